Source: an optimization exercise on an open RTL-to-GDS flow (aim: small area and a short achievable clock period). Production flows keep margins and buffers that such runs may drop. RTL that was checked went through simulation tests only; none was proved equivalent to the original. Runs are listed by start time; runs that overlapped did not see each other's results, and the first one shown may already differ from the original design. The series may have gaps, and a smaller design here may also do less where the tests do not look. The RTL of runs 1, 5 to 7, 13, 15, 16, 20, 26, 27 and 29 was laid out without a check of its function. No activity file was given, so power comes from the tool's default toggle rates.

==> flow/design.v <==
module divmodder
  #( parameter WIDTH = 32,
     parameter LATENCY = 4 
   )
   (
     input clock,
     input reset,
     input [WIDTH-1:0] in1,
     input [WIDTH-1:0] in2,
     output reg [WIDTH-1:0] div,
     output reg [WIDTH-1:0] mod
   );
  integer i;
  reg [WIDTH-1:0] sr1[LATENCY];
  reg [WIDTH-1:0] sr2[LATENCY];
  always @(posedge clock) begin
    begin
      sr1[0] <= in1 % in2;
      sr2[0] <= in1 / in2;
      for(i=1; i<LATENCY; i=i+1) begin
        sr1[i] <= sr1[i-1];
        sr2[i] <= sr2[i-1];
      end
    end
  end
  always @(*) begin
    mod = sr1[LATENCY-1];
    div = sr2[LATENCY-1];
  end
endmodule 
==> flow/run.sh <==
#!/bin/bash
# synth_recipe.tcl (not shown) runs the flow's synth.tcl, then flattens the netlist and writes it again
# the make line also repeats each setting of config.mk as NAME=value (left out here)
make -C /OpenROAD-flow-scripts/flow DESIGN_CONFIG=/design/flow/config.mk WORK_HOME=/design/flow/orfs CLKGATE_MAP_FILE= SYNTH_SCRIPT=/design/flow/synth_recipe.tcl finish
==> flow/config.mk <==
export PLATFORM = sky130hd
export DESIGN_NAME = divmodder
export DESIGN_NICKNAME = divmodder
export VERILOG_FILES = /design/flow/design.v
export SDC_FILE = /design/flow/constraint.sdc
export NUM_CORES = 4
export LEC_CHECK = 0
export CAP_MARGIN = 20
export CORE_MARGIN = 2
export CORE_UTILIZATION = 40
export SLEW_MARGIN = 20
==> flow/constraint.sdc <==
create_clock -name core_clock -period 85.0 [get_ports {clock}]
set_input_delay 17.0000 -clock core_clock [delete_from_list [all_inputs] [get_ports {clock}]]
set_output_delay 17.0000 -clock core_clock [all_outputs]
set_load 0.01 [all_outputs]
==> results of run 1 <==
registers in the layout, summed over array words and instances, names as in the netlist:
register,cells
sr1,128
sr2,128
critical path, delay by kind of cell:
kind            cells  cell delay [ns]
compound gates    138            26.18
simple gates       91            20.26
buf+inv            67             9.90
fa+ha+maj          31             8.36
mux                 2             0.67
xor+xnor            3             0.37
final cells by class:
class / count / area, µm²
Sequential cell: 256 / 5120
Multi-Input combinational cell: 4277 / 31000
Clock buffer: 32 / 692
Timing Repair Buffer: 2348 / 18200
Fill cell: 8100 / 32700
Inverter: 209 / 793
Tap cell: 1176 / 1470
Antenna cell: 2 / 5.00
Clock inverter: 13 / 119
stage by stage:
stage	utilization [%]	cell area, µm²	hold slack, ns
4_1_cts	62.1	55900	0.317
5_1_grt	63.7	57300	0.323
2_1_floorplan	-	36400	0.310
3_5_place_dp	61.1	55000	0.312
6_report	63.7	57300	0.317
3_3_place_gp	61.1	55000	0.310
cell families after synthesis:
kind of cell	share of synthesized area, %
xor+xnor	8.45
buf+inv	4.16
flops	14.1
simple gates	21.8
fa+ha+maj	18.3
mux	2.76
compound gates	30.5
cell usage in the layout, fill, tap and decap left out, drive strengths merged, types with 37 or more instances in the layout:
| cell type | netlist | layout |
|---|---|---|
| inv | 204 | 205 |
| nor2 | 421 | 421 |
| o21ai | 307 | 307 |
| a211oi | 58 | 58 |
| nor4 | 37 | 37 |
| dfxtp | 256 | 256 |
| o211ai | 63 | 63 |
| a21oi | 387 | 387 |
| ha | 529 | 529 |
| xnor2 | 201 | 201 |
| xor2 | 150 | 150 |
| o21bai | 44 | 44 |
| nand3 | 129 | 129 |
| nand2b | 47 | 47 |
| nor3 | 182 | 182 |
| buf | 32 | 2219 |
| and2 | 45 | 45 |
| a31oi | 88 | 88 |
| o31ai | 40 | 40 |
| o21a | 135 | 135 |
| or3 | 63 | 63 |
| and3 | 41 | 41 |
| a21o | 176 | 176 |
| nand4 | 37 | 37 |
| mux2 | 65 | 65 |
| clkdlybuf4s50 | 0 | 126 |
| nor2b | 40 | 40 |
| or2 | 37 | 37 |
| nand2 | 506 | 506 |
Yosys cell counts (15+ instances only):
cell type | n | area share [%]
dfxtp_1 | 256 | 14
a221o_1 | 19 | 0.52
or3_1 | 61 | 1.0
o211ai_1 | 62 | 1.3
clkbuf_1 | 100 | 1.0
nand3_1 | 127 | 1.7
nor4_1 | 33 | 0.57
nand2b_1 | 47 | 0.81
nand3b_1 | 15 | 0.31
o22ai_1 | 26 | 0.45
xor2_1 | 150 | 3.6
mux2_2 | 65 | 2.0
ha_1 | 529 | 18
xnor2_1 | 201 | 4.8
a21oi_1 | 384 | 5.3
o21a_1 | 135 | 2.8
o31ai_1 | 37 | 0.76
o211a_1 | 17 | 0.47
nor2_1 | 418 | 4.3
o31a_1 | 17 | 0.41
nand4_1 | 37 | 0.64
a21boi_0 | 33 | 0.68
o21ai_0 | 292 | 4.0
nor3_1 | 179 | 2.5
o21bai_1 | 44 | 0.91
nor2b_1 | 40 | 0.69
a21o_1 | 176 | 3.6
nand2_1 | 504 | 5.2
and3_1 | 41 | 0.71
o2111ai_1 | 17 | 0.41
a31o_2 | 21 | 0.51
a211oi_1 | 55 | 1.1
or2_2 | 37 | 0.64
and2_1 | 43 | 0.74
inv_1 | 195 | 2.0
mux2i_1 | 27 | 0.74
a31oi_1 | 87 | 1.5
final timing paths:
kind              startpoint         end  slack [ns]  cells after the start
setup / recovery     in2[19]  sr1[0][26]        2.41                    332
hold / removal    sr2[1][21]  sr2[2][21]        0.32                      0
setup reg to reg  sr2[2][10]  sr2[3][10]       84.44                      0
hold reg to reg   sr2[1][21]  sr2[2][21]        0.32                      0
power by group through the flow:
stage | sequential, mW | clock (mW) | combinational [mW]
6_report | 0.160 | 0.107 | 0.457
5_1_grt | 0.163 | 0.114 | 0.497
4_1_cts | 0.161 | 0.110 | 0.443
3_5_place_dp | 0.163 | 0 | 0.438
3_3_place_gp | 0.161 | 0 | 0.430
2_1_floorplan | 0.165 | 0 | 0.221
repair_timing:
| item | 4_1_cts | 5_1_grt |
|---|---|---|
| setup endpoints to repair | 33 | 34 |
| gates cloned | 0 | 2 |
| hold buffers | 0 | 0 |
| gates resized for setup | 35 | 282 |
| setup buffers | 1 | 40 |
| pin swaps | 2 | 87 |
metal layers:
metal	track usage, %	up-vias
met2	53.2	1429
met3	2.84	333
met1	40.4	21170
met5	0	-
met4	12.8	2
li1	-	22686
==> key figures, run 1 <==
Floorplan
  • I/O pin count: 130
  • Die Area: 93300 µm²
  • Placeable Area: 90000 µm²
  • Initial core utilization: 40.4%
  • Die X: 306 µm
  • Die Y: 306 µm
  • # rows: 110

STA
  • Endpoints failing setup: 0
  • Tmin final: slightly above 80 ns
  • Final Hold Fails: 0
  • Max Freq: between 10 and 15 MHz
  • Max Slew Vio Count: 0
  • Slew at the pin with the worst max-slew slack: about 1.2 ns
  • Slew headroom: 22.5%
  • Clk_skew: 0.0129 ns
  • Setup TNS Final: 0 ns
  • Fin crit share: 97.2%
  • Setup WS post-layout: 2.41 ns

Synthesis
  • Post-synth EDFFs: 0
  • Syn avg cell area: 7.44 µm²
  • Yosys cell types: between 100 and 150
  • Mapped Nets: 5484
  • #FFs+latches synth: ~260
  • Syn Inst Count: 4888
  • Async set-reset flop share out of synthesis: 0%
  • Synthesized area: 36400 µm²
  • Syn. warnings: 3
  • Ys flop type: dfxtp_1
  • Register area share after synthesis: 14.1%

Outcome
  • Status: complete, no violations

Clocking
  • # H-tree levels: 1
  • Num CTS Buffers: 25
  • Clock sink count: around 260
  • Latest clock arrival within the worst-skew pair: ~0.55 ns
  • CTS max path bufs: 3
  • CTS tree: yes
  • Clock slew at reported path FFs: approximately 0.07 ns
  • Root buffer cell: clkbuf_16

Route
  • First DRT Iteration DRCs: 2979
  • Vias/cell: 5.49
  • Routed met2 length: 69200 µm
  • WL met3: between 8000 and 9000 µm
  • Pre-Repair DR Iteration Count: 6
  • Post-route DRC: 0
  • Antenna viol nets, final: 0
  • DRT met1 WL: between 60000 and 70000 µm
  • Top sig layer: met5
  • Aggregate routed wire length: ~150000 µm
  • Post-DR wirelength/cell: 18.4 µm
  • Vias: ~46000

Worst setup path
  • Critical path type: primary input to flop
  • Crit-path slowest cell: or4_2
  • Crit path largest cell delay: around 0.71 ns
  • Most used cell, CP: buf_4
  • Worst-path maximum fanout: 16
  • Nature of the critical path endpoint: flop
  • Startpoint Class: primary input
  • Crit path DAT: slightly above 80 ns
  • CP required: approximately 85 ns

Power and ir drop
  • Gate power share: 63.1%
  • Pwr/cell area: 12.6 nW/µm²
  • Psw: 0.267 mW
  • Sequential Power Share: 22.1%
  • Clock Power Share: ~15%
  • Switch share: 36.9%
  • Lkg Pwr: 28.6 nW
  • Max rail drop VDD: between 0.01 and 0.015 mV
  • Pint: around 0.46 mW
  • Tot Pwr: between 0.7 and 0.8 mW

Global route
  • Initial antenna violation count: 2
  • First-pass GRT wire length: 234000 µm
  • Vias in the first global route: 43836
  • Congestion Overflow GR: 0
  • Total track usage: 31.2%
  • Largest net degree at the start of global routing: 31

Cells and area
  • Layout area overhead: 57.7%
  • Final-stage net count: 7713
  • Non-Filler Instances: 8313
  • Fraction of layout instances using a drive strength above 1: 37.7%

Placed design
  • GP Congestion: 1.03
  • Post-placement worst setup slack: -1.58 ns
  • HPWL Detailed: 127000 µm
  • Dpl cells: a little over 8000
  • Port bufs: 128

Job
  • Max_cap viols: 0

Hold path
  • Hold WC Path Type: flop to flop
==> run 2, diff against run 1 <==
==> flow/design.v (replaced) <==
module divmodder #(parameter WIDTH = 32, parameter LATENCY = 4) (
  input clock, input reset,
  input [WIDTH-1:0] in1, input [WIDTH-1:0] in2,
  output [WIDTH-1:0] div, output [WIDTH-1:0] mod);
  wire [0:0] t0 = in1[31];
  wire hi0 = |in2[31:1];
  wire [1:0] df0 = {1'b0, t0} - {1'b0, in2[0:0]};
  wire ge0 = ~df0[1] & ~hi0;
  wire [0:0] r1 = ge0 ? df0[0:0] : t0;
  wire [0:0] q1 = ge0;
  wire [1:0] t1 = {r1, in1[30]};
  wire hi1 = |in2[31:2];
  wire [2:0] df1 = {1'b0, t1} - {1'b0, in2[1:0]};
  wire ge1 = ~df1[2] & ~hi1;
  wire [1:0] r2 = ge1 ? df1[1:0] : t1;
  wire [1:0] q2 = {q1, ge1};
  wire [2:0] t2 = {r2, in1[29]};
  wire hi2 = |in2[31:3];
  wire [3:0] df2 = {1'b0, t2} - {1'b0, in2[2:0]};
  wire ge2 = ~df2[3] & ~hi2;
  wire [2:0] r3 = ge2 ? df2[2:0] : t2;
  wire [2:0] q3 = {q2, ge2};
  reg [31:0] s1_d;
  always @(posedge clock) s1_d <= in2;
  reg [28:0] s1_a;
  always @(posedge clock) s1_a <= in1[28:0];
  reg [2:0] s1_r;
  always @(posedge clock) s1_r <= r3;
  reg [2:0] s1_q;
  always @(posedge clock) s1_q <= q3;
  wire [3:0] t3 = {s1_r, s1_a[28]};
  wire hi3 = |s1_d[31:4];
  wire [4:0] df3 = {1'b0, t3} - {1'b0, s1_d[3:0]};
  wire ge3 = ~df3[4] & ~hi3;
  wire [3:0] r4 = ge3 ? df3[3:0] : t3;
  wire [3:0] q4 = {s1_q, ge3};
  wire [4:0] t4 = {r4, s1_a[27]};
  wire hi4 = |s1_d[31:5];
  wire [5:0] df4 = {1'b0, t4} - {1'b0, s1_d[4:0]};
  wire ge4 = ~df4[5] & ~hi4;
  wire [4:0] r5 = ge4 ? df4[4:0] : t4;
  wire [4:0] q5 = {q4, ge4};
  wire [5:0] t5 = {r5, s1_a[26]};
  wire hi5 = |s1_d[31:6];
  wire [6:0] df5 = {1'b0, t5} - {1'b0, s1_d[5:0]};
  wire ge5 = ~df5[6] & ~hi5;
  wire [5:0] r6 = ge5 ? df5[5:0] : t5;
  wire [5:0] q6 = {q5, ge5};
  wire [6:0] t6 = {r6, s1_a[25]};
  wire hi6 = |s1_d[31:7];
  wire [7:0] df6 = {1'b0, t6} - {1'b0, s1_d[6:0]};
  wire ge6 = ~df6[7] & ~hi6;
  wire [6:0] r7 = ge6 ? df6[6:0] : t6;
  wire [6:0] q7 = {q6, ge6};
  wire [7:0] t7 = {r7, s1_a[24]};
  wire hi7 = |s1_d[31:8];
  wire [8:0] df7 = {1'b0, t7} - {1'b0, s1_d[7:0]};
  wire ge7 = ~df7[8] & ~hi7;
  wire [7:0] r8 = ge7 ? df7[7:0] : t7;
  wire [7:0] q8 = {q7, ge7};
  wire [8:0] t8 = {r8, s1_a[23]};
  wire hi8 = |s1_d[31:9];
  wire [9:0] df8 = {1'b0, t8} - {1'b0, s1_d[8:0]};
  wire ge8 = ~df8[9] & ~hi8;
  wire [8:0] r9 = ge8 ? df8[8:0] : t8;
  wire [8:0] q9 = {q8, ge8};
  wire [9:0] t9 = {r9, s1_a[22]};
  wire hi9 = |s1_d[31:10];
  wire [10:0] df9 = {1'b0, t9} - {1'b0, s1_d[9:0]};
  wire ge9 = ~df9[10] & ~hi9;
  wire [9:0] r10 = ge9 ? df9[9:0] : t9;
  wire [9:0] q10 = {q9, ge9};
  wire [10:0] t10 = {r10, s1_a[21]};
  wire hi10 = |s1_d[31:11];
  wire [11:0] df10 = {1'b0, t10} - {1'b0, s1_d[10:0]};
  wire ge10 = ~df10[11] & ~hi10;
  wire [10:0] r11 = ge10 ? df10[10:0] : t10;
  wire [10:0] q11 = {q10, ge10};
  wire [11:0] t11 = {r11, s1_a[20]};
  wire hi11 = |s1_d[31:12];
  wire [12:0] df11 = {1'b0, t11} - {1'b0, s1_d[11:0]};
  wire ge11 = ~df11[12] & ~hi11;
  wire [11:0] r12 = ge11 ? df11[11:0] : t11;
  wire [11:0] q12 = {q11, ge11};
  wire [12:0] t12 = {r12, s1_a[19]};
  wire hi12 = |s1_d[31:13];
  wire [13:0] df12 = {1'b0, t12} - {1'b0, s1_d[12:0]};
  wire ge12 = ~df12[13] & ~hi12;
  wire [12:0] r13 = ge12 ? df12[12:0] : t12;
  wire [12:0] q13 = {q12, ge12};
  wire [13:0] t13 = {r13, s1_a[18]};
  wire hi13 = |s1_d[31:14];
  wire [14:0] df13 = {1'b0, t13} - {1'b0, s1_d[13:0]};
  wire ge13 = ~df13[14] & ~hi13;
  wire [13:0] r14 = ge13 ? df13[13:0] : t13;
  wire [13:0] q14 = {q13, ge13};
  reg [31:0] s2_d;
  always @(posedge clock) s2_d <= s1_d;
  reg [17:0] s2_a;
  always @(posedge clock) s2_a <= s1_a[17:0];
  reg [13:0] s2_r;
  always @(posedge clock) s2_r <= r14;
  reg [13:0] s2_q;
  always @(posedge clock) s2_q <= q14;
  wire [14:0] t14 = {s2_r, s2_a[17]};
  wire hi14 = |s2_d[31:15];
  wire [15:0] df14 = {1'b0, t14} - {1'b0, s2_d[14:0]};
  wire ge14 = ~df14[15] & ~hi14;
  wire [14:0] r15 = ge14 ? df14[14:0] : t14;
  wire [14:0] q15 = {s2_q, ge14};
  wire [15:0] t15 = {r15, s2_a[16]};
  wire hi15 = |s2_d[31:16];
  wire [16:0] df15 = {1'b0, t15} - {1'b0, s2_d[15:0]};
  wire ge15 = ~df15[16] & ~hi15;
  wire [15:0] r16 = ge15 ? df15[15:0] : t15;
  wire [15:0] q16 = {q15, ge15};
  wire [16:0] t16 = {r16, s2_a[15]};
  wire hi16 = |s2_d[31:17];
  wire [17:0] df16 = {1'b0, t16} - {1'b0, s2_d[16:0]};
  wire ge16 = ~df16[17] & ~hi16;
  wire [16:0] r17 = ge16 ? df16[16:0] : t16;
  wire [16:0] q17 = {q16, ge16};
  wire [17:0] t17 = {r17, s2_a[14]};
  wire hi17 = |s2_d[31:18];
  wire [18:0] df17 = {1'b0, t17} - {1'b0, s2_d[17:0]};
  wire ge17 = ~df17[18] & ~hi17;
  wire [17:0] r18 = ge17 ? df17[17:0] : t17;
  wire [17:0] q18 = {q17, ge17};
  wire [18:0] t18 = {r18, s2_a[13]};
  wire hi18 = |s2_d[31:19];
  wire [19:0] df18 = {1'b0, t18} - {1'b0, s2_d[18:0]};
  wire ge18 = ~df18[19] & ~hi18;
  wire [18:0] r19 = ge18 ? df18[18:0] : t18;
  wire [18:0] q19 = {q18, ge18};
  wire [19:0] t19 = {r19, s2_a[12]};
  wire hi19 = |s2_d[31:20];
  wire [20:0] df19 = {1'b0, t19} - {1'b0, s2_d[19:0]};
  wire ge19 = ~df19[20] & ~hi19;
  wire [19:0] r20 = ge19 ? df19[19:0] : t19;
  wire [19:0] q20 = {q19, ge19};
  wire [20:0] t20 = {r20, s2_a[11]};
  wire hi20 = |s2_d[31:21];
  wire [21:0] df20 = {1'b0, t20} - {1'b0, s2_d[20:0]};
  wire ge20 = ~df20[21] & ~hi20;
  wire [20:0] r21 = ge20 ? df20[20:0] : t20;
  wire [20:0] q21 = {q20, ge20};
  wire [21:0] t21 = {r21, s2_a[10]};
  wire hi21 = |s2_d[31:22];
  wire [22:0] df21 = {1'b0, t21} - {1'b0, s2_d[21:0]};
  wire ge21 = ~df21[22] & ~hi21;
  wire [21:0] r22 = ge21 ? df21[21:0] : t21;
  wire [21:0] q22 = {q21, ge21};
  wire [22:0] t22 = {r22, s2_a[9]};
  wire hi22 = |s2_d[31:23];
  wire [23:0] df22 = {1'b0, t22} - {1'b0, s2_d[22:0]};
  wire ge22 = ~df22[23] & ~hi22;
  wire [22:0] r23 = ge22 ? df22[22:0] : t22;
  wire [22:0] q23 = {q22, ge22};
  reg [31:0] s3_d;
  always @(posedge clock) s3_d <= s2_d;
  reg [8:0] s3_a;
  always @(posedge clock) s3_a <= s2_a[8:0];
  reg [22:0] s3_r;
  always @(posedge clock) s3_r <= r23;
  reg [22:0] s3_q;
  always @(posedge clock) s3_q <= q23;
  wire [23:0] t23 = {s3_r, s3_a[8]};
  wire hi23 = |s3_d[31:24];
  wire [24:0] df23 = {1'b0, t23} - {1'b0, s3_d[23:0]};
  wire ge23 = ~df23[24] & ~hi23;
  wire [23:0] r24 = ge23 ? df23[23:0] : t23;
  wire [23:0] q24 = {s3_q, ge23};
  wire [24:0] t24 = {r24, s3_a[7]};
  wire hi24 = |s3_d[31:25];
  wire [25:0] df24 = {1'b0, t24} - {1'b0, s3_d[24:0]};
  wire ge24 = ~df24[25] & ~hi24;
  wire [24:0] r25 = ge24 ? df24[24:0] : t24;
  wire [24:0] q25 = {q24, ge24};
  wire [25:0] t25 = {r25, s3_a[6]};
  wire hi25 = |s3_d[31:26];
  wire [26:0] df25 = {1'b0, t25} - {1'b0, s3_d[25:0]};
  wire ge25 = ~df25[26] & ~hi25;
  wire [25:0] r26 = ge25 ? df25[25:0] : t25;
  wire [25:0] q26 = {q25, ge25};
  wire [26:0] t26 = {r26, s3_a[5]};
  wire hi26 = |s3_d[31:27];
  wire [27:0] df26 = {1'b0, t26} - {1'b0, s3_d[26:0]};
  wire ge26 = ~df26[27] & ~hi26;
  wire [26:0] r27 = ge26 ? df26[26:0] : t26;
  wire [26:0] q27 = {q26, ge26};
  wire [27:0] t27 = {r27, s3_a[4]};
  wire hi27 = |s3_d[31:28];
  wire [28:0] df27 = {1'b0, t27} - {1'b0, s3_d[27:0]};
  wire ge27 = ~df27[28] & ~hi27;
  wire [27:0] r28 = ge27 ? df27[27:0] : t27;
  wire [27:0] q28 = {q27, ge27};
  wire [28:0] t28 = {r28, s3_a[3]};
  wire hi28 = |s3_d[31:29];
  wire [29:0] df28 = {1'b0, t28} - {1'b0, s3_d[28:0]};
  wire ge28 = ~df28[29] & ~hi28;
  wire [28:0] r29 = ge28 ? df28[28:0] : t28;
  wire [28:0] q29 = {q28, ge28};
  wire [29:0] t29 = {r29, s3_a[2]};
  wire hi29 = |s3_d[31:30];
  wire [30:0] df29 = {1'b0, t29} - {1'b0, s3_d[29:0]};
  wire ge29 = ~df29[30] & ~hi29;
  wire [29:0] r30 = ge29 ? df29[29:0] : t29;
  wire [29:0] q30 = {q29, ge29};
  wire [30:0] t30 = {r30, s3_a[1]};
  wire hi30 = |s3_d[31:31];
  wire [31:0] df30 = {1'b0, t30} - {1'b0, s3_d[30:0]};
  wire ge30 = ~df30[31] & ~hi30;
  wire [30:0] r31 = ge30 ? df30[30:0] : t30;
  wire [30:0] q31 = {q30, ge30};
  reg [31:0] s4_d;
  always @(posedge clock) s4_d <= s3_d;
  reg [0:0] s4_a;
  always @(posedge clock) s4_a <= s3_a[0:0];
  reg [30:0] s4_r;
  always @(posedge clock) s4_r <= r31;
  reg [30:0] s4_q;
  always @(posedge clock) s4_q <= q31;
  wire [31:0] t31 = {s4_r, s4_a[0]};
  wire hi31 = 1'b0;
  wire [32:0] df31 = {1'b0, t31} - {1'b0, s4_d[31:0]};
  wire ge31 = ~df31[32] & ~hi31;
  wire [31:0] r32 = ge31 ? df31[31:0] : t31;
  wire [31:0] q32 = {s4_q, ge31};
  assign div = q32;
  assign mod = r32;
endmodule
==> key figures, run 2 <==
Cells and area
  • Most common cell after layout, fill and taps aside: ha_1
  • Final-stage net count: 5926 (-23%)
  • Final Cell Area: 43500 µm² (-24%)
  • Layout area overhead: 10.7%
  • Fraction of layout instances using a drive strength above 1: 5.74% (-32 points)
  • Most frequent cells in the layout: ha_1 (527), nor2_1 (459), nand2_1 (435)

Worst setup path
  • Worst-path maximum fanout: 42 (+26)
  • Worst Setup EP: s4_r[16]
  • Worst flop-to-flop path endpoint: s4_r[16]
  • Most used cell, CP: buf_4
  • R2R Path Start: s3_d[1]
  • Startpoint Class: flop
  • Critical path type: flop to flop
  • Start point of the critical path: s3_d[1]
  • Nature of the critical path endpoint: flop
  • Worst R2R Path Depth: 94 (+94)
  • Crit path largest cell delay: 0.90 ns (+0.19 ns)
  • Reg2Reg Setup Slack: 56.95 ns (-27.49 ns)
  • Crit path DAT: 28.53 ns (-54.48 ns)
  • CP required: 85.47 ns (+0.05 ns)
  • Crit-path slowest cell: o41ai_1

Hold path
  • Worst Hold Depth: 0 (unchanged)
  • Hold WC Path Type: flop to flop

Clocking
  • Root buffer cell: clkbuf_16
  • CTS max path bufs: 3 (unchanged)
  • Post-CTS setup buffer count: 0 (-1)
  • Clock sink count: 327 (+28%)
  • Clock slew at reported path FFs: 0.06 ns (about the same)
  • # H-tree levels: 2 (+1)
  • Cts repair resizes: 0 (-100%)
  • CTS tree: yes
  • Num CTS Buffers: 40 (+60%)
  • Post-CTS Hold Buffers: 0 (unchanged)
  • Latest clock arrival within the worst-skew pair: 0.64 ns (+0.09 ns)

Job
  • Max_cap viols: 0 (unchanged)

Floorplan
  • Placeable Area: 97000 µm² (+7.8%)
  • Initial core utilization: 40.5% (+0.12 points)
  • Die Y: 317 µm (+3.9%)
  • Die Area: 101000 µm² (+8.0%)
  • # rows: 114 (+3.6%)
  • I/O pin count: 130 (unchanged)
  • Die X: 317 µm (+3.9%)

Synthesis
  • Synth top area cells: ha_1 (17%), dfxtp_1 (17%), a21oi_1 (5.4%)
  • Synthesized area: 39300 µm² (+8.1%)
  • Async set-reset flop share out of synthesis: 0% (unchanged)
  • Post-synth top area share: 16.8% (-1.4 points)
  • Syn Inst Count: 5203 (+6.4%)
  • Syn avg cell area: 7.55 µm² (+1.5%)
  • Register area share after synthesis: 16.7% (+2.6 points)
  • #FFs+latches synth: 327 (+28%)
  • Post-synth EDFFs: 0 (unchanged)
  • Top-count cell post-synth: ha_1
  • Mapped Nets: 5827 (+6.3%)
  • Most common library cells after synthesis: ha_1 (527), nor2_1 (460), nand2_1 (435), a21oi_1 (424), inv_1 (365)
  • Synth area leader: ha_1
  • Ys flop type: dfxtp_1
  • Yosys cell types: 96 (-15%)
  • Syn. warnings: 1 (-2)

Power and ir drop
  • Lkg Pwr: 19.3 nW (-32%)
  • Pwr/cell area: 15.6 nW/µm² (+24%)
  • Pint: 0.411 mW (-10%)
  • Switch share: 39.4% (+2.5 points)
  • Gate power share: 47.9% (-15 points)
  • Clock Power Share: 26.7% (+12 points)
  • Tot Pwr: 0.678 mW (-6.2%)
  • Max rail drop VDD: 0.0205 mV (+68%)
  • Sequential Power Share: 25.4% (+3.3 points)
  • Psw: 0.267 mW (+0.24%)

Route
  • First DRT Iteration DRCs: 2700 (-9.4%)
  • Post-route DRC: 0 (unchanged)
  • Vias/cell: 5.80 (+5.7%)
  • Post-DR wirelength/cell: 19.1 µm (+3.8%)
  • Vias: 38331 (-16%)
  • Aggregate routed wire length: 126000 µm (-17%)
  • Pre-Repair DR Iteration Count: 6 (unchanged)
  • Antenna viol nets, final: 0 (unchanged)

Placed design
  • Port bufs: 128 (unchanged)
  • DP Area: 42100 µm² (-23%)
  • GP Congestion: 0.924 (-10%)
  • HPWL Detailed: 101000 µm (-20%)

STA
  • RSZ-0062 raised after global routing: no
  • Fin crit share: 33.0% (-64 points)
  • Setup TNS Final: 0 ns (unchanged)
  • Tmin final: 28.05 ns (-54.53 ns)
  • Endpoints failing setup: 0 (unchanged)
  • Max Freq: 35.6 MHz (+190%)
  • Final Hold Fails: 0 (unchanged)
  • Fin Hold WS: 0.318 ns (+0.00129 ns)
  • Slew headroom: 26.3% (+3.8 points)
  • Slew at the pin with the worst max-slew slack: 1.10 ns (-0.0651 ns)
  • Clk_skew: 0.0532 ns (+0.0403 ns)
  • Max Slew Vio Count: 0 (unchanged)

Global route
  • Congestion Overflow GR: 0 (unchanged)
  • First-pass GRT wire length: 195000 µm (-16%)
  • Total track usage: 24.0% (-7.3 points)
  • Largest net degree at the start of global routing: 56 (+81%)
  • Vias in the first global route: 35364 (-19%)
  • Initial antenna violation count: 2 (unchanged)

Outcome
  • Status: complete, no violations
run 2: changes by cell type after synthesis, moves of 30 or more:
| cell | before | now |
|---|---|---|
| nor2_1 | 418 | 460 |
| nor3_1 | 179 | 122 |
| a21oi_1 | 384 | 424 |
| inv_1 | 195 | 365 |
| o21ai_0 | 292 | 361 |
| a211oi_1 | 55 | 106 |
| xor2_1 | 150 | 120 |
| dfxtp_1 | 256 | 327 |
| nand2_1 | 504 | 435 |
| nor2b_1 | 40 | 78 |
| fa_1 | 1 | 31 |
run 2: layout make-up:
cell class / instances / area (µm²)
antenna: 1 / 2.50
clock buffer: 49 / 1070
clock inverter: 23 / 314
fill: 9779 / 53500
inverter: 370 / 1390
multi-input combinational: 4383 / 30900
sequential: 327 / 6550
tap: 1276 / 1600
timing repair buffer: 180 / 1670
run 2: stage by stage:
step | instances | worst slack, ns | utilization (%)
floorplan | 5203 | 61.91 | -
global placement | 6536 | 57.60 | 43.4
detailed placement | 6536 | 57.54 | 43.4
CTS | 6608 | 57.38 | 44.8
global route | 6608 | 54.87 | 44.8
finish | 6609 | 56.95 | 44.8
run 2: worst min path at each step:
| stage | slack [ns] | start | to |
|---|---|---|---|
| 2_1_floorplan | 0.31 | s1_a[0] | s2_a[0] |
| 3_3_place_gp | 0.31 | s3_q[13] | s4_q[21] |
| 3_5_place_dp | 0.31 | s3_q[9] | s4_q[17] |
| 4_1_cts | 0.32 | s3_q[14] | s4_q[22] |
| 5_1_grt | 0.32 | s3_q[8] | s4_q[16] |
| 6_report | 0.32 | s3_q[8] | s4_q[16] |
run 2: critical path: cells and delay by family (launching register included):
family	cells	cell delay [ns]
multiplexers	1	0.61
buffers and inverters	19	5.26
AO/OA/AOI/OAI	47	13.43
AND/OR/NAND/NOR	19	5.23
flip-flops	1	0.46
adder cells (fa/ha/maj)	8	2.74
run 2: logic make-up (layout without fill, tap and decap cells):
logic type               count (synthesis)  after routing  synth area share, %
adder cells (fa/ha/maj)                558            558                 18.4
buffers and inverters                  493            622                 4.79
AO/OA/AOI/OAI                         1779           1779                 30.1
flip-flops                             327            327                 16.7
multiplexers                           132            132                 3.63
AND/OR/NAND/NOR                       1590           1590                 19.2
other                                    0              1                    0
XOR/XNOR                               324            324                 7.22
run 2: per-layer routing:
layer / track usage [%] / part of all wire [%] / vias to the layer above
met4: 7.43 / 3.1 / 0
met3: 2.79 / 4.9 / 174
li1: - / - / 19346
met2: 39.8 / 46 / 953
met5: 0 / 0 / -
met1: 32.4 / 47 / 17858
run 2: power by group through the flow:
| stage | Combinational, mW | Sequential (mW) | Clock, mW |
|---|---|---|---|
| floorplan | 0.238 | 0.171 | 0 |
| global placement | 0.318 | 0.176 | 0 |
| detailed placement | 0.320 | 0.176 | 0 |
| CTS | 0.323 | 0.172 | 0.187 |
| global route | 0.361 | 0.173 | 0.194 |
| finish | 0.325 | 0.172 | 0.181 |
==> run 3, diff against run 2 <==
--- a/flow/config.mk
+++ b/flow/config.mk
@@ -7,5 +7,6 @@
 export LEC_CHECK = 0
 export CAP_MARGIN = 20
 export CORE_MARGIN = 2
-export CORE_UTILIZATION = 40
+export CORE_UTILIZATION = 65
+export PLACE_DENSITY = 0.75
 export SLEW_MARGIN = 20
==> key figures, run 3 <==
Synthesis
  • Synth top area cells: ha_1 (17%), dfxtp_1 (17%), a21oi_1 (5.4%)
  • Top-count cell post-synth: ha_1
  • Async set-reset flop share out of synthesis: 0% (unchanged)
  • Mapped Nets: 5827 (unchanged)
  • Register area share after synthesis: 16.7% (unchanged)
  • Synth area leader: ha_1
  • #FFs+latches synth: 327 (unchanged)
  • Post-synth EDFFs: 0 (unchanged)
  • Syn Inst Count: 5203 (unchanged)
  • Syn avg cell area: 7.55 µm² (unchanged)
  • Post-synth top area share: 16.8% (unchanged)
  • Synthesized area: 39300 µm² (unchanged)
  • Most common library cells after synthesis: ha_1 (527), nor2_1 (460), nand2_1 (435), a21oi_1 (424), inv_1 (365)
  • Ys flop type: dfxtp_1
  • Syn. warnings: 1 (unchanged)
  • Yosys cell types: 96 (unchanged)

Floorplan
  • Die X: 250 µm (-21%)
  • I/O pin count: 130 (unchanged)
  • Die Area: 62400 µm² (-38%)
  • # rows: 90 (-21%)
  • Die Y: 250 µm (-21%)
  • Placeable Area: 60000 µm² (-38%)
  • Initial core utilization: 65.5% (+25 points)

Route
  • Routed met2 length: 54400 µm (-5.1%)
  • Vias/cell: 6.42 (+11%)
  • Antenna viol nets, final: 0 (unchanged)
  • Aggregate routed wire length: 118000 µm (-6.0%)
  • Post-route DRC: 0 (unchanged)
  • Vias: 39184 (+2.2%)
  • First DRT Iteration DRCs: 3240 (+20%)
  • Post-DR wirelength/cell: 19.4 µm (+1.8%)
  • Top sig layer: met4
  • Pre-Repair DR Iteration Count: 6 (unchanged)
  • DRT met1 WL: 50500 µm (-14%)
  • WL met3: 8000 µm (+29%)

Placed design
  • Post-placement worst setup slack: 56.93 ns (-0.611 ns)
  • GP Congestion: 0.988 (+7.0%)
  • HPWL Detailed: 94200 µm (-7.2%)
  • DP Area: 41400 µm² (-1.6%)
  • Port bufs: 128 (unchanged)

Cells and area
  • Layout area overhead: 8.52%
  • Most frequent cells in the layout: ha_1 (527), nor2_1 (459), nand2_1 (435)
  • Final Cell Area: 42600 µm² (-1.9%)
  • Most common cell after layout, fill and taps aside: ha_1
  • Final-stage net count: 5914 (-0.20%)
  • # diodes: 0 (-1)
  • Fillers: 5135 (-47%)
  • Fraction of layout instances using a drive strength above 1: 5.47% (-0.27 points)

Global route
  • Congestion Overflow GR: 0 (unchanged)
  • First-pass GRT wire length: 187000 µm (-4.4%)
  • Initial antenna violation count: 5 (+3)
  • Vias in the first global route: 36036 (+1.9%)
  • Largest net degree at the start of global routing: 63 (+13%)
  • Total track usage: 36.6% (+13 points)

Worst setup path
  • Nature of the critical path endpoint: flop
  • CP Buf/Inv Count: 17 (-2)
  • CP top delay family: compound AO/OA/AOI/OAI gates
  • Critical path type: flop to flop
  • Worst R2R Path Depth: 99 (+5.3%)
  • Worst-path maximum fanout: 31 (-26%)
  • Crit path DAT: 29.44 ns (+0.91 ns)
  • Crit path depth: 99 (+5.3%)
  • CP required: 85.44 ns (-0.03 ns)
  • Crit-path slowest cell: inv_1
  • Startpoint Class: flop
  • Crit path largest cell delay: 0.72 ns (-0.18 ns)
  • Reg2Reg Setup Slack: 56.00 ns (-0.95 ns)
  • Most used cell, CP: inv_1

STA
  • Setup TNS Final: 0 ns (unchanged)
  • Endpoints failing setup: 0 (unchanged)
  • Clk_skew: 0.0379 ns (-0.0152 ns)
  • Slew headroom: 25.0% (-1.2 points)
  • Max Freq: 34.5 MHz (-3.3%)
  • Fin crit share: 34.1% (+1.1 points)
  • Max Slew Vio Count: 0 (unchanged)
  • Final Hold Fails: 0 (unchanged)
  • RSZ-0062 raised after global routing: no
  • Slew at the pin with the worst max-slew slack: 1.12 ns (+0.0186 ns)
  • Tmin final: 29.00 ns (+0.951 ns)
  • Setup WS post-layout: 56.00 ns (-0.951 ns)

Clocking
  • Num CTS Buffers: 36 (-10%)
  • CTS tree: yes
  • Post-CTS Hold Buffers: 0 (unchanged)
  • Post-CTS setup buffer count: 0 (unchanged)
  • Root buffer cell: clkbuf_16
  • Latest clock arrival within the worst-skew pair: 0.59 ns (-0.05 ns)
  • CTS max path bufs: 3 (unchanged)
  • Cts repair resizes: 0 (unchanged)
  • # H-tree levels: 2 (unchanged)
  • Clock sink count: 327 (unchanged)
  • Clock slew at reported path FFs: 0.06 ns (about the same)

Power and ir drop
  • Pwr/cell area: 15.5 nW/µm² (-0.87%)
  • Lkg Pwr: 19.2 nW (-0.64%)
  • Max rail drop VDD: 0.0165 mV (-19%)

Hold path
  • Hold WC Path Type: flop to flop
  • Worst Hold Depth: 0 (unchanged)

Outcome
  • Status: complete, no violations

Job
  • Max_cap viols: 0 (unchanged)
## run 3: cell counts after synthesis
Identical to the previous run, type by type.
## run 3: area by class of cell
class	count	area, µm²	area share (%)
flip-flops and latches	327	6550	15.4
clock inverters	19	229	0.537
multi-input cells	4383	30900	72.4
inverters	370	1390	3.26
well taps	782	978	2.29
clock buffers	46	1000	2.34
repair buffers	172	1610	3.78
## run 3: final timing paths
| kind | from | endpoint |
|---|---|---|
| worst max-delay path | s2_d[1] | s3_r[10] |
| worst min-delay path | s3_q[18] | s4_q[26] |
| worst max register to register | s2_d[1] | s3_r[10] |
| worst min register to register | s3_q[18] | s4_q[26] |
## run 3: routing by layer
| layer | up-vias | GRT usage, % |
|---|---|---|
| li1 | 19352 | - |
| met1 | 18169 | 47.3 |
| met2 | 1350 | 61.6 |
| met3 | 313 | 4.22 |
| met4 | 0 | 15.5 |
| met5 | - | 0 |
## run 3: where the power goes
group | switching, mW | internal [mW]
clock network | 0.0690 | 0.0936
registers | 0.00872 | 0.164
logic | 0.182 | 0.142
total | 0.260 | 0.400
## run 3: through the flow
step	power (mW)	std cells	hold WS (ns)	util (%)
global route	0.703	6099	0.330	71.0
global placement	0.487	6034	0.310	69.0
detailed placement	0.492	6034	0.312	69.0
finish	0.660	6099	0.323	71.0
CTS	0.658	6099	0.325	71.0
floorplan	0.410	5203	0.310	-
## run 3: kinds of logic after synthesis
group / count (synthesis) / synth area share [%]
simple gates: 1590 / 19.2
mux: 132 / 3.63
buf+inv: 493 / 4.79
compound gates: 1779 / 30.1
xor+xnor: 324 / 7.22
fa+ha+maj: 558 / 18.4
flops: 327 / 16.7
==> run 4, diff against run 3 <==
--- a/flow/config.mk
+++ b/flow/config.mk
@@ -8,5 +8,6 @@
 export CAP_MARGIN = 20
 export CORE_MARGIN = 2
 export CORE_UTILIZATION = 65
+export GPL_TIMING_DRIVEN = 1
 export PLACE_DENSITY = 0.75
 export SLEW_MARGIN = 20
==> key figures, run 4 <==
Synthesis
  • Synth top area cells: ha_1 (17%), dfxtp_1 (17%), a21oi_1 (5.4%)
  • #FFs+latches synth: 327 (unchanged)
  • Mapped Nets: 5827 (unchanged)
  • Syn. warnings: 1 (unchanged)
  • Ys flop type: dfxtp_1
  • Register area share after synthesis: 16.7% (unchanged)
  • Async set-reset flop share out of synthesis: 0% (unchanged)
  • Syn Inst Count: 5203 (unchanged)
  • Synthesized area: 39300 µm² (unchanged)
  • Most common library cells after synthesis: ha_1 (527), nor2_1 (460), nand2_1 (435), a21oi_1 (424), inv_1 (365)
  • Syn avg cell area: 7.55 µm² (unchanged)
  • Post-synth EDFFs: 0 (unchanged)
  • Synth area leader: ha_1
  • Yosys cell types: 96 (unchanged)
  • Top-count cell post-synth: ha_1
  • Post-synth top area share: 16.8% (unchanged)

Global route
  • Vias in the first global route: 36036 (unchanged)
  • Total track usage: 36.6% (unchanged)
  • First-pass GRT wire length: 187000 µm (unchanged)
  • Initial antenna violation count: 5 (unchanged)
  • Largest net degree at the start of global routing: 63 (unchanged)
  • Congestion Overflow GR: 0 (unchanged)

STA
  • Slew at the pin with the worst max-slew slack: 1.12 ns (unchanged)
  • Fin Hold WS: 0.323 ns (unchanged)
  • Max Freq: 34.5 MHz (unchanged)
  • Max Slew Vio Count: 0 (unchanged)
  • Setup TNS Final: 0 ns (unchanged)
  • Final Hold Fails: 0 (unchanged)
  • Endpoints failing setup: 0 (unchanged)
  • Tmin final: 29.00 ns (unchanged)
  • Slew headroom: 25.0% (unchanged)
  • RSZ-0062 raised after global routing: no
  • Setup WS post-layout: 56.00 ns (unchanged)
  • Fin crit share: 34.1% (unchanged)
  • Clk_skew: 0.0379 ns (unchanged)

Clocking
  • Cts repair resizes: 0 (unchanged)
  • # H-tree levels: 2 (unchanged)
  • Clock slew at reported path FFs: 0.06 ns (about the same)
  • Latest clock arrival within the worst-skew pair: 0.59 ns (about the same)
  • Num CTS Buffers: 36 (unchanged)
  • Clock sink count: 327 (unchanged)
  • Root buffer cell: clkbuf_16
  • Post-CTS setup buffer count: 0 (unchanged)
  • CTS tree: yes
  • CTS max path bufs: 3 (unchanged)
  • Post-CTS Hold Buffers: 0 (unchanged)

Worst setup path
  • Worst-path maximum fanout: 31 (unchanged)
  • Crit path DAT: 29.44 ns (about the same)
  • Crit-path slowest cell: inv_1
  • Crit path largest cell delay: 0.72 ns (about the same)
  • Worst R2R Path Depth: 99 (unchanged)
  • Worst flop-to-flop path endpoint: s3_r[10]
  • R2R Path Start: s2_d[1]
  • Startpoint Class: flop
  • CP required: 85.44 ns (about the same)
  • Critical path type: flop to flop
  • Nature of the critical path endpoint: flop
  • Reg2Reg Setup Slack: 56.00 ns (about the same)
  • Most used cell, CP: inv_1

Outcome
  • Status: complete, no violations

Power and ir drop
  • Sequential Power Share: 26.2% (about the same)
  • Pint: 0.400 mW (unchanged)
  • Psw: 0.260 mW (unchanged)
  • Clock Power Share: 24.7% (about the same)
  • Tot Pwr: 0.660 mW (unchanged)
  • Gate power share: 49.2% (about the same)
  • Lkg Pwr: 19.2 nW (unchanged)
  • Switch share: 39.4% (unchanged)
  • Max rail drop VDD: 0.0165 mV (unchanged)
  • Pwr/cell area: 15.5 nW/µm² (unchanged)

Cells and area
  • Fillers: 5135 (unchanged)
  • Storage cell area: 6550 µm² (unchanged)
  • Most common cell after layout, fill and taps aside: ha_1
  • Fraction of layout instances using a drive strength above 1: 5.47% (unchanged)
  • Fin util: 71.0% (unchanged)
  • Multi-input gate area: 30900 µm² (unchanged)
  • Final-stage net count: 5914 (unchanged)
  • Layout area overhead: 8.52% (unchanged)
  • Most frequent cells in the layout: ha_1 (527), nor2_1 (459), nand2_1 (435)
  • # diodes: 0 (unchanged)

Route
  • Aggregate routed wire length: 118000 µm (unchanged)
  • Routed met2 length: 54400 µm (unchanged)
  • Pre-Repair DR Iteration Count: 6 (unchanged)
  • Post-route DRC: 0 (unchanged)
  • Top sig layer: met4
  • Vias: 39184 (unchanged)
  • WL met3: 8000 µm (unchanged)
  • First DRT Iteration DRCs: 3240 (unchanged)
  • Vias/cell: 6.42 (unchanged)
  • Antenna viol nets, final: 0 (unchanged)
  • DRT met1 WL: 50500 µm (unchanged)
  • Post-DR wirelength/cell: 19.4 µm (unchanged)

Hold path
  • WHS Endpoint: s4_q[26]
  • HP Start: s3_q[18]
  • Hold WC Path Type: flop to flop
  • Worst Hold Depth: 0 (unchanged)

Placed design
  • HPWL Detailed: 94200 µm (unchanged)
  • Port bufs: 128 (unchanged)
  • GP Congestion: 0.988 (unchanged)
  • Post-placement worst setup slack: 56.93 ns (unchanged)

Floorplan
  • Die Y: 250 µm (unchanged)
  • Initial core utilization: 65.5% (unchanged)
  • Placeable Area: 60000 µm² (unchanged)
  • I/O pin count: 130 (unchanged)
  • Die X: 250 µm (unchanged)
  • # rows: 90 (unchanged)
  • Die Area: 62400 µm² (unchanged)

Job
  • Max_cap viols: 0 (unchanged)
## run 4: cell families (layout without fill, tap and decap cells)
logic type | count (synthesis) | in the layout | synth area share (%)
AO/OA/AOI/OAI | 1779 | 1779 | 30.1
buffers and inverters | 493 | 607 | 4.79
adder cells (fa/ha/maj) | 558 | 558 | 18.4
XOR/XNOR | 324 | 324 | 7.22
multiplexers | 132 | 132 | 3.63
flip-flops | 327 | 327 | 16.7
AND/OR/NAND/NOR | 1590 | 1590 | 19.2
## run 4: power groups by stage
stage | logic, mW | clock network (mW) | registers (mW)
CTS | 0.320 | 0.165 | 0.172
global placement | 0.312 | 0 | 0.176
finish | 0.324 | 0.163 | 0.173
global route | 0.358 | 0.171 | 0.173
detailed placement | 0.317 | 0 | 0.176
floorplan | 0.238 | 0 | 0.171
## run 4: metal layers
metal	up-vias	GRT usage, %
met5	-	0
met4	0	15.5
met3	313	4.22
met2	1350	61.6
met1	18169	47.3
li1	19352	-
## run 4: through the flow
step                      std cells  instance area (µm²)
after floorplan                5203                39300
after global placement         6034                41400
after detailed placement       6034                41400
after CTS                      6099                42600
after global routing           6099                42600
final                          6099                42600
## run 4: critical path: cells and delay by family (launching register included)
kind / cells / cell delay (ns)
AO/OA/AOI/OAI: 51 / 14.13
adder cells (fa/ha/maj): 9 / 2.89
buffers and inverters: 17 / 5.66
flip-flops: 1 / 0.30
multiplexers: 2 / 0.85
AND/OR/NAND/NOR: 20 / 4.91
## run 4: cell type report
type | instances | area share [%]
Timing Repair Buffer | 172 | 3.78
Sequential cell | 327 | 15.4
Clock inverter | 19 | 0.537
Multi-Input combinational cell | 4383 | 72.4
Inverter | 370 | 3.26
Clock buffer | 46 | 2.34
Tap cell | 782 | 2.29
## run 4: how the worst max path moves through the flow
stage                       start        to  slack, ns  cells after the start
after floorplan           s2_d[1]  s3_r[14]      61.91                    103
after CTS                 s2_d[1]  s3_r[10]      56.76                     98
final                     s2_d[1]  s3_r[10]      56.00                     99
after global placement    s2_d[1]  s3_r[10]      57.11                     99
after detailed placement  s2_d[1]  s3_r[10]      56.93                     98
after global routing      s2_d[1]  s3_r[10]      54.63                     99
--- run 5: outline of the changes from run 4 ---
flow/design.v: 231 -> 2503 lines; modules unchanged: 0
  divmodder: edited, 231 -> 2503 lines, shown in part
==> module divmodder, changes in run 5, first 52 of 2626 lines <==
@@ -4,157 +4,1233 @@
   output [WIDTH-1:0] div, output [WIDTH-1:0] mod);
   wire [0:0] t0 = in1[31];
   wire hi0 = |in2[31:1];
-  wire [1:0] df0 = {1'b0, t0} - {1'b0, in2[0:0]};
-  wire ge0 = ~df0[1] & ~hi0;
-  wire [0:0] r1 = ge0 ? df0[0:0] : t0;
+  wire [0:0] dd0 = in2[0:0];
+  wire [0:0] pg0 = ~(t0 ^ dd0);
+  wire [0:0] gg0 = ~t0 & dd0;
+  wire [1:0] bw0 = {gg0[0], 1'b0};
+  wire [0:0] df0 = ~pg0 ^ bw0[0:0];
+  wire ge0 = ~bw0[1] & ~hi0;
+  wire [0:0] r1 = ge0 ? df0 : t0;
   wire [0:0] q1 = ge0;
   wire [1:0] t1 = {r1, in1[30]};
   wire hi1 = |in2[31:2];
-  wire [2:0] df1 = {1'b0, t1} - {1'b0, in2[1:0]};
-  wire ge1 = ~df1[2] & ~hi1;
-  wire [1:0] r2 = ge1 ? df1[1:0] : t1;
+  wire [1:0] dd1 = in2[1:0];
+  wire [1:0] pg1 = ~(t1 ^ dd1);
+  wire [1:0] gg1 = ~t1 & dd1;
+  wire G1_1 = gg1[1] | (pg1[1] & gg1[0]);
+  wire P1_1 = pg1[1] & pg1[0];
+  wire [2:0] bw1 = {G1_1, gg1[0], 1'b0};
+  wire [1:0] df1 = ~pg1 ^ bw1[1:0];
+  wire ge1 = ~bw1[2] & ~hi1;
+  wire [1:0] r2 = ge1 ? df1 : t1;
   wire [1:0] q2 = {q1, ge1};
   wire [2:0] t2 = {r2, in1[29]};
   wire hi2 = |in2[31:3];
-  wire [3:0] df2 = {1'b0, t2} - {1'b0, in2[2:0]};
-  wire ge2 = ~df2[3] & ~hi2;
-  wire [2:0] r3 = ge2 ? df2[2:0] : t2;
+  wire [2:0] dd2 = in2[2:0];
+  wire [2:0] pg2 = ~(t2 ^ dd2);
+  wire [2:0] gg2 = ~t2 & dd2;
+  wire G2_1 = gg2[1] | (pg2[1] & gg2[0]);
+  wire P2_1 = pg2[1] & pg2[0];
+  wire G2_2 = gg2[2] | (pg2[2] & G2_1);
+  wire P2_2 = pg2[2] & P2_1;
+  wire [3:0] bw2 = {G2_2, G2_1, gg2[0], 1'b0};
+  wire [2:0] df2 = ~pg2 ^ bw2[2:0];
+  wire ge2 = ~bw2[3] & ~hi2;
+  wire [2:0] r3 = ge2 ? df2 : t2;
   wire [2:0] q3 = {q2, ge2};
+  wire [3:0] t3 = {r3, in1[28]};
+  wire hi3 = |in2[31:4];
+  wire [3:0] dd3 = in2[3:0];
+  wire [3:0] pg3 = ~(t3 ^ dd3);
+  wire [3:0] gg3 = ~t3 & dd3;
--- a/flow/config.mk
+++ b/flow/config.mk
@@ -7,7 +7,5 @@
 export LEC_CHECK = 0
 export CAP_MARGIN = 20
 export CORE_MARGIN = 2
-export CORE_UTILIZATION = 65
-export GPL_TIMING_DRIVEN = 1
-export PLACE_DENSITY = 0.75
+export CORE_UTILIZATION = 40
 export SLEW_MARGIN = 20
==> key figures, run 5 <==
STA
  • Final Hold Fails: 0 (unchanged)
  • Max Slew Vio Count: 0 (unchanged)
  • Slew headroom: 28.7% (+3.7 points)
  • Endpoints failing setup: 0 (unchanged)
  • Max Freq: 36.3 MHz (+5.4%)
  • Clk_skew: 0.0345 ns (-0.00342 ns)
  • Setup TNS Final: 0 ns (unchanged)
  • Slew at the pin with the worst max-slew slack: 1.07 ns (-0.0463 ns)
  • Fin crit share: 32.4% (-1.7 points)
  • Setup WS post-layout: 57.48 ns (+1.49 ns)
  • RSZ-0062 raised after global routing: no
  • Tmin final: 27.52 ns (-1.49 ns)

Clocking
  • Num CTS Buffers: 39 (+8.3%)
  • Post-CTS setup buffer count: 0 (unchanged)
  • Post-CTS Hold Buffers: 0 (unchanged)
  • Latest clock arrival within the worst-skew pair: 0.59 ns (about the same)
  • CTS max path bufs: 3 (unchanged)
  • # H-tree levels: 2 (unchanged)
  • Clock sink count: 328 (+0.31%)
  • Clock slew at reported path FFs: 0.06 ns (about the same)
  • Cts repair resizes: 0 (unchanged)
  • CTS tree: yes
  • Root buffer cell: clkbuf_16

Floorplan
  • Die Y: 297 µm (+19%)
  • # rows: 107 (+19%)
  • Die X: 297 µm (+19%)
  • Placeable Area: 85000 µm² (+42%)
  • I/O pin count: 130 (unchanged)
  • Die Area: 88100 µm² (+41%)
  • Initial core utilization: 40.3% (-25 points)

Synthesis
  • Mapped Nets: 4715 (-19%)
  • Ys flop type: dfxtp_1
  • Compound-gate portion of the synthesized area: 23.3% (-6.9 points)
  • Synthesized area: 34300 µm² (-13%)
  • #FFs+latches synth: 328 (+0.31%)
  • Largest family of logic cells by synthesized area: adder cells
  • Most common library cells after synthesis: ha_1 (493), dfxtp_1 (328), inv_1 (314), nor2_1 (273)
  • Register area share after synthesis: 19.2% (+2.5 points)
  • Adder-Cell Fraction of Synth Area: 25.5% (+7.1 points)
  • Synth top area cells: dfxtp_1 (19%), ha_1 (18%), fa_1 (7.5%)
  • Simple-Gate Fraction of Synth Area: 15.0% (-4.2 points)
  • Post-synth EDFFs: 0 (unchanged)
  • Top-count cell post-synth: ha_1
  • Mux cell area share after synthesis: 5.26% (+1.6 points)
  • Xor and xnor area share after synthesis: 6.95% (-0.27 points)
  • Post-synth top area share: 19.2% (+2.4 points)
  • Synth area leader: dfxtp_1
  • Syn avg cell area: 8.51 µm² (+13%)
  • Yosys cell types: 104 (+8.3%)
  • Syn. warnings: 1 (unchanged)
  • Syn Inst Count: 4028 (-23%)
  • Async set-reset flop share out of synthesis: 0% (unchanged)

Route
  • Post-route DRC: 0 (unchanged)
  • First DRT Iteration DRCs: 1622 (-50%)
  • Vias/cell: 5.49 (-15%)
  • Post-DR wirelength/cell: 17.0 µm (-13%)
  • Aggregate routed wire length: 90100 µm (-24%)
  • Vias: 29120 (-26%)
  • Pre-Repair DR Iteration Count: 5 (-1)
  • Antenna viol nets, final: 0 (unchanged)

Placed design
  • Post-placement worst setup slack: 57.66 ns (+0.732 ns)
  • Dpl cells: 5237 (-13%)
  • GP Congestion: 0.898 (-9.2%)
  • Port bufs: 128 (unchanged)
  • HPWL Detailed: 73500 µm (-22%)

Worst setup path
  • Crit path DAT: 27.98 ns (-1.46 ns)
  • CP required: 85.46 ns (+0.02 ns)
  • Startpoint Class: flop
  • Crit path largest cell delay: 0.87 ns (+0.15 ns)
  • Critical path type: flop to flop
  • Nature of the critical path endpoint: flop
  • Crit-path slowest cell: a31oi_4
  • Worst-path maximum fanout: 37 (+19%)

Global route
  • Met2 usage: 34.3% (-27 points)
  • Congestion Overflow GR: 0 (unchanged)
  • Largest net degree at the start of global routing: 57 (-9.5%)
  • Met1 GRT Util: 27.5% (-20 points)
  • Total track usage: 20.3% (-16 points)
  • Met3 Use GR: 2.29% (-1.9 points)
  • Initial antenna violation count: 5 (unchanged)
  • First-pass GRT wire length: 148000 µm (-21%)
  • Vias in the first global route: 28382 (-21%)
  • GRT busiest layer: met2

Cells and area
  • Most common cell after layout, fill and taps aside: ha_1
  • Fraction of layout instances using a drive strength above 1: 6.77% (+1.3 points)
  • Most frequent cells in the layout: ha_1 (493), dfxtp_1 (328), inv_1 (314)
  • Fillers: 8377 (+63%)
  • Layout area overhead: 11.5%
  • Final-stage net count: 4821 (-18%)
  • Multi-input gate area: 26100 µm² (-16%)
  • Storage cell area: 6570 µm² (+0.31%)
  • Non-Filler Instances: 5309 (-13%)

Power and ir drop
  • Lkg Pwr: 17.3 nW (-9.7%)
  • Pwr/cell area: 17.6 nW/µm² (+14%)
  • Max rail drop VDD: 0.0165 mV (-0.16%)

Job
  • Max_cap viols: 0 (unchanged)

Hold path
  • Hold WC Path Type: flop to flop

Outcome
  • Status: complete, no violations
[run 5: stage by stage]
| step | total power [mW] | util (%) | area [µm²] | hold WS [ns] |
|---|---|---|---|---|
| final | 0.674 | 45.0 | 38200 | 0.322 |
| after global placement | 0.496 | 43.3 | 36800 | 0.311 |
| after detailed placement | 0.500 | 43.3 | 36800 | 0.312 |
| after global routing | 0.730 | 44.9 | 38200 | 0.327 |
| after CTS | 0.682 | 44.9 | 38200 | 0.323 |
| after floorplan | 0.411 | - | 34300 | 0.310 |
[run 5: worst paths after layout]
check | cells after the start | startpoint | slack, ns | end
max | 84 | s2_d[26] | 57.48 | s3_r[8]
min | 0 | s1_a[11] | 0.32 | s2_a[11]
max reg2reg | 84 | s2_d[26] | 57.48 | s3_r[8]
min reg2reg | 0 | s1_a[11] | 0.32 | s2_a[11]
[run 5: final cells by class]
type	instances	area share, %
clock inverters	20	0.779
repair buffers	160	3.98
diodes	2	0.0131
inverters	331	3.27
flip-flops and latches	328	17.2
well taps	1144	3.75
clock buffers	50	2.79
multi-input cells	3274	68.2
[run 5: logic make-up after synthesis]
group / after synthesis
and+or+nand+nor: 1045
buffers and inverters: 426
xor gates and xnor gates: 272
muxes: 171
adders and majority gates: 622
DFF: 328
AOI/OAI and AO/OA: 1164
[run 5: critical path: cells and delay by family (launching register included)]
family | cells | cell delay [ns]
multiplexers | 3 | 1.07
buffers and inverters | 7 | 3.18
AO/OA/AOI/OAI | 50 | 14.56
adder cells (fa/ha/maj) | 8 | 2.79
AND/OR/NAND/NOR | 16 | 5.39
flip-flops | 1 | 0.32
[run 5: report_power, final]
part / internal (mW) / switching, mW
combinational: 0.155 / 0.167
sequential: 0.163 / 0.0108
clock: 0.106 / 0.0721
total: 0.424 / 0.250
[run 5: per-layer routing]
layer	vias to the layer above	wire [µm]
li1	14909	-
met3	110	3220
met1	13644	43800
met2	457	41100
met5	-	0
met4	0	1990
==> run 6, diff against run 5 <==
--- a/flow/config.mk
+++ b/flow/config.mk
@@ -5,6 +5,7 @@
 export SDC_FILE = /design/flow/constraint.sdc
 export NUM_CORES = 4
 export LEC_CHECK = 0
+export ABC_AREA = 1
 export CAP_MARGIN = 20
 export CORE_MARGIN = 2
 export CORE_UTILIZATION = 40
==> key figures, run 6 <==
Outcome
  • Status: complete, no violations

Power and ir drop
  • Sequential Power Share: 27.7% (+1.9 points)
  • Lkg Pwr: 20.5 nW (+19%)
  • Switch share: 38.6% (+1.5 points)
  • Clock Power Share: 29.6% (+3.3 points)
  • Max rail drop VDD: 0.0173 mV (+5.0%)
  • Gate power share: 42.7% (-5.1 points)
  • Psw: 0.239 mW (-4.4%)
  • Pint: 0.380 mW (-11%)
  • Pwr/cell area: 15.7 nW/µm² (-11%)

Cells and area
  • Most frequent cells in the layout: nand2_1 (1346), inv_1 (656), nand3_1 (614)
  • Final-stage net count: 5908 (+23%)
  • Fin util: 44.6% (-0.33 points)
  • Fraction of layout instances using a drive strength above 1: 6.19% (-0.59 points)
  • # diodes: 0 (-2)
  • Most common cell after layout, fill and taps aside: nand2_1
  • Non-Filler Instances: 6418 (+21%)
  • Fillers: 9016 (+7.6%)
  • Layout area overhead: 10.6%

Synthesis
  • Top-count cell post-synth: nand2_1
  • Async set-reset flop share out of synthesis: 0% (unchanged)
  • Syn avg cell area: 6.96 µm² (-18%)
  • Mapped Nets: 5798 (+23%)
  • Synth area leader: dfxtp_1
  • Post-synth top area share: 18.4% (-0.70 points)
  • Post-synth EDFFs: 0 (unchanged)
  • Yosys cell types: 67 (-36%)
  • Synth top area cells: dfxtp_1 (18%), ha_1 (17%), nand2_1 (14%)
  • Syn Inst Count: 5111 (+27%)
  • Register area share after synthesis: 18.4% (-0.70 points)
  • Ys flop type: dfxtp_1
  • #FFs+latches synth: 328 (unchanged)
  • Most common library cells after synthesis: nand2_1 (1346), inv_1 (656), nand3_1 (614), ha_1 (493), dfxtp_1 (328)
  • Synthesized area: 35600 µm² (+3.8%)
  • Syn. warnings: 1 (unchanged)

Global route
  • Vias in the first global route: 30141 (+6.2%)
  • Largest net degree at the start of global routing: 47 (-18%)
  • Total track usage: 20.1% (-0.19 points)
  • Initial antenna violation count: 5 (unchanged)
  • Congestion Overflow GR: 0 (unchanged)
  • First-pass GRT wire length: 151000 µm (+1.8%)

Route
  • Antenna viol nets, final: 0 (unchanged)
  • Aggregate routed wire length: 90300 µm (+0.28%)
  • Post-route DRC: 0 (unchanged)
  • Vias: 31692 (+8.8%)
  • Post-DR wirelength/cell: 14.1 µm (-17%)
  • Pre-Repair DR Iteration Count: 5 (unchanged)
  • Vias/cell: 4.94 (-10%)
  • First DRT Iteration DRCs: 1472 (-9.2%)

STA
  • Setup TNS Final: 0 ns (unchanged)
  • Max Slew Vio Count: 0 (unchanged)
  • Final Hold Fails: 0 (unchanged)
  • Fin crit share: 28.7% (-3.7 points)
  • Max Freq: 41.0 MHz (+13%)
  • Slew at the pin with the worst max-slew slack: 0.837 ns (-0.232 ns)
  • Tmin final: 24.39 ns (-3.13 ns)
  • Endpoints failing setup: 0 (unchanged)
  • Slew headroom: 43.7% (+15 points)
  • Clk_skew: 0.0607 ns (+0.0262 ns)
  • RSZ-0062 raised after global routing: no

Worst setup path
  • Nature of the critical path endpoint: output port
  • Crit path DAT: 7.39 ns (-20.59 ns)
  • Critical path type: flop to output port
  • CP required: 68.00 ns (-17.46 ns)
  • Crit path largest cell delay: 0.63 ns (-0.24 ns)
  • Start point of the critical path: s4_a[1]
  • Crit-path slowest cell: inv_2
  • Worst-path maximum fanout: 46 (+24%)
  • R2R Path Start: s1_d[1]
  • CP top delay family: compound AO/OA/AOI/OAI gates
  • Startpoint Class: flop
  • CP Buf/Inv Count: 6 (-1)
  • Most used cell, CP: nand2_1

Job
  • Max_cap viols: 0 (unchanged)

Clocking
  • Post-CTS setup buffer count: 0 (unchanged)
  • CTS max path bufs: 3 (unchanged)
  • CTS tree: yes
  • Num CTS Buffers: 41 (+5.1%)
  • Post-CTS Hold Buffers: 0 (unchanged)
  • Clock sink count: 328 (unchanged)
  • Root buffer cell: clkbuf_16
  • Clock slew at reported path FFs: 0.06 ns (about the same)
  • Latest clock arrival within the worst-skew pair: 0.61 ns (+0.02 ns)
  • Cts repair resizes: 0 (unchanged)
  • # H-tree levels: 2 (unchanged)

Floorplan
  • I/O pin count: 130 (unchanged)
  • Die Y: 302 µm (+1.9%)
  • Placeable Area: 88200 µm² (+3.8%)
  • Die X: 302 µm (+1.9%)
  • # rows: 109 (+1.9%)
  • Initial core utilization: 40.3% (about the same)
  • Die Area: 91400 µm² (+3.8%)

Hold path
  • Hold WC Path Type: flop to flop
  • HP Start: s1_a[14]

Placed design
  • Dpl cells: 6343 (+21%)
  • HPWL Detailed: 75700 µm (+2.9%)
  • Port bufs: 128 (unchanged)
  • GP Congestion: 0.913 (+1.7%)
-- run 6: final timing paths --
check,to,slack [ns],cells after the start
max,mod[12],60.61,31
min,s2_a[14],0.32,0
max reg2reg,s2_r[3],63.68,127
min reg2reg,s2_a[14],0.32,0
-- run 6: cells by family after synthesis --
group                      count (synthesis)  synth area share, %
buffers and inverters                    769                 8.83
and+or+nand+nor                         2567                 32.3
adders and majority gates                621                 24.5
AOI/OAI and AO/OA                        585                 9.93
DFF                                      328                 18.4
xor gates and xnor gates                 235                 5.78
muxes                                      6                0.172
-- run 6: final cells by class --
type	instances	area (µm²)	share of cell area (%)
Clock buffer	49	1120	2.83
Multi-Input combinational cell	4014	25900	65.7
Tap cell	1165	1460	3.70
Inverter	685	2580	6.56
Sequential cell	328	6570	16.7
Clock inverter	26	317	0.804
Timing Repair Buffer	151	1450	3.69
-- run 6: layer usage --
layer | share of wire (%) | vias up | routed length [µm] | GRT usage [%]
met5 | 0.016 | - | 14 | 0
met4 | 3.0 | 2 | 2680 | 5.67
met3 | 3.3 | 121 | 3020 | 2.23
met2 | 47 | 429 | 42000 | 35.1
met1 | 47 | 14278 | 42600 | 26.0
li1 | - | 16862 | - | -
-- run 6: power by group through the flow --
stage                     clock network, mW  registers, mW  logic [mW]
after global routing                  0.196          0.173       0.305
after floorplan                           0          0.172       0.198
after global placement                    0          0.175       0.260
after CTS                             0.189          0.172       0.266
after detailed placement                  0          0.175       0.264
final                                 0.183          0.172       0.264
-- run 6: through the flow --
stage | area [µm²] | hold WS, ns | setup slack (ns) | power (mW)
2_1_floorplan | 35600 | 0.310 | 63.42 | 0.370
3_3_place_gp | 37900 | 0.311 | 61.30 | 0.435
6_report | 39400 | 0.321 | 60.61 | 0.619
3_5_place_dp | 37900 | 0.312 | 61.28 | 0.440
5_1_grt | 39400 | 0.329 | 59.84 | 0.673
4_1_cts | 39400 | 0.320 | 60.57 | 0.627
==> run 7, diff against run 6 <==
--- a/flow/design.v
+++ b/flow/design.v
@@ -2160,17 +2160,9 @@
   wire ge29 = ~bw29[30] & ~hi29;
   wire [29:0] r30 = ge29 ? df29 : t29;
   wire [29:0] q30 = {q29, ge29};
-  reg [31:0] s4_d;
-  always @(posedge clock) s4_d <= s3_d;
-  reg [1:0] s4_a;
-  always @(posedge clock) s4_a <= s3_a[1:0];
-  reg [29:0] s4_r;
-  always @(posedge clock) s4_r <= r30;
-  reg [29:0] s4_q;
-  always @(posedge clock) s4_q <= q30;
-  wire [30:0] t30 = {s4_r, s4_a[1]};
-  wire hi30 = |s4_d[31:31];
-  wire [30:0] dd30 = s4_d[30:0];
+  wire [30:0] t30 = {r30, s3_a[1]};
+  wire hi30 = |s3_d[31:31];
+  wire [30:0] dd30 = s3_d[30:0];
   wire [30:0] pg30 = ~(t30 ^ dd30);
   wire [30:0] gg30 = ~t30 & dd30;
   wire G30_1 = gg30[1] | (pg30[1] & gg30[0]);
@@ -2327,8 +2319,16 @@
   wire [30:0] df30 = ~pg30 ^ bw30[30:0];
   wire ge30 = ~bw30[31] & ~hi30;
   wire [30:0] r31 = ge30 ? df30 : t30;
-  wire [30:0] q31 = {s4_q, ge30};
-  wire [31:0] t31 = {r31, s4_a[0]};
+  wire [30:0] q31 = {q30, ge30};
+  reg [31:0] s4_d;
+  always @(posedge clock) s4_d <= s3_d;
+  reg [0:0] s4_a;
+  always @(posedge clock) s4_a <= s3_a[0:0];
+  reg [30:0] s4_r;
+  always @(posedge clock) s4_r <= r31;
+  reg [30:0] s4_q;
+  always @(posedge clock) s4_q <= q31;
+  wire [31:0] t31 = {s4_r, s4_a[0]};
   wire hi31 = 1'b0;
   wire [31:0] dd31 = s4_d[31:0];
   wire [31:0] pg31 = ~(t31 ^ dd31);
@@ -2497,7 +2497,7 @@
   wire [31:0] df31 = ~pg31 ^ bw31[31:0];
   wire ge31 = ~bw31[32] & ~hi31;
   wire [31:0] r32 = ge31 ? df31 : t31;
-  wire [31:0] q32 = {q31, ge31};
+  wire [31:0] q32 = {s4_q, ge31};
   assign div = q32;
   assign mod = r32;
 endmodule
==> key figures, run 7 <==
Synthesis
  • Yosys cell types: 63 (-6.0%)
  • Async set-reset flop share out of synthesis: 0% (unchanged)
  • Syn Inst Count: 5260 (+2.9%)
  • Register area share after synthesis: 18.3% (-0.11 points)
  • Post-synth EDFFs: 0 (unchanged)
  • Top-count cell post-synth: nand2_1
  • Post-synth top area share: 18.3% (-0.11 points)
  • Syn. warnings: 1 (unchanged)
  • Synth top area cells: dfxtp_1 (18%), ha_1 (17%), nand2_1 (15%)
  • Synth area leader: dfxtp_1
  • #FFs+latches synth: 329 (+0.30%)
  • Most common library cells after synthesis: nand2_1 (1400), inv_1 (700), nand3_1 (675), ha_1 (493), dfxtp_1 (329)
  • Synthesized area: 35900 µm² (+0.91%)
  • Syn avg cell area: 6.83 µm² (-2.0%)
  • Mapped Nets: 5947 (+2.6%)
  • Ys flop type: dfxtp_1

Clocking
  • Clock slew at reported path FFs: 0.06 ns (about the same)
  • Cts repair resizes: 0 (unchanged)
  • Post-CTS setup buffer count: 0 (unchanged)
  • Root buffer cell: clkbuf_16
  • Latest clock arrival within the worst-skew pair: 0.62 ns (about the same)
  • # H-tree levels: 2 (unchanged)
  • Clock sink count: 329 (+0.30%)
  • Post-CTS Hold Buffers: 0 (unchanged)
  • CTS max path bufs: 3 (unchanged)
  • CTS tree: yes
  • Num CTS Buffers: 43 (+4.9%)

Global route
  • First-pass GRT wire length: 156000 µm (+3.7%)
  • Vias in the first global route: 31514 (+4.6%)
  • Congestion Overflow GR: 0 (unchanged)
  • Largest net degree at the start of global routing: 38 (-19%)
  • Total track usage: 20.3% (+0.24 points)
  • Initial antenna violation count: 2 (-3)

Worst setup path
  • Reg2Reg Setup Slack: 61.96 ns (-1.72 ns)
  • Nature of the critical path endpoint: flop
  • Crit path DAT: 23.50 ns (+16.11 ns)
  • Critical path type: flop to flop
  • Worst R2R Path Depth: 121 (-4.7%)
  • Worst flop-to-flop path endpoint: s2_r[6]
  • Crit path largest cell delay: 0.66 ns (+0.03 ns)
  • CP required: 85.46 ns (+17.46 ns)
  • R2R Path Start: s1_d[3]
  • Most used cell, CP: nand2_1
  • Worst-path maximum fanout: 21 (-54%)
  • Crit-path slowest cell: nand3_1
  • Startpoint Class: flop

Cells and area
  • Most common cell after layout, fill and taps aside: nand2_1
  • Final Cell Area: 39800 µm² (+1.1%)
  • Non-Filler Instances: 6572 (+2.4%)
  • Most frequent cells in the layout: nand2_1 (1400), inv_1 (700), nand3_1 (675)
  • Layout area overhead: 10.8%
  • Fraction of layout instances using a drive strength above 1: 5.49% (-0.69 points)
  • Fin util: 44.9% (+0.28 points)
  • Final-stage net count: 6060 (+2.6%)

Route
  • Post-route DRC: 0 (unchanged)
  • Post-DR wirelength/cell: 14.1 µm (+0.26%)
  • Vias/cell: 4.97 (+0.74%)
  • Vias: 32691 (+3.2%)
  • Aggregate routed wire length: 92700 µm (+2.7%)
  • Pre-Repair DR Iteration Count: 6 (+1)
  • Antenna viol nets, final: 0 (unchanged)
  • First DRT Iteration DRCs: 1500 (+1.9%)

Power and ir drop
  • Tot Pwr: 0.629 mW (+1.7%)
  • Max rail drop VDD: 0.0154 mV (-11%)
  • Lkg Pwr: 21.0 nW (+2.3%)
  • Pwr/cell area: 15.8 nW/µm² (+0.56%)

STA
  • Endpoints failing setup: 0 (unchanged)
  • Tmin final: 23.04 ns (-1.35 ns)
  • Final Hold Fails: 0 (unchanged)
  • RSZ-0062 raised after global routing: no
  • Slew at the pin with the worst max-slew slack: 0.967 ns (+0.130 ns)
  • Slew headroom: 35.4% (-8.3 points)
  • Max Freq: 43.4 MHz (+5.9%)
  • Max Slew Vio Count: 0 (unchanged)
  • Fin crit share: 27.1% (-1.6 points)
  • Clk_skew: 0.0399 ns (-0.0208 ns)
  • Setup TNS Final: 0 ns (unchanged)

Hold path
  • WHS Endpoint: s2_a[16]
  • Hold WC Path Type: flop to flop
  • HP Start: s1_a[16]
  • Worst Hold Depth: 0 (unchanged)

Floorplan
  • Die Area: 92200 µm² (+0.90%)
  • # rows: 109 (unchanged)
  • I/O pin count: 130 (unchanged)
  • Die Y: 304 µm (+0.45%)
  • Die X: 304 µm (+0.45%)
  • Placeable Area: 88600 µm² (+0.46%)
  • Initial core utilization: 40.5% (+0.18 points)

Placed design
  • HPWL Detailed: 77800 µm (+2.8%)
  • Dpl cells: 6493 (+2.4%)
  • GP Congestion: 0.901 (-1.4%)
  • Port bufs: 128 (unchanged)
  • DP Area: 38400 µm² (+1.1%)

Job
  • Max_cap viols: 0 (unchanged)

Outcome
  • Status: complete, no violations
## run 7: cell count changes after synthesis, moves of 13 or more
cell	previous run	this run
nand4_1	20	33
o21ai_1	55	23
nand3_1	614	675
or2_2	71	84
a21oi_1	250	264
inv_1	656	700
nand2_1	1346	1400
o21ai_2	18	3
o21ai_0	96	118
and2_1	98	114
## run 7: worst max-delay path by stage
stage	from	end	slack (ns)	cells after the start
after floorplan	in2[6]	s1_r[1]	63.64	24
after global placement	in2[20]	s1_r[3]	61.92	26
after detailed placement	in2[20]	s1_r[3]	61.92	28
after CTS	s1_d[3]	s2_r[6]	61.93	123
after global routing	s1_d[3]	s2_r[6]	59.30	123
final	s1_d[3]	s2_r[6]	61.96	121
## run 7: layout make-up
| cell class | count | area [µm²] |
|---|---|---|
| fill | 9190 | 48800 |
| multi-input combinational | 4123 | 26100 |
| sequential | 329 | 6590 |
| inverter | 720 | 2700 |
| timing repair buffer | 156 | 1490 |
| tap | 1165 | 1460 |
| clock buffer | 57 | 1210 |
| clock inverter | 21 | 226 |
| antenna | 1 | 2.50 |
## run 7: layer usage
metal | GRT usage (%) | up-vias | share of wire, %
met5 | 0 | - | 0.025
met4 | 5.36 | 4 | 2.5
met1 | 26.4 | 14815 | 48
li1 | - | 17323 | -
met3 | 2.32 | 113 | 3.3
met2 | 35.7 | 436 | 47
## run 7: logic make-up (layout without fill, tap and decap cells)
kind of cell	Yosys count	after routing	synth area share [%]
AO/OA/AOI/OAI	556	556	8.98
XOR/XNOR	228	228	5.56
adder cells (fa/ha/maj)	621	621	24.3
buffers and inverters	808	954	8.93
flip-flops	329	329	18.3
multiplexers	5	5	0.143
other	0	1	0
AND/OR/NAND/NOR	2713	2713	33.7
## run 7: power by group
part | internal [mW] | switching [mW] | leakage, nW
Sequential | 0.165 | 0.0105 | 2.75
Clock | 0.107 | 0.0764 | 0.697
Combinational | 0.115 | 0.154 | 17.5
Total | 0.388 | 0.241 | 21.0
## run 7: critical path: cells and delay by family (launching register included)
family	cells	cell delay (ns)
compound gates	19	3.42
flops	1	0.30
buf+inv	20	4.11
fa+ha+maj	14	4.67
simple gates	68	10.32
## run 7: per-stage QoR
stage / setup slack [ns] / hold slack [ns]
after floorplan: 63.64 / 0.310
after global placement: 61.92 / 0.310
after detailed placement: 61.92 / 0.312
after CTS: 61.93 / 0.320
after global routing: 59.30 / 0.323
final: 61.96 / 0.316
==> run 8, diff against run 7 <==
--- a/flow/design.v
+++ b/flow/design.v
@@ -38,9 +38,17 @@
   wire ge2 = ~bw2[3] & ~hi2;
   wire [2:0] r3 = ge2 ? df2 : t2;
   wire [2:0] q3 = {q2, ge2};
-  wire [3:0] t3 = {r3, in1[28]};
-  wire hi3 = |in2[31:4];
-  wire [3:0] dd3 = in2[3:0];
+  reg [31:0] s1_d;
+  always @(posedge clock) s1_d <= in2;
+  reg [28:0] s1_a;
+  always @(posedge clock) s1_a <= in1[28:0];
+  reg [2:0] s1_r;
+  always @(posedge clock) s1_r <= r3;
+  reg [2:0] s1_q;
+  always @(posedge clock) s1_q <= q3;
+  wire [3:0] t3 = {s1_r, s1_a[28]};
+  wire hi3 = |s1_d[31:4];
+  wire [3:0] dd3 = s1_d[3:0];
   wire [3:0] pg3 = ~(t3 ^ dd3);
   wire [3:0] gg3 = ~t3 & dd3;
   wire G3_1 = gg3[1] | (pg3[1] & gg3[0]);
@@ -55,16 +63,8 @@
   wire [3:0] df3 = ~pg3 ^ bw3[3:0];
   wire ge3 = ~bw3[4] & ~hi3;
   wire [3:0] r4 = ge3 ? df3 : t3;
-  wire [3:0] q4 = {q3, ge3};
-  reg [31:0] s1_d;
-  always @(posedge clock) s1_d <= in2;
-  reg [27:0] s1_a;
-  always @(posedge clock) s1_a <= in1[27:0];
-  reg [3:0] s1_r;
-  always @(posedge clock) s1_r <= r4;
-  reg [3:0] s1_q;
-  always @(posedge clock) s1_q <= q4;
-  wire [4:0] t4 = {s1_r, s1_a[27]};
+  wire [3:0] q4 = {s1_q, ge3};
+  wire [4:0] t4 = {r4, s1_a[27]};
   wire hi4 = |s1_d[31:5];
   wire [4:0] dd4 = s1_d[4:0];
   wire [4:0] pg4 = ~(t4 ^ dd4);
@@ -83,7 +83,7 @@
   wire [4:0] df4 = ~pg4 ^ bw4[4:0];
   wire ge4 = ~bw4[5] & ~hi4;
   wire [4:0] r5 = ge4 ? df4 : t4;
-  wire [4:0] q5 = {s1_q, ge4};
+  wire [4:0] q5 = {q4, ge4};
   wire [5:0] t5 = {r5, s1_a[26]};
   wire hi5 = |s1_d[31:6];
   wire [5:0] dd5 = s1_d[5:0];
@@ -454,9 +454,17 @@
   wire ge13 = ~bw13[14] & ~hi13;
   wire [13:0] r14 = ge13 ? df13 : t13;
   wire [13:0] q14 = {q13, ge13};
-  wire [14:0] t14 = {r14, s1_a[17]};
-  wire hi14 = |s1_d[31:15];
-  wire [14:0] dd14 = s1_d[14:0];
+  reg [31:0] s2_d;
+  always @(posedge clock) s2_d <= s1_d;
+  reg [17:0] s2_a;
+  always @(posedge clock) s2_a <= s1_a[17:0];
+  reg [13:0] s2_r;
+  always @(posedge clock) s2_r <= r14;
+  reg [13:0] s2_q;
+  always @(posedge clock) s2_q <= q14;
+  wire [14:0] t14 = {s2_r, s2_a[17]};
+  wire hi14 = |s2_d[31:15];
+  wire [14:0] dd14 = s2_d[14:0];
   wire [14:0] pg14 = ~(t14 ^ dd14);
   wire [14:0] gg14 = ~t14 & dd14;
   wire G14_1 = gg14[1] | (pg14[1] & gg14[0]);
@@ -519,16 +527,8 @@
   wire [14:0] df14 = ~pg14 ^ bw14[14:0];
   wire ge14 = ~bw14[15] & ~hi14;
   wire [14:0] r15 = ge14 ? df14 : t14;
-  wire [14:0] q15 = {q14, ge14};
-  reg [31:0] s2_d;
-  always @(posedge clock) s2_d <= s1_d;
-  reg [16:0] s2_a;
-  always @(posedge clock) s2_a <= s1_a[16:0];
-  reg [14:0] s2_r;
-  always @(posedge clock) s2_r <= r15;
-  reg [14:0] s2_q;
-  always @(posedge clock) s2_q <= q15;
-  wire [15:0] t15 = {s2_r, s2_a[16]};
+  wire [14:0] q15 = {s2_q, ge14};
+  wire [15:0] t15 = {r15, s2_a[16]};
   wire hi15 = |s2_d[31:16];
   wire [15:0] dd15 = s2_d[15:0];
   wire [15:0] pg15 = ~(t15 ^ dd15);
@@ -601,7 +601,7 @@
   wire [15:0] df15 = ~pg15 ^ bw15[15:0];
   wire ge15 = ~bw15[16] & ~hi15;
   wire [15:0] r16 = ge15 ? df15 : t15;
-  wire [15:0] q16 = {s2_q, ge15};
+  wire [15:0] q16 = {q15, ge15};
   wire [16:0] t16 = {r16, s2_a[15]};
   wire hi16 = |s2_d[31:17];
   wire [16:0] dd16 = s2_d[16:0];
==> key figures, run 8 <==
Cells and area
  • Non-Filler Instances: 6441 (-2.0%)
  • Most common cell after layout, fill and taps aside: nand2_1
  • Fin util: 45.0% (+0.091 points)
  • # diodes: 0 (-1)
  • Final Cell Area: 39200 µm² (-1.5%)
  • Most frequent cells in the layout: nand2_1 (1376), inv_1 (672), nand3_1 (601)
  • Final-stage net count: 5942 (-1.9%)
  • Fraction of layout instances using a drive strength above 1: 4.82% (-0.67 points)
  • Fillers: 8973 (-2.4%)
  • Layout area overhead: 11.0%

Worst setup path
  • Reg2Reg Setup Slack: 61.95 ns (-0.02 ns)
  • Startpoint Class: flop
  • CP Buf/Inv Count: 16 (-20%)
  • Critical path type: flop to flop
  • Worst-path maximum fanout: 21 (unchanged)
  • Crit-path slowest cell: dfxtp_1
  • CP required: 85.45 ns (about the same)
  • Worst R2R Path Depth: 129 (+6.6%)
  • Most used cell, CP: nand2_1
  • Worst flop-to-flop path endpoint: s2_r[2]
  • CP top delay family: simple AND/OR/NAND/NOR gates
  • Crit path DAT: 23.50 ns (about the same)
  • R2R Path Start: s1_d[0]
  • Nature of the critical path endpoint: flop
  • Crit path largest cell delay: 0.57 ns (-0.09 ns)

Synthesis
  • Top-count cell post-synth: nand2_1
  • Synth top area cells: dfxtp_1 (19%), ha_1 (17%), nand2_1 (15%)
  • #FFs+latches synth: 327 (-0.61%)
  • Synthesized area: 35300 µm² (-1.7%)
  • Post-synth top area share: 18.5% (+0.20 points)
  • Synth area leader: dfxtp_1
  • Syn. warnings: 1 (unchanged)
  • Syn avg cell area: 6.86 µm² (+0.49%)
  • Syn Inst Count: 5147 (-2.1%)
  • Async set-reset flop share out of synthesis: 0% (unchanged)
  • Mapped Nets: 5834 (-1.9%)
  • Yosys cell types: 58 (-7.9%)
  • Most common library cells after synthesis: nand2_1 (1376), inv_1 (672), nand3_1 (601), ha_1 (493), dfxtp_1 (327)
  • Register area share after synthesis: 18.5% (+0.20 points)
  • Ys flop type: dfxtp_1
  • Post-synth EDFFs: 0 (unchanged)

Power and ir drop
  • Lkg Pwr: 20.5 nW (-2.2%)
  • Switch share: 38.0% (-0.39 points)
  • Pwr/cell area: 16.0 nW/µm² (+1.6%)
  • Sequential Power Share: 27.9% (about the same)
  • Gate power share: 42.3% (-0.5 points)
  • Pint: 0.390 mW (+0.68%)
  • Clock Power Share: 29.8% (+0.6 points)
  • Max rail drop VDD: 0.0170 mV (+10%)
  • Tot Pwr: 0.629 mW (about the same)
  • Psw: 0.239 mW (-0.96%)

Hold path
  • WHS Endpoint: s2_a[13]
  • Hold WC Path Type: flop to flop
  • Worst Hold Depth: 0 (unchanged)
  • HP Start: s1_a[13]

STA
  • Fin Hold WS: 0.315 ns (-0.00125 ns)
  • Max Slew Vio Count: 0 (unchanged)
  • Setup WS post-layout: 61.95 ns (-0.0184 ns)
  • Tmin final: 23.06 ns (+0.0184 ns)
  • Final Hold Fails: 0 (unchanged)
  • Slew headroom: 35.4% (-0.062 points)
  • Max Freq: 43.4 MHz (about the same)
  • Slew at the pin with the worst max-slew slack: 0.968 ns (+0.000931 ns)
  • RSZ-0062 raised after global routing: no
  • Endpoints failing setup: 0 (unchanged)
  • Setup TNS Final: 0 ns (unchanged)
  • Fin crit share: 27.1% (about the same)
  • Clk_skew: 0.0234 ns (-0.0166 ns)

Global route
  • Vias in the first global route: 30563 (-3.0%)
  • First-pass GRT wire length: 152000 µm (-2.7%)
  • Congestion Overflow GR: 0 (unchanged)
  • Total track usage: 20.3% (-0.051 points)
  • Largest net degree at the start of global routing: 43 (+13%)
  • Initial antenna violation count: 2 (unchanged)

Floorplan
  • Placeable Area: 87200 µm² (-1.7%)
  • Initial core utilization: 40.5% (about the same)
  • # rows: 108 (-0.92%)
  • Die Area: 90700 µm² (-1.6%)
  • I/O pin count: 130 (unchanged)
  • Die Y: 301 µm (-0.83%)
  • Die X: 301 µm (-0.83%)

Clocking
  • Latest clock arrival within the worst-skew pair: 0.59 ns (-0.03 ns)
  • # H-tree levels: 2 (unchanged)
  • Post-CTS Hold Buffers: 0 (unchanged)
  • Clock slew at reported path FFs: 0.07 ns (about the same)
  • Num CTS Buffers: 42 (-2.3%)
  • CTS tree: yes
  • CTS max path bufs: 3 (unchanged)
  • Post-CTS setup buffer count: 0 (unchanged)
  • Clock sink count: 327 (-0.61%)
  • Cts repair resizes: 0 (unchanged)
  • Root buffer cell: clkbuf_16

Route
  • Aggregate routed wire length: 90200 µm (-2.7%)
  • Pre-Repair DR Iteration Count: 5 (-1)
  • Vias/cell: 4.95 (-0.56%)
  • Post-route DRC: 0 (unchanged)
  • Post-DR wirelength/cell: 14.0 µm (-0.69%)
  • First DRT Iteration DRCs: 1605 (+7.0%)
  • Antenna viol nets, final: 0 (unchanged)
  • Vias: 31861 (-2.5%)

Placed design
  • Port bufs: 128 (unchanged)
  • Dpl cells: 6366 (-2.0%)
  • Post-placement worst setup slack: 61.83 ns (-0.0918 ns)
  • DP Area: 37800 µm² (-1.6%)
  • GP Congestion: 0.878 (-2.5%)
  • HPWL Detailed: 75300 µm (-3.3%)

Job
  • Max_cap viols: 0 (unchanged)

Outcome
  • Status: complete, no violations
run 8: per-layer routing:
layer	wire [µm]	share of wire, %	track usage, %
met2	41900	46	35.3
met5	0	0	0
met4	2180	2.4	5.18
met1	43600	48	26.7
met3	2610	2.9	2.06
run 8: worst max path at each step:
stage,slack (ns),depth (start not counted),end,from
final,61.95,129,s2_r[2],s1_d[0]
after global routing,59.04,123,s4_r[5],s3_d[4]
after CTS,61.74,128,s2_r[2],s1_d[0]
after detailed placement,61.83,128,s2_r[2],s1_d[0]
after global placement,62.03,130,s2_r[4],s1_d[0]
after floorplan,64.31,16,s1_r[2],in2[18]
run 8: logic make-up after synthesis:
group / after synthesis / synth area share (%)
and+or+nand+nor: 2573 / 32.2
DFF: 327 / 18.5
adders and majority gates: 621 / 24.7
xor gates and xnor gates: 237 / 5.88
AOI/OAI and AO/OA: 613 / 10.0
buffers and inverters: 775 / 8.59
muxes: 1 / 0.0283
run 8: worst register-to-register path: cells and delay by family (launching register included):
family,cells,cell delay [ns]
adder cells (fa/ha/maj),14,4.67
buffers and inverters,16,2.97
flip-flops,1,0.57
AND/OR/NAND/NOR,67,8.08
AO/OA/AOI/OAI,32,6.66
run 8: area by class of cell:
type	count	area, µm²	area share (%)
clock inverters	21	245	0.625
multi-input cells	4045	25700	65.6
well taps	1155	1450	3.69
flip-flops and latches	327	6550	16.7
repair buffers	149	1440	3.67
clock buffers	54	1210	3.09
inverters	690	2590	6.61
run 8: power by group through the flow:
stage | sequential, mW | combinational, mW | clock (mW)
5_1_grt | 0.177 | 0.307 | 0.200
6_report | 0.176 | 0.266 | 0.188
4_1_cts | 0.176 | 0.267 | 0.194
3_5_place_dp | 0.179 | 0.266 | 0
2_1_floorplan | 0.174 | 0.196 | 0
3_3_place_gp | 0.179 | 0.262 | 0
==> run 9, diff against run 8 <==
==> flow/flow/run.sh (new file) <==
#!/bin/bash
# The standard layout, with plain buf_1 cells as the port buffers
# (instead of the default delay-buffer cells), and timing repair asked
# to leave a setup margin, so that it speeds up the critical paths.
set -euo pipefail
bash standard.sh "BUFFER_PORTS_ARGS=-buffer_cell sky130_fd_sc_hd__buf_1" "SETUP_SLACK_MARGIN=63" finish > standard.log 2>&1
==> flow/standard.sh (new file) <==
#!/bin/bash
# synth_recipe.tcl (not shown) runs the flow's synth.tcl, then flattens the netlist and writes it again
# the make line also repeats each setting of config.mk as NAME=value (left out here)
make -C /OpenROAD-flow-scripts/flow DESIGN_CONFIG=/design/flow/config.mk WORK_HOME=/design/flow/orfs CLKGATE_MAP_FILE= SYNTH_SCRIPT=/design/flow/synth_recipe.tcl "${@:-finish}"
removed: flow/run.sh
==> key figures, run 9 <==
Cells and area
  • Most frequent cells in the layout: nand2_1 (1371), inv_1 (664), nand3_1 (597)
  • Layout area overhead: 10.9% (about the same)
  • Storage cell area: 6570 µm² (+0.38%)
  • Fraction of layout instances using a drive strength above 1: 6.69% (+1.9 points)
  • Most common cell after layout, fill and taps aside: nand2_1
  • # diodes: 0 (unchanged)
  • Final Cell Area: 39200 µm² (about the same)
  • Multi-input gate area: 26000 µm² (+1.1%)
  • Fillers: 9005 (+0.36%)
  • Final-stage net count: 5993 (+0.86%)
  • Fin util: 44.9% (about the same)

STA
  • Slew headroom: 32.2% (-3.2 points)
  • Tmin final: 21.66 ns (-1.39 ns)
  • Slew at the pin with the worst max-slew slack: 1.01 ns (+0.0399 ns)
  • Endpoints failing setup: 0 (unchanged)
  • Setup TNS Final: 0 ns (unchanged)
  • Fin crit share: 25.5% (-1.6 points)
  • RSZ-0062 raised after global routing: no
  • Max Slew Vio Count: 0 (unchanged)
  • Setup WS post-layout: 63.34 ns (+1.39 ns)
  • Final Hold Fails: 0 (unchanged)
  • Clk_skew: 0.0264 ns (+0.00303 ns)
  • Max Freq: 46.2 MHz (+6.4%)
  • Fin Hold WS: 0.324 ns (+0.00935 ns)

Global route
  • Congestion Overflow GR: 0 (unchanged)
  • Largest net degree at the start of global routing: 42 (-2.3%)
  • First-pass GRT wire length: 151000 µm (-0.59%)
  • Vias in the first global route: 30642 (+0.26%)
  • Initial antenna violation count: 0 (-2)
  • Total track usage: 20.2% (-0.070 points)

Clocking
  • Clock sink count: 327 (unchanged)
  • CTS tree: yes
  • Clock slew at reported path FFs: 0.06 ns (about the same)
  • Latest clock arrival within the worst-skew pair: 0.62 ns (+0.03 ns)
  • # H-tree levels: 2 (unchanged)
  • CTS max path bufs: 3 (unchanged)
  • Num CTS Buffers: 42 (unchanged)
  • Root buffer cell: clkbuf_16

Worst setup path
  • Crit path largest cell delay: 0.90 ns (+0.33 ns)
  • Nature of the critical path endpoint: flop
  • CP required: 85.50 ns (+0.05 ns)
  • Critical path type: primary input to flop
  • Most used cell, CP: inv_1
  • Cell Chain, Critical Path: buf_1, nor4_1, nand4_1, inv_1, nand3_1, or4_1, inv_1, o21ai_0, fa_1, nor4_1, nand4_1, inv_1, o21ai_0, fa_1, fa_1, nor3_1, inv_1, o21ai_0
  • Startpoint Class: primary input
  • Crit path DAT: 22.16 ns (-1.34 ns)
  • Crit-path slowest cell: nor4_1
  • Worst-path maximum fanout: 4 (-81%)

Synthesis
  • Synthesized area: 35300 µm² (unchanged)
  • Post-synth top area share: 18.5% (unchanged)
  • Top-count cell post-synth: nand2_1
  • Synth area leader: dfxtp_1
  • Syn Inst Count: 5147 (unchanged)
  • Most common library cells after synthesis: nand2_1 (1376), inv_1 (672), nand3_1 (601), ha_1 (493), dfxtp_1 (327)
  • Syn avg cell area: 6.86 µm² (unchanged)
  • Ys flop type: dfxtp_1
  • Syn. warnings: 1 (unchanged)
  • Yosys cell types: 58 (unchanged)
  • Mapped Nets: 5834 (unchanged)
  • Async set-reset flop share out of synthesis: 0% (unchanged)
  • Synth top area cells: dfxtp_1 (19%), ha_1 (17%), nand2_1 (15%)
  • #FFs+latches synth: 327 (unchanged)
  • Register area share after synthesis: 18.5% (unchanged)
  • Post-synth EDFFs: 0 (unchanged)

Route
  • Pre-Repair DR Iteration Count: 7 (+2)
  • Antenna viol nets, final: 0 (unchanged)
  • Post-DR wirelength/cell: 14.2 µm (+1.4%)
  • Vias/cell: 5.00 (+1.0%)
  • Aggregate routed wire length: 92300 µm (+2.3%)
  • Post-route DRC: 0 (unchanged)
  • Vias: 32456 (+1.9%)
  • First DRT Iteration DRCs: 1811 (+13%)

Floorplan
  • # rows: 108 (unchanged)
  • Die Area: 90700 µm² (unchanged)
  • I/O pin count: 130 (unchanged)
  • Placeable Area: 87200 µm² (unchanged)
  • Initial core utilization: 40.5% (unchanged)
  • Die Y: 301 µm (unchanged)
  • Die X: 301 µm (unchanged)

Outcome
  • Status: complete, no violations

Placed design
  • DP Area: 36900 µm² (-2.1%)
  • GP Congestion: 0.889 (+1.2%)
  • HPWL Detailed: 75100 µm (-0.29%)
  • Post-placement worst setup slack: 61.80 ns (-0.0307 ns)
  • Port bufs: 128 (unchanged)

Power and ir drop
  • Max rail drop VDD: 0.0149 mV (-12%)
  • Pwr/cell area: 15.7 nW/µm² (-1.9%)
  • Lkg Pwr: 20.4 nW (-0.70%)

Hold path
  • Hold WC Path Type: flop to flop

Job
  • Max_cap viols: 0 (unchanged)
==> run 9: cell counts after synthesis <==
Identical to the previous run, type by type.
==> run 9: power breakdown <==
group	switching, mW	internal [mW]
combinational	0.155	0.0969
clock	0.0756	0.113
sequential	0.0113	0.164
total	0.242	0.375
==> run 9: critical path: cells and delay by family <==
kind | cells | cell delay (ns)
AND/OR/NAND/NOR | 7 | 2.59
adder cells (fa/ha/maj) | 3 | 1.27
buffers and inverters | 5 | 0.74
AO/OA/AOI/OAI | 3 | 0.56
==> run 9: per-stage QoR <==
stage,std cells,total power [mW]
floorplan,5147,0.370
global placement,6365,0.424
detailed placement,6365,0.428
CTS,6443,0.622
global route,6495,0.670
finish,6495,0.617
==> run 9: kinds of logic after synthesis <==
kind of cell	Yosys count	synth area share, %
mux	1	0.0283
simple gates	2573	32.2
buf+inv	775	8.59
flops	327	18.5
xor+xnor	237	5.88
compound gates	613	10.0
fa+ha+maj	621	24.7
==> run 9: repair_timing <==
item                                    CTS  global route
hold buffers                              0             0
endpoints found under the setup margin   70            71
pin swaps                                 1             7
resized for setup                        15            83
setup buffers                             0            45
cloned                                    0             7
==> run 9: layout make-up <==
type | instances | area share, %
clock buffers | 53 | 2.86
clock inverters | 25 | 0.853
inverters | 690 | 6.77
multi-input cells | 4052 | 66.4
flip-flops and latches | 327 | 16.8
well taps | 1155 | 3.69
repair buffers | 193 | 2.64
==> run 9: worst paths after layout <==
| check | from | to | slack, ns | cells after the start |
|---|---|---|---|---|
| setup / recovery | in2[20] | s1_r[0] | 63.34 | 18 |
| hold / removal | s1_a[17] | s2_a[17] | 0.32 | 0 |
| hold reg to reg | s1_a[17] | s2_a[17] | 0.32 | 0 |
| setup reg to reg | s1_d[0] | s2_r[8] | 64.91 | 129 |
==> run 9: routing by layer <==
metal	wire length, µm	vias up	track usage [%]	part of all wire (%)
met5	0	-	0	0
met3	3030	136	1.90	3.3
met1	44100	14694	26.3	48
met4	2730	0	6.72	3.0
li1	-	17133	-	-
met2	42400	493	35.0	46
==> run 10, diff against run 9 <==
==> flow/flow/run.sh (replaced) <==
#!/bin/bash
# The standard layout, with plain buf_1 cells as the port buffers
# (instead of the default delay-buffer cells).
set -euo pipefail
bash standard.sh "BUFFER_PORTS_ARGS=-buffer_cell sky130_fd_sc_hd__buf_1" finish > standard.log 2>&1
==> key figures, run 10 <==
Route
  • Vias/cell: 4.97 (-0.53%)
  • First DRT Iteration DRCs: 1808 (-0.17%)
  • Vias: 32025 (-1.3%)
  • Antenna viol nets, final: 0 (unchanged)
  • Pre-Repair DR Iteration Count: 6 (-1)
  • Aggregate routed wire length: 90000 µm (-2.5%)
  • Post-DR wirelength/cell: 14.0 µm (-1.7%)
  • Post-route DRC: 0 (unchanged)

Synthesis
  • Register area share after synthesis: 18.5% (unchanged)
  • Most common library cells after synthesis: nand2_1 (1376), inv_1 (672), nand3_1 (601), ha_1 (493), dfxtp_1 (327)
  • Xor and xnor area share after synthesis: 5.88% (unchanged)
  • Top-count cell post-synth: nand2_1
  • Synth area leader: dfxtp_1
  • Synth top area cells: dfxtp_1 (19%), ha_1 (17%), nand2_1 (15%)
  • Async set-reset flop share out of synthesis: 0% (unchanged)
  • Post-synth top area share: 18.5% (unchanged)
  • Yosys cell types: 58 (unchanged)
  • Largest family of logic cells by synthesized area: simple AND/OR/NAND/NOR gates
  • Compound-gate portion of the synthesized area: 10.0% (unchanged)
  • #FFs+latches synth: 327 (unchanged)
  • Syn. warnings: 1 (unchanged)
  • Ys flop type: dfxtp_1
  • Syn avg cell area: 6.86 µm² (unchanged)
  • Mapped Nets: 5834 (unchanged)
  • Adder-Cell Fraction of Synth Area: 24.7% (unchanged)
  • Simple-Gate Fraction of Synth Area: 32.2% (unchanged)
  • Post-synth EDFFs: 0 (unchanged)
  • Mux cell area share after synthesis: 0.0283% (unchanged)
  • Syn Inst Count: 5147 (unchanged)
  • Synthesized area: 35300 µm² (unchanged)

Global route
  • Vias in the first global route: 30572 (-0.23%)
  • Total track usage: 20.2% (-0.023 points)
  • Initial antenna violation count: 0 (unchanged)
  • Congestion Overflow GR: 0 (unchanged)
  • Largest net degree at the start of global routing: 42 (unchanged)
  • First-pass GRT wire length: 151000 µm (-0.13%)

STA
  • Setup WS post-layout: 61.90 ns (-1.44 ns)
  • Fin crit share: 27.2% (+1.7 points)
  • Fin Hold WS: 0.324 ns (-0.00000400 ns)
  • Setup TNS Final: 0 ns (unchanged)
  • Slew at the pin with the worst max-slew slack: 0.987 ns (-0.0215 ns)
  • Slew headroom: 34.2% (+2.0 points)
  • Max Slew Vio Count: 0 (unchanged)
  • Endpoints failing setup: 0 (unchanged)
  • Tmin final: 23.10 ns (+1.44 ns)
  • Clk_skew: 0.0242 ns (-0.00223 ns)
  • Max Freq: 43.3 MHz (-6.2%)
  • RSZ-0062 raised after global routing: no
  • Final Hold Fails: 0 (unchanged)

Worst setup path
  • Crit-path slowest cell: dfxtp_1
  • Worst-path maximum fanout: 21 (+17)
  • Crit path largest cell delay: 0.56 ns (-0.34 ns)
  • Crit path DAT: 23.59 ns (+1.43 ns)
  • CP required: 85.48 ns (-0.02 ns)
  • Nature of the critical path endpoint: flop
  • Most used cell, CP: nand2_1
  • Critical path type: flop to flop
  • Startpoint Class: flop

Floorplan
  • # rows: 108 (unchanged)
  • Die X: 301 µm (unchanged)
  • Placeable Area: 87200 µm² (unchanged)
  • Initial core utilization: 40.5% (unchanged)
  • Die Area: 90700 µm² (unchanged)
  • I/O pin count: 130 (unchanged)
  • Die Y: 301 µm (unchanged)

Hold path
  • Hold WC Path Type: flop to flop

Power and ir drop
  • Max rail drop VDD: 0.0149 mV (about the same)
  • Tot Pwr: 0.614 mW (-0.55%)
  • Lkg Pwr: 20.2 nW (-0.95%)
  • Pwr/cell area: 16.0 nW/µm² (+1.4%)

Cells and area
  • Most frequent cells in the layout: nand2_1 (1376), inv_1 (672), nand3_1 (601)
  • Fillers: 9084 (+0.88%)
  • Layout area overhead: 8.75%
  • # diodes: 0 (unchanged)
  • Fraction of layout instances using a drive strength above 1: 4.80% (-1.9 points)
  • Most common cell after layout, fill and taps aside: nand2_1
  • Final-stage net count: 5941 (-0.87%)

Clocking
  • CTS tree: yes
  • # H-tree levels: 2 (unchanged)
  • Clock sink count: 327 (unchanged)
  • Cts repair resizes: 0 (-15)
  • Clock slew at reported path FFs: 0.06 ns (about the same)
  • Root buffer cell: clkbuf_16
  • CTS max path bufs: 3 (unchanged)
  • Latest clock arrival within the worst-skew pair: 0.61 ns (about the same)
  • Post-CTS setup buffer count: 0 (unchanged)
  • Post-CTS Hold Buffers: 0 (unchanged)
  • Num CTS Buffers: 42 (unchanged)

Outcome
  • Status: complete, no violations

Placed design
  • HPWL Detailed: 75100 µm (unchanged)
  • Port bufs: 128 (unchanged)
  • GP Congestion: 0.889 (unchanged)
  • Post-placement worst setup slack: 61.80 ns (unchanged)

Job
  • Max_cap viols: 0 (unchanged)
==> run 10: cell counts after synthesis <==
No cell type changed its count.
==> run 10: final timing paths <==
check | startpoint | endpoint | slack, ns | cells after the start
max reg2reg | s1_d[0] | s2_r[8] | 61.90 | 129
min reg2reg | s1_a[17] | s2_a[17] | 0.32 | 0
max | s1_d[0] | s2_r[8] | 61.90 | 129
min | s1_a[17] | s2_a[17] | 0.32 | 0
==> run 10: area by class of cell <==
| class | instances | area (µm²) | area share (%) |
|---|---|---|---|
| Multi-Input combinational cell | 4045 | 25700 | 67.0 |
| Sequential cell | 327 | 6550 | 17.0 |
| Inverter | 690 | 2590 | 6.75 |
| Tap cell | 1155 | 1450 | 3.76 |
| Clock buffer | 53 | 1120 | 2.92 |
| Timing Repair Buffer | 148 | 631 | 1.64 |
| Clock inverter | 25 | 334 | 0.870 |
==> run 10: per-stage QoR <==
step,cell area (µm²),instances,utilization (%)
after global routing,38400,6443,44.1
after detailed placement,36900,6365,42.4
final,38400,6443,44.1
after global placement,36900,6365,42.4
after CTS,38400,6443,44.1
after floorplan,35300,5147,-
==> run 10: cell families (layout without fill, tap and decap cells) <==
logic type / after synthesis / in the layout
AOI/OAI and AO/OA: 613 / 613
xor gates and xnor gates: 237 / 237
adders and majority gates: 621 / 621
buffers and inverters: 775 / 916
DFF: 327 / 327
muxes: 1 / 1
and+or+nand+nor: 2573 / 2573
==> run 10: worst max-delay path, delay by kind of cell (launching register included) <==
kind	cells	cell delay, ns
AOI/OAI and AO/OA	32	6.71
adders and majority gates	14	4.68
buffers and inverters	16	2.86
and+or+nand+nor	67	8.11
DFF	1	0.56
==> run 10: report_power, final <==
group / switching (mW) / total (mW) / internal (mW)
logic: 0.153 / 0.249 / 0.0959
clock network: 0.0753 / 0.189 / 0.113
registers: 0.0113 / 0.176 / 0.164
total: 0.240 / 0.614 / 0.374
==> run 10: metal layers <==
layer,part of all wire (%),vias up,GRT usage [%]
met3,2.8,139,1.90
met5,0,-,0
met2,46,436,34.9
met4,3.1,0,6.63
met1,48,14442,26.3
li1,-,17008,-
==> run 11, diff against run 10 <==
==> flow/flow/run.sh (replaced) <==
#!/bin/bash
# The standard layout, with plain buf_1 cells as the port buffers
# (instead of the default delay-buffer cells), and timing repair asked
# to leave a setup margin, so that it speeds up the critical paths.
set -euo pipefail
bash standard.sh "BUFFER_PORTS_ARGS=-buffer_cell sky130_fd_sc_hd__buf_1" "SETUP_SLACK_MARGIN=67" finish > standard.log 2>&1
==> key figures, run 11 <==
Synthesis
  • Post-synth top area share: 18.5% (unchanged)
  • #FFs+latches synth: 327 (unchanged)
  • Post-synth EDFFs: 0 (unchanged)
  • Top-count cell post-synth: nand2_1
  • Syn avg cell area: 6.86 µm² (unchanged)
  • Yosys cell types: 58 (unchanged)
  • Async set-reset flop share out of synthesis: 0% (unchanged)
  • Ys flop type: dfxtp_1
  • Synthesized area: 35300 µm² (unchanged)
  • Syn Inst Count: 5147 (unchanged)
  • Mapped Nets: 5834 (unchanged)
  • Synth area leader: dfxtp_1
  • Register area share after synthesis: 18.5% (unchanged)
  • Most common library cells after synthesis: nand2_1 (1376), inv_1 (672), nand3_1 (601), ha_1 (493), dfxtp_1 (327)
  • Synth top area cells: dfxtp_1 (19%), ha_1 (17%), nand2_1 (15%)
  • Syn. warnings: 1 (unchanged)

Worst setup path
  • Worst-path maximum fanout: 5 (-76%)
  • Worst R2R Path Depth: 131 (+1.6%)
  • R2R Path Start: s1_d[0]
  • CP required: 68.00 ns (-17.48 ns)
  • Nature of the critical path endpoint: output port
  • Critical path type: flop to output port
  • Crit path DAT: 3.56 ns (-20.03 ns)
  • Startpoint Class: flop
  • Start point of the critical path: s4_r[15]

Cells and area
  • Non-Filler Instances: 6847 (+6.3%)
  • Fillers: 8155 (-10%)
  • Most frequent cells in the layout: nand2_1 (1200), inv_1 (621), nand3_1 (557)
  • Most common cell after layout, fill and taps aside: nand2_1
  • Layout area overhead: 32.0%
  • Final-stage net count: 6346 (+6.8%)
  • Fraction of layout instances using a drive strength above 1: 24.1% (+19 points)

Route
  • Pre-Repair DR Iteration Count: 5 (-1)
  • Vias: 35161 (+9.8%)
  • Post-route DRC: 0 (unchanged)
  • Antenna viol nets, final: 0 (unchanged)
  • First DRT Iteration DRCs: 2007 (+11%)
  • Aggregate routed wire length: 110000 µm (+23%)
  • Vias/cell: 5.14 (+3.3%)
  • Post-DR wirelength/cell: 16.1 µm (+15%)

STA
  • Endpoints failing setup: 0 (unchanged)
  • RSZ-0062 raised after global routing: yes
  • Setup TNS Final: 0 ns (unchanged)
  • Fin crit share: 24.2% (-3.0 points)
  • Clk_skew: 0.0366 ns (+0.0125 ns)
  • Tmin final: 20.56 ns (-2.55 ns)
  • Slew headroom: 39.9% (+5.7 points)
  • Max Freq: 48.6 MHz (+12%)
  • Final Hold Fails: 0 (unchanged)
  • Fin Hold WS: 0.320 ns (-0.00438 ns)
  • Max Slew Vio Count: 0 (unchanged)
  • Slew at the pin with the worst max-slew slack: 0.895 ns (-0.0918 ns)

Power and ir drop
  • Pwr/cell area: 15.8 nW/µm² (-0.81%)
  • Lkg Pwr: 23.4 nW (+16%)
  • Max rail drop VDD: 0.0196 mV (+32%)

Floorplan
  • Die Y: 301 µm (unchanged)
  • Placeable Area: 87200 µm² (unchanged)
  • Die X: 301 µm (unchanged)
  • Die Area: 90700 µm² (unchanged)
  • Initial core utilization: 40.5% (unchanged)
  • I/O pin count: 130 (unchanged)
  • # rows: 108 (unchanged)

Clocking
  • Clock slew at reported path FFs: 0.06 ns (about the same)
  • # H-tree levels: 2 (unchanged)
  • Num CTS Buffers: 41 (-2.4%)
  • Latest clock arrival within the worst-skew pair: 0.61 ns (about the same)
  • Post-CTS Hold Buffers: 0 (unchanged)
  • Root buffer cell: clkbuf_16
  • Clock sink count: 327 (unchanged)
  • CTS tree: yes
  • CTS max path bufs: 3 (unchanged)

Global route
  • Vias in the first global route: 32922 (+7.7%)
  • Congestion Overflow GR: 0 (unchanged)
  • Total track usage: 22.7% (+2.5 points)
  • Initial antenna violation count: 0 (unchanged)
  • First-pass GRT wire length: 167000 µm (+11%)
  • Largest net degree at the start of global routing: 43 (+2.4%)

Placed design
  • Dpl cells: 6364 (-0.016%)
  • HPWL Detailed: 75400 µm (+0.47%)
  • Port bufs: 128 (unchanged)
  • GP Congestion: 0.880 (-1.0%)

Outcome
  • Status: complete, no violations

Job
  • Max_cap viols: 0 (unchanged)

Hold path
  • Hold WC Path Type: flop to flop
  • HP Start: s3_q[10]
  • Worst Hold Depth: 0 (unchanged)
==> run 11: worst max-delay path, stage by stage, from the launching register on <==
cell and delay, ns:
dfxtp_2 0.35, inv_1 0.10, ha_1 0.25, a21oi_2 0.19, nor2_1 0.07, nor2_2 0.14, nor2_1 0.07, nor2_2 0.13
inv_1 0.10, a221o_2 0.40, a211oi_4 0.28, buf_6 0.17, nand2_8 0.07, buf_4 0.14, buf_6 0.12, inv_8 0.10
nand3_4 0.08, o21ai_4 0.06, buf_6 0.13
==> run 11: kinds of logic (layout without fill, tap and decap cells) <==
family,count (synthesis),after routing,synth area share (%)
and+or+nand+nor,2573,2588,32.2
buffers and inverters,775,1303,8.59
adders and majority gates,621,621,24.7
AOI/OAI and AO/OA,613,614,10.0
DFF,327,327,18.5
xor gates and xnor gates,237,237,5.88
muxes,1,1,0.0283
other,0,1,0
==> run 11: path summary, 6_finish.rpt <==
kind | to | slack, ns
worst min-delay path | s4_q[18] | 0.32
worst min register to register | s4_q[18] | 0.32
worst max register to register | s2_r[5] | 67.33
worst max-delay path | mod[30] | 64.44
==> run 11: per-stage QoR <==
step                worst slack, ns  instance area, µm²  power [mW]  util (%)
floorplan                     64.75               35900       0.397         -
global placement              61.89               37400       0.448      42.9
global route                  64.28               46600       0.791      53.5
detailed placement            61.71               37400       0.452      42.9
finish                        64.44               46600       0.739      53.5
CTS                           64.48               42800       0.706      49.1
==> run 11: cell type report <==
type | instances | area [µm²] | share of cell area [%]
diodes | 1 | 2.50 | 0.00537
clock buffers | 47 | 1080 | 2.31
clock inverters | 28 | 343 | 0.736
inverters | 690 | 2730 | 5.85
multi-input cells | 4061 | 29400 | 63.0
flip-flops and latches | 327 | 6690 | 14.3
well taps | 1155 | 1450 | 3.10
repair buffers | 525 | 4790 | 10.3
repair inverters | 13 | 171 | 0.368
==> run 11: what timing repair did <==
| item | 4_1_cts | 5_1_grt |
|---|---|---|
| gates cloned | 28 | 22 |
| setup endpoints to repair | 144 | 141 |
| resized for setup | 543 | 524 |
| setup buffers | 195 | 162 |
| pin swaps | 97 | 241 |
==> run 11: layer usage <==
metal / wire length (µm) / GRT usage, %
met1: 50700 / 29.8
met2: 52800 / 39.3
met3: 3910 / 2.42
met4: 3010 / 6.10
met5: 0 / 0
==> run 11: report_power, final <==
group	switching, mW	leakage (nW)	internal [mW]
Clock	0.0789	0.677	0.106
Sequential	0.0121	2.75	0.164
Combinational	0.212	19.9	0.165
Total	0.303	23.4	0.436
==> run 12, diff against run 11 <==
==> flow/flow/run.sh (replaced) <==
#!/bin/bash
# The standard layout, with plain buf_1 cells as the port buffers
# (instead of the default delay-buffer cells), and timing repair asked
# to leave a setup margin, so that it speeds up the critical paths.
set -euo pipefail
bash standard.sh "BUFFER_PORTS_ARGS=-buffer_cell sky130_fd_sc_hd__buf_1" "SETUP_SLACK_MARGIN=65" finish > standard.log 2>&1
==> key figures, run 12 <==
Global route
  • Initial antenna violation count: 1 (+1)
  • Congestion Overflow GR: 0 (unchanged)
  • Total track usage: 21.2% (-1.5 points)
  • Vias in the first global route: 31421 (-4.6%)
  • Largest net degree at the start of global routing: 43 (unchanged)
  • First-pass GRT wire length: 158000 µm (-5.9%)

Synthesis
  • Syn Inst Count: 5147 (unchanged)
  • Top-count cell post-synth: nand2_1
  • #FFs+latches synth: 327 (unchanged)
  • Async set-reset flop share out of synthesis: 0% (unchanged)
  • Post-synth EDFFs: 0 (unchanged)
  • Yosys cell types: 58 (unchanged)
  • Syn. warnings: 1 (unchanged)
  • Register area share after synthesis: 18.5% (unchanged)
  • Most common library cells after synthesis: nand2_1 (1376), inv_1 (672), nand3_1 (601), ha_1 (493), dfxtp_1 (327)
  • Synthesized area: 35300 µm² (unchanged)
  • Synth area leader: dfxtp_1
  • Synth top area cells: dfxtp_1 (19%), ha_1 (17%), nand2_1 (15%)
  • Ys flop type: dfxtp_1
  • Mapped Nets: 5834 (unchanged)
  • Post-synth top area share: 18.5% (unchanged)
  • Syn avg cell area: 6.86 µm² (unchanged)

Cells and area
  • Final Cell Area: 41100 µm² (-12%)
  • Layout area overhead: 16.4%
  • Fillers: 8835 (+8.3%)
  • Most frequent cells in the layout: nand2_1 (1339), inv_1 (650), nand3_1 (590)
  • Multi-input gate area: 27000 µm² (-8.2%)
  • Final-stage net count: 6088 (-4.1%)
  • # diodes: 0 (-1)
  • Most common cell after layout, fill and taps aside: nand2_1
  • Storage cell area: 6600 µm² (-1.2%)
  • Fraction of layout instances using a drive strength above 1: 12.1% (-12 points)

Placed design
  • Port bufs: 128 (unchanged)
  • GP Congestion: 0.859 (-2.4%)
  • HPWL Detailed: 75300 µm (-0.11%)
  • DP Area: 37000 µm² (-1.0%)

Outcome
  • Status: complete, no violations

Route
  • Post-DR wirelength/cell: 14.9 µm (-7.8%)
  • Aggregate routed wire length: 97900 µm (-11%)
  • Pre-Repair DR Iteration Count: 7 (+2)
  • Vias: 33203 (-5.6%)
  • First DRT Iteration DRCs: 1762 (-12%)
  • Vias/cell: 5.04 (-1.9%)
  • Antenna viol nets, final: 0 (unchanged)
  • Post-route DRC: 0 (unchanged)

Hold path
  • Worst Hold Depth: 0 (unchanged)
  • WHS Endpoint: s4_q[25]
  • Hold WC Path Type: flop to flop
  • HP Start: s3_q[17]

STA
  • Slew headroom: 47.8% (+7.9 points)
  • Endpoints failing setup: 0 (unchanged)
  • Fin crit share: 24.1% (-0.052 points)
  • Slew at the pin with the worst max-slew slack: 0.782 ns (-0.113 ns)
  • Fin Hold WS: 0.326 ns (+0.00571 ns)
  • Tmin final: 20.51 ns (-0.0441 ns)
  • Final Hold Fails: 0 (unchanged)
  • RSZ-0062 raised after global routing: yes
  • Setup TNS Final: 0 ns (unchanged)
  • Max Freq: 48.7 MHz (+0.22%)
  • Clk_skew: 0.0253 ns (-0.0114 ns)
  • Max Slew Vio Count: 0 (unchanged)

Worst setup path
  • Crit-path slowest cell: fa_2
  • R2R Path Start: s1_d[0]
  • Crit path DAT: 3.51 ns (-0.05 ns)
  • CP Buf/Inv Count: 4 (-3)
  • CP top delay family: adder cells
  • Crit path largest cell delay: 0.48 ns (+0.08 ns)
  • Cell Chain, Critical Path: inv_2, ha_4, inv_2, fa_2, nor2_2, a211oi_2, o21ai_1, nand2_1, nand2_1, nand2_1, nand2_2, a21oi_4, nor2_4, buf_4, o22ai_4, fa_2, nand2_1, o21ai_1, buf_2
  • Startpoint Class: flop
  • Worst-path maximum fanout: 4 (-1)
  • Nature of the critical path endpoint: output port
  • Most used cell, CP: nand2_1
  • Reg2Reg Setup Slack: 66.16 ns (-1.17 ns)
  • CP required: 68.00 ns (about the same)
  • Worst R2R Path Depth: 124 (-5.3%)
  • Critical path type: flop to output port
  • Worst flop-to-flop path endpoint: s2_r[8]

Clocking
  • Latest clock arrival within the worst-skew pair: 0.59 ns (-0.02 ns)
  • CTS max path bufs: 3 (unchanged)
  • Num CTS Buffers: 41 (unchanged)
  • Clock sink count: 327 (unchanged)
  • Root buffer cell: clkbuf_16
  • CTS tree: yes
  • # H-tree levels: 2 (unchanged)
  • Clock slew at reported path FFs: 0.06 ns (about the same)

Floorplan
  • Die Y: 301 µm (unchanged)
  • Die X: 301 µm (unchanged)
  • I/O pin count: 130 (unchanged)
  • Placeable Area: 87200 µm² (unchanged)
  • Die Area: 90700 µm² (unchanged)
  • # rows: 108 (unchanged)
  • Initial core utilization: 40.5% (unchanged)

Power and ir drop
  • Pwr/cell area: 15.9 nW/µm² (+0.56%)
  • Tot Pwr: 0.655 mW (-11%)
  • Lkg Pwr: 21.2 nW (-9.3%)
  • Max rail drop VDD: 0.0177 mV (-10%)

Job
  • Max_cap viols: 0 (unchanged)
[run 12: final cells by class]
cell class                 count  area share (%)
clock inverter                22           0.715
sequential                   327            16.1
inverter                     690            6.53
clock buffer                  53            2.81
timing repair inverter         3          0.0426
multi-input combinational   4060            65.6
timing repair buffer         278            4.77
tap                         1155            3.51
[run 12: per-layer routing]
metal	GRT usage (%)	routed length, µm	vias up	share of wire, %
met3	1.75	3110	119	3.2
met2	37.4	45700	496	47
met4	5.70	2570	0	2.6
li1	-	-	17367	-
met5	0	0	-	0
met1	27.7	46500	15221	47
[run 12: repair_timing]
| item | in CTS | in global routing |
|---|---|---|
| gates resized for setup | 221 | 224 |
| cloned | 7 | 14 |
| buffers inserted | 54 | 69 |
| setup endpoints to repair | 109 | 108 |
| endpoints found under the hold margin | 0 | 0 |
| hold buffers | 0 | 0 |
| pin swaps | 35 | 57 |
[run 12: logic make-up after synthesis]
| family | Yosys count | share of synthesized area, % |
|---|---|---|
| AO/OA/AOI/OAI | 613 | 10.0 |
| AND/OR/NAND/NOR | 2573 | 32.2 |
| buffers and inverters | 775 | 8.59 |
| adder cells (fa/ha/maj) | 621 | 24.7 |
| multiplexers | 1 | 0.0283 |
| XOR/XNOR | 237 | 5.88 |
| flip-flops | 327 | 18.5 |
[run 12: how the worst max path moves through the flow]
stage / from / endpoint / slack [ns] / depth (start not counted)
global route: s4_a / mod[16] / 64.25 / 19
CTS: s4_a / mod[16] / 64.39 / 19
finish: s4_a / mod[16] / 64.49 / 19
detailed placement: s1_d[8] / s2_r[2] / 61.64 / 125
global placement: s1_d[8] / s2_r[4] / 61.73 / 124
floorplan: in2[8] / s1_r[2] / 64.75 / 18
[run 12: power by group]
part | internal [mW] | switching (mW) | leakage (nW)
Clock | 0.115 | 0.0739 | 0.711
Sequential | 0.164 | 0.0113 | 2.74
Combinational | 0.119 | 0.172 | 17.7
[run 12: per-stage QoR]
step           instances  setup WS (ns)  util (%)
3_3_place_gp        6369          61.73      42.5
2_1_floorplan       5147          64.75         -
5_1_grt             6588          64.25      47.2
4_1_cts             6505          64.39      45.5
6_report            6588          64.49      47.2
3_5_place_dp        6369          61.64      42.5
==> run 13, diff against run 12 <==
--- a/flow/design.v
+++ b/flow/design.v
@@ -24,9 +24,17 @@
   wire ge1 = ~bw1[2] & ~hi1;
   wire [1:0] r2 = ge1 ? df1 : t1;
   wire [1:0] q2 = {q1, ge1};
-  wire [2:0] t2 = {r2, in1[29]};
-  wire hi2 = |in2[31:3];
-  wire [2:0] dd2 = in2[2:0];
+  reg [31:0] s1_d;
+  always @(posedge clock) s1_d <= in2;
+  reg [29:0] s1_a;
+  always @(posedge clock) s1_a <= in1[29:0];
+  reg [1:0] s1_r;
+  always @(posedge clock) s1_r <= r2;
+  reg [1:0] s1_q;
+  always @(posedge clock) s1_q <= q2;
+  wire [2:0] t2 = {s1_r, s1_a[29]};
+  wire hi2 = |s1_d[31:3];
+  wire [2:0] dd2 = s1_d[2:0];
   wire [2:0] pg2 = ~(t2 ^ dd2);
   wire [2:0] gg2 = ~t2 & dd2;
   wire G2_1 = gg2[1] | (pg2[1] & gg2[0]);
@@ -37,16 +45,8 @@
   wire [2:0] df2 = ~pg2 ^ bw2[2:0];
   wire ge2 = ~bw2[3] & ~hi2;
   wire [2:0] r3 = ge2 ? df2 : t2;
-  wire [2:0] q3 = {q2, ge2};
-  reg [31:0] s1_d;
-  always @(posedge clock) s1_d <= in2;
-  reg [28:0] s1_a;
-  always @(posedge clock) s1_a <= in1[28:0];
-  reg [2:0] s1_r;
-  always @(posedge clock) s1_r <= r3;
-  reg [2:0] s1_q;
-  always @(posedge clock) s1_q <= q3;
-  wire [3:0] t3 = {s1_r, s1_a[28]};
+  wire [2:0] q3 = {s1_q, ge2};
+  wire [3:0] t3 = {r3, s1_a[28]};
   wire hi3 = |s1_d[31:4];
   wire [3:0] dd3 = s1_d[3:0];
   wire [3:0] pg3 = ~(t3 ^ dd3);
@@ -63,7 +63,7 @@
   wire [3:0] df3 = ~pg3 ^ bw3[3:0];
   wire ge3 = ~bw3[4] & ~hi3;
   wire [3:0] r4 = ge3 ? df3 : t3;
-  wire [3:0] q4 = {s1_q, ge3};
+  wire [3:0] q4 = {q3, ge3};
   wire [4:0] t4 = {r4, s1_a[27]};
   wire hi4 = |s1_d[31:5];
   wire [4:0] dd4 = s1_d[4:0];
==> key figures, run 13 <==
Outcome
  • Status: complete, no violations

Worst setup path
  • R2R Path Start: s1_d[0]
  • Start point of the critical path: s4_a
  • Crit path largest cell delay: 0.35 ns (-0.13 ns)
  • Most used cell, CP: nand2_2
  • CP required: 68.00 ns (about the same)
  • Critical path type: flop to output port
  • Nature of the critical path endpoint: output port
  • Worst-path maximum fanout: 7 (+3)
  • Cell Chain, Critical Path: inv_2, ha_4, inv_2, fa_2, inv_2, nand3_2, nand2_2, nand3_2, nand2_2, a21o_1, nand2_1, nand2_2, a21oi_4, o21ai_2, nand2_2, nand2_8, inv_4, fa_2, xor2_1, nand2_1, o21ai_1, buf_2
  • Crit path DAT: 3.54 ns (+0.03 ns)
  • Startpoint Class: flop
  • Crit-path slowest cell: fa_2

Cells and area
  • Layout area overhead: 18.5%
  • Most common cell after layout, fill and taps aside: nand2_1
  • Final-stage net count: 6090 (+0.033%)
  • Fraction of layout instances using a drive strength above 1: 15.4% (+3.3 points)
  • Most frequent cells in the layout: nand2_1 (1231), inv_1 (626), nand3_1 (560)
  • Fin util: 47.8% (+0.60 points)

Global route
  • Total track usage: 20.7% (-0.48 points)
  • Congestion Overflow GR: 0 (unchanged)
  • Largest net degree at the start of global routing: 45 (+4.7%)
  • Initial antenna violation count: 4 (+3)
  • First-pass GRT wire length: 154000 µm (-2.1%)
  • Vias in the first global route: 31020 (-1.3%)

STA
  • Setup TNS Final: 0 ns (unchanged)
  • Max Slew Vio Count: 0 (unchanged)
  • Final Hold Fails: 0 (unchanged)
  • Tmin final: 20.54 ns (+0.0245 ns)
  • RSZ-0062 raised after global routing: yes
  • Max Freq: 48.7 MHz (-0.12%)
  • Endpoints failing setup: 0 (unchanged)
  • Fin crit share: 24.2% (+0.029 points)
  • Slew at the pin with the worst max-slew slack: 0.819 ns (+0.0375 ns)
  • Setup WS post-layout: 64.46 ns (-0.0245 ns)
  • Slew headroom: 44.9% (-2.9 points)
  • Clk_skew: 0.0575 ns (+0.0322 ns)

Clocking
  • CTS max path bufs: 3 (unchanged)
  • Clock slew at reported path FFs: 0.08 ns (+0.02 ns)
  • CTS tree: yes
  • Num CTS Buffers: 40 (-2.4%)
  • Root buffer cell: clkbuf_16
  • Latest clock arrival within the worst-skew pair: 0.64 ns (+0.05 ns)
  • # H-tree levels: 2 (unchanged)
  • Clock sink count: 326 (-0.31%)

Job
  • Max_cap viols: 0 (unchanged)

Floorplan
  • Die Y: 302 µm (+0.44%)
  • Die X: 302 µm (+0.44%)
  • Placeable Area: 88400 µm² (+1.4%)
  • # rows: 109 (+0.93%)
  • Die Area: 91500 µm² (+0.88%)
  • I/O pin count: 130 (unchanged)
  • Initial core utilization: 40.3% (-0.20 points)

Hold path
  • Hold WC Path Type: flop to flop
  • HP Start: s1_a[10]

Route
  • Vias: 33004 (-0.60%)
  • Pre-Repair DR Iteration Count: 5 (-2)
  • Vias/cell: 5.00 (-0.73%)
  • Antenna viol nets, final: 0 (unchanged)
  • Post-route DRC: 0 (unchanged)
  • Aggregate routed wire length: 98400 µm (+0.55%)
  • First DRT Iteration DRCs: 1602 (-9.1%)
  • Post-DR wirelength/cell: 14.9 µm (+0.42%)

Synthesis
  • Syn avg cell area: 6.99 µm² (+1.9%)
  • Mapped Nets: 5781 (-0.91%)
  • Post-synth EDFFs: 0 (unchanged)
  • Synthesized area: 35600 µm² (+0.89%)
  • #FFs+latches synth: 326 (-0.31%)
  • Register area share after synthesis: 18.3% (-0.22 points)
  • Top-count cell post-synth: nand2_1
  • Ys flop type: dfxtp_1
  • Yosys cell types: 69 (+19%)
  • Async set-reset flop share out of synthesis: 0% (unchanged)
  • Syn Inst Count: 5094 (-1.0%)
  • Synth area leader: dfxtp_1
  • Post-synth top area share: 18.3% (-0.22 points)
  • Synth top area cells: dfxtp_1 (18%), ha_1 (17%), nand2_1 (14%)
  • Syn. warnings: 1 (unchanged)
  • Most common library cells after synthesis: nand2_1 (1301), inv_1 (647), nand3_1 (576), ha_1 (493), dfxtp_1 (326)

Power and ir drop
  • Pwr/cell area: 15.7 nW/µm² (-1.6%)
  • Lkg Pwr: 21.6 nW (+1.7%)
  • Max rail drop VDD: 0.0185 mV (+4.7%)

Placed design
  • Port bufs: 128 (unchanged)
  • HPWL Detailed: 74200 µm (-1.5%)
  • GP Congestion: 0.882 (+2.7%)
  • Post-placement worst setup slack: 61.82 ns (+0.184 ns)
-- run 13: area by class of cell --
type	instances	area (µm²)
Antenna cell	1	2.50
Clock inverter	23	308
Sequential cell	326	6560
Fill cell	8867	46200
Inverter	686	2750
Tap cell	1165	1460
Multi-Input combinational cell	4009	27500
Clock buffer	47	1050
Timing Repair inverter	5	45.0
Timing Repair Buffer	335	2500
-- run 13: metal layers --
metal	vias to the layer above	routed length (µm)	global-route usage [%]
met4	0	3490	6.97
li1	17293	-	-
met2	488	47000	36.5
met5	-	0	0
met1	15061	44300	26.4
met3	162	3620	2.12
-- run 13: worst paths after layout --
check / endpoint / slack [ns] / cells past startpoint
min reg2reg: s2_a[10] / 0.31 / 0
max reg2reg: s2_r[0] / 65.87 / 121
max: mod[17] / 64.46 / 22
min: s2_a[10] / 0.31 / 0
-- run 13: where the power goes --
part           switching [mW]  internal [mW]
Sequential             0.0113          0.164
Clock                  0.0745          0.102
Combinational           0.177          0.133
-- run 13: logic make-up after synthesis --
logic type      after synthesis  synth area share, %
compound gates              603                 10.0
xor+xnor                    242                 5.95
fa+ha+maj                   621                 24.5
buf+inv                     770                 8.86
flops                       326                 18.3
mux                           2               0.0562
simple gates               2530                 32.3
-- run 13: critical path: cells and delay by family (launching register included) --
family | cells | cell delay [ns]
buffers and inverters | 5 | 0.34
DFF | 1 | 0.32
AOI/OAI and AO/OA | 4 | 0.48
xor gates and xnor gates | 1 | 0.20
adders and majority gates | 3 | 0.79
and+or+nand+nor | 9 | 0.78
-- run 13: repair_timing --
item / CTS / global route
hold buffers: 0 / 0
gates cloned: 11 / 18
resized for setup: 199 / 333
pin swaps: 34 / 103
endpoints found under the setup margin: 102 / 104
buffers inserted: 74 / 94
-- run 13: through the flow --
| step | total power, mW | instance area, µm² | instances | hold WS (ns) |
|---|---|---|---|---|
| 6_report | 0.662 | 42200 | 6597 | 0.306 |
| 5_1_grt | 0.717 | 42200 | 6597 | 0.320 |
| 4_1_cts | 0.639 | 39900 | 6484 | 0.307 |
| 3_5_place_dp | 0.425 | 37200 | 6329 | 0.312 |
| 3_3_place_gp | 0.420 | 37200 | 6329 | 0.310 |
| 2_1_floorplan | 0.370 | 35600 | 5094 | 0.310 |
==> run 14, diff against run 13 <==
--- a/flow/design.v
+++ b/flow/design.v
@@ -2320,17 +2320,9 @@
   wire ge30 = ~bw30[31] & ~hi30;
   wire [30:0] r31 = ge30 ? df30 : t30;
   wire [30:0] q31 = {q30, ge30};
-  reg [31:0] s4_d;
-  always @(posedge clock) s4_d <= s3_d;
-  reg [0:0] s4_a;
-  always @(posedge clock) s4_a <= s3_a[0:0];
-  reg [30:0] s4_r;
-  always @(posedge clock) s4_r <= r31;
-  reg [30:0] s4_q;
-  always @(posedge clock) s4_q <= q31;
-  wire [31:0] t31 = {s4_r, s4_a[0]};
+  wire [31:0] t31 = {r31, s3_a[0]};
   wire hi31 = 1'b0;
-  wire [31:0] dd31 = s4_d[31:0];
+  wire [31:0] dd31 = s3_d[31:0];
   wire [31:0] pg31 = ~(t31 ^ dd31);
   wire [31:0] gg31 = ~t31 & dd31;
   wire G31_1 = gg31[1] | (pg31[1] & gg31[0]);
@@ -2496,8 +2488,13 @@
   wire [32:0] bw31 = {G31_80, G31_79, G31_78, G31_77, G31_76, G31_75, G31_74, G31_73, G31_72, G31_71, G31_70, G31_69, G31_68, G31_67, G31_66, G31_65, G31_56, G31_55, G31_54, G31_53, G31_52, G31_51, G31_50, G31_49, G31_36, G31_35, G31_34, G31_33, G31_18, G31_17, G31_1, gg31[0], 1'b0};
   wire [31:0] df31 = ~pg31 ^ bw31[31:0];
   wire ge31 = ~bw31[32] & ~hi31;
-  wire [31:0] r32 = ge31 ? df31 : t31;
-  wire [31:0] q32 = {s4_q, ge31};
-  assign div = q32;
-  assign mod = r32;
+  wire [31:0] q32 = {q31, ge31};
+  reg [31:0] s4_t;
+  always @(posedge clock) s4_t <= t31;
+  reg [31:0] s4_df;
+  always @(posedge clock) s4_df <= df31;
+  reg [31:0] s4_q;
+  always @(posedge clock) s4_q <= q32;
+  assign div = s4_q;
+  assign mod = (s4_q[0] ? s4_df : s4_t);
 endmodule
==> key figures, run 14 <==
Floorplan
  • Placeable Area: 88600 µm² (+0.31%)
  • Die X: 304 µm (+0.38%)
  • Die Area: 92200 µm² (+0.77%)
  • Die Y: 304 µm (+0.38%)
  • Initial core utilization: 40.5% (+0.19 points)
  • # rows: 109 (unchanged)
  • I/O pin count: 130 (unchanged)

Cells and area
  • # diodes: 0 (-1)
  • Final-stage net count: 6078 (-0.20%)
  • Most frequent cells in the layout: nand2_1 (1228), inv_1 (614), nand3_1 (494)
  • Most common cell after layout, fill and taps aside: nand2_1
  • Layout area overhead: 18.5% (about the same)
  • Fraction of layout instances using a drive strength above 1: 17.2% (+1.8 points)
  • Non-Filler Instances: 6584 (-0.20%)
  • Fillers: 8773 (-1.1%)

Clocking
  • CTS tree: yes
  • Root buffer cell: clkbuf_16
  • Post-CTS Hold Buffers: 0 (unchanged)
  • # H-tree levels: 2 (unchanged)
  • CTS max path bufs: 3 (unchanged)
  • Clock sink count: 327 (+0.31%)
  • Num CTS Buffers: 41 (+2.5%)
  • Latest clock arrival within the worst-skew pair: 0.62 ns (-0.02 ns)
  • Clock slew at reported path FFs: 0.06 ns (-0.02 ns)

Route
  • Vias: 33070 (+0.20%)
  • Post-route DRC: 0 (unchanged)
  • Antenna viol nets, final: 0 (unchanged)
  • Aggregate routed wire length: 99400 µm (+1.0%)
  • Vias/cell: 5.02 (+0.40%)
  • Pre-Repair DR Iteration Count: 6 (+1)
  • Post-DR wirelength/cell: 15.1 µm (+1.2%)
  • First DRT Iteration DRCs: 1651 (+3.1%)

STA
  • Setup WS post-layout: 65.87 ns (+1.41 ns)
  • Clk_skew: 0.0325 ns (-0.0249 ns)
  • Final Hold Fails: 0 (unchanged)
  • Endpoints failing setup: 0 (unchanged)
  • Max Slew Vio Count: 0 (unchanged)
  • Max Freq: 52.3 MHz (+7.3%)
  • Slew headroom: 50.1% (+5.2 points)
  • Setup TNS Final: 0 ns (unchanged)
  • Fin crit share: 22.5% (-1.7 points)
  • RSZ-0062 raised after global routing: no
  • Slew at the pin with the worst max-slew slack: 0.742 ns (-0.0775 ns)
  • Tmin final: 19.13 ns (-1.41 ns)

Job
  • Max_cap viols: 0 (unchanged)

Worst setup path
  • Most used cell, CP: inv_1
  • Startpoint Class: flop
  • Critical path type: flop to flop
  • Crit-path slowest cell: fa_1
  • Crit path DAT: 19.64 ns (+16.10 ns)
  • Nature of the critical path endpoint: flop
  • CP required: 85.51 ns (+17.51 ns)
  • Worst-path maximum fanout: 8 (+1)
  • Crit path largest cell delay: 0.44 ns (+0.09 ns)

Power and ir drop
  • Gate power share: 42.7% (-4.1 points)
  • Sequential Power Share: 28.3% (+1.8 points)
  • Lkg Pwr: 21.6 nW (about the same)
  • Max rail drop VDD: 0.0153 mV (-17%)
  • Pint: 0.400 mW (+0.17%)
  • Switch share: 38.4% (-1.3 points)
  • Psw: 0.249 mW (-5.0%)
  • Pwr/cell area: 15.3 nW/µm² (-2.7%)
  • Clock Power Share: 29.0% (+2.3 points)

Synthesis
  • Ys flop type: dfxtp_1
  • Post-synth EDFFs: 0 (unchanged)
  • Post-synth top area share: 18.2% (-0.085 points)
  • Syn Inst Count: 5083 (-0.22%)
  • Async set-reset flop share out of synthesis: 0% (unchanged)
  • Top-count cell post-synth: nand2_1
  • Synthesized area: 35900 µm² (+0.78%)
  • Most common library cells after synthesis: nand2_1 (1286), inv_1 (640), nand3_1 (511), ha_1 (493), dfxtp_1 (327)
  • Synth area leader: dfxtp_1
  • Register area share after synthesis: 18.2% (-0.085 points)
  • #FFs+latches synth: 327 (+0.31%)
  • Synth top area cells: dfxtp_1 (18%), ha_1 (17%), nand2_1 (13%)
  • Syn. warnings: 1 (unchanged)
  • Mapped Nets: 5770 (-0.19%)
  • Yosys cell types: 70 (+1.4%)
  • Syn avg cell area: 7.06 µm² (+0.99%)

Global route
  • Largest net degree at the start of global routing: 42 (-6.7%)
  • First-pass GRT wire length: 157000 µm (+1.9%)
  • Congestion Overflow GR: 0 (unchanged)
  • Vias in the first global route: 31486 (+1.5%)
  • Initial antenna violation count: 4 (unchanged)
  • Total track usage: 20.6% (-0.13 points)

Hold path
  • Hold WC Path Type: flop to flop

Placed design
  • HPWL Detailed: 74600 µm (+0.58%)
  • Port bufs: 128 (unchanged)
  • Dpl cells: 6311 (-0.28%)
  • GP Congestion: 0.895 (+1.5%)
  • Post-placement worst setup slack: 61.93 ns (+0.111 ns)

Outcome
  • Status: complete, no violations
==> run 14: cell types whose count changed after synthesis, sizes merged, moves of 12 or more <==
cell   previous run  this run
nand3           614       561
and2            101        69
mux2              0        32
or2              92       115
xnor2            84        97
inv             680       668
==> run 14: cell type report <==
type | instances | area (µm²) | area share (%)
multi-input combinational | 4002 | 27800 | 65.3
sequential | 327 | 6610 | 15.5
inverter | 671 | 2640 | 6.20
timing repair buffer | 344 | 2590 | 6.08
tap | 1165 | 1460 | 3.42
clock buffer | 47 | 1100 | 2.58
clock inverter | 24 | 368 | 0.864
timing repair inverter | 4 | 27.5 | 0.0647
==> run 14: path summary, 6_finish.rpt <==
kind | start | to | slack (ns) | depth (start not counted)
setup reg to reg | s1_a[29] | s2_q[0] | 65.87 | 126
setup / recovery | s1_a[29] | s2_q[0] | 65.87 | 126
hold / removal | s3_q[14] | s4_q[23] | 0.32 | 0
hold reg to reg | s3_q[14] | s4_q[23] | 0.32 | 0
==> run 14: stage by stage <==
stage / hold slack (ns) / util [%] / total power, mW / cell area, µm²
after floorplan: 0.310 / - / 0.383 / 35900
final: 0.324 / 48.0 / 0.650 / 42600
after global routing: 0.330 / 48.0 / 0.704 / 42600
after CTS: 0.326 / 45.1 / 0.639 / 40000
after detailed placement: 0.312 / 42.3 / 0.440 / 37500
after global placement: 0.309 / 42.3 / 0.434 / 37500
==> run 14: worst max-delay path, delay by kind of cell (launching register included) <==
| kind | cells | cell delay [ns] |
|---|---|---|
| simple gates | 55 | 7.46 |
| buf+inv | 31 | 3.16 |
| compound gates | 23 | 3.38 |
| fa+ha+maj | 17 | 4.65 |
| flops | 1 | 0.33 |
==> run 14: power by group through the flow <==
stage | Clock, mW | Combinational [mW] | Sequential, mW
floorplan | 0 | 0.201 | 0.183
global placement | 0 | 0.248 | 0.186
global route | 0.201 | 0.317 | 0.185
finish | 0.189 | 0.278 | 0.184
CTS | 0.196 | 0.260 | 0.184
detailed placement | 0 | 0.253 | 0.187
==> run 14: timing repair <==
item                       CTS  global route
setup endpoints to repair  104            71
buffers inserted            58           116
cloned                      12            16
pin swaps                   20           104
gates resized for setup    125           358
==> run 14: cell families (layout without fill, tap and decap cells) <==
group	Yosys count	in the layout	synth area share [%]
AO/OA/AOI/OAI	595	595	9.94
XOR/XNOR	265	265	6.46
adder cells (fa/ha/maj)	621	621	24.3
buffers and inverters	764	1090	8.61
flip-flops	327	327	18.2
multiplexers	33	33	1.03
AND/OR/NAND/NOR	2478	2488	31.4
==> run 14: routing by layer <==
metal / global-route usage, % / wire length, µm / vias up
li1: - / - / 17223
met1: 26.5 / 45800 / 15162
met2: 36.3 / 47000 / 552
met3: 2.42 / 4020 / 133
met4: 5.43 / 2580 / 0
met5: 0 / 0 / -
==> run 15, diff against run 14 <==
--- a/flow/design.v
+++ b/flow/design.v
@@ -394,9 +394,17 @@
   wire ge12 = ~bw12[13] & ~hi12;
   wire [12:0] r13 = ge12 ? df12 : t12;
   wire [12:0] q13 = {q12, ge12};
-  wire [13:0] t13 = {r13, s1_a[18]};
-  wire hi13 = |s1_d[31:14];
-  wire [13:0] dd13 = s1_d[13:0];
+  reg [31:0] s2_d;
+  always @(posedge clock) s2_d <= s1_d;
+  reg [18:0] s2_a;
+  always @(posedge clock) s2_a <= s1_a[18:0];
+  reg [12:0] s2_r;
+  always @(posedge clock) s2_r <= r13;
+  reg [12:0] s2_q;
+  always @(posedge clock) s2_q <= q13;
+  wire [13:0] t13 = {s2_r, s2_a[18]};
+  wire hi13 = |s2_d[31:14];
+  wire [13:0] dd13 = s2_d[13:0];
   wire [13:0] pg13 = ~(t13 ^ dd13);
   wire [13:0] gg13 = ~t13 & dd13;
   wire G13_1 = gg13[1] | (pg13[1] & gg13[0]);
@@ -453,16 +461,8 @@
   wire [13:0] df13 = ~pg13 ^ bw13[13:0];
   wire ge13 = ~bw13[14] & ~hi13;
   wire [13:0] r14 = ge13 ? df13 : t13;
-  wire [13:0] q14 = {q13, ge13};
-  reg [31:0] s2_d;
-  always @(posedge clock) s2_d <= s1_d;
-  reg [17:0] s2_a;
-  always @(posedge clock) s2_a <= s1_a[17:0];
-  reg [13:0] s2_r;
-  always @(posedge clock) s2_r <= r14;
-  reg [13:0] s2_q;
-  always @(posedge clock) s2_q <= q14;
-  wire [14:0] t14 = {s2_r, s2_a[17]};
+  wire [13:0] q14 = {s2_q, ge13};
+  wire [14:0] t14 = {r14, s2_a[17]};
   wire hi14 = |s2_d[31:15];
   wire [14:0] dd14 = s2_d[14:0];
   wire [14:0] pg14 = ~(t14 ^ dd14);
@@ -527,7 +527,7 @@
   wire [14:0] df14 = ~pg14 ^ bw14[14:0];
   wire ge14 = ~bw14[15] & ~hi14;
   wire [14:0] r15 = ge14 ? df14 : t14;
-  wire [14:0] q15 = {s2_q, ge14};
+  wire [14:0] q15 = {q14, ge14};
   wire [15:0] t15 = {r15, s2_a[16]};
   wire hi15 = |s2_d[31:16];
   wire [15:0] dd15 = s2_d[15:0];
==> key figures, run 15 <==
Outcome
  • Status: complete, no violations

Synthesis
  • Synth area leader: dfxtp_1
  • #FFs+latches synth: 326 (-0.31%)
  • Compound-gate portion of the synthesized area: 10.7% (+0.79 points)
  • Syn avg cell area: 7.02 µm² (-0.62%)
  • Yosys cell types: 72 (+2.9%)
  • Mapped Nets: 5748 (-0.38%)
  • Top-count cell post-synth: nand2_1
  • Ys flop type: dfxtp_1
  • Largest family of logic cells by synthesized area: simple AND/OR/NAND/NOR gates
  • Async set-reset flop share out of synthesis: 0% (unchanged)
  • Post-synth top area share: 18.4% (+0.13 points)
  • Syn Inst Count: 5062 (-0.41%)
  • Mux cell area share after synthesis: 1.13% (+0.095 points)
  • Register area share after synthesis: 18.4% (+0.13 points)
  • Post-synth EDFFs: 0 (unchanged)
  • Most common library cells after synthesis: nand2_1 (1402), inv_1 (655), ha_1 (492), nand3_1 (467), dfxtp_1 (326)
  • Synthesized area: 35500 µm² (-1.0%)
  • Xor and xnor area share after synthesis: 6.58% (+0.12 points)
  • Synth top area cells: dfxtp_1 (18%), ha_1 (17%), nand2_1 (15%)
  • Syn. warnings: 1 (unchanged)
  • Simple-Gate Fraction of Synth Area: 30.0% (-1.4 points)
  • Adder-Cell Fraction of Synth Area: 24.5% (+0.22 points)

Clocking
  • Clock sink count: 326 (-0.31%)
  • # H-tree levels: 2 (unchanged)
  • Num CTS Buffers: 40 (-2.4%)
  • CTS max path bufs: 3 (unchanged)
  • Clock slew at reported path FFs: 0.06 ns (about the same)
  • Latest clock arrival within the worst-skew pair: 0.63 ns (about the same)
  • CTS tree: yes
  • Root buffer cell: clkbuf_16

Floorplan
  • # rows: 109 (unchanged)
  • I/O pin count: 130 (unchanged)
  • Initial core utilization: 40.3% (-0.23 points)
  • Die Area: 91200 µm² (-1.0%)
  • Die Y: 302 µm (-0.51%)
  • Die X: 302 µm (-0.51%)
  • Placeable Area: 88200 µm² (-0.46%)

Global route
  • Met1 GRT Util: 27.9% (+1.5 points)
  • GRT busiest layer: met2
  • Met2 usage: 36.4% (about the same)
  • Total track usage: 21.0% (+0.40 points)
  • Congestion Overflow GR: 0 (unchanged)
  • Largest net degree at the start of global routing: 63 (+50%)
  • Vias in the first global route: 30628 (-2.7%)
  • Initial antenna violation count: 4 (unchanged)
  • Met3 Use GR: 1.75% (-0.67 points)
  • First-pass GRT wire length: 155000 µm (-1.4%)

Job
  • Max_cap viols: 0 (unchanged)

Route
  • Antenna viol nets, final: 0 (unchanged)
  • Aggregate routed wire length: 102000 µm (+2.1%)
  • First DRT Iteration DRCs: 1737 (+5.2%)
  • Post-route DRC: 0 (unchanged)
  • Post-DR wirelength/cell: 15.5 µm (+2.6%)
  • Vias/cell: 5.03 (+0.23%)
  • Pre-Repair DR Iteration Count: 7 (+1)
  • Vias: 32984 (-0.26%)

Worst setup path
  • Startpoint Class: primary input
  • R2R Path Start: s2_d[1]
  • Worst-path maximum fanout: 3 (-5)
  • Critical path type: primary input to flop
  • Reg2Reg Setup Slack: 66.11 ns (+0.24 ns)
  • CP required: 85.52 ns (about the same)
  • Worst flop-to-flop path endpoint: s3_r[17]
  • Nature of the critical path endpoint: flop
  • Worst R2R Path Depth: 126 (unchanged)
  • Crit path DAT: 20.10 ns (+0.46 ns)

STA
  • Endpoints failing setup: 0 (unchanged)
  • Max Slew Vio Count: 0 (unchanged)
  • Fin Hold WS: 0.323 ns (-0.000812 ns)
  • Final Hold Fails: 0 (unchanged)
  • Clk_skew: 0.0476 ns (+0.0151 ns)
  • Tmin final: 19.58 ns (+0.452 ns)
  • Slew at the pin with the worst max-slew slack: 1.01 ns (+0.265 ns)
  • Setup WS post-layout: 65.42 ns (-0.452 ns)
  • Fin crit share: 23.0% (+0.53 points)
  • Slew headroom: 32.8% (-17 points)
  • Max Freq: 51.1 MHz (-2.3%)
  • Setup TNS Final: 0 ns (unchanged)
  • RSZ-0062 raised after global routing: no

Hold path
  • WHS Endpoint: s4_q[29]
  • Hold WC Path Type: flop to flop
  • HP Start: s3_q[20]
  • Worst Hold Depth: 0 (unchanged)

Placed design
  • Port bufs: 128 (unchanged)
  • HPWL Detailed: 75200 µm (+0.79%)
  • GP Congestion: 0.911 (+1.7%)
  • Post-placement worst setup slack: 62.06 ns (+0.122 ns)
  • DP Area: 37200 µm² (-0.74%)

Power and ir drop
  • Tot Pwr: 0.635 mW (-2.4%)
  • Pwr/cell area: 15.1 nW/µm² (-1.1%)
  • Max rail drop VDD: 0.0197 mV (+28%)
  • Lkg Pwr: 21.5 nW (about the same)

Cells and area
  • Final Cell Area: 42000 µm² (-1.2%)
  • Fillers: 8825 (+0.59%)
  • Most frequent cells in the layout: nand2_1 (1359), inv_1 (628), ha_1 (462)
  • Final-stage net count: 6043 (-0.58%)
  • Most common cell after layout, fill and taps aside: nand2_1
  • Multi-input gate area: 27500 µm² (-0.95%)
  • Fraction of layout instances using a drive strength above 1: 15.3% (-1.9 points)
  • Storage cell area: 6560 µm² (-0.78%)
  • Layout area overhead: 18.3%
## run 15: cells by family after synthesis
family	Yosys count
and+or+nand+nor	2402
buffers and inverters	773
AOI/OAI and AO/OA	638
adders and majority gates	620
DFF	326
xor gates and xnor gates	267
muxes	36
## run 15: critical path, stage by stage
cell and delay (ns):
buf_1 0.16, or2_2 0.31, nor3_1 0.16, nand4_1 0.24
nor4b_1 0.48, inv_1 0.11, nor2_1 0.19, nor2_1 0.07
a21oi_1 0.21, fa_1 0.22, nand3b_1 0.08, nor4_1 0.49
inv_1 0.14, o21ai_0 0.23
## run 15: worst max path at each step
stage                        from   endpoint  slack [ns]  cells past startpoint
after floorplan           in2[18]    s1_r[0]       65.89                     14
after global placement    s2_d[5]    s3_r[9]       62.21                    121
after detailed placement  s2_d[5]   s3_r[14]       62.06                    125
after CTS                 s3_d[0]  s4_df[30]       65.00                    140
after global routing      s2_d[1]   s3_r[17]       64.65                    140
final                     in2[19]    s1_r[0]       65.42                     14
## run 15: per-layer routing
| metal | wire length, µm | vias to the layer above | part of all wire, % |
|---|---|---|---|
| li1 | - | 17062 | - |
| met1 | 47200 | 15152 | 47 |
| met2 | 47500 | 633 | 47 |
| met3 | 4170 | 137 | 4.1 |
| met4 | 2690 | 0 | 2.7 |
| met5 | 0 | - | 0 |
## run 15: power breakdown
group	total (mW)	leakage [nW]	internal (mW)	switching, mW
Combinational	0.275	18.2	0.114	0.162
Sequential	0.183	2.73	0.171	0.0114
Clock	0.176	0.651	0.102	0.0745
Total	0.635	21.5	0.387	0.247
## run 15: layout make-up
| type | instances | share of cell area, % |
|---|---|---|
| Antenna cell | 1 | 0.00595 |
| Timing Repair Buffer | 317 | 5.80 |
| Clock inverter | 23 | 0.664 |
| Multi-Input combinational cell | 3980 | 65.4 |
| Tap cell | 1165 | 3.47 |
| Inverter | 685 | 6.33 |
| Timing Repair inverter | 7 | 0.128 |
| Sequential cell | 326 | 15.6 |
| Clock buffer | 48 | 2.57 |
## run 15: what timing repair did
action                                  CTS  global route
buffers inserted                         30           111
cloned                                   10            29
endpoints found under the hold margin     0             0
hold buffers                              0             0
pin swaps                                 7            86
endpoints found under the setup margin   71            69
resized for setup                        91           325
## run 15: per-stage QoR
stage | util (%) | std cells
final | 47.7 | 6552
after global routing | 47.6 | 6551
after CTS | 44.5 | 6411
after detailed placement | 42.2 | 6300
after global placement | 42.2 | 6300
after floorplan | - | 5062
--- run 16: outline of the changes from run 15 ---
flow/design.v: 2500 -> 2509 lines; modules unchanged: 0
  divmodder: edited, 2500 -> 2509 lines, shown in part
==> module divmodder, changes in run 16, first 56 of 3469 lines <==
@@ -1,386 +1,392 @@
 module divmodder #(parameter WIDTH = 32, parameter LATENCY = 4) (
-  input clock, input reset,
-  input [WIDTH-1:0] in1, input [WIDTH-1:0] in2,
-  output [WIDTH-1:0] div, output [WIDTH-1:0] mod);
+  input clock,
+  input reset,
+  input [WIDTH-1:0] in1,
+  input [WIDTH-1:0] in2,
+  output [WIDTH-1:0] div,
+  output [WIDTH-1:0] mod);
+  wire [31:0] in2n = ~in2;
   wire [0:0] t0 = in1[31];
-  wire hi0 = |in2[31:1];
-  wire [0:0] dd0 = in2[0:0];
-  wire [0:0] pg0 = ~(t0 ^ dd0);
-  wire [0:0] gg0 = ~t0 & dd0;
-  wire [1:0] bw0 = {gg0[0], 1'b0};
-  wire [0:0] df0 = ~pg0 ^ bw0[0:0];
-  wire ge0 = ~bw0[1] & ~hi0;
+  wire hi0 = ~&in2n[31:1];
+  wire [0:0] p0 = t0 ^ in2n[0:0];
+  wire [0:0] g0 = t0 & in2n[0:0];
+  wire c0_0 = t0[0] | in2n[0];
+  wire [1:0] c0 = {c0_0, 1'b1};
+  wire [0:0] df0 = p0 ^ c0[0:0];
+  wire ge0 = c0[1] & ~hi0;
   wire [0:0] r1 = ge0 ? df0 : t0;
   wire [0:0] q1 = ge0;
   wire [1:0] t1 = {r1, in1[30]};
-  wire hi1 = |in2[31:2];
-  wire [1:0] dd1 = in2[1:0];
-  wire [1:0] pg1 = ~(t1 ^ dd1);
-  wire [1:0] gg1 = ~t1 & dd1;
-  wire G1_1 = gg1[1] | (pg1[1] & gg1[0]);
-  wire P1_1 = pg1[1] & pg1[0];
-  wire [2:0] bw1 = {G1_1, gg1[0], 1'b0};
-  wire [1:0] df1 = ~pg1 ^ bw1[1:0];
-  wire ge1 = ~bw1[2] & ~hi1;
+  wire hi1 = ~&in2n[31:2];
+  wire [1:0] p1 = t1 ^ in2n[1:0];
+  wire [1:0] g1 = t1 & in2n[1:0];
+  wire c1_0 = t1[0] | in2n[0];
+  wire G1_1 = g1[1] | (p1[1] & c1_0);
+  wire P1_1 = p1[1] & p1[0];
+  wire [2:0] c1 = {G1_1, c1_0, 1'b1};
+  wire [1:0] df1 = p1 ^ c1[1:0];
+  wire ge1 = c1[2] & ~hi1;
   wire [1:0] r2 = ge1 ? df1 : t1;
   wire [1:0] q2 = {q1, ge1};
-  reg [31:0] s1_d;
-  always @(posedge clock) s1_d <= in2;
+  reg [31:0] s1_dn;
   reg [29:0] s1_a;
-  always @(posedge clock) s1_a <= in1[29:0];
   reg [1:0] s1_r;
==> key figures, run 16 <==
Placed design
  • HPWL Detailed: 78400 µm (+4.3%)
  • Port bufs: 128 (unchanged)
  • GP Congestion: 0.879 (-3.5%)

Worst setup path
  • Most used cell, CP: nand2_2
  • R2R Path Start: s1_dn[0]
  • Start point of the critical path: s1_dn[0]
  • Worst R2R Path Depth: 144 (+14%)
  • Worst-path maximum fanout: 8 (+5)
  • Startpoint Class: flop
  • Nature of the critical path endpoint: flop
  • Crit-path slowest cell: fa_1
  • Critical path type: flop to flop
  • Worst flop-to-flop path endpoint: s2_r[4]
  • Crit path largest cell delay: 0.45 ns (-0.04 ns)
  • Worst Setup EP: s2_r[4]
  • Reg2Reg Setup Slack: 65.56 ns (-0.55 ns)
  • Crit path DAT: 19.92 ns (-0.18 ns)
  • CP required: 85.48 ns (-0.04 ns)

Synthesis
  • Most common library cells after synthesis: nand2_1 (1447), inv_1 (704), nand3_1 (616), ha_1 (493), dfxtp_1 (327)
  • Syn Inst Count: 5238 (+3.5%)
  • Syn. warnings: 1 (unchanged)
  • Adder-Cell Fraction of Synth Area: 24.3% (-0.21 points)
  • Register area share after synthesis: 18.2% (-0.17 points)
  • Synth area leader: dfxtp_1
  • Top-count cell post-synth: nand2_1
  • Synth top area cells: dfxtp_1 (18%), ha_1 (17%), nand2_1 (15%)
  • Post-synth EDFFs: 0 (unchanged)
  • #FFs+latches synth: 327 (+0.31%)
  • Xor and xnor area share after synthesis: 5.55% (-1.0 points)
  • Simple-Gate Fraction of Synth Area: 33.4% (+3.4 points)
  • Mux cell area share after synthesis: 1.09% (-0.042 points)
  • Synthesized area: 36000 µm² (+1.2%)
  • Compound-gate portion of the synthesized area: 8.83% (-1.9 points)
  • Post-synth top area share: 18.2% (-0.17 points)
  • Async set-reset flop share out of synthesis: 0% (unchanged)
  • Mapped Nets: 5926 (+3.1%)
  • Yosys cell types: 60 (-17%)
  • Ys flop type: dfxtp_1
  • Syn avg cell area: 6.87 µm² (-2.2%)
  • Largest family of logic cells by synthesized area: simple AND/OR/NAND/NOR gates

Clocking
  • Clock slew at reported path FFs: 0.06 ns (about the same)
  • CTS max path bufs: 3 (unchanged)
  • Post-CTS Hold Buffers: 0 (unchanged)
  • Clock sink count: 327 (+0.31%)
  • Latest clock arrival within the worst-skew pair: 0.62 ns (about the same)
  • # H-tree levels: 2 (unchanged)
  • Root buffer cell: clkbuf_16
  • CTS tree: yes
  • Num CTS Buffers: 40 (unchanged)

Global route
  • Initial antenna violation count: 3 (-1)
  • Congestion Overflow GR: 0 (unchanged)
  • First-pass GRT wire length: 161000 µm (+4.2%)
  • Largest net degree at the start of global routing: 38 (-40%)
  • Total track usage: 21.3% (+0.33 points)
  • Vias in the first global route: 32078 (+4.7%)

Hold path
  • Hold WC Path Type: flop to flop

STA
  • Tmin final: 19.44 ns (-0.149 ns)
  • Max Freq: 51.5 MHz (+0.77%)
  • Fin crit share: 22.9% (-0.18 points)
  • Endpoints failing setup: 0 (unchanged)
  • RSZ-0062 raised after global routing: yes
  • Final Hold Fails: 0 (unchanged)
  • Max Slew Vio Count: 0 (unchanged)
  • Setup TNS Final: 0 ns (unchanged)
  • Slew headroom: 18.9% (-14 points)
  • Clk_skew: 0.0323 ns (-0.0153 ns)
  • Slew at the pin with the worst max-slew slack: 1.21 ns (+0.198 ns)

Power and ir drop
  • Switch share: 38.0% (-0.98 points)
  • Clock Power Share: 28.1% (+0.3 points)
  • Gate power share: 43.0% (-0.4 points)
  • Lkg Pwr: 22.4 nW (+4.0%)
  • Pwr/cell area: 14.3 nW/µm² (-5.0%)
  • Pint: 0.389 mW (+0.54%)
  • Max rail drop VDD: 0.0154 mV (-22%)
  • Psw: 0.239 mW (-3.5%)
  • Sequential Power Share: 28.9% (about the same)

Floorplan
  • Initial core utilization: 40.5% (+0.25 points)
  • I/O pin count: 130 (unchanged)
  • Die Y: 304 µm (+0.61%)
  • Die Area: 92400 µm² (+1.2%)
  • # rows: 109 (unchanged)
  • Placeable Area: 88800 µm² (+0.62%)
  • Die X: 304 µm (+0.61%)

Route
  • Vias: 34449 (+4.4%)
  • Vias/cell: 5.07 (+0.81%)
  • Post-DR wirelength/cell: 15.3 µm (-1.2%)
  • First DRT Iteration DRCs: 1875 (+7.9%)
  • Post-route DRC: 0 (unchanged)
  • Aggregate routed wire length: 104000 µm (+2.3%)
  • Antenna viol nets, final: 0 (unchanged)
  • Pre-Repair DR Iteration Count: 5 (-2)

Cells and area
  • Fraction of layout instances using a drive strength above 1: 17.7% (+2.4 points)
  • Final-stage net count: 6281 (+3.9%)
  • Fin util: 49.3% (+1.7 points)
  • Most frequent cells in the layout: nand2_1 (1309), inv_1 (650), nand3_1 (566)
  • Most common cell after layout, fill and taps aside: nand2_1
  • Layout area overhead: 21.7%
  • # diodes: 0 (-1)

Job
  • Max_cap viols: 0 (unchanged)

Outcome
  • Status: complete, no violations
run 16: changes by cell type after synthesis, moves of 15 or more:
cell      change
and2_1       +76
o21ai_0      -18
nand3_1     +149
nand2_1      +45
inv_1        +49
xor2_1       -36
o21ai_1      -36
inv_2        -17
a21oi_1      +15
nor2_1       +16
o21ai_2      -39
nand3b_1     +15
run 16: layout make-up:
type	count	area, µm²
Clock buffer	54	1120
Timing Repair inverter	2	16.3
Sequential cell	327	6600
Tap cell	1165	1460
Inverter	718	2820
Multi-Input combinational cell	4131	28800
Fill cell	8803	45000
Clock inverter	18	239
Timing Repair Buffer	373	2770
run 16: what timing repair did:
action                                  in CTS  in global routing
pin swaps                                   45                192
setup buffers                               51                150
endpoints found under the setup margin     105                102
gates resized for setup                    260                457
gates cloned                                 8                 11
hold endpoints to repair                     0                  0
run 16: power by group through the flow:
stage / Combinational (mW) / Clock [mW] / Sequential, mW
2_1_floorplan: 0.184 / 0 / 0.182
3_3_place_gp: 0.229 / 0 / 0.185
3_5_place_dp: 0.233 / 0 / 0.185
4_1_cts: 0.244 / 0.183 / 0.182
5_1_grt: 0.307 / 0.188 / 0.184
6_report: 0.270 / 0.176 / 0.182
run 16: per-stage QoR:
| stage | instance area [µm²] | setup WS (ns) | total power, mW | instances | hold slack [ns] |
|---|---|---|---|---|---|
| 6_report | 43800 | 65.56 | 0.628 | 6788 | 0.314 |
| 2_1_floorplan | 36000 | 65.45 | 0.366 | 5238 | 0.310 |
| 3_3_place_gp | 37800 | 61.11 | 0.413 | 6496 | 0.310 |
| 5_1_grt | 43800 | 64.46 | 0.679 | 6788 | 0.331 |
| 3_5_place_dp | 37800 | 60.91 | 0.418 | 6496 | 0.312 |
| 4_1_cts | 40600 | 65.00 | 0.609 | 6627 | 0.322 |
run 16: kinds of logic after synthesis:
family / Yosys count
xor gates and xnor gates: 228
and+or+nand+nor: 2696
DFF: 327
adders and majority gates: 622
buffers and inverters: 786
muxes: 35
AOI/OAI and AO/OA: 544
run 16: worst min-delay path by stage:
stage	startpoint	to	slack, ns	cells after the start
after CTS	s1_a[5]	s2_a[5]	0.32	0
after detailed placement	s1_a[6]	s2_a[6]	0.31	0
after floorplan	s1_a[0]	s2_a[0]	0.31	0
after global routing	s3_q[4]	s4_q[13]	0.33	0
after global placement	s3_q[3]	s4_q[12]	0.31	0
final	s1_a[5]	s2_a[5]	0.31	0
run 16: routing by layer:
layer | up-vias | global-route usage (%) | wire, µm
met5 | - | 0 | 0
met4 | 0 | 5.43 | 2610
met3 | 142 | 2.34 | 4220
met2 | 602 | 37.7 | 49200
met1 | 15936 | 27.5 | 47800
li1 | 17769 | - | -
run 16: worst max-delay path, delay by kind of cell, from the launching register on:
kind | cells | cell delay [ns]
AND/OR/NAND/NOR | 87 | 8.53
adder cells (fa/ha/maj) | 17 | 5.17
AO/OA/AOI/OAI | 21 | 3.35
buffers and inverters | 18 | 1.68
flip-flops | 1 | 0.38
multiplexers | 1 | 0.11
==> run 17, diff against run 16 <==
==> flow/design.v: back to that of run 14 <==
==> flow/flow/run.sh (replaced) <==
#!/bin/bash
# The standard layout, with plain buf_1 cells as the port buffers
# (instead of the default delay-buffer cells), and timing repair asked
# to leave a setup margin, so that it speeds up the critical paths.
set -euo pipefail
bash standard.sh "BUFFER_PORTS_ARGS=-buffer_cell sky130_fd_sc_hd__buf_1" "SETUP_SLACK_MARGIN=67" finish > standard.log 2>&1
==> key figures, run 17 <==
Cells and area
  • Layout area overhead: 37.8%
  • Fin util: 55.8% (+6.5 points)
  • Non-Filler Instances: 6920 (+1.9%)
  • Final Cell Area: 49500 µm² (+13%)
  • Fraction of layout instances using a drive strength above 1: 32.4% (+15 points)
  • Most common cell after layout, fill and taps aside: nand2_1
  • Most frequent cells in the layout: nand2_1 (1094), inv_1 (549), nand3_1 (445)
  • Fillers: 7981 (-9.3%)
  • Final-stage net count: 6410 (+2.1%)

Worst setup path
  • R2R Path Start: s1_a[29]
  • Worst-path maximum fanout: 8 (unchanged)
  • Most used cell, CP: buf_4
  • Startpoint Class: flop
  • Worst flop-to-flop path endpoint: s2_r[8]
  • Crit path largest cell delay: 0.45 ns (about the same)
  • CP top delay family: simple AND/OR/NAND/NOR gates
  • Crit-path slowest cell: fa_1
  • Worst R2R Path Depth: 136 (-5.6%)
  • Nature of the critical path endpoint: flop
  • Reg2Reg Setup Slack: 65.77 ns (+0.20 ns)
  • Crit path DAT: 19.82 ns (-0.10 ns)
  • CP Buf/Inv Count: 45 (+27)
  • CP required: 85.59 ns (+0.11 ns)
  • Critical path type: flop to flop

Power and ir drop
  • Psw: 0.284 mW (+19%)
  • Max rail drop VDD: 0.0178 mV (+15%)
  • Pwr/cell area: 14.7 nW/µm² (+2.7%)
  • Switch share: 39.0% (+0.96 points)
  • Clock Power Share: 24.6% (-3.5 points)
  • Gate power share: 50.1% (+7.1 points)
  • Sequential Power Share: 25.3% (-3.6 points)
  • Tot Pwr: 0.729 mW (+16%)
  • Pint: 0.445 mW (+14%)
  • Lkg Pwr: 24.5 nW (+9.2%)

Synthesis
  • #FFs+latches synth: 327 (unchanged)
  • Top-count cell post-synth: nand2_1
  • Post-synth top area share: 18.2% (+0.036 points)
  • Mapped Nets: 5770 (-2.6%)
  • Syn Inst Count: 5083 (-3.0%)
  • Async set-reset flop share out of synthesis: 0% (unchanged)
  • Xor and xnor area share after synthesis: 6.46% (+0.91 points)
  • Yosys cell types: 70 (+17%)
  • Simple-Gate Fraction of Synth Area: 31.4% (-2.0 points)
  • Syn avg cell area: 7.06 µm² (+2.8%)
  • Largest family of logic cells by synthesized area: simple AND/OR/NAND/NOR gates
  • Ys flop type: dfxtp_1
  • Synthesized area: 35900 µm² (-0.20%)
  • Mux cell area share after synthesis: 1.03% (-0.054 points)
  • Synth top area cells: dfxtp_1 (18%), ha_1 (17%), nand2_1 (13%)
  • Compound-gate portion of the synthesized area: 9.94% (+1.1 points)
  • Register area share after synthesis: 18.2% (+0.036 points)
  • Synth area leader: dfxtp_1
  • Adder-Cell Fraction of Synth Area: 24.3% (about the same)
  • Most common library cells after synthesis: nand2_1 (1286), inv_1 (640), nand3_1 (511), ha_1 (493), dfxtp_1 (327)
  • Post-synth EDFFs: 0 (unchanged)
  • Syn. warnings: 1 (unchanged)

Clocking
  • Clock slew at reported path FFs: 0.06 ns (about the same)
  • Root buffer cell: clkbuf_16
  • # H-tree levels: 2 (unchanged)
  • Clock sink count: 327 (unchanged)
  • Post-CTS Hold Buffers: 0 (unchanged)
  • Latest clock arrival within the worst-skew pair: 0.65 ns (+0.03 ns)
  • CTS max path bufs: 3 (unchanged)
  • CTS tree: yes
  • Num CTS Buffers: 41 (+2.5%)

Placed design
  • HPWL Detailed: 76300 µm (-2.7%)
  • Port bufs: 128 (unchanged)
  • Dpl cells: 6313 (-2.8%)
  • GP Congestion: 0.887 (+0.89%)
  • DP Area: 37700 µm² (about the same)

Floorplan
  • Die Area: 92200 µm² (-0.20%)
  • Die Y: 304 µm (about the same)
  • I/O pin count: 130 (unchanged)
  • Initial core utilization: 40.5% (about the same)
  • Die X: 304 µm (about the same)
  • Placeable Area: 88600 µm² (-0.15%)
  • # rows: 109 (unchanged)

STA
  • RSZ-0062 raised after global routing: yes
  • Slew at the pin with the worst max-slew slack: 0.877 ns (-0.329 ns)
  • Endpoints failing setup: 0 (unchanged)
  • Max Slew Vio Count: 0 (unchanged)
  • Slew headroom: 41.5% (+23 points)
  • Fin crit share: 22.6% (-0.24 points)
  • Clk_skew: 0.0311 ns (-0.00119 ns)
  • Final Hold Fails: 0 (unchanged)
  • Setup TNS Final: 0 ns (unchanged)
  • Max Freq: 52.0 MHz (+1.1%)
  • Tmin final: 19.23 ns (-0.205 ns)

Job
  • Max_cap viols: 0 (unchanged)

Global route
  • Congestion Overflow GR: 0 (unchanged)
  • First-pass GRT wire length: 173000 µm (+7.4%)
  • Vias in the first global route: 33431 (+4.2%)
  • Total track usage: 23.1% (+1.8 points)
  • Largest net degree at the start of global routing: 56 (+47%)
  • Initial antenna violation count: 2 (-1)

Route
  • First DRT Iteration DRCs: 2271 (+21%)
  • Post-route DRC: 0 (unchanged)
  • Aggregate routed wire length: 118000 µm (+13%)
  • Vias/cell: 5.22 (+2.8%)
  • Post-DR wirelength/cell: 17.0 µm (+11%)
  • Pre-Repair DR Iteration Count: 5 (unchanged)
  • Antenna viol nets, final: 0 (unchanged)
  • Vias: 36095 (+4.8%)

Outcome
  • Status: complete, no violations

Hold path
  • Worst Hold Depth: 0 (unchanged)
  • HP Start: s2_q[6]
  • WHS Endpoint: s3_q[15]
  • Hold WC Path Type: flop to flop
-- run 17: power groups by stage --
stage / Sequential, mW / Combinational (mW) / Clock (mW)
6_report: 0.184 / 0.365 / 0.180
5_1_grt: 0.186 / 0.404 / 0.192
4_1_cts: 0.183 / 0.303 / 0.186
3_5_place_dp: 0.189 / 0.252 / 0
3_3_place_gp: 0.188 / 0.248 / 0
2_1_floorplan: 0.183 / 0.203 / 0
-- run 17: per-stage QoR --
stage               setup slack [ns]  hold WS, ns
global placement               62.08        0.311
CTS                            66.28        0.308
finish                         65.77        0.317
global route                   65.00        0.323
detailed placement             61.88        0.312
floorplan                      66.25        0.310
-- run 17: cell families after synthesis --
logic type	count (synthesis)
muxes	33
xor gates and xnor gates	265
adders and majority gates	621
and+or+nand+nor	2478
DFF	327
AOI/OAI and AO/OA	595
buffers and inverters	764
-- run 17: routing by layer --
| metal | vias to the layer above | share of wire [%] | routed length, µm | GRT usage (%) |
|---|---|---|---|---|
| met3 | 253 | 4.9 | 5780 | 2.40 |
| met2 | 941 | 48 | 56300 | 40.6 |
| met5 | - | 0 | 0 | 0 |
| met4 | 0 | 3.6 | 4180 | 7.39 |
| met1 | 16990 | 44 | 51400 | 29.5 |
| li1 | 17911 | - | - | - |
-- run 17: repair_timing --
item / CTS / global route
cloned: 34 / 14
endpoints found under the setup margin: 173 / 142
resized for setup: 649 / 747
setup buffers: 283 / 201
pin swaps: 206 / 347
-- run 17: layout make-up --
class,instances,area (µm²),share of cell area [%]
multi-input combinational,4005,31000,62.7
timing repair buffer,668,6140,12.4
timing repair inverter,9,70.1,0.142
clock inverter,24,325,0.657
inverter,671,2740,5.53
sequential,327,6670,13.5
tap,1165,1460,2.95
antenna,1,2.50,0.00506
clock buffer,50,1070,2.16
-- run 17: worst max-delay path by stage --
stage | from | depth (start not counted) | to | slack [ns]
floorplan | in2[18] | 14 | s1_r[0] | 66.25
finish | s1_a[29] | 136 | s2_r[8] | 65.77
detailed placement | s2_d[0] | 143 | s3_r[8] | 61.88
global placement | s2_d[0] | 143 | s3_r[8] | 62.08
global route | s1_a[29] | 140 | s2_r[8] | 65.00
CTS | s4_q[0] | 3 | mod[13] | 66.28
==> run 18, diff against run 17 <==
==> flow/flow/run.sh (replaced) <==
#!/bin/bash
# The standard layout, with plain buf_1 cells as the port buffers
# (instead of the default delay-buffer cells), and timing repair asked
# to leave a setup margin, so that it speeds up the critical paths.
set -euo pipefail
bash standard.sh "BUFFER_PORTS_ARGS=-buffer_cell sky130_fd_sc_hd__buf_1" "SETUP_SLACK_MARGIN=65" finish > standard.log 2>&1
--- a/flow/config.mk
+++ b/flow/config.mk
@@ -9,4 +9,5 @@
 export CAP_MARGIN = 20
 export CORE_MARGIN = 2
 export CORE_UTILIZATION = 40
+export CTS_BUF_LIST = sky130_fd_sc_hd__clkbuf_4 sky130_fd_sc_hd__clkbuf_8
 export SLEW_MARGIN = 20
==> key figures, run 18 <==
Outcome
  • Status: complete, no violations

STA
  • Max Freq: 52.2 MHz (+0.47%)
  • Fin crit share: 22.5% (-0.11 points)
  • Slew at the pin with the worst max-slew slack: 0.724 ns (-0.153 ns)
  • RSZ-0062 raised after global routing: no
  • Fin Hold WS: 0.320 ns (+0.00373 ns)
  • Clk_skew: 0.0725 ns (+0.0413 ns)
  • Max Slew Vio Count: 0 (unchanged)
  • Endpoints failing setup: 0 (unchanged)
  • Final Hold Fails: 0 (unchanged)
  • Setup TNS Final: 0 ns (unchanged)
  • Setup WS post-layout: 65.86 ns (+0.0906 ns)
  • Slew headroom: 51.6% (+10 points)
  • Tmin final: 19.14 ns (-0.0906 ns)

Clocking
  • Clock slew at reported path FFs: 0.06 ns (about the same)
  • Root buffer cell: clkbuf_8
  • Clock sink count: 327 (unchanged)
  • Num CTS Buffers: 59 (+44%)
  • # H-tree levels: 2 (unchanged)
  • CTS tree: yes
  • Post-CTS Hold Buffers: 0 (unchanged)
  • Latest clock arrival within the worst-skew pair: 0.76 ns (+0.11 ns)
  • CTS max path bufs: 3 (unchanged)

Worst setup path
  • Start point of the critical path: s1_a[29]
  • Crit path largest cell delay: 0.44 ns (about the same)
  • Worst R2R Path Depth: 130 (-4.4%)
  • Worst Setup EP: s2_r[9]
  • Crit path DAT: 19.83 ns (about the same)
  • R2R Path Start: s1_a[29]
  • CP top delay family: simple AND/OR/NAND/NOR gates
  • Nature of the critical path endpoint: flop
  • CP Buf/Inv Count: 28 (-38%)
  • Worst-path maximum fanout: 8 (unchanged)
  • Crit-path slowest cell: fa_1
  • CP required: 85.69 ns (+0.10 ns)
  • Worst flop-to-flop path endpoint: s2_r[9]
  • Startpoint Class: flop
  • Crit path depth: 130 (-4.4%)
  • Critical path type: flop to flop
  • Reg2Reg Setup Slack: 65.86 ns (+0.09 ns)

Cells and area
  • Most frequent cells in the layout: nand2_1 (1230), inv_1 (614), nand3_1 (494)
  • Fraction of layout instances using a drive strength above 1: 17.9% (-14 points)
  • Layout area overhead: 19.1%
  • Most common cell after layout, fill and taps aside: nand2_1
  • Fillers: 8779 (+10%)
  • Final-stage net count: 6101 (-4.8%)
  • Fin util: 48.2% (-7.6 points)

Route
  • First DRT Iteration DRCs: 1675 (-26%)
  • Vias/cell: 5.02 (-3.7%)
  • Antenna viol nets, final: 0 (unchanged)
  • Vias: 33301 (-7.7%)
  • Pre-Repair DR Iteration Count: 8 (+3)
  • Post-DR wirelength/cell: 15.0 µm (-12%)
  • Aggregate routed wire length: 99600 µm (-15%)
  • Post-route DRC: 0 (unchanged)

Job
  • Max_cap viols: 0 (unchanged)

Floorplan
  • Die X: 304 µm (unchanged)
  • Placeable Area: 88600 µm² (unchanged)
  • Die Y: 304 µm (unchanged)
  • Initial core utilization: 40.5% (unchanged)
  • # rows: 109 (unchanged)
  • I/O pin count: 130 (unchanged)
  • Die Area: 92200 µm² (unchanged)

Synthesis
  • #FFs+latches synth: 327 (unchanged)
  • Synth area leader: dfxtp_1
  • Async set-reset flop share out of synthesis: 0% (unchanged)
  • Top-count cell post-synth: nand2_1
  • Syn avg cell area: 7.06 µm² (unchanged)
  • Mapped Nets: 5770 (unchanged)
  • Yosys cell types: 70 (unchanged)
  • Post-synth EDFFs: 0 (unchanged)
  • Synth top area cells: dfxtp_1 (18%), ha_1 (17%), nand2_1 (13%)
  • Register area share after synthesis: 18.2% (unchanged)
  • Syn Inst Count: 5083 (unchanged)
  • Syn. warnings: 1 (unchanged)
  • Ys flop type: dfxtp_1
  • Post-synth top area share: 18.2% (unchanged)
  • Most common library cells after synthesis: nand2_1 (1286), inv_1 (640), nand3_1 (511), ha_1 (493), dfxtp_1 (327)
  • Synthesized area: 35900 µm² (unchanged)

Global route
  • Initial antenna violation count: 6 (+4)
  • Vias in the first global route: 31627 (-5.4%)
  • Congestion Overflow GR: 0 (unchanged)
  • Total track usage: 20.6% (-2.5 points)
  • Largest net degree at the start of global routing: 42 (-25%)
  • First-pass GRT wire length: 157000 µm (-9.2%)

Power and ir drop
  • Tot Pwr: 0.650 mW (-11%)
  • Lkg Pwr: 21.7 nW (-11%)
  • Pwr/cell area: 15.2 nW/µm² (+3.3%)
  • Max rail drop VDD: 0.0152 mV (-14%)

Placed design
  • Port bufs: 128 (unchanged)
  • GP Congestion: 0.895 (+0.92%)
  • HPWL Detailed: 74600 µm (-2.2%)
  • Post-placement worst setup slack: 61.93 ns (+0.0499 ns)

Hold path
  • Hold WC Path Type: flop to flop
## run 18: cell counts after synthesis
Identical to the previous run, type by type.
## run 18: worst reg2reg max path: cells and delay by family, from the launching register on
family / cells / cell delay, ns
buffers and inverters: 28 / 2.88
AND/OR/NAND/NOR: 59 / 7.30
adder cells (fa/ha/maj): 18 / 4.87
flip-flops: 1 / 0.33
AO/OA/AOI/OAI: 25 / 3.76
## run 18: worst min path at each step
stage             start        to  slack [ns]  cells after the start
3_3_place_gp    s3_q[6]  s4_q[15]        0.31                      0
5_1_grt        s3_q[19]  s4_q[28]        0.33                      0
4_1_cts        s3_q[21]  s4_q[30]        0.33                      0
6_report       s3_q[21]  s4_q[30]        0.32                      0
2_1_floorplan   s1_a[0]   s2_a[0]        0.31                      0
3_5_place_dp    s3_q[2]  s4_q[11]        0.31                      0
## run 18: logic make-up (layout without fill, tap and decap cells)
| family | Yosys count | in the layout | synth area share (%) |
|---|---|---|---|
| flip-flops | 327 | 327 | 18.2 |
| AO/OA/AOI/OAI | 595 | 595 | 9.94 |
| XOR/XNOR | 265 | 265 | 6.46 |
| adder cells (fa/ha/maj) | 621 | 621 | 24.3 |
| AND/OR/NAND/NOR | 2478 | 2488 | 31.4 |
| multiplexers | 33 | 33 | 1.03 |
| buffers and inverters | 764 | 1133 | 8.61 |
| other | 0 | 3 | 0 |
## run 18: timing repair
action	4_1_cts	5_1_grt
pin swaps	16	105
setup buffers	58	120
cloned	11	18
gates resized for setup	124	359
endpoints found under the setup margin	104	71
## run 18: per-stage QoR
stage | std cells | cell area (µm²)
global route | 6630 | 42800
global placement | 6311 | 37500
finish | 6630 | 42800
floorplan | 5083 | 35900
detailed placement | 6311 | 37500
CTS | 6489 | 40000
## run 18: routing by layer
layer	track usage (%)	vias up	wire length, µm
met5	0	-	0
met4	5.46	0	2580
met3	2.36	136	4260
met2	36.3	612	47200
met1	26.5	15287	45600
li1	-	17266	-
## run 18: area by class of cell
| cell class | count | area [µm²] | area share, % |
|---|---|---|---|
| repair buffers | 349 | 2690 | 6.29 |
| flip-flops and latches | 327 | 6610 | 15.5 |
| repair inverters | 4 | 27.5 | 0.0644 |
| multi-input cells | 4002 | 27800 | 65.0 |
| inverters | 671 | 2640 | 6.18 |
| clock buffers | 83 | 1090 | 2.56 |
| well taps | 1165 | 1460 | 3.41 |
| diodes | 3 | 7.51 | 0.0176 |
| clock inverters | 26 | 449 | 1.05 |
## run 18: where the power goes
group          internal [mW]  switching [mW]
clock                  0.115          0.0743
sequential             0.172          0.0115
combinational          0.116           0.162
total                  0.403           0.248
==> run 19, diff against run 18 <==
--- a/flow/config.mk
+++ b/flow/config.mk
@@ -9,5 +9,6 @@
 export CAP_MARGIN = 20
 export CORE_MARGIN = 2
 export CORE_UTILIZATION = 40
-export CTS_BUF_LIST = sky130_fd_sc_hd__clkbuf_4 sky130_fd_sc_hd__clkbuf_8
+export CTS_BUF_LIST = sky130_fd_sc_hd__clkbuf_8
+export CTS_CLUSTER_SIZE = 30
 export SLEW_MARGIN = 20
==> key figures, run 19 <==
Global route
  • Vias in the first global route: 31637 (+0.032%)
  • Initial antenna violation count: 6 (unchanged)
  • Total track usage: 20.6% (about the same)
  • Largest net degree at the start of global routing: 42 (unchanged)
  • First-pass GRT wire length: 157000 µm (about the same)
  • Congestion Overflow GR: 0 (unchanged)

Synthesis
  • Async set-reset flop share out of synthesis: 0% (unchanged)
  • Ys flop type: dfxtp_1
  • Yosys cell types: 70 (unchanged)
  • Syn avg cell area: 7.06 µm² (unchanged)
  • Mapped Nets: 5770 (unchanged)
  • Syn Inst Count: 5083 (unchanged)
  • Synth area leader: dfxtp_1
  • Most common library cells after synthesis: nand2_1 (1286), inv_1 (640), nand3_1 (511), ha_1 (493), dfxtp_1 (327)
  • Syn. warnings: 1 (unchanged)
  • Top-count cell post-synth: nand2_1
  • Synthesized area: 35900 µm² (unchanged)
  • Post-synth EDFFs: 0 (unchanged)
  • Register area share after synthesis: 18.2% (unchanged)
  • Post-synth top area share: 18.2% (unchanged)
  • #FFs+latches synth: 327 (unchanged)
  • Synth top area cells: dfxtp_1 (18%), ha_1 (17%), nand2_1 (13%)

STA
  • Fin crit share: 22.5% (about the same)
  • Setup TNS Final: 0 ns (unchanged)
  • Max Slew Vio Count: 0 (unchanged)
  • Setup WS post-layout: 65.86 ns (+0.00320 ns)
  • Clk_skew: 0.0723 ns (-0.000180 ns)
  • Slew headroom: 49.2% (-2.4 points)
  • Endpoints failing setup: 0 (unchanged)
  • RSZ-0062 raised after global routing: no
  • Tmin final: 19.14 ns (-0.00320 ns)
  • Slew at the pin with the worst max-slew slack: 0.761 ns (+0.0367 ns)
  • Max Freq: 52.3 MHz (about the same)
  • Final Hold Fails: 0 (unchanged)

Worst setup path
  • R2R Path Start: s1_a[29]
  • Crit path largest cell delay: 0.44 ns (about the same)
  • Critical path type: flop to flop
  • Reg2Reg Setup Slack: 65.86 ns (about the same)
  • Worst R2R Path Depth: 130 (unchanged)
  • CP top delay family: simple AND/OR/NAND/NOR gates
  • Worst flop-to-flop path endpoint: s2_r[9]
  • CP Buf/Inv Count: 28 (unchanged)
  • Crit path depth: 130 (unchanged)
  • CP required: 85.69 ns (about the same)
  • Crit path DAT: 19.83 ns (about the same)
  • Nature of the critical path endpoint: flop
  • Crit-path slowest cell: fa_1
  • Startpoint Class: flop
  • Worst-path maximum fanout: 8 (unchanged)

Power and ir drop
  • Lkg Pwr: 21.7 nW (about the same)
  • Tot Pwr: 0.647 mW (-0.54%)
  • Pwr/cell area: 15.1 nW/µm² (-0.50%)
  • Max rail drop VDD: 0.0152 mV (-0.30%)

Floorplan
  • # rows: 109 (unchanged)
  • Placeable Area: 88600 µm² (unchanged)
  • Initial core utilization: 40.5% (unchanged)
  • Die X: 304 µm (unchanged)
  • Die Area: 92200 µm² (unchanged)
  • I/O pin count: 130 (unchanged)
  • Die Y: 304 µm (unchanged)

Clocking
  • CTS max path bufs: 3 (unchanged)
  • Root buffer cell: clkbuf_8
  • # H-tree levels: 2 (unchanged)
  • Num CTS Buffers: 59 (unchanged)
  • Clock sink count: 327 (unchanged)
  • CTS tree: yes
  • Clock slew at reported path FFs: 0.06 ns (about the same)
  • Post-CTS Hold Buffers: 0 (unchanged)
  • Latest clock arrival within the worst-skew pair: 0.76 ns (about the same)

Hold path
  • HP Start: s3_q[21]
  • Worst Hold Depth: 0 (unchanged)
  • WHS Endpoint: s4_q[30]
  • Hold WC Path Type: flop to flop

Route
  • Post-DR wirelength/cell: 15.0 µm (about the same)
  • Antenna viol nets, final: 0 (unchanged)
  • First DRT Iteration DRCs: 1698 (+1.4%)
  • Post-route DRC: 0 (unchanged)
  • Vias: 33304 (+0.0090%)
  • Pre-Repair DR Iteration Count: 6 (-2)
  • Vias/cell: 5.02 (about the same)
  • Aggregate routed wire length: 99500 µm (about the same)

Cells and area
  • Fraction of layout instances using a drive strength above 1: 17.8% (-0.11 points)
  • Final-stage net count: 6102 (+0.016%)
  • Most common cell after layout, fill and taps aside: nand2_1
  • Non-Filler Instances: 6632 (+0.030%)
  • Most frequent cells in the layout: nand2_1 (1229), inv_1 (622), nand3_1 (493)
  • Fin util: 48.2% (about the same)
  • Layout area overhead: 19.0% (about the same)

Outcome
  • Status: complete, no violations

Placed design
  • Port bufs: 128 (unchanged)
  • Dpl cells: 6311 (unchanged)
  • HPWL Detailed: 74600 µm (unchanged)
  • GP Congestion: 0.895 (unchanged)
  • Post-placement worst setup slack: 61.93 ns (unchanged)

Job
  • Max_cap viols: 0 (unchanged)
## run 19: cell counts after synthesis
No cell type changed its count.
## run 19: final cells by class
cell class,instances,area [µm²]
sequential,327,6610
timing repair inverter,4,27.5
tap,1165,1460
timing repair buffer,350,2700
inverter,671,2640
multi-input combinational,4002,27800
antenna,4,10.0
clock inverter,34,479
fill,8774,45900
clock buffer,75,1030
## run 19: cells by family after synthesis
logic type | share of synthesized area (%)
XOR/XNOR | 6.46
multiplexers | 1.03
AND/OR/NAND/NOR | 31.4
adder cells (fa/ha/maj) | 24.3
buffers and inverters | 8.61
flip-flops | 18.2
AO/OA/AOI/OAI | 9.94
## run 19: timing repair
item | in CTS | in global routing
setup endpoints to repair | 104 | 71
gates cloned | 11 | 18
setup buffers | 58 | 121
resized for setup | 124 | 361
pin swaps | 16 | 108
## run 19: per-layer routing
layer / global-route usage, % / vias up / routed length (µm)
met2: 36.2 / 596 / 47000
met4: 5.47 / 0 / 2660
met5: 0 / - / 0
met3: 2.36 / 147 / 3990
met1: 26.5 / 15288 / 45900
li1: - / 17273 / -
## run 19: worst max path at each step
| stage | from | endpoint | slack [ns] |
|---|---|---|---|
| 5_1_grt | s1_a[29] | s2_r[7] | 64.72 |
| 3_5_place_dp | s3_d[2] | s4_df[29] | 61.93 |
| 3_3_place_gp | s3_d[2] | s4_df[29] | 62.09 |
| 2_1_floorplan | in2[18] | s1_r[0] | 66.10 |
| 6_report | s1_a[29] | s2_r[9] | 65.86 |
| 4_1_cts | s3_d[0] | s4_df[29] | 65.00 |
## run 19: metrics by stage
step / hold WS (ns) / cell area [µm²]
2_1_floorplan: 0.310 / 35900
4_1_cts: 0.325 / 40000
5_1_grt: 0.330 / 42700
3_5_place_dp: 0.312 / 37500
6_report: 0.320 / 42700
3_3_place_gp: 0.309 / 37500
## run 19: power by group
part / switching, mW / leakage, nW / internal [mW]
sequential: 0.0115 / 2.74 / 0.172
combinational: 0.162 / 18.2 / 0.116
clock: 0.0744 / 0.774 / 0.111
==> run 20, diff against run 19 <==
--- a/flow/design.v
+++ b/flow/design.v
@@ -12,9 +12,17 @@
   wire ge0 = ~bw0[1] & ~hi0;
   wire [0:0] r1 = ge0 ? df0 : t0;
   wire [0:0] q1 = ge0;
-  wire [1:0] t1 = {r1, in1[30]};
-  wire hi1 = |in2[31:2];
-  wire [1:0] dd1 = in2[1:0];
+  reg [31:0] s1_d;
+  always @(posedge clock) s1_d <= in2;
+  reg [30:0] s1_a;
+  always @(posedge clock) s1_a <= in1[30:0];
+  reg [0:0] s1_r;
+  always @(posedge clock) s1_r <= r1;
+  reg [0:0] s1_q;
+  always @(posedge clock) s1_q <= q1;
+  wire [1:0] t1 = {s1_r, s1_a[30]};
+  wire hi1 = |s1_d[31:2];
+  wire [1:0] dd1 = s1_d[1:0];
   wire [1:0] pg1 = ~(t1 ^ dd1);
   wire [1:0] gg1 = ~t1 & dd1;
   wire G1_1 = gg1[1] | (pg1[1] & gg1[0]);
@@ -23,16 +31,8 @@
   wire [1:0] df1 = ~pg1 ^ bw1[1:0];
   wire ge1 = ~bw1[2] & ~hi1;
   wire [1:0] r2 = ge1 ? df1 : t1;
-  wire [1:0] q2 = {q1, ge1};
-  reg [31:0] s1_d;
-  always @(posedge clock) s1_d <= in2;
-  reg [29:0] s1_a;
-  always @(posedge clock) s1_a <= in1[29:0];
-  reg [1:0] s1_r;
-  always @(posedge clock) s1_r <= r2;
-  reg [1:0] s1_q;
-  always @(posedge clock) s1_q <= q2;
-  wire [2:0] t2 = {s1_r, s1_a[29]};
+  wire [1:0] q2 = {s1_q, ge1};
+  wire [2:0] t2 = {r2, s1_a[29]};
   wire hi2 = |s1_d[31:3];
   wire [2:0] dd2 = s1_d[2:0];
   wire [2:0] pg2 = ~(t2 ^ dd2);
@@ -45,7 +45,7 @@
   wire [2:0] df2 = ~pg2 ^ bw2[2:0];
   wire ge2 = ~bw2[3] & ~hi2;
   wire [2:0] r3 = ge2 ? df2 : t2;
-  wire [2:0] q3 = {s1_q, ge2};
+  wire [2:0] q3 = {q2, ge2};
   wire [3:0] t3 = {r3, s1_a[28]};
   wire hi3 = |s1_d[31:4];
   wire [3:0] dd3 = s1_d[3:0];
@@ -394,9 +394,17 @@
   wire ge12 = ~bw12[13] & ~hi12;
   wire [12:0] r13 = ge12 ? df12 : t12;
   wire [12:0] q13 = {q12, ge12};
-  wire [13:0] t13 = {r13, s1_a[18]};
-  wire hi13 = |s1_d[31:14];
-  wire [13:0] dd13 = s1_d[13:0];
+  reg [31:0] s2_d;
+  always @(posedge clock) s2_d <= s1_d;
+  reg [18:0] s2_a;
+  always @(posedge clock) s2_a <= s1_a[18:0];
+  reg [12:0] s2_r;
+  always @(posedge clock) s2_r <= r13;
+  reg [12:0] s2_q;
+  always @(posedge clock) s2_q <= q13;
+  wire [13:0] t13 = {s2_r, s2_a[18]};
+  wire hi13 = |s2_d[31:14];
+  wire [13:0] dd13 = s2_d[13:0];
   wire [13:0] pg13 = ~(t13 ^ dd13);
   wire [13:0] gg13 = ~t13 & dd13;
   wire G13_1 = gg13[1] | (pg13[1] & gg13[0]);
@@ -453,16 +461,8 @@
   wire [13:0] df13 = ~pg13 ^ bw13[13:0];
   wire ge13 = ~bw13[14] & ~hi13;
   wire [13:0] r14 = ge13 ? df13 : t13;
-  wire [13:0] q14 = {q13, ge13};
-  reg [31:0] s2_d;
-  always @(posedge clock) s2_d <= s1_d;
-  reg [17:0] s2_a;
-  always @(posedge clock) s2_a <= s1_a[17:0];
-  reg [13:0] s2_r;
-  always @(posedge clock) s2_r <= r14;
-  reg [13:0] s2_q;
-  always @(posedge clock) s2_q <= q14;
-  wire [14:0] t14 = {s2_r, s2_a[17]};
+  wire [13:0] q14 = {s2_q, ge13};
+  wire [14:0] t14 = {r14, s2_a[17]};
   wire hi14 = |s2_d[31:15];
   wire [14:0] dd14 = s2_d[14:0];
   wire [14:0] pg14 = ~(t14 ^ dd14);
@@ -527,7 +527,7 @@
   wire [14:0] df14 = ~pg14 ^ bw14[14:0];
   wire ge14 = ~bw14[15] & ~hi14;
   wire [14:0] r15 = ge14 ? df14 : t14;
-  wire [14:0] q15 = {s2_q, ge14};
+  wire [14:0] q15 = {q14, ge14};
   wire [15:0] t15 = {r15, s2_a[16]};
   wire hi15 = |s2_d[31:16];
   wire [15:0] dd15 = s2_d[15:0];
--- a/flow/config.mk
+++ b/flow/config.mk
@@ -9,6 +9,4 @@
 export CAP_MARGIN = 20
 export CORE_MARGIN = 2
 export CORE_UTILIZATION = 40
-export CTS_BUF_LIST = sky130_fd_sc_hd__clkbuf_8
-export CTS_CLUSTER_SIZE = 30
 export SLEW_MARGIN = 20
==> key figures, run 20 <==
Cells and area
  • Non-Filler Instances: 6593 (-0.59%)
  • Most common cell after layout, fill and taps aside: nand2_1
  • Final Cell Area: 42800 µm² (+0.26%)
  • Storage cell area: 6560 µm² (-0.89%)
  • Most frequent cells in the layout: nand2_1 (1314), inv_1 (611), ha_1 (464)
  • Layout area overhead: 21.2%
  • Final-stage net count: 6082 (-0.33%)
  • Fillers: 8698 (-0.87%)
  • Multi-input gate area: 27600 µm² (-0.55%)
  • Fraction of layout instances using a drive strength above 1: 17.4% (-0.40 points)

Power and ir drop
  • Sequential Power Share: 28.4% (about the same)
  • Pint: 0.392 mW (-1.8%)
  • Psw: 0.249 mW (+0.66%)
  • Lkg Pwr: 21.9 nW (+0.77%)
  • Switch share: 38.9% (+0.58 points)
  • Gate power share: 44.2% (+1.3 points)
  • Max rail drop VDD: 0.0197 mV (+29%)
  • Clock Power Share: 27.4% (-1.3 points)
  • Pwr/cell area: 15.0 nW/µm² (-1.1%)

STA
  • Final Hold Fails: 0 (unchanged)
  • Clk_skew: 0.0353 ns (-0.0370 ns)
  • Slew at the pin with the worst max-slew slack: 0.879 ns (+0.118 ns)
  • Fin Hold WS: 0.303 ns (-0.0169 ns)
  • Endpoints failing setup: 0 (unchanged)
  • Slew headroom: 41.3% (-7.9 points)
  • Max Freq: 51.8 MHz (-0.90%)
  • Setup TNS Final: 0 ns (unchanged)
  • Max Slew Vio Count: 0 (unchanged)
  • RSZ-0062 raised after global routing: no
  • Tmin final: 19.31 ns (+0.174 ns)
  • Fin crit share: 22.7% (+0.20 points)

Clocking
  • Clock sink count: 325 (-0.61%)
  • Root buffer cell: clkbuf_16
  • Latest clock arrival within the worst-skew pair: 0.62 ns (-0.14 ns)
  • CTS max path bufs: 3 (unchanged)
  • Num CTS Buffers: 39 (-34%)
  • # H-tree levels: 2 (unchanged)
  • CTS tree: yes
  • Clock slew at reported path FFs: 0.06 ns (about the same)

Synthesis
  • Synth top area cells: dfxtp_1 (18%), ha_1 (17%), nand2_1 (15%)
  • Async set-reset flop share out of synthesis: 0% (unchanged)
  • Synthesized area: 35400 µm² (-1.5%)
  • Syn Inst Count: 5027 (-1.1%)
  • Register area share after synthesis: 18.4% (+0.17 points)
  • Yosys cell types: 67 (-4.3%)
  • Syn avg cell area: 7.03 µm² (-0.43%)
  • Top-count cell post-synth: nand2_1
  • Mapped Nets: 5713 (-0.99%)
  • Synth area leader: dfxtp_1
  • #FFs+latches synth: 325 (-0.61%)
  • Syn. warnings: 1 (unchanged)
  • Most common library cells after synthesis: nand2_1 (1386), inv_1 (641), ha_1 (492), nand3_1 (464), dfxtp_1 (325)
  • Post-synth top area share: 18.4% (+0.17 points)
  • Ys flop type: dfxtp_1
  • Post-synth EDFFs: 0 (unchanged)

Route
  • Post-route DRC: 0 (unchanged)
  • Vias/cell: 5.09 (+1.3%)
  • First DRT Iteration DRCs: 1808 (+6.5%)
  • Post-DR wirelength/cell: 15.8 µm (+5.2%)
  • Antenna viol nets, final: 0 (unchanged)
  • Aggregate routed wire length: 104000 µm (+4.6%)
  • Pre-Repair DR Iteration Count: 5 (-1)
  • Vias: 33555 (+0.75%)

Worst setup path
  • Nature of the critical path endpoint: flop
  • Crit-path slowest cell: or3b_4
  • Crit path largest cell delay: 0.41 ns (-0.03 ns)
  • Critical path type: flop to flop
  • Crit path DAT: 19.80 ns (-0.03 ns)
  • Worst-path maximum fanout: 8 (unchanged)
  • CP required: 85.49 ns (-0.20 ns)
  • Startpoint Class: flop
  • Most used cell, CP: buf_4

Global route
  • First-pass GRT wire length: 156000 µm (-0.90%)
  • Initial antenna violation count: 2 (-4)
  • Largest net degree at the start of global routing: 63 (+50%)
  • Total track usage: 21.2% (+0.67 points)
  • Congestion Overflow GR: 0 (unchanged)
  • Vias in the first global route: 30740 (-2.8%)

Placed design
  • Dpl cells: 6263 (-0.76%)
  • HPWL Detailed: 74300 µm (-0.36%)
  • GP Congestion: 0.885 (-1.2%)
  • DP Area: 37000 µm² (-1.3%)
  • Port bufs: 128 (unchanged)

Floorplan
  • Die Area: 90800 µm² (-1.5%)
  • # rows: 109 (unchanged)
  • Die Y: 301 µm (-0.75%)
  • Placeable Area: 88000 µm² (-0.77%)
  • I/O pin count: 130 (unchanged)
  • Die X: 301 µm (-0.75%)
  • Initial core utilization: 40.2% (-0.31 points)

Job
  • Max_cap viols: 0 (unchanged)

Hold path
  • Hold WC Path Type: flop to flop

Outcome
  • Status: complete, no violations
==> run 20: cell count changes in the layout (fill, tap and decap cells not counted), moves of 12 or more <==
cell and delta:
clkbuf_16 +45, clkbuf_8 -70, nand2_1 +85, and2_1 -18
nand2_2 -12, buf_4 +33, nand3_2 -23, a21oi_1 -18
nor2_1 -57, o21ai_2 +12, nand3_1 -48, o21ai_1 +16
or2_2 -14
==> run 20: worst max-delay path, delay by kind of cell (launching register included) <==
kind / cells / cell delay (ns)
DFF: 1 / 0.34
AOI/OAI and AO/OA: 33 / 4.70
and+or+nand+nor: 53 / 5.54
buffers and inverters: 42 / 4.91
adders and majority gates: 13 / 3.67
==> run 20: power groups by stage <==
stage / Sequential (mW) / Combinational [mW] / Clock, mW
final: 0.182 / 0.283 / 0.176
after global routing: 0.184 / 0.323 / 0.188
after CTS: 0.183 / 0.261 / 0.181
after detailed placement: 0.186 / 0.252 / 0
after global placement: 0.185 / 0.248 / 0
after floorplan: 0.181 / 0.200 / 0
==> run 20: kinds of logic after synthesis <==
| kind of cell | share of synthesized area (%) |
|---|---|
| AND/OR/NAND/NOR | 29.7 |
| buffers and inverters | 8.59 |
| AO/OA/AOI/OAI | 10.7 |
| adder cells (fa/ha/maj) | 24.7 |
| flip-flops | 18.4 |
| XOR/XNOR | 6.86 |
| multiplexers | 1.10 |
==> run 20: per-stage QoR <==
step	worst slack (ns)	util [%]	total power [mW]
5_1_grt	64.61	48.7	0.694
4_1_cts	65.01	45.2	0.624
6_report	65.69	48.7	0.642
3_3_place_gp	61.65	42.1	0.433
3_5_place_dp	61.54	42.1	0.438
2_1_floorplan	65.78	-	0.381
==> run 20: worst paths after layout <==
path	from	endpoint	slack, ns	cells past startpoint
max	s1_d[0]	s2_r[4]	65.69	141
min	s2_q[4]	s3_q[14]	0.30	0
max reg2reg	s1_d[0]	s2_r[4]	65.69	141
min reg2reg	s2_q[4]	s3_q[14]	0.30	0
==> run 20: cell type report <==
cell class | instances | area share [%]
sequential | 325 | 15.3
inverter | 671 | 6.13
tap | 1165 | 3.40
clock inverter | 19 | 0.663
timing repair buffer | 393 | 7.42
multi-input combinational | 3961 | 64.5
clock buffer | 53 | 2.52
antenna | 1 | 0.00584
timing repair inverter | 5 | 0.0876
==> run 20: layer usage <==
| metal | vias to the layer above | track usage, % | routed length, µm |
|---|---|---|---|
| li1 | 17179 | - | - |
| met1 | 15472 | 28.0 | 47800 |
| met2 | 734 | 35.9 | 48000 |
| met3 | 170 | 2.74 | 5120 |
| met4 | 0 | 6.67 | 3240 |
| met5 | - | 0 | 0 |
==> run 20: what timing repair did <==
action / CTS / global route
pin swaps: 32 / 129
gates resized for setup: 164 / 358
buffers inserted: 81 / 134
gates cloned: 15 / 27
hold buffers: 0 / 0
endpoints found under the setup margin: 72 / 70
==> run 21, diff against run 20 <==
==> flow/design.v: back to that of run 14 <==
--- a/flow/config.mk
+++ b/flow/config.mk
@@ -6,7 +6,7 @@
 export NUM_CORES = 4
 export LEC_CHECK = 0
 export ABC_AREA = 1
-export CAP_MARGIN = 20
+export CAP_MARGIN = 0
 export CORE_MARGIN = 2
-export CORE_UTILIZATION = 40
-export SLEW_MARGIN = 20
+export CORE_UTILIZATION = 55
+export SLEW_MARGIN = 0
==> key figures, run 21 <==
Synthesis
  • Syn Inst Count: 5083 (+1.1%)
  • Ys flop type: dfxtp_1
  • Top-count cell post-synth: nand2_1
  • Most common library cells after synthesis: nand2_1 (1286), inv_1 (640), nand3_1 (511), ha_1 (493), dfxtp_1 (327)
  • Post-synth EDFFs: 0 (unchanged)
  • Yosys cell types: 70 (+4.5%)
  • Synthesized area: 35900 µm² (+1.5%)
  • Syn avg cell area: 7.06 µm² (+0.43%)
  • #FFs+latches synth: 327 (+0.62%)
  • Register area share after synthesis: 18.2% (-0.17 points)
  • Post-synth top area share: 18.2% (-0.17 points)
  • Synth top area cells: dfxtp_1 (18%), ha_1 (17%), nand2_1 (13%)
  • Async set-reset flop share out of synthesis: 0% (unchanged)
  • Mapped Nets: 5770 (+1.0%)
  • Synth area leader: dfxtp_1
  • Syn. warnings: 1 (unchanged)

Route
  • Post-route DRC: 0 (unchanged)
  • First DRT Iteration DRCs: 2011 (+11%)
  • Vias/cell: 5.36 (+5.4%)
  • Pre-Repair DR Iteration Count: 6 (+1)
  • Antenna viol nets, final: 0 (unchanged)
  • Vias: 33695 (+0.42%)
  • Post-DR wirelength/cell: 16.4 µm (+3.9%)
  • Aggregate routed wire length: 103000 µm (-0.97%)

Floorplan
  • Die Area: 67300 µm² (-26%)
  • Placeable Area: 64500 µm² (-27%)
  • # rows: 93 (-15%)
  • I/O pin count: 130 (unchanged)
  • Die X: 260 µm (-14%)
  • Die Y: 260 µm (-14%)
  • Initial core utilization: 55.7% (+16 points)

STA
  • Endpoints failing setup: 0 (unchanged)
  • Slew headroom: 38.4% (-3.0 points)
  • Fin crit share: 22.6% (-0.093 points)
  • Max Slew Vio Count: 0 (unchanged)
  • Max Freq: 52.0 MHz (+0.41%)
  • Clk_skew: 0.0217 ns (-0.0136 ns)
  • Fin Hold WS: 0.321 ns (+0.0177 ns)
  • Slew at the pin with the worst max-slew slack: 0.916 ns (+0.0371 ns)
  • Tmin final: 19.23 ns (-0.0793 ns)
  • RSZ-0062 raised after global routing: no
  • Setup TNS Final: 0 ns (unchanged)
  • Final Hold Fails: 0 (unchanged)

Cells and area
  • Most frequent cells in the layout: nand2_1 (1235), inv_1 (612), nand3_1 (498)
  • Storage cell area: 6610 µm² (+0.82%)
  • Fillers: 5959 (-31%)
  • Multi-input gate area: 27600 µm² (about the same)
  • Most common cell after layout, fill and taps aside: nand2_1
  • Fraction of layout instances using a drive strength above 1: 16.6% (-0.77 points)
  • Final-stage net count: 6086 (+0.066%)
  • Layout area overhead: 17.0%

Worst setup path
  • Crit-path slowest cell: dfxtp_1
  • Worst-path maximum fanout: 20 (+12)
  • Critical path type: flop to output port
  • Crit path DAT: 2.23 ns (-17.57 ns)
  • CP required: 68.00 ns (-17.49 ns)
  • Start point of the critical path: s4_q[0]
  • Crit path largest cell delay: 0.71 ns (+0.30 ns)
  • Startpoint Class: flop
  • Nature of the critical path endpoint: output port
  • R2R Path Start: s1_a[29]
  • Cell Chain, Critical Path: buf_4, mux2_2, buf_1

Placed design
  • GP Congestion: 0.886 (+0.11%)
  • Port bufs: 128 (unchanged)
  • HPWL Detailed: 76300 µm (+2.7%)

Hold path
  • Hold WC Path Type: flop to flop
  • HP Start: s3_q[16]

Global route
  • Total track usage: 29.0% (+7.8 points)
  • Initial antenna violation count: 6 (+4)
  • Largest net degree at the start of global routing: 69 (+9.5%)
  • Congestion Overflow GR: 0 (unchanged)
  • Vias in the first global route: 30859 (+0.39%)
  • First-pass GRT wire length: 157000 µm (+0.88%)

Clocking
  • # H-tree levels: 2 (unchanged)
  • Num CTS Buffers: 39 (unchanged)
  • Latest clock arrival within the worst-skew pair: 0.59 ns (-0.03 ns)
  • Clock slew at reported path FFs: 0.06 ns (about the same)
  • CTS tree: yes
  • Clock sink count: 327 (+0.62%)
  • CTS max path bufs: 3 (unchanged)
  • Root buffer cell: clkbuf_16
  • Post-CTS Hold Buffers: 0 (unchanged)

Job
  • Max_cap viols: 0 (unchanged)

Power and ir drop
  • Lkg Pwr: 21.6 nW (-1.3%)
  • Clock Power Share: 26.9% (-0.5 points)
  • Gate power share: 43.8% (-0.4 points)
  • Psw: 0.244 mW (-2.1%)
  • Max rail drop VDD: 0.0188 mV (-4.2%)
  • Sequential Power Share: 29.3% (+0.9 points)
  • Pint: 0.386 mW (-1.5%)
  • Pwr/cell area: 15.0 nW/µm² (+0.17%)
  • Switch share: 38.7% (-0.15 points)

Outcome
  • Status: complete, no violations
-- run 21: changes by cell type after synthesis, sizes merged, moves of 7 or more --
cell / previous run / this run
or2: 97 / 115
nand2: 1428 / 1351
nor3: 34 / 47
xnor2: 107 / 97
and2: 50 / 69
nor2: 207 / 266
nor4: 20 / 13
a21oi: 265 / 278
buf: 78 / 85
nand3: 484 / 561
o21ai: 213 / 172
o21a: 11 / 4
-- run 21: cells by family (layout without fill, tap and decap cells) --
| kind of cell | Yosys count | in the layout | share of synthesized area, % |
|---|---|---|---|
| fa+ha+maj | 621 | 621 | 24.3 |
| compound gates | 595 | 596 | 9.94 |
| xor+xnor | 265 | 265 | 6.46 |
| mux | 33 | 33 | 1.03 |
| other cells | 0 | 1 | 0 |
| buf+inv | 764 | 1096 | 8.61 |
| flops | 327 | 327 | 18.2 |
| simple gates | 2478 | 2488 | 31.4 |
-- run 21: cell type report --
type | instances | share of cell area (%)
clock inverter | 20 | 0.503
multi-input combinational | 4003 | 65.7
tap | 855 | 2.55
inverter | 671 | 6.27
clock buffer | 48 | 2.57
timing repair buffer | 355 | 6.65
timing repair inverter | 2 | 0.0298
sequential | 327 | 15.7
antenna | 1 | 0.00595
-- run 21: power by group through the flow --
stage | registers [mW] | clock network [mW] | logic, mW
2_1_floorplan | 0.183 | 0 | 0.201
3_3_place_gp | 0.187 | 0 | 0.250
3_5_place_dp | 0.188 | 0 | 0.253
4_1_cts | 0.185 | 0.174 | 0.258
5_1_grt | 0.186 | 0.180 | 0.315
6_report | 0.184 | 0.170 | 0.276
-- run 21: what timing repair did --
action | in CTS | in global routing
gates cloned | 10 | 23
pin swaps | 15 | 107
resized for setup | 134 | 297
endpoints found under the setup margin | 104 | 70
setup buffers | 50 | 126
endpoints found under the hold margin | 0 | 0
-- run 21: critical path, delay by kind of cell (launching register included) --
| family | cells | cell delay (ns) |
|---|---|---|
| muxes | 1 | 0.42 |
| DFF | 1 | 0.71 |
| buffers and inverters | 2 | 0.52 |
-- run 21: layer usage --
| layer | vias up | wire length [µm] | part of all wire, % | GRT usage (%) |
|---|---|---|---|---|
| met3 | 160 | 5500 | 5.3 | 3.29 |
| met2 | 759 | 49200 | 48 | 50.1 |
| met4 | 0 | 2470 | 2.4 | 7.69 |
| met5 | - | 0 | 0 | 0 |
| li1 | 17234 | - | - | - |
| met1 | 15542 | 46000 | 45 | 38.4 |
-- run 21: path summary, 6_finish.rpt --
| check | end | slack [ns] | cells past startpoint |
|---|---|---|---|
| setup reg to reg | s2_r[8] | 65.94 | 122 |
| hold / removal | s4_q[25] | 0.32 | 0 |
| setup / recovery | mod[24] | 65.77 | 3 |
| hold reg to reg | s4_q[25] | 0.32 | 0 |
-- run 21: through the flow --
| step | power (mW) | setup WS, ns | cells | utilization, % | cell area, µm² |
|---|---|---|---|---|---|
| floorplan | 0.383 | 66.10 | 5083 | - | 35900 |
| global placement | 0.437 | 61.55 | 6004 | 57.6 | 37100 |
| detailed placement | 0.441 | 61.53 | 6004 | 57.6 | 37100 |
| CTS | 0.618 | 65.00 | 6132 | 61.1 | 39400 |
| global route | 0.682 | 64.72 | 6281 | 65.2 | 42000 |
| finish | 0.630 | 65.77 | 6282 | 65.2 | 42000 |
==> run 22, diff against run 21 <==
==> flow/flow/run.sh (replaced) <==
#!/bin/bash
# The standard layout, with plain buf_1 cells as the port buffers
# (instead of the default delay-buffer cells), and timing repair asked
# to leave a setup margin, so that it speeds up the critical paths.
set -euo pipefail
bash standard.sh "BUFFER_PORTS_ARGS=-buffer_cell sky130_fd_sc_hd__buf_1" "SETUP_SLACK_MARGIN=66" finish > standard.log 2>&1
--- a/flow/config.mk
+++ b/flow/config.mk
@@ -6,7 +6,7 @@
 export NUM_CORES = 4
 export LEC_CHECK = 0
 export ABC_AREA = 1
-export CAP_MARGIN = 0
+export CAP_MARGIN = 20
 export CORE_MARGIN = 2
 export CORE_UTILIZATION = 55
-export SLEW_MARGIN = 0
+export SLEW_MARGIN = 20
==> key figures, run 22 <==
Outcome
  • Status: complete, no violations

Clocking
  • CTS tree: yes
  • Num CTS Buffers: 39 (unchanged)
  • Latest clock arrival within the worst-skew pair: 0.59 ns (about the same)
  • Root buffer cell: clkbuf_16
  • Clock sink count: 327 (unchanged)
  • Clock slew at reported path FFs: 0.07 ns (about the same)
  • CTS max path bufs: 3 (unchanged)
  • # H-tree levels: 2 (unchanged)

Global route
  • Initial antenna violation count: 7 (+1)
  • Largest net degree at the start of global routing: 42 (-39%)
  • Total track usage: 30.0% (+0.95 points)
  • First-pass GRT wire length: 162000 µm (+2.8%)
  • Congestion Overflow GR: 0 (unchanged)
  • Vias in the first global route: 31445 (+1.9%)

STA
  • Clk_skew: 0.0211 ns (-0.000589 ns)
  • Slew at the pin with the worst max-slew slack: 0.852 ns (-0.0643 ns)
  • Max Slew Vio Count: 0 (unchanged)
  • Max Freq: 53.1 MHz (+2.2%)
  • Endpoints failing setup: 0 (unchanged)
  • Slew headroom: 42.7% (+4.3 points)
  • Fin crit share: 22.1% (-0.48 points)
  • RSZ-0062 raised after global routing: yes
  • Setup TNS Final: 0 ns (unchanged)
  • Tmin final: 18.82 ns (-0.409 ns)
  • Final Hold Fails: 0 (unchanged)

Worst setup path
  • CP required: 68.00 ns (about the same)
  • Startpoint Class: flop
  • Crit path DAT: 1.82 ns (-0.41 ns)
  • Nature of the critical path endpoint: output port
  • Worst-path maximum fanout: 20 (unchanged)
  • Critical path type: flop to output port

Placed design
  • HPWL Detailed: 76300 µm (unchanged)
  • DP Area: 37100 µm² (unchanged)
  • Port bufs: 128 (unchanged)
  • GP Congestion: 0.886 (unchanged)

Synthesis
  • Register area share after synthesis: 18.2% (unchanged)
  • Syn avg cell area: 7.06 µm² (unchanged)
  • Synthesized area: 35900 µm² (unchanged)
  • Top-count cell post-synth: nand2_1
  • Mapped Nets: 5770 (unchanged)
  • Post-synth EDFFs: 0 (unchanged)
  • Most common library cells after synthesis: nand2_1 (1286), inv_1 (640), nand3_1 (511), ha_1 (493), dfxtp_1 (327)
  • Syn Inst Count: 5083 (unchanged)
  • Async set-reset flop share out of synthesis: 0% (unchanged)
  • Ys flop type: dfxtp_1
  • Syn. warnings: 1 (unchanged)
  • Yosys cell types: 70 (unchanged)
  • Synth top area cells: dfxtp_1 (18%), ha_1 (17%), nand2_1 (13%)
  • #FFs+latches synth: 327 (unchanged)
  • Post-synth top area share: 18.2% (unchanged)
  • Synth area leader: dfxtp_1

Route
  • Post-DR wirelength/cell: 16.8 µm (+2.6%)
  • Routed met2 length: 51300 µm (+4.3%)
  • Antenna viol nets, final: 0 (unchanged)
  • DRT met1 WL: 47100 µm (+2.4%)
  • Top sig layer: met4
  • WL met3: 6130 µm (+11%)
  • Vias/cell: 5.40 (+0.69%)
  • First DRT Iteration DRCs: 2077 (+3.3%)
  • Pre-Repair DR Iteration Count: 5 (-1)
  • Vias: 34408 (+2.1%)
  • Post-route DRC: 0 (unchanged)
  • Aggregate routed wire length: 107000 µm (+4.0%)

Floorplan
  • Die Y: 260 µm (unchanged)
  • Placeable Area: 64500 µm² (unchanged)
  • Initial core utilization: 55.7% (unchanged)
  • Die Area: 67300 µm² (unchanged)
  • Die X: 260 µm (unchanged)
  • I/O pin count: 130 (unchanged)
  • # rows: 93 (unchanged)

Cells and area
  • Most common cell after layout, fill and taps aside: nand2_1
  • Fin util: 68.5% (+3.3 points)
  • Final-stage net count: 6175 (+1.5%)
  • Fraction of layout instances using a drive strength above 1: 22.0% (+5.4 points)
  • Final Cell Area: 44200 µm² (+5.1%)
  • Layout area overhead: 23.0%
  • Most frequent cells in the layout: nand2_1 (1189), inv_1 (586), nand3_1 (476)

Hold path
  • Hold WC Path Type: flop to flop

Power and ir drop
  • Lkg Pwr: 22.2 nW (+3.2%)
  • Max rail drop VDD: 0.0187 mV (-0.81%)
  • Pwr/cell area: 14.7 nW/µm² (-2.3%)

Job
  • Max_cap viols: 0 (unchanged)
## run 22: worst max-delay path, stage by stage, from the launching register on
cell	delay (ns)
dfxtp_4	0.46
buf_6	0.24
mux2_2	0.40
buf_1	0.14
## run 22: layer usage
metal,up-vias,global-route usage [%]
li1,17434,-
met1,15956,39.7
met2,814,51.5
met3,204,3.85
met4,0,7.71
met5,-,0
## run 22: area by class of cell
class                   instances  area, µm²
fillers                      5668      20300
flip-flops and latches        327       6640
repair buffers                443       3660
repair inverters                3       21.3
inverters                     671       2670
clock buffers                  48       1080
diodes                          1       2.50
multi-input cells            4003      28800
well taps                     855       1070
clock inverters                20        211
## run 22: report_power, final
group	switching (mW)	internal (mW)
sequential	0.0124	0.172
clock	0.0701	0.0997
combinational	0.169	0.124
## run 22: cells by family after synthesis
family,count (synthesis),synth area share [%]
buffers and inverters,764,8.61
adder cells (fa/ha/maj),621,24.3
flip-flops,327,18.2
AO/OA/AOI/OAI,595,9.94
XOR/XNOR,265,6.46
AND/OR/NAND/NOR,2478,31.4
multiplexers,33,1.03
## run 22: repair_timing
item / CTS / global route
gates cloned: 22 / 16
resized for setup: 226 / 529
setup buffers: 83 / 177
hold endpoints to repair: 0 / 0
hold buffers: 0 / 0
endpoints found under the setup margin: 126 / 74
pin swaps: 42 / 192
## run 22: stage by stage
| stage | std cells | hold slack [ns] | setup slack, ns | power (mW) |
|---|---|---|---|---|
| 2_1_floorplan | 5083 | 0.310 | 66.10 | 0.383 |
| 6_report | 6371 | 0.319 | 66.18 | 0.647 |
| 3_5_place_dp | 6004 | 0.312 | 61.53 | 0.441 |
| 3_3_place_gp | 6004 | 0.310 | 61.55 | 0.437 |
| 4_1_cts | 6177 | 0.322 | 65.08 | 0.623 |
| 5_1_grt | 6370 | 0.324 | 65.35 | 0.698 |
## run 22: path summary, 6_finish.rpt
kind | startpoint | endpoint | slack (ns) | cells after the start
min reg2reg | s3_q[16] | s4_q[25] | 0.32 | 0
max | s4_q[0] | mod[24] | 66.18 | 3
max reg2reg | s1_a[29] | s2_r[8] | 66.23 | 127
min | s3_q[16] | s4_q[25] | 0.32 | 0
==> run 23, diff against run 22 <==
==> flow/flow/run.sh (replaced) <==
#!/bin/bash
# The standard layout, with plain buf_1 cells as the port buffers
# (instead of the default delay-buffer cells), and timing repair asked
# to leave a setup margin, so that it speeds up the critical paths.
set -euo pipefail
bash standard.sh "BUFFER_PORTS_ARGS=-buffer_cell sky130_fd_sc_hd__buf_1" "SETUP_SLACK_MARGIN=65" finish > standard.log 2>&1
==> key figures, run 23 <==
Clocking
  • CTS max path bufs: 3 (unchanged)
  • CTS tree: yes
  • Num CTS Buffers: 39 (unchanged)
  • Clock sink count: 327 (unchanged)
  • Latest clock arrival within the worst-skew pair: 0.59 ns (about the same)
  • Clock slew at reported path FFs: 0.06 ns (about the same)
  • Root buffer cell: clkbuf_16
  • # H-tree levels: 2 (unchanged)

Cells and area
  • Most frequent cells in the layout: nand2_1 (1235), inv_1 (612), nand3_1 (498)
  • Most common cell after layout, fill and taps aside: nand2_1
  • Layout area overhead: 17.0%
  • Fraction of layout instances using a drive strength above 1: 16.6% (-5.4 points)
  • Non-Filler Instances: 6282 (-1.4%)
  • Final-stage net count: 6086 (-1.4%)

Route
  • Pre-Repair DR Iteration Count: 6 (+1)
  • Post-route DRC: 0 (unchanged)
  • Aggregate routed wire length: 103000 µm (-3.9%)
  • First DRT Iteration DRCs: 2011 (-3.2%)
  • Post-DR wirelength/cell: 16.4 µm (-2.5%)
  • Antenna viol nets, final: 0 (unchanged)
  • Vias/cell: 5.36 (-0.68%)
  • Vias: 33695 (-2.1%)

Global route
  • Largest net degree at the start of global routing: 69 (+64%)
  • Vias in the first global route: 30859 (-1.9%)
  • Initial antenna violation count: 6 (-1)
  • First-pass GRT wire length: 157000 µm (-2.8%)
  • Total track usage: 29.0% (-0.95 points)
  • Congestion Overflow GR: 0 (unchanged)

Worst setup path
  • Crit path largest cell delay: 0.71 ns (+0.25 ns)
  • Critical path type: flop to output port
  • Worst-path maximum fanout: 20 (unchanged)
  • R2R Path Start: s1_a[29]
  • Worst flop-to-flop path endpoint: s2_r[8]
  • CP required: 68.00 ns (about the same)
  • Startpoint Class: flop
  • Nature of the critical path endpoint: output port
  • Crit path DAT: 2.23 ns (+0.41 ns)
  • Start point of the critical path: s4_q[0]
  • Reg2Reg Setup Slack: 65.94 ns (-0.29 ns)
  • Cell Chain, Critical Path: buf_4, mux2_2, buf_1
  • Crit-path slowest cell: dfxtp_1
  • Worst R2R Path Depth: 122 (-3.9%)
  • Worst Setup EP: mod[24]

STA
  • Slew at the pin with the worst max-slew slack: 0.916 ns (+0.0643 ns)
  • RSZ-0062 raised after global routing: no
  • Setup WS post-layout: 65.77 ns (-0.409 ns)
  • Fin crit share: 22.6% (+0.48 points)
  • Final Hold Fails: 0 (unchanged)
  • Slew headroom: 38.4% (-4.3 points)
  • Endpoints failing setup: 0 (unchanged)
  • Max Slew Vio Count: 0 (unchanged)
  • Tmin final: 19.23 ns (+0.409 ns)
  • Clk_skew: 0.0217 ns (+0.000589 ns)
  • Setup TNS Final: 0 ns (unchanged)
  • Max Freq: 52.0 MHz (-2.1%)

Power and ir drop
  • Clock Power Share: 26.9% (+0.7 points)
  • Switch share: 38.7% (-0.16 points)
  • Max rail drop VDD: 0.0188 mV (+0.81%)
  • Gate power share: 43.8% (-1.5 points)
  • Pwr/cell area: 15.0 nW/µm² (+2.3%)
  • Psw: 0.244 mW (-3.0%)
  • Pint: 0.386 mW (-2.4%)
  • Lkg Pwr: 21.6 nW (-3.1%)
  • Sequential Power Share: 29.3% (+0.8 points)

Placed design
  • Post-placement worst setup slack: 61.53 ns (unchanged)
  • Port bufs: 128 (unchanged)
  • Dpl cells: 6004 (unchanged)
  • HPWL Detailed: 76300 µm (unchanged)
  • GP Congestion: 0.886 (unchanged)

Synthesis
  • Register area share after synthesis: 18.2% (unchanged)
  • Syn Inst Count: 5083 (unchanged)
  • Async set-reset flop share out of synthesis: 0% (unchanged)
  • Synth area leader: dfxtp_1
  • Most common library cells after synthesis: nand2_1 (1286), inv_1 (640), nand3_1 (511), ha_1 (493), dfxtp_1 (327)
  • Post-synth top area share: 18.2% (unchanged)
  • Syn. warnings: 1 (unchanged)
  • Synth top area cells: dfxtp_1 (18%), ha_1 (17%), nand2_1 (13%)
  • Syn avg cell area: 7.06 µm² (unchanged)
  • Mapped Nets: 5770 (unchanged)
  • Ys flop type: dfxtp_1
  • Post-synth EDFFs: 0 (unchanged)
  • #FFs+latches synth: 327 (unchanged)
  • Yosys cell types: 70 (unchanged)
  • Synthesized area: 35900 µm² (unchanged)
  • Top-count cell post-synth: nand2_1

Floorplan
  • Initial core utilization: 55.7% (unchanged)
  • Die X: 260 µm (unchanged)
  • Placeable Area: 64500 µm² (unchanged)
  • Die Area: 67300 µm² (unchanged)
  • # rows: 93 (unchanged)
  • Die Y: 260 µm (unchanged)
  • I/O pin count: 130 (unchanged)

Job
  • Max_cap viols: 0 (unchanged)

Outcome
  • Status: complete, no violations

Hold path
  • Hold WC Path Type: flop to flop
-- run 23: cell counts after synthesis --
Identical to the previous run, type by type.
-- run 23: layout make-up --
class	instances	area, µm²
Timing Repair inverter	2	12.5
Inverter	671	2630
Antenna cell	1	2.50
Clock inverter	20	211
Tap cell	855	1070
Clock buffer	48	1080
Fill cell	5959	22400
Multi-Input combinational cell	4003	27600
Timing Repair Buffer	355	2790
Sequential cell	327	6610
-- run 23: cells by family (layout without fill, tap and decap cells) --
logic type	Yosys count	after routing	synth area share, %
AO/OA/AOI/OAI	595	596	9.94
XOR/XNOR	265	265	6.46
adder cells (fa/ha/maj)	621	621	24.3
buffers and inverters	764	1096	8.61
flip-flops	327	327	18.2
multiplexers	33	33	1.03
other	0	1	0
AND/OR/NAND/NOR	2478	2488	31.4
-- run 23: metal layers --
metal | routed length [µm] | share of wire (%) | global-route usage, % | vias to the layer above
met3 | 5500 | 5.3 | 3.29 | 160
li1 | - | - | - | 17234
met5 | 0 | 0 | 0 | -
met4 | 2470 | 2.4 | 7.69 | 0
met1 | 46000 | 45 | 38.4 | 15542
met2 | 49200 | 48 | 50.1 | 759
-- run 23: worst min-delay path by stage --
stage                     depth (start not counted)     start  slack [ns]       end
after CTS                                         0  s3_q[16]        0.32  s4_q[25]
after global placement                            0   s3_q[2]        0.31  s4_q[11]
after floorplan                                   0   s1_a[0]        0.31   s2_a[0]
final                                             0  s3_q[16]        0.32  s4_q[25]
after global routing                              0   s3_q[1]        0.32  s4_q[10]
after detailed placement                          0   s2_a[2]        0.31   s3_a[2]
-- run 23: stage by stage --
step	area, µm²	hold slack (ns)	utilization, %	power, mW
floorplan	35900	0.310	-	0.383
global placement	37100	0.310	57.6	0.437
detailed placement	37100	0.312	57.6	0.441
CTS	39400	0.322	61.1	0.618
global route	42000	0.324	65.2	0.682
finish	42000	0.321	65.2	0.630
-- run 23: timing repair --
item | CTS | global route
cloned | 10 | 23
setup buffers | 50 | 126
resized for setup | 134 | 297
endpoints found under the setup margin | 104 | 70
pin swaps | 15 | 107
hold buffers | 0 | 0
-- run 23: power by group through the flow --
stage | Clock, mW | Combinational [mW] | Sequential, mW
after global routing | 0.180 | 0.315 | 0.186
after detailed placement | 0 | 0.253 | 0.188
after CTS | 0.174 | 0.258 | 0.185
final | 0.170 | 0.276 | 0.184
after floorplan | 0 | 0.201 | 0.183
after global placement | 0 | 0.250 | 0.187
-- run 23: critical path: cells and delay by family (launching register included) --
kind	cells	cell delay (ns)
DFF	1	0.71
buffers and inverters	2	0.52
muxes	1	0.42
==> run 24, diff against run 23 <==
--- a/flow/config.mk
+++ b/flow/config.mk
@@ -5,7 +5,6 @@
 export SDC_FILE = /design/flow/constraint.sdc
 export NUM_CORES = 4
 export LEC_CHECK = 0
-export ABC_AREA = 1
 export CAP_MARGIN = 20
 export CORE_MARGIN = 2
 export CORE_UTILIZATION = 55
==> key figures, run 24 <==
Synthesis
  • Synth top area cells: dfxtp_1 (19%), ha_1 (17%), fa_1 (7.2%)
  • Xor and xnor area share after synthesis: 6.81% (+0.35 points)
  • Syn. warnings: 1 (unchanged)
  • Largest family of logic cells by synthesized area: adder cells
  • Most common library cells after synthesis: ha_1 (493), dfxtp_1 (327), inv_1 (315), nand2_1 (283), nor2_1 (276)
  • Synth area leader: dfxtp_1
  • Syn Inst Count: 4168 (-18%)
  • Mux cell area share after synthesis: 6.17% (+5.1 points)
  • Post-synth EDFFs: 0 (unchanged)
  • Syn avg cell area: 8.48 µm² (+20%)
  • Compound-gate portion of the synthesized area: 23.2% (+13 points)
  • Synthesized area: 35400 µm² (-1.5%)
  • #FFs+latches synth: 327 (unchanged)
  • Post-synth top area share: 18.5% (+0.28 points)
  • Register area share after synthesis: 18.5% (+0.28 points)
  • Top-count cell post-synth: ha_1
  • Async set-reset flop share out of synthesis: 0% (unchanged)
  • Mapped Nets: 4855 (-16%)
  • Ys flop type: dfxtp_1
  • Adder-Cell Fraction of Synth Area: 24.7% (+0.38 points)
  • Yosys cell types: 117 (+67%)
  • Simple-Gate Fraction of Synth Area: 15.7% (-16 points)

Clocking
  • CTS max path bufs: 3 (unchanged)
  • Post-CTS Hold Buffers: 0 (unchanged)
  • # H-tree levels: 2 (unchanged)
  • CTS tree: yes
  • Root buffer cell: clkbuf_16
  • Clock sink count: 327 (unchanged)
  • Num CTS Buffers: 39 (unchanged)
  • Latest clock arrival within the worst-skew pair: 0.61 ns (+0.02 ns)
  • Clock slew at reported path FFs: 0.06 ns (about the same)

Power and ir drop
  • Gate power share: 51.7% (+7.9 points)
  • Max rail drop VDD: 0.0178 mV (-5.7%)
  • Sequential Power Share: 24.6% (-4.7 points)
  • Pwr/cell area: 15.2 nW/µm² (+1.4%)
  • Lkg Pwr: 21.5 nW (-0.43%)
  • Psw: 0.294 mW (+21%)
  • Switch share: 38.7% (-0.051 points)
  • Pint: 0.467 mW (+21%)
  • Clock Power Share: 23.7% (-3.2 points)
  • Tot Pwr: 0.761 mW (+21%)

STA
  • Slew at the pin with the worst max-slew slack: 0.953 ns (+0.0367 ns)
  • Fin crit share: 25.4% (+2.8 points)
  • Tmin final: 21.58 ns (+2.35 ns)
  • RSZ-0062 raised after global routing: yes
  • Final Hold Fails: 0 (unchanged)
  • Endpoints failing setup: 0 (unchanged)
  • Clk_skew: 0.0287 ns (+0.00699 ns)
  • Max Freq: 46.3 MHz (-11%)
  • Max Slew Vio Count: 0 (unchanged)
  • Setup TNS Final: 0 ns (unchanged)
  • Setup WS post-layout: 63.42 ns (-2.35 ns)
  • Fin Hold WS: 0.320 ns (-0.00147 ns)
  • Slew headroom: 36.4% (-2.0 points)

Cells and area
  • Most frequent cells in the layout: buf_4 (547), ha_1 (384), dfxtp_1 (288)
  • Most common cell after layout, fill and taps aside: buf_4
  • Final Cell Area: 50000 µm² (+19%)
  • Layout area overhead: 41.5%
  • Fraction of layout instances using a drive strength above 1: 34.6% (+18 points)
  • Fillers: 4144 (-30%)
  • Final-stage net count: 5636 (-7.4%)

Hold path
  • Hold WC Path Type: flop to flop

Global route
  • Largest net degree at the start of global routing: 26 (-62%)
  • Initial antenna violation count: 6 (unchanged)
  • Vias in the first global route: 33944 (+10%)
  • Total track usage: 34.5% (+5.5 points)
  • First-pass GRT wire length: 184000 µm (+17%)
  • Congestion Overflow GR: 0 (unchanged)

Route
  • Aggregate routed wire length: 129000 µm (+25%)
  • First DRT Iteration DRCs: 2890 (+44%)
  • Vias/cell: 6.26 (+17%)
  • Vias: 36491 (+8.3%)
  • Antenna viol nets, final: 0 (unchanged)
  • Pre-Repair DR Iteration Count: 8 (+2)
  • Post-route DRC: 0 (unchanged)
  • Post-DR wirelength/cell: 22.1 µm (+34%)

Worst setup path
  • Startpoint Class: flop
  • CP required: 85.54 ns (+17.54 ns)
  • Most used cell, CP: a21oi_4
  • Nature of the critical path endpoint: flop
  • Crit path DAT: 22.12 ns (+19.89 ns)
  • Crit path largest cell delay: 0.56 ns (-0.15 ns)
  • Critical path type: flop to flop
  • Crit-path slowest cell: or4_4
  • Worst-path maximum fanout: 8 (-60%)

Placed design
  • GP Congestion: 0.907 (+2.4%)
  • HPWL Detailed: 79500 µm (+4.2%)
  • DP Area: 37500 µm² (+1.0%)
  • Post-placement worst setup slack: 58.04 ns (-3.50 ns)
  • Port bufs: 128 (unchanged)

Floorplan
  • Placeable Area: 63300 µm² (-1.8%)
  • # rows: 92 (-1.1%)
  • Die Y: 258 µm (-0.75%)
  • Initial core utilization: 55.8% (+0.15 points)
  • Die Area: 66300 µm² (-1.5%)
  • I/O pin count: 130 (unchanged)
  • Die X: 258 µm (-0.75%)

Job
  • Max_cap viols: 0 (unchanged)

Outcome
  • Status: complete, no violations
run 24: changes by cell type after synthesis, moves of 83 or more:
cell	previous run	this run
nand3_1	511	71
nand2_1	1286	283
nand2b_1	0	83
o21ai_0	102	215
inv_1	640	315
mux2i_1	1	92
run 24: final timing paths:
kind / startpoint / endpoint / slack, ns / cells past startpoint
hold / removal: s1_a[5] / s2_a[5] / 0.32 / 0
setup reg to reg: s3_a[8] / s4_df[26] / 63.42 / 107
hold reg to reg: s1_a[5] / s2_a[5] / 0.32 / 0
setup / recovery: s3_a[8] / s4_df[26] / 63.42 / 107
run 24: logic make-up (layout without fill, tap and decap cells):
kind of cell	after synthesis	count (layout)
flip-flops	327	327
other	0	3
XOR/XNOR	275	275
multiplexers	203	203
AND/OR/NAND/NOR	1117	1121
AO/OA/AOI/OAI	1199	1205
adder cells (fa/ha/maj)	621	621
buffers and inverters	426	1227
run 24: stage by stage:
step,util [%],cells
floorplan,-,4168
global placement,59.3,5079
detailed placement,59.3,5079
CTS,72.0,5598
global route,79.0,5825
finish,79.0,5828
run 24: layer usage:
metal	global-route usage, %	wire length, µm	share of wire [%]
met1	44.4	52000	40
met2	57.8	60000	47
met3	5.97	10100	7.8
met4	13.3	6610	5.1
met5	0	0	0
run 24: what timing repair did:
| item | 4_1_cts | 5_1_grt |
|---|---|---|
| pin swaps | 251 | 363 |
| setup buffers | 415 | 219 |
| cloned | 33 | 8 |
| gates resized for setup | 607 | 535 |
| endpoints found under the setup margin | 107 | 95 |
run 24: power by group through the flow:
stage	registers (mW)	clock network (mW)	logic, mW
floorplan	0.184	0	0.230
global placement	0.189	0	0.283
detailed placement	0.190	0	0.286
CTS	0.186	0.183	0.339
global route	0.189	0.190	0.428
finish	0.187	0.180	0.393
run 24: area by class of cell:
type	count	area [µm²]	area share (%)
well taps	846	1060	2.12
diodes	3	7.51	0.0150
clock buffers	50	1080	2.15
repair inverters	10	100	0.200
flip-flops and latches	327	6660	13.3
inverters	327	1450	2.90
multi-input cells	3425	32700	65.3
clock inverters	21	285	0.570
repair buffers	819	6740	13.5
run 24: critical path: cells and delay by family, from the launching register on:
family | cells | cell delay [ns]
AOI/OAI and AO/OA | 56 | 12.09
adders and majority gates | 10 | 2.56
buffers and inverters | 20 | 2.76
and+or+nand+nor | 19 | 3.25
DFF | 1 | 0.37
muxes | 2 | 0.43
==> run 25, diff against run 24 <==
==> flow/flow/run.sh (replaced) <==
#!/bin/bash
# The standard layout, with plain buf_1 cells as the port buffers
# (instead of the default delay-buffer cells), and timing repair asked
# to leave a setup margin, so that it speeds up the critical paths.
set -euo pipefail
bash standard.sh "BUFFER_PORTS_ARGS=-buffer_cell sky130_fd_sc_hd__buf_1" "SETUP_SLACK_MARGIN=64.5" finish > standard.log 2>&1
--- a/flow/config.mk
+++ b/flow/config.mk
@@ -5,7 +5,8 @@
 export SDC_FILE = /design/flow/constraint.sdc
 export NUM_CORES = 4
 export LEC_CHECK = 0
+export ABC_AREA = 1
 export CAP_MARGIN = 20
 export CORE_MARGIN = 2
-export CORE_UTILIZATION = 55
+export CORE_UTILIZATION = 70
 export SLEW_MARGIN = 20
==> key figures, run 25 <==
Placed design
  • Dpl cells: 5827 (+15%)
  • Post-placement worst setup slack: 61.67 ns (+3.64 ns)
  • GP Congestion: 0.956 (+5.4%)
  • Port bufs: 128 (unchanged)
  • HPWL Detailed: 72300 µm (-9.1%)

Synthesis
  • Most common library cells after synthesis: nand2_1 (1286), inv_1 (640), nand3_1 (511), ha_1 (493), dfxtp_1 (327)
  • Syn Inst Count: 5083 (+22%)
  • Mux cell area share after synthesis: 1.03% (-5.1 points)
  • Top-count cell post-synth: nand2_1
  • Simple-Gate Fraction of Synth Area: 31.4% (+16 points)
  • Ys flop type: dfxtp_1
  • #FFs+latches synth: 327 (unchanged)
  • Register area share after synthesis: 18.2% (-0.28 points)
  • Compound-gate portion of the synthesized area: 9.94% (-13 points)
  • Syn avg cell area: 7.06 µm² (-17%)
  • Adder-Cell Fraction of Synth Area: 24.3% (-0.38 points)
  • Syn. warnings: 1 (unchanged)
  • Synth top area cells: dfxtp_1 (18%), ha_1 (17%), nand2_1 (13%)
  • Post-synth EDFFs: 0 (unchanged)
  • Yosys cell types: 70 (-40%)
  • Xor and xnor area share after synthesis: 6.46% (-0.35 points)
  • Async set-reset flop share out of synthesis: 0% (unchanged)
  • Post-synth top area share: 18.2% (-0.28 points)
  • Mapped Nets: 5770 (+19%)
  • Synth area leader: dfxtp_1
  • Largest family of logic cells by synthesized area: simple AND/OR/NAND/NOR gates
  • Synthesized area: 35900 µm² (+1.5%)

Route
  • Post-route DRC: 0 (unchanged)
  • Post-DR wirelength/cell: 16.6 µm (-25%)
  • First DRT Iteration DRCs: 2373 (-18%)
  • Vias: 34579 (-5.2%)
  • Pre-Repair DR Iteration Count: 6 (-2)
  • Vias/cell: 5.71 (-8.8%)
  • Aggregate routed wire length: 101000 µm (-22%)
  • Antenna viol nets, final: 0 (unchanged)

STA
  • Tmin final: 19.67 ns (-1.91 ns)
  • RSZ-0062 raised after global routing: no
  • Setup WS post-layout: 65.33 ns (+1.91 ns)
  • Slew at the pin with the worst max-slew slack: 1.07 ns (+0.114 ns)
  • Endpoints failing setup: 0 (unchanged)
  • Fin Hold WS: 0.322 ns (+0.00219 ns)
  • Slew headroom: 28.2% (-8.2 points)
  • Clk_skew: 0.0269 ns (-0.00176 ns)
  • Final Hold Fails: 0 (unchanged)
  • Max Slew Vio Count: 0 (unchanged)
  • Setup TNS Final: 0 ns (unchanged)
  • Max Freq: 50.8 MHz (+9.7%)
  • Fin crit share: 23.1% (-2.3 points)

Clocking
  • Clock sink count: 327 (unchanged)
  • CTS tree: yes
  • Latest clock arrival within the worst-skew pair: 0.58 ns (-0.03 ns)
  • CTS max path bufs: 3 (unchanged)
  • # H-tree levels: 2 (unchanged)
  • Root buffer cell: clkbuf_16
  • Num CTS Buffers: 37 (-5.1%)
  • Post-CTS Hold Buffers: 0 (unchanged)
  • Clock slew at reported path FFs: 0.06 ns (about the same)

Floorplan
  • Placeable Area: 51000 µm² (-19%)
  • # rows: 83 (-9.8%)
  • I/O pin count: 130 (unchanged)
  • Die Y: 230 µm (-11%)
  • Die X: 230 µm (-11%)
  • Die Area: 53100 µm² (-20%)
  • Initial core utilization: 70.4% (+15 points)

Worst setup path
  • Worst-path maximum fanout: 9 (+1)
  • Most used cell, CP: inv_1
  • Crit path largest cell delay: 0.42 ns (-0.14 ns)
  • Critical path type: flop to flop
  • Crit path DAT: 20.19 ns (-1.93 ns)
  • Crit-path slowest cell: fa_1
  • Nature of the critical path endpoint: flop
  • Reg2Reg Setup Slack: 65.33 ns (+1.91 ns)
  • CP required: 85.52 ns (-0.02 ns)
  • Startpoint Class: flop

Global route
  • Congestion Overflow GR: 0 (unchanged)
  • Largest net degree at the start of global routing: 69 (+170%)
  • First-pass GRT wire length: 154000 µm (-16%)
  • Vias in the first global route: 31561 (-7.0%)
  • Initial antenna violation count: 7 (+1)
  • Total track usage: 35.4% (+0.90 points)

Cells and area
  • Final-stage net count: 6033 (+7.0%)
  • Non-Filler Instances: 6056 (+3.9%)
  • Fillers: 3748 (-9.6%)
  • Most frequent cells in the layout: nand2_1 (1257), inv_1 (624), nand3_1 (503)
  • Fraction of layout instances using a drive strength above 1: 14.2% (-20 points)
  • Layout area overhead: 13.6%
  • Fin util: 80.0% (+0.96 points)
  • Most common cell after layout, fill and taps aside: nand2_1

Job
  • Max_cap viols: 0 (unchanged)

Power and ir drop
  • Pwr/cell area: 15.3 nW/µm² (+0.51%)
  • Max rail drop VDD: 0.0160 mV (-10%)
  • Lkg Pwr: 21.1 nW (-1.5%)

Outcome
  • Status: complete, no violations

Hold path
  • Hold WC Path Type: flop to flop
## run 25: layout make-up
type / count / area, µm² / share of cell area, %
Multi-Input combinational cell: 4002 / 27200 / 66.8
Timing Repair inverter: 5 / 28.8 / 0.0706
Antenna cell: 2 / 5.00 / 0.0123
Clock inverter: 23 / 250 / 0.614
Tap cell: 680 / 851 / 2.09
Clock buffer: 44 / 992 / 2.43
Timing Repair Buffer: 302 / 2220 / 5.44
Inverter: 671 / 2620 / 6.41
Sequential cell: 327 / 6590 / 16.2
## run 25: cell families after synthesis
logic type | count (synthesis)
and+or+nand+nor | 2478
buffers and inverters | 764
adders and majority gates | 621
AOI/OAI and AO/OA | 595
DFF | 327
xor gates and xnor gates | 265
muxes | 33
## run 25: timing repair
item,4_1_cts,5_1_grt
resized for setup,81,226
pin swaps,9,65
gates cloned,9,19
setup buffers,32,100
setup endpoints to repair,103,70
endpoints found under the hold margin,0,0
## run 25: per-stage QoR
stage	power, mW	cell area (µm²)
finish	0.623	40800
global route	0.667	40800
CTS	0.608	38800
detailed placement	0.440	36900
global placement	0.432	36900
floorplan	0.383	35900
## run 25: final timing paths
check	startpoint	endpoint	cells past startpoint
max	s1_a[29]	s2_r[13]	127
min	s3_q[17]	s4_q[26]	0
max reg2reg	s1_a[29]	s2_r[13]	127
min reg2reg	s3_q[17]	s4_q[26]	0
## run 25: critical path, delay by kind of cell, from the launching register on
kind / cells / cell delay [ns]
and+or+nand+nor: 66 / 8.64
buffers and inverters: 23 / 2.34
adders and majority gates: 18 / 5.10
DFF: 1 / 0.31
AOI/OAI and AO/OA: 20 / 3.17
## run 25: layer usage
metal | up-vias | part of all wire [%] | track usage, %
met5 | - | 0 | 0
met4 | 0 | 4.0 | 13.4
met3 | 298 | 7.0 | 4.67
met2 | 1188 | 48 | 61.5
met1 | 15940 | 41 | 44.7
li1 | 17153 | - | -
## run 25: report_power, final
group          leakage [nW]  internal (mW)  total [mW]  switching, mW
combinational          17.8          0.112       0.274          0.162
clock                 0.597         0.0920       0.164         0.0724
sequential             2.73          0.172       0.185         0.0128
==> run 26, diff against run 25 <==
--- a/flow/design.v
+++ b/flow/design.v
@@ -2488,13 +2488,12 @@
   wire [32:0] bw31 = {G31_80, G31_79, G31_78, G31_77, G31_76, G31_75, G31_74, G31_73, G31_72, G31_71, G31_70, G31_69, G31_68, G31_67, G31_66, G31_65, G31_56, G31_55, G31_54, G31_53, G31_52, G31_51, G31_50, G31_49, G31_36, G31_35, G31_34, G31_33, G31_18, G31_17, G31_1, gg31[0], 1'b0};
   wire [31:0] df31 = ~pg31 ^ bw31[31:0];
   wire ge31 = ~bw31[32] & ~hi31;
+  wire [31:0] r32 = ge31 ? df31 : t31;
   wire [31:0] q32 = {q31, ge31};
-  reg [31:0] s4_t;
-  always @(posedge clock) s4_t <= t31;
-  reg [31:0] s4_df;
-  always @(posedge clock) s4_df <= df31;
+  reg [31:0] s4_r;
+  always @(posedge clock) s4_r <= r32;
   reg [31:0] s4_q;
   always @(posedge clock) s4_q <= q32;
   assign div = s4_q;
-  assign mod = (s4_q[0] ? s4_df : s4_t);
+  assign mod = s4_r;
 endmodule
--- a/flow/config.mk
+++ b/flow/config.mk
@@ -8,5 +8,5 @@
 export ABC_AREA = 1
 export CAP_MARGIN = 20
 export CORE_MARGIN = 2
-export CORE_UTILIZATION = 70
+export CORE_UTILIZATION = 55
 export SLEW_MARGIN = 20
==> key figures, run 26 <==
Hold path
  • Hold WC Path Type: flop to flop
  • Worst Hold Depth: 0 (unchanged)

STA
  • Final Hold Fails: 0 (unchanged)
  • Max Freq: 50.1 MHz (-1.5%)
  • Slew headroom: 26.0% (-2.2 points)
  • Endpoints failing setup: 0 (unchanged)
  • Max Slew Vio Count: 0 (unchanged)
  • RSZ-0062 raised after global routing: no
  • Setup TNS Final: 0 ns (unchanged)
  • Slew at the pin with the worst max-slew slack: 1.10 ns (+0.0333 ns)
  • Fin crit share: 23.5% (+0.34 points)
  • Tmin final: 19.96 ns (+0.290 ns)
  • Setup WS post-layout: 65.04 ns (-0.290 ns)
  • Clk_skew: 0.0308 ns (+0.00388 ns)

Cells and area
  • Most frequent cells in the layout: nand2_1 (1339), inv_1 (631), nand3_1 (564)
  • Fraction of layout instances using a drive strength above 1: 14.6% (+0.33 points)
  • Layout area overhead: 16.8%
  • Final-stage net count: 6074 (+0.68%)
  • Non-Filler Instances: 6264 (+3.4%)
  • Final Cell Area: 40800 µm² (about the same)
  • Most common cell after layout, fill and taps aside: nand2_1
  • Multi-input gate area: 27500 µm² (+0.99%)
  • Storage cell area: 5950 µm² (-9.8%)
  • Fillers: 5864 (+56%)

Clocking
  • Clock slew at reported path FFs: 0.06 ns (about the same)
  • # H-tree levels: 2 (unchanged)
  • Clock sink count: 295 (-9.8%)
  • Latest clock arrival within the worst-skew pair: 0.58 ns (about the same)
  • Num CTS Buffers: 37 (unchanged)
  • CTS tree: yes
  • Root buffer cell: clkbuf_16
  • Post-CTS Hold Buffers: 0 (unchanged)
  • CTS max path bufs: 3 (unchanged)

Synthesis
  • #FFs+latches synth: 295 (-9.8%)
  • Register area share after synthesis: 16.9% (-1.3 points)
  • Yosys cell types: 65 (-7.1%)
  • Syn. warnings: 1 (unchanged)
  • Post-synth EDFFs: 0 (unchanged)
  • Top-count cell post-synth: nand2_1
  • Post-synth top area share: 17.6% (-0.59 points)
  • Ys flop type: dfxtp_1
  • Most common library cells after synthesis: nand2_1 (1403), inv_1 (657), nand3_1 (575), ha_1 (493), dfxtp_1 (295)
  • Syn avg cell area: 6.86 µm² (-2.9%)
  • Synth area leader: ha_1
  • Mapped Nets: 5784 (+0.24%)
  • Async set-reset flop share out of synthesis: 0% (unchanged)
  • Synth top area cells: ha_1 (18%), dfxtp_1 (17%), nand2_1 (15%)
  • Syn Inst Count: 5097 (+0.28%)
  • Synthesized area: 35000 µm² (-2.6%)

Worst setup path
  • Worst R2R Path Depth: 137 (+7.9%)
  • Startpoint Class: primary input
  • Crit path DAT: 20.38 ns (+0.19 ns)
  • Critical path type: primary input to flop
  • Nature of the critical path endpoint: flop
  • CP required: 85.42 ns (-0.10 ns)
  • Worst-path maximum fanout: 3 (-6)

Power and ir drop
  • Psw: 0.243 mW (-1.7%)
  • Max rail drop VDD: 0.0200 mV (+25%)
  • Pint: 0.358 mW (-4.8%)
  • Gate power share: 45.1% (+1.1 points)
  • Pwr/cell area: 14.7 nW/µm² (-3.6%)
  • Clock Power Share: 28.0% (+1.6 points)
  • Sequential Power Share: 27.0% (-2.7 points)
  • Lkg Pwr: 21.1 nW (about the same)
  • Switch share: 40.5% (+0.78 points)

Floorplan
  • Die X: 256 µm (+11%)
  • # rows: 92 (+11%)
  • Die Area: 65600 µm² (+23%)
  • Initial core utilization: 55.5% (-15 points)
  • I/O pin count: 130 (unchanged)
  • Die Y: 256 µm (+11%)
  • Placeable Area: 63000 µm² (+23%)

Global route
  • First-pass GRT wire length: 154000 µm (-0.33%)
  • Total track usage: 28.7% (-6.7 points)
  • Initial antenna violation count: 7 (unchanged)
  • Largest net degree at the start of global routing: 45 (-35%)
  • Vias in the first global route: 30499 (-3.4%)
  • Congestion Overflow GR: 0 (unchanged)

Route
  • Aggregate routed wire length: 101000 µm (about the same)
  • Vias/cell: 5.35 (-6.2%)
  • Post-DR wirelength/cell: 16.1 µm (-3.4%)
  • Pre-Repair DR Iteration Count: 8 (+2)
  • Post-route DRC: 0 (unchanged)
  • Antenna viol nets, final: 0 (unchanged)
  • First DRT Iteration DRCs: 1967 (-17%)
  • Vias: 33534 (-3.0%)

Placed design
  • Post-placement worst setup slack: 61.88 ns (+0.205 ns)
  • Port bufs: 128 (unchanged)
  • HPWL Detailed: 73900 µm (+2.3%)
  • Dpl cells: 6011 (+3.2%)
  • DP Area: 36100 µm² (-2.1%)
  • GP Congestion: 0.897 (-6.1%)

Outcome
  • Status: complete, no violations

Job
  • Max_cap viols: 0 (unchanged)
==> run 26: changes by cell type after synthesis, moves of 16 or more <==
cell     change
dfxtp_1     -32
xor2_1      -20
nand3_1     +64
buf_2       -16
nor2_1      -38
mux2_2      -32
inv_1       +17
nand3_2     -24
nand2_1    +117
nand2_2     -28
and2_1      +20
==> run 26: power by group through the flow <==
| stage | Combinational, mW | Sequential (mW) | Clock, mW |
|---|---|---|---|
| after floorplan | 0.194 | 0.167 | 0 |
| after global routing | 0.310 | 0.164 | 0.177 |
| after detailed placement | 0.246 | 0.165 | 0 |
| final | 0.271 | 0.162 | 0.168 |
| after global placement | 0.243 | 0.165 | 0 |
| after CTS | 0.251 | 0.162 | 0.172 |
==> run 26: per-layer routing <==
layer | part of all wire, % | up-vias | global-route usage (%)
li1 | - | 17216 | -
met1 | 45 | 15540 | 37.6
met2 | 48 | 644 | 50.7
met3 | 4.8 | 134 | 2.92
met4 | 2.1 | 0 | 6.64
met5 | 0 | - | 0
==> run 26: logic make-up after synthesis <==
kind of cell | share of synthesized area (%)
AO/OA/AOI/OAI | 9.60
XOR/XNOR | 6.09
buffers and inverters | 9.01
adder cells (fa/ha/maj) | 25.0
AND/OR/NAND/NOR | 33.4
multiplexers | 0.0573
flip-flops | 16.9
==> run 26: worst max-delay path, stage by stage <==
cell      delay [ns]
buf_1           0.08
or2_2           0.30
nor3_1          0.13
nand4_1         0.12
nor4b_1         0.59
inv_1           0.25
nor2_1          0.26
nor2_1          0.06
a21oi_1         0.22
fa_1            0.21
nand3b_1        0.07
nor4_1          0.47
inv_1           0.16
o21ai_0         0.45
==> run 26: final timing paths <==
kind / slack, ns / to / from
setup / recovery: 65.04 / s1_r[0] / in2[18]
setup reg to reg: 65.45 / s2_r[11] / s1_d[0]
hold / removal: 0.32 / s4_q[9] / s3_q[0]
hold reg to reg: 0.32 / s4_q[9] / s3_q[0]
==> run 26: cell type report <==
class | count | share of cell area [%]
tap | 846 | 2.59
inverter | 684 | 6.58
timing repair buffer | 320 | 5.67
timing repair inverter | 3 | 0.0429
clock inverter | 25 | 0.736
multi-input combinational | 4046 | 67.4
clock buffer | 43 | 2.42
antenna | 2 | 0.0123
sequential | 295 | 14.6
==> run 26: repair_timing <==
item	4_1_cts	5_1_grt
endpoints found under the setup margin	73	72
setup buffers	35	114
pin swaps	17	113
gates resized for setup	113	329
cloned	11	23
endpoints found under the hold margin	0	0
==> run 26: per-stage QoR <==
stage	util, %	hold WS (ns)	total power, mW
final	64.8	0.324	0.601
after global routing	64.8	0.327	0.651
after CTS	60.6	0.325	0.586
after detailed placement	57.4	0.312	0.412
after global placement	57.4	0.310	0.408
after floorplan	-	0.310	0.360
==> run 27: too many edits to list; what changed since run 26 <==
flow/design.v: 2499 -> 2036 lines; modules unchanged: 0
  divmodder: edited, 2499 -> 2036 lines, shown in part
==> module divmodder, changes in run 27, first 50 of 3070 lines <==
@@ -55,11 +55,11 @@
   wire P3_1 = pg3[1] & pg3[0];
   wire G3_2 = gg3[3] | (pg3[3] & gg3[2]);
   wire P3_2 = pg3[3] & pg3[2];
-  wire G3_3 = gg3[2] | (pg3[2] & G3_1);
-  wire P3_3 = pg3[2] & P3_1;
-  wire G3_4 = G3_2 | (P3_2 & G3_1);
-  wire P3_4 = P3_2 & P3_1;
-  wire [4:0] bw3 = {G3_4, G3_3, G3_1, gg3[0], 1'b0};
+  wire G3_3 = G3_2 | (P3_2 & G3_1);
+  wire P3_3 = P3_2 & P3_1;
+  wire G3_4 = gg3[2] | (pg3[2] & G3_1);
+  wire P3_4 = pg3[2] & P3_1;
+  wire [4:0] bw3 = {G3_3, G3_4, G3_1, gg3[0], 1'b0};
   wire [3:0] df3 = ~pg3 ^ bw3[3:0];
   wire ge3 = ~bw3[4] & ~hi3;
   wire [3:0] r4 = ge3 ? df3 : t3;
@@ -73,13 +73,13 @@
   wire P4_1 = pg4[1] & pg4[0];
   wire G4_2 = gg4[3] | (pg4[3] & gg4[2]);
   wire P4_2 = pg4[3] & pg4[2];
-  wire G4_3 = gg4[2] | (pg4[2] & G4_1);
-  wire P4_3 = pg4[2] & P4_1;
-  wire G4_4 = G4_2 | (P4_2 & G4_1);
-  wire P4_4 = P4_2 & P4_1;
-  wire G4_5 = gg4[4] | (pg4[4] & G4_4);
-  wire P4_5 = pg4[4] & P4_4;
-  wire [5:0] bw4 = {G4_5, G4_4, G4_3, G4_1, gg4[0], 1'b0};
+  wire G4_3 = G4_2 | (P4_2 & G4_1);
+  wire P4_3 = P4_2 & P4_1;
+  wire G4_4 = gg4[2] | (pg4[2] & G4_1);
+  wire P4_4 = pg4[2] & P4_1;
+  wire G4_5 = gg4[4] | (pg4[4] & G4_3);
+  wire P4_5 = pg4[4] & P4_3;
+  wire [5:0] bw4 = {G4_5, G4_3, G4_4, G4_1, gg4[0], 1'b0};
   wire [4:0] df4 = ~pg4 ^ bw4[4:0];
   wire ge4 = ~bw4[5] & ~hi4;
   wire [4:0] r5 = ge4 ? df4 : t4;
@@ -95,15 +95,15 @@
   wire P5_2 = pg5[3] & pg5[2];
   wire G5_3 = gg5[5] | (pg5[5] & gg5[4]);
   wire P5_3 = pg5[5] & pg5[4];
-  wire G5_4 = gg5[2] | (pg5[2] & G5_1);
-  wire P5_4 = pg5[2] & P5_1;
-  wire G5_5 = G5_2 | (P5_2 & G5_1);
-  wire P5_5 = P5_2 & P5_1;
-  wire G5_6 = gg5[4] | (pg5[4] & G5_5);
-  wire P5_6 = pg5[4] & P5_5;
-  wire G5_7 = G5_3 | (P5_3 & G5_5);
-  wire P5_7 = P5_3 & P5_5;
==> key figures, run 27 <==
Cells and area
  • Most common cell after layout, fill and taps aside: nand2_1
  • Layout area overhead: 34.7%
  • Fin util: 74.7% (+9.9 points)
  • Fraction of layout instances using a drive strength above 1: 33.8% (+19 points)
  • Most frequent cells in the layout: nand2_1 (884), inv_1 (392), ha_1 (382)
  • # diodes: 0 (-2)
  • Final-stage net count: 5672 (-6.6%)
  • Final Cell Area: 45900 µm² (+13%)

Global route
  • Largest net degree at the start of global routing: 41 (-8.9%)
  • Vias in the first global route: 29942 (-1.8%)
  • First-pass GRT wire length: 152000 µm (-0.99%)
  • Total track usage: 29.7% (+0.98 points)
  • Congestion Overflow GR: 0 (unchanged)
  • Initial antenna violation count: 1 (-6)

Synthesis
  • Synth top area cells: dfxtp_1 (19%), ha_1 (18%), fa_1 (16%)
  • Synthesized area: 34100 µm² (-2.4%)
  • Syn Inst Count: 4257 (-16%)
  • Synth area leader: dfxtp_1
  • Most common library cells after synthesis: nand2_1 (1099), ha_1 (481), inv_1 (458), dfxtp_1 (327), nand3_1 (307)
  • Post-synth top area share: 19.2% (+1.6 points)
  • Register area share after synthesis: 19.2% (+2.3 points)
  • Syn avg cell area: 8.01 µm² (+17%)
  • Top-count cell post-synth: nand2_1
  • Yosys cell types: 60 (-7.7%)
  • #FFs+latches synth: 327 (+11%)
  • Async set-reset flop share out of synthesis: 0% (unchanged)
  • Mapped Nets: 5075 (-12%)
  • Syn. warnings: 1 (unchanged)
  • Ys flop type: dfxtp_1
  • Post-synth EDFFs: 0 (unchanged)

Placed design
  • Post-placement worst setup slack: 57.22 ns (-4.66 ns)
  • DP Area: 35400 µm² (-2.1%)
  • Port bufs: 128 (unchanged)
  • HPWL Detailed: 65700 µm (-11%)
  • GP Congestion: 0.858 (-4.3%)

Clocking
  • CTS max path bufs: 3 (unchanged)
  • Post-CTS Hold Buffers: 0 (unchanged)
  • # H-tree levels: 2 (unchanged)
  • Clock sink count: 327 (+11%)
  • Latest clock arrival within the worst-skew pair: 0.58 ns (about the same)
  • Root buffer cell: clkbuf_16
  • CTS tree: yes
  • Num CTS Buffers: 38 (+2.7%)
  • Clock slew at reported path FFs: 0.06 ns (about the same)

Worst setup path
  • Crit path largest cell delay: 0.43 ns (-0.16 ns)
  • Critical path type: flop to flop
  • CP required: 85.45 ns (+0.03 ns)
  • Crit-path slowest cell: fa_1
  • Worst-path maximum fanout: 8 (+5)
  • CP Buf/Inv Count: 42 (+39)
  • CP top delay family: simple AND/OR/NAND/NOR gates
  • Crit path DAT: 21.54 ns (+1.16 ns)
  • Most used cell, CP: nand2_2
  • Nature of the critical path endpoint: flop
  • Startpoint Class: flop

STA
  • Fin Hold WS: 0.321 ns (-0.00290 ns)
  • Tmin final: 21.09 ns (+1.13 ns)
  • Max Freq: 47.4 MHz (-5.3%)
  • Endpoints failing setup: 0 (unchanged)
  • Slew headroom: 27.7% (+1.7 points)
  • RSZ-0062 raised after global routing: yes
  • Setup TNS Final: 0 ns (unchanged)
  • Clk_skew: 0.0207 ns (-0.0101 ns)
  • Slew at the pin with the worst max-slew slack: 1.08 ns (-0.0169 ns)
  • Final Hold Fails: 0 (unchanged)
  • Setup WS post-layout: 63.91 ns (-1.13 ns)
  • Fin crit share: 24.8% (+1.3 points)
  • Max Slew Vio Count: 0 (unchanged)

Route
  • Aggregate routed wire length: 100000 µm (-0.20%)
  • Vias: 31053 (-7.4%)
  • Antenna viol nets, final: 0 (unchanged)
  • Pre-Repair DR Iteration Count: 6 (-2)
  • Post-DR wirelength/cell: 17.7 µm (+10%)
  • First DRT Iteration DRCs: 1423 (-28%)
  • Vias/cell: 5.47 (+2.2%)
  • Post-route DRC: 0 (unchanged)

Power and ir drop
  • Pwr/cell area: 14.6 nW/µm² (-1.1%)
  • Max rail drop VDD: 0.0230 mV (+15%)
  • Lkg Pwr: 22.0 nW (+4.0%)

Floorplan
  • # rows: 91 (-1.1%)
  • Die X: 253 µm (-1.2%)
  • I/O pin count: 130 (unchanged)
  • Initial core utilization: 55.5% (about the same)
  • Placeable Area: 61500 µm² (-2.4%)
  • Die Area: 64000 µm² (-2.4%)
  • Die Y: 253 µm (-1.2%)

Hold path
  • Hold WC Path Type: flop to flop

Job
  • Max_cap viols: 0 (unchanged)

Outcome
  • Status: complete, no violations
==> run 27: final timing paths <==
check	end	cells after the start	from	slack (ns)
max	s3_r[6]	154	s2_a[17]	63.91
min	s4_q[26]	0	s3_q[17]	0.32
max reg2reg	s3_r[6]	154	s2_a[17]	63.91
min reg2reg	s4_q[26]	0	s3_q[17]	0.32
==> run 27: cell type report <==
class / count / area [µm²]
Multi-Input combinational cell: 3364 / 29600
Fill cell: 4627 / 15500
Sequential cell: 327 / 6640
Timing Repair Buffer: 624 / 5250
Inverter: 487 / 2000
Clock buffer: 50 / 1060
Tap cell: 790 / 988
Clock inverter: 19 / 305
Timing Repair inverter: 12 / 92.6
==> run 27: power breakdown <==
part / switching (mW) / internal (mW) / leakage [nW] / total [mW]
clock network: 0.0696 / 0.110 / 0.664 / 0.179
logic: 0.165 / 0.140 / 18.6 / 0.305
registers: 0.0131 / 0.172 / 2.74 / 0.185
==> run 27: what timing repair did <==
item                       in CTS  in global routing
pin swaps                     214                326
gates resized for setup       674                516
buffers inserted              275                171
cloned                         35                  6
setup endpoints to repair     105                 69
==> run 27: logic make-up after synthesis <==
kind of cell | count (synthesis) | synth area share (%)
and+or+nand+nor | 1845 | 24.2
adders and majority gates | 752 | 33.6
buffers and inverters | 575 | 6.81
AOI/OAI and AO/OA | 501 | 9.29
DFF | 327 | 19.2
xor gates and xnor gates | 217 | 5.57
muxes | 40 | 1.33
==> run 27: routing by layer <==
layer  global-route usage [%]  up-vias  wire (µm)
met3                     3.97      223       4730
met2                     53.1      697      50100
met5                        0        -          0
met1                     37.0    14951      42000
li1                         -    15182          -
met4                     9.01        0       3530
==> run 27: per-stage QoR <==
stage | power [mW] | std cells
after global routing | 0.718 | 5673
after detailed placement | 0.414 | 5117
after CTS | 0.632 | 5496
final | 0.669 | 5673
after floorplan | 0.363 | 4257
after global placement | 0.410 | 5117
==> run 28, diff against run 27 <==
==> flow/design.v: back to that of run 14 <==
==> key figures, run 28 <==
Power and ir drop
  • Clock Power Share: 27.2% (+0.4 points)
  • Sequential Power Share: 29.6% (+2.0 points)
  • Switch share: 38.6% (+1.6 points)
  • Lkg Pwr: 21.2 nW (-3.6%)
  • Pwr/cell area: 15.2 nW/µm² (+4.1%)
  • Tot Pwr: 0.623 mW (-7.0%)
  • Gate power share: 43.1% (-2.5 points)
  • Max rail drop VDD: 0.0188 mV (-18%)
  • Pint: 0.382 mW (-9.3%)
  • Psw: 0.241 mW (-2.9%)

Worst setup path
  • CP Buf/Inv Count: 20 (-52%)
  • Start point of the critical path: s1_a[29]
  • Worst R2R Path Depth: 125 (-19%)
  • Crit path depth: 125 (-19%)
  • Nature of the critical path endpoint: flop
  • Crit path largest cell delay: 0.42 ns (about the same)
  • Worst-path maximum fanout: 9 (+1)
  • CP top delay family: simple AND/OR/NAND/NOR gates
  • R2R Path Start: s1_a[29]
  • CP required: 85.52 ns (+0.07 ns)
  • Reg2Reg Setup Slack: 65.60 ns (+1.69 ns)
  • Crit-path slowest cell: fa_1
  • Worst flop-to-flop path endpoint: s2_r[8]
  • Worst Setup EP: s2_r[8]
  • Startpoint Class: flop
  • Critical path type: flop to flop
  • Crit path DAT: 19.92 ns (-1.62 ns)

Clocking
  • Num CTS Buffers: 39 (+2.6%)
  • Latest clock arrival within the worst-skew pair: 0.58 ns (about the same)
  • Root buffer cell: clkbuf_16
  • Post-CTS Hold Buffers: 0 (unchanged)
  • Clock sink count: 327 (unchanged)
  • Clock slew at reported path FFs: 0.06 ns (about the same)
  • CTS max path bufs: 3 (unchanged)
  • # H-tree levels: 2 (unchanged)
  • CTS tree: yes

Synthesis
  • Adder-Cell Fraction of Synth Area: 24.3% (-9.2 points)
  • Synth area leader: dfxtp_1
  • Most common library cells after synthesis: nand2_1 (1286), inv_1 (640), nand3_1 (511), ha_1 (493), dfxtp_1 (327)
  • Synth top area cells: dfxtp_1 (18%), ha_1 (17%), nand2_1 (13%)
  • Mapped Nets: 5770 (+14%)
  • Register area share after synthesis: 18.2% (-0.96 points)
  • Syn avg cell area: 7.06 µm² (-12%)
  • Largest family of logic cells by synthesized area: simple AND/OR/NAND/NOR gates
  • Synthesized area: 35900 µm² (+5.3%)
  • Simple-Gate Fraction of Synth Area: 31.4% (+7.2 points)
  • Post-synth EDFFs: 0 (unchanged)
  • Yosys cell types: 70 (+17%)
  • Post-synth top area share: 18.2% (-0.96 points)
  • #FFs+latches synth: 327 (unchanged)
  • Mux cell area share after synthesis: 1.03% (-0.30 points)
  • Syn Inst Count: 5083 (+19%)
  • Top-count cell post-synth: nand2_1
  • Syn. warnings: 1 (unchanged)
  • Compound-gate portion of the synthesized area: 9.94% (+0.65 points)
  • Ys flop type: dfxtp_1
  • Xor and xnor area share after synthesis: 6.46% (+0.89 points)
  • Async set-reset flop share out of synthesis: 0% (unchanged)

Global route
  • Initial antenna violation count: 7 (+6)
  • First-pass GRT wire length: 156000 µm (+2.7%)
  • Vias in the first global route: 30693 (+2.5%)
  • Total track usage: 28.8% (-0.89 points)
  • Congestion Overflow GR: 0 (unchanged)
  • Largest net degree at the start of global routing: 69 (+68%)

STA
  • Slew headroom: 34.3% (+6.7 points)
  • RSZ-0062 raised after global routing: yes
  • Tmin final: 19.40 ns (-1.69 ns)
  • Max Freq: 51.5 MHz (+8.7%)
  • Max Slew Vio Count: 0 (unchanged)
  • Fin crit share: 22.8% (-2.0 points)
  • Endpoints failing setup: 0 (unchanged)
  • Clk_skew: 0.0209 ns (+0.000168 ns)
  • Setup TNS Final: 0 ns (unchanged)
  • Slew at the pin with the worst max-slew slack: 0.976 ns (-0.108 ns)
  • Final Hold Fails: 0 (unchanged)

Job
  • Max_cap viols: 0 (unchanged)

Floorplan
  • I/O pin count: 130 (unchanged)
  • Die X: 260 µm (+2.6%)
  • Die Y: 260 µm (+2.6%)
  • Die Area: 67300 µm² (+5.2%)
  • Placeable Area: 64500 µm² (+4.8%)
  • # rows: 93 (+2.2%)
  • Initial core utilization: 55.7% (+0.23 points)

Placed design
  • HPWL Detailed: 76300 µm (+16%)
  • Port bufs: 128 (unchanged)
  • GP Congestion: 0.886 (+3.2%)
  • Dpl cells: 6004 (+17%)

Route
  • Vias: 33378 (+7.5%)
  • Post-DR wirelength/cell: 16.2 µm (-8.3%)
  • First DRT Iteration DRCs: 1956 (+37%)
  • Vias/cell: 5.36 (-2.2%)
  • Antenna viol nets, final: 0 (unchanged)
  • Pre-Repair DR Iteration Count: 6 (unchanged)
  • Post-route DRC: 0 (unchanged)
  • Aggregate routed wire length: 101000 µm (+0.72%)

Hold path
  • Hold WC Path Type: flop to flop
  • Worst Hold Depth: 0 (unchanged)

Cells and area
  • Layout area overhead: 14.4%
  • Fraction of layout instances using a drive strength above 1: 14.3% (-20 points)
  • Fillers: 6101 (+32%)
  • Most common cell after layout, fill and taps aside: nand2_1
  • Most frequent cells in the layout: nand2_1 (1257), inv_1 (624), nand3_1 (503)
  • Final-stage net count: 6037 (+6.4%)
  • Non-Filler Instances: 6233 (+9.9%)

Outcome
  • Status: complete, no violations
-- run 28: cell types whose count changed in the layout (fill, tap and decap cells not counted), moves of 44 or more --
cell / before / now
ha_1: 382 / 479
buf_6: 88 / 9
nand3_2: 92 / 48
inv_1: 392 / 624
nand2_1: 884 / 1257
nor2_1: 102 / 248
nand2_2: 257 / 83
buf_4: 359 / 136
o21ai_0: 24 / 82
fa_1: 234 / 122
ha_4: 96 / 13
nand3_1: 225 / 503
a21oi_1: 110 / 238
-- run 28: per-stage QoR --
| step | worst slack [ns] | area, µm² | utilization [%] | hold WS [ns] |
|---|---|---|---|---|
| global route | 64.25 | 41100 | 63.7 | 0.324 |
| CTS | 64.51 | 39100 | 60.7 | 0.322 |
| global placement | 61.55 | 37100 | 57.6 | 0.310 |
| floorplan | 66.10 | 35900 | - | 0.310 |
| finish | 65.60 | 41100 | 63.7 | 0.322 |
| detailed placement | 61.53 | 37100 | 57.6 | 0.312 |
-- run 28: cell families after synthesis --
| group | Yosys count |
|---|---|
| AND/OR/NAND/NOR | 2478 |
| buffers and inverters | 764 |
| adder cells (fa/ha/maj) | 621 |
| AO/OA/AOI/OAI | 595 |
| flip-flops | 327 |
| XOR/XNOR | 265 |
| multiplexers | 33 |
-- run 28: final cells by class --
type                       count  area (µm²)  share of cell area [%]
multi-input combinational   4003       27200                    66.3
sequential                   327        6600                    16.1
inverter                     671        2620                    6.39
timing repair buffer         306        2240                    5.46
clock buffer                  48        1080                    2.63
tap                          855        1070                    2.60
clock inverter                20         211                   0.515
timing repair inverter         2        15.0                  0.0366
antenna                        1        2.50                 0.00609
-- run 28: layer usage --
layer  up-vias  routed length (µm)  GRT usage [%]
li1      17170                   -              -
met1     15324               45200           38.1
met2       718               48000           49.8
met3       166                5430           3.23
met4         0                2490           7.33
met5         -                   0              0
-- run 28: how the worst min path moves through the flow --
stage / from / end / slack [ns]
4_1_cts: s3_q[16] / s4_q[25] / 0.32
2_1_floorplan: s1_a[0] / s2_a[0] / 0.31
5_1_grt: s3_q[1] / s4_q[10] / 0.32
3_3_place_gp: s3_q[2] / s4_q[11] / 0.31
6_report: s3_q[16] / s4_q[25] / 0.32
3_5_place_dp: s2_a[2] / s3_a[2] / 0.31
-- run 28: repair_timing --
| item | 4_1_cts | 5_1_grt |
|---|---|---|
| endpoints found under the hold margin | 0 | 0 |
| gates cloned | 6 | 19 |
| setup endpoints to repair | 76 | 69 |
| setup buffers | 42 | 93 |
| pin swaps | 8 | 66 |
| resized for setup | 88 | 222 |
-- run 28: power by group through the flow --
stage	clock (mW)	sequential (mW)	combinational [mW]
final	0.170	0.185	0.269
after global routing	0.180	0.186	0.308
after CTS	0.174	0.185	0.257
after detailed placement	0	0.188	0.253
after global placement	0	0.187	0.250
after floorplan	0	0.183	0.201
==> run 29, diff against run 28 <==
--- a/flow/design.v
+++ b/flow/design.v
@@ -394,9 +394,17 @@
   wire ge12 = ~bw12[13] & ~hi12;
   wire [12:0] r13 = ge12 ? df12 : t12;
   wire [12:0] q13 = {q12, ge12};
-  wire [13:0] t13 = {r13, s1_a[18]};
-  wire hi13 = |s1_d[31:14];
-  wire [13:0] dd13 = s1_d[13:0];
+  reg [31:0] s2_d;
+  always @(posedge clock) s2_d <= s1_d;
+  reg [18:0] s2_a;
+  always @(posedge clock) s2_a <= s1_a[18:0];
+  reg [12:0] s2_r;
+  always @(posedge clock) s2_r <= r13;
+  reg [12:0] s2_q;
+  always @(posedge clock) s2_q <= q13;
+  wire [13:0] t13 = {s2_r, s2_a[18]};
+  wire hi13 = |s2_d[31:14];
+  wire [13:0] dd13 = s2_d[13:0];
   wire [13:0] pg13 = ~(t13 ^ dd13);
   wire [13:0] gg13 = ~t13 & dd13;
   wire G13_1 = gg13[1] | (pg13[1] & gg13[0]);
@@ -453,16 +461,8 @@
   wire [13:0] df13 = ~pg13 ^ bw13[13:0];
   wire ge13 = ~bw13[14] & ~hi13;
   wire [13:0] r14 = ge13 ? df13 : t13;
-  wire [13:0] q14 = {q13, ge13};
-  reg [31:0] s2_d;
-  always @(posedge clock) s2_d <= s1_d;
-  reg [17:0] s2_a;
-  always @(posedge clock) s2_a <= s1_a[17:0];
-  reg [13:0] s2_r;
-  always @(posedge clock) s2_r <= r14;
-  reg [13:0] s2_q;
-  always @(posedge clock) s2_q <= q14;
-  wire [14:0] t14 = {s2_r, s2_a[17]};
+  wire [13:0] q14 = {s2_q, ge13};
+  wire [14:0] t14 = {r14, s2_a[17]};
   wire hi14 = |s2_d[31:15];
   wire [14:0] dd14 = s2_d[14:0];
   wire [14:0] pg14 = ~(t14 ^ dd14);
@@ -527,7 +527,7 @@
   wire [14:0] df14 = ~pg14 ^ bw14[14:0];
   wire ge14 = ~bw14[15] & ~hi14;
   wire [14:0] r15 = ge14 ? df14 : t14;
-  wire [14:0] q15 = {s2_q, ge14};
+  wire [14:0] q15 = {q14, ge14};
   wire [15:0] t15 = {r15, s2_a[16]};
   wire hi15 = |s2_d[31:16];
   wire [15:0] dd15 = s2_d[15:0];
==> key figures, run 29 <==
Worst setup path
  • Crit-path slowest cell: nor4b_1
  • CP Buf/Inv Count: 3 (-85%)
  • Worst-path maximum fanout: 3 (-6)
  • Nature of the critical path endpoint: flop
  • Crit path largest cell delay: 0.46 ns (+0.04 ns)
  • CP required: 85.45 ns (-0.07 ns)
  • Crit path DAT: 20.14 ns (+0.22 ns)
  • Reg2Reg Setup Slack: 65.45 ns (-0.15 ns)
  • Worst Setup EP: s1_r[0]
  • Critical path type: primary input to flop
  • Cell Chain, Critical Path: buf_1, or2_2, nor3_1, nand4_1, nor4b_1, inv_1, nor2_1, nor2_1, a21oi_1, fa_1, nand3b_1, nor4_1, inv_1, o21ai_0
  • Start point of the critical path: in2[18]
  • Worst flop-to-flop path endpoint: s2_r[5]
  • CP top delay family: simple AND/OR/NAND/NOR gates
  • Worst R2R Path Depth: 119 (-4.8%)
  • R2R Path Start: s1_d[0]
  • Startpoint Class: primary input
  • Crit path depth: 14 (-89%)

STA
  • Setup TNS Final: 0 ns (unchanged)
  • Tmin final: 19.69 ns (+0.292 ns)
  • Max Freq: 50.8 MHz (-1.5%)
  • Clk_skew: 0.0316 ns (+0.0107 ns)
  • Final Hold Fails: 0 (unchanged)
  • Max Slew Vio Count: 0 (unchanged)
  • Slew at the pin with the worst max-slew slack: 1.16 ns (+0.182 ns)
  • Endpoints failing setup: 0 (unchanged)
  • RSZ-0062 raised after global routing: no
  • Fin crit share: 23.2% (+0.34 points)
  • Slew headroom: 22.2% (-12 points)

Power and ir drop
  • Max rail drop VDD: 0.0193 mV (+2.4%)
  • Lkg Pwr: 21.5 nW (+1.7%)
  • Pwr/cell area: 15.5 nW/µm² (+1.9%)
  • Tot Pwr: 0.637 mW (+2.3%)

Cells and area
  • Fillers: 6062 (-0.64%)
  • Fraction of layout instances using a drive strength above 1: 14.4% (+0.084 points)
  • Most common cell after layout, fill and taps aside: nand2_1
  • Layout area overhead: 16.1%
  • Non-Filler Instances: 6258 (+0.40%)
  • Multi-input gate area: 27200 µm² (-0.10%)
  • Final-stage net count: 6057 (+0.33%)
  • Storage cell area: 6570 µm² (-0.40%)
  • Most frequent cells in the layout: nand2_1 (1370), inv_1 (635), ha_1 (480)
  • Final Cell Area: 41300 µm² (+0.44%)

Synthesis
  • Post-synth top area share: 18.4% (+0.13 points)
  • Synth area leader: dfxtp_1
  • Yosys cell types: 72 (+2.9%)
  • Synthesized area: 35500 µm² (-1.0%)
  • Syn. warnings: 1 (unchanged)
  • Synth top area cells: dfxtp_1 (18%), ha_1 (17%), nand2_1 (15%)
  • Most common library cells after synthesis: nand2_1 (1402), inv_1 (655), ha_1 (492), nand3_1 (467), dfxtp_1 (326)
  • Mapped Nets: 5748 (-0.38%)
  • Ys flop type: dfxtp_1
  • Post-synth EDFFs: 0 (unchanged)
  • Async set-reset flop share out of synthesis: 0% (unchanged)
  • Syn Inst Count: 5062 (-0.41%)
  • Syn avg cell area: 7.02 µm² (-0.62%)
  • #FFs+latches synth: 326 (-0.31%)
  • Top-count cell post-synth: nand2_1
  • Register area share after synthesis: 18.4% (+0.13 points)

Floorplan
  • Initial core utilization: 55.4% (-0.27 points)
  • # rows: 93 (unchanged)
  • Die Area: 66700 µm² (-1.0%)
  • I/O pin count: 130 (unchanged)
  • Die X: 258 µm (-0.51%)
  • Die Y: 258 µm (-0.51%)
  • Placeable Area: 64100 µm² (-0.54%)

Placed design
  • HPWL Detailed: 75300 µm (-1.4%)
  • Dpl cells: 5979 (-0.42%)
  • DP Area: 36700 µm² (-1.0%)
  • GP Congestion: 0.939 (+6.0%)
  • Port bufs: 128 (unchanged)

Route
  • Vias: 33393 (+0.045%)
  • Aggregate routed wire length: 102000 µm (+0.54%)
  • Antenna viol nets, final: 0 (unchanged)
  • Vias/cell: 5.34 (-0.35%)
  • First DRT Iteration DRCs: 1976 (+1.0%)
  • Pre-Repair DR Iteration Count: 6 (unchanged)
  • Post-route DRC: 0 (unchanged)
  • Post-DR wirelength/cell: 16.2 µm (+0.14%)

Clocking
  • Latest clock arrival within the worst-skew pair: 0.61 ns (+0.03 ns)
  • Root buffer cell: clkbuf_16
  • # H-tree levels: 2 (unchanged)
  • Post-CTS Hold Buffers: 0 (unchanged)
  • CTS tree: yes
  • Clock sink count: 326 (-0.31%)
  • Clock slew at reported path FFs: 0.06 ns (about the same)
  • Num CTS Buffers: 41 (+5.1%)
  • CTS max path bufs: 3 (unchanged)

Global route
  • Initial antenna violation count: 7 (unchanged)
  • First-pass GRT wire length: 155000 µm (-0.88%)
  • Congestion Overflow GR: 0 (unchanged)
  • Largest net degree at the start of global routing: 63 (-8.7%)
  • Vias in the first global route: 30491 (-0.66%)
  • Total track usage: 28.7% (-0.088 points)

Hold path
  • Hold WC Path Type: flop to flop

Job
  • Max_cap viols: 0 (unchanged)

Outcome
  • Status: complete, no violations
==> run 29: report_power, final <==
group | switching [mW] | internal, mW | leakage [nW]
logic | 0.159 | 0.111 | 18.1
registers | 0.0120 | 0.171 | 2.73
clock network | 0.0762 | 0.108 | 0.706
==> run 29: cell families (layout without fill, tap and decap cells) <==
family,after synthesis,after routing,share of synthesized area [%]
adder cells (fa/ha/maj),620,620,24.5
AND/OR/NAND/NOR,2402,2427,30.0
AO/OA/AOI/OAI,638,639,10.7
other,0,2,0
multiplexers,36,36,1.13
XOR/XNOR,267,267,6.58
flip-flops,326,326,18.4
buffers and inverters,773,1086,8.68
==> run 29: worst min path at each step <==
stage / from / cells after the start / end
after global placement: s3_q[1] / 0 / s4_q[10]
after CTS: s2_q[6] / 0 / s3_q[16]
final: s2_q[6] / 0 / s3_q[16]
after global routing: s2_a[2] / 0 / s3_a[2]
after floorplan: s1_a[0] / 0 / s2_a[0]
after detailed placement: s1_a[8] / 0 / s2_a[8]
==> run 29: routing by layer <==
metal,up-vias,track usage (%),wire (µm),part of all wire (%)
met3,137,3.08,4880,4.8
met2,705,50.6,48800,48
met5,-,0,0,0
met1,15447,37.6,45700,45
li1,17104,-,-,-
met4,0,6.63,2360,2.3
==> run 29: stage by stage <==
stage	hold slack, ns	utilization (%)	setup slack (ns)
floorplan	0.310	-	65.89
global placement	0.310	57.3	60.48
detailed placement	0.312	57.3	60.35
CTS	0.324	60.6	64.50
global route	0.329	64.3	64.06
finish	0.324	64.3	65.31
==> run 29: final cells by class <==
type,instances,area share [%]
diodes,2,0.0121
clock inverters,21,0.728
well taps,855,2.59
flip-flops and latches,326,15.9
inverters,685,6.42
repair buffers,321,5.45
multi-input cells,3989,65.9
clock buffers,52,2.81
repair inverters,7,0.118
==> run 29: what timing repair did <==
action                     in CTS  in global routing
buffers inserted               35                127
hold endpoints to repair        0                  0
pin swaps                      10                 62
gates cloned                   13                 29
gates resized for setup        73                247
setup endpoints to repair      68                 69

## what the ideal ports hide
How much do the figures lean on ideal ports? The routed layouts below were timed once more, with nothing changed but the port constraints. Step 1 sets driving cells, clkbuf_16 on the clock port and buf_2 on the other inputs (assumed; they add their load-dependent delay and slew). Step 2, shift: input delay + t, output delay - t, t = (earliest + latest rising clock arrival at the registers) / 2. This alone moves slack from input paths to output paths. Three values: ideal, step 1, step 2; two values: the first two.
run	t, ns	slack for setup (ns)	worst hold slack (ns)	latest minus earliest clock arrival (ns)
run 1	0.605	2.414 / 2.456 / 1.850	0.317 / 0.317 / 0.317	0.020 / 0.019
run 2	0.685	56.946 / 56.946 / 56.946	0.318 / 0.318 / 0.318	0.061 / 0.061
run 3	0.635	55.996 / 55.996 / 55.996	0.323 / 0.323 / 0.323	0.039 / 0.039
run 4	0.635	55.996 / 55.996 / 55.996	0.323 / 0.323 / 0.323	0.039 / 0.039
run 5	0.635	57.482 / 57.482 / 57.482	0.322 / 0.322 / 0.322	0.034 / 0.035
run 6	0.639	60.610 / 60.549 / 61.188	0.321 / 0.321 / 0.321	0.062 / 0.062
run 7	0.661	61.963 / 61.963 / 61.857	0.316 / 0.316 / 0.316	0.041 / 0.042
run 8	0.645	61.945 / 61.945 / 61.945	0.315 / 0.315 / 0.315	0.024 / 0.023
run 9	0.671	63.336 / 63.328 / 62.713	0.324 / 0.324 / 0.324	0.027 / 0.028
run 10	0.669	61.895 / 61.895 / 61.895	0.324 / 0.324 / 0.324	0.025 / 0.024
run 11	0.662	64.442 / 64.374 / 64.139	0.320 / 0.320 / 0.320	0.038 / 0.038
run 12	0.644	64.486 / 64.421 / 64.185	0.326 / 0.326 / 0.326	0.027 / 0.028
run 13	0.684	64.461 / 64.391 / 64.917	0.306 / 0.306 / 0.306	0.058 / 0.058
run 14	0.669	65.867 / 65.867 / 65.569	0.324 / 0.324 / 0.324	0.034 / 0.034
run 15	0.668	65.415 / 65.453 / 64.785	0.323 / 0.323 / 0.323	0.049 / 0.048
run 16	0.671	65.564 / 65.564 / 65.322	0.314 / 0.314 / 0.314	0.037 / 0.036
run 17	0.695	65.770 / 65.770 / 65.702	0.317 / 0.317 / 0.317	0.036 / 0.036
run 18	0.794	65.860 / 65.860 / 65.553	0.320 / 0.320 / 0.320	0.073 / 0.073
run 19	0.795	65.863 / 65.863 / 65.554	0.320 / 0.320 / 0.320	0.072 / 0.072
run 20	0.677	65.690 / 65.690 / 65.690	0.303 / 0.303 / 0.303	0.038 / 0.038
run 21	0.638	65.769 / 65.703 / 65.328	0.321 / 0.321 / 0.321	0.026 / 0.026
run 22	0.639	66.177 / 66.111 / 65.671	0.319 / 0.319 / 0.319	0.026 / 0.026
run 23	0.638	65.769 / 65.703 / 65.328	0.321 / 0.321 / 0.321	0.026 / 0.026
run 24	0.664	63.416 / 63.416 / 63.416	0.320 / 0.320 / 0.320	0.034 / 0.034
run 25	0.631	65.329 / 65.329 / 65.329	0.322 / 0.322 / 0.322	0.027 / 0.027
run 26	0.627	65.039 / 65.084 / 64.457	0.324 / 0.324 / 0.324	0.032 / 0.031
run 27	0.634	63.913 / 63.913 / 63.913	0.321 / 0.321 / 0.321	0.022 / 0.022
run 28	0.635	65.600 / 65.600 / 65.259	0.322 / 0.322 / 0.322	0.025 / 0.025
run 29	0.655	65.308 / 65.353 / 64.698	0.324 / 0.324 / 0.324	0.032 / 0.031
After both steps every run listed still meets setup and hold. The setup slack of run 15, which loses most, moves by +0.038 ns with the drivers and by -0.630 ns with both steps.
